Source: an optimization exercise on an open RTL-to-GDS flow (aim: small area). Production flows keep margins and buffers that such runs may drop.
Only simulation tests tie the RTL to the original design; equivalence was not proved.
Runs are listed by start time; runs that overlapped did not see each other's results, and the first one shown may already differ from the original design.
Not every run is shown, and edits may drop behaviour that the tests do not exercise.
Power is estimated from default activity; no workload was simulated.

### flow/run.sh
#!/bin/bash
# synth_recipe.tcl (not shown) runs the flow's synth.tcl, then flattens the netlist and writes it again
# the make line also repeats each setting of config.mk as NAME=value (left out here)
make -C /OpenROAD-flow-scripts/flow DESIGN_CONFIG=/design/flow/config.mk WORK_HOME=/design/flow/orfs CLKGATE_MAP_FILE= SYNTH_SCRIPT=/design/flow/synth_recipe.tcl finish
### flow/config.mk
export PLATFORM = sky130hd
export DESIGN_NAME = proc
export DESIGN_NICKNAME = proc
export VERILOG_FILES = /design/flow/design.v
export SDC_FILE = /design/flow/constraint.sdc
export NUM_CORES = 8
export LEC_CHECK = 0
export CAP_MARGIN = 20
export CORE_MARGIN = 2
export CORE_UTILIZATION = 40
export SLEW_MARGIN = 20
### flow/constraint.sdc
create_clock -name core_clock -period 8.0 [get_ports {Clock}]
set_input_delay 1.6000 -clock core_clock [delete_from_list [all_inputs] [get_ports {Clock}]]
set_output_delay 1.6000 -clock core_clock [all_outputs]
set_load 0.01 [all_outputs]
### flow/design.v
module proc(Clock,Reset,Run,data,Done,reg_A,reg_B,contentA,contentB,memoryB,Gtmp,curr_stage,stage,out);
	input Reset, Clock, Run;
	output reg Done;  
	input [15:0]data;
	output reg [2:0]  reg_A;
	output reg [15:0] contentA;
	output reg [15:0] contentB;
	output reg [15:0] memoryB;
	output reg [2:0]  reg_B;
	output reg [1:0]  curr_stage;  
	output reg [15:0]out;
	output reg [3:0]stage;
	(* mem2reg *) reg [15:0] RegisterBank [7:0];  
	(* mem2reg *) reg [15:0] DataMemory [7:0];  
	reg [15:0] instruction;  
	reg [3:0]  instructionIndex; 
	reg [5:0]  imediate;
	reg [15:0] tmpreg;
	reg [15:0] addrreg;  
	output reg [15:0] Gtmp;
	integer i;
	always @(posedge Clock) begin
		if (Run) begin
			if (Reset) begin
				for(i=0;i<8;i=i+1) begin
					RegisterBank[i] = i;
					DataMemory[i] = i;
				end
				Done = 1'b0;
				curr_stage = 2'b00;
				Gtmp = 0;
				tmpreg = 0;
				out = 0;
			end
			if(Done) begin
				Done = 1'b0;
				curr_stage = 2'b00;
			end
			case (curr_stage)
				2'b00:  
				begin
					stage = 4'b1000;
					instruction = data;
					instructionIndex = instruction[15:12];
					reg_A = instruction[11:9];
					reg_B = instruction[8:6];
					imediate = instruction[5:0];
					contentA = RegisterBank[reg_A];
					contentB = RegisterBank[reg_B];
					memoryB = DataMemory[contentB[2:0]];
				end
				2'b01:begin  
				stage = 4'b0100;
				case (instructionIndex)
					4'b0000:  
					begin
						RegisterBank[reg_A] = RegisterBank[reg_B];
						Done = 1'b1;
						contentA = RegisterBank[reg_A];
						out = RegisterBank[reg_A];
					end
					4'b0001:  
					begin
						RegisterBank[reg_A] = {reg_B,imediate};
						Done = 1'b1;
						contentA = RegisterBank[reg_A];
						out = RegisterBank[reg_A];
					end
					4'b0010:  
					begin
						tmpreg = RegisterBank[reg_A];
					end
					4'b0011:  
					begin
						tmpreg = RegisterBank[reg_A];
					end
					4'b0100:  
					begin
						RegisterBank[reg_A] = RegisterBank[reg_A] & RegisterBank[reg_B];
						Done = 1'b1;
						out = RegisterBank[reg_A];
						contentA = RegisterBank[reg_A];
					end
					4'b0101:  
					begin
						if (RegisterBank[reg_A] < RegisterBank[reg_B])
							RegisterBank[reg_A] = 1;
						else
							RegisterBank[reg_A] = 0;
						Done = 1'b1;
						out = RegisterBank[reg_A];
						contentA = RegisterBank[reg_A];
					end
					4'b0110:  
					begin
						RegisterBank[reg_A] = RegisterBank[reg_A] << RegisterBank[reg_B];
						Done = 1'b1;
						out = RegisterBank[reg_A];
						contentA = RegisterBank[reg_A];
					end
					4'b0111:  
					begin
						RegisterBank[reg_A] = RegisterBank[reg_A] >> RegisterBank[reg_B];
						Done = 1'b1;
						out = RegisterBank[reg_A];
						contentA = RegisterBank[reg_A];
					end
					4'b1000:  
					begin
						if (Gtmp != 0) begin
							RegisterBank[reg_A] = RegisterBank[reg_B];
						end
						contentA = RegisterBank[reg_A];
						Done = 1'b1;
					end
					4'b1001:  
					begin
						tmpreg = RegisterBank[reg_B];
					end
					4'b1010:  
					begin
						tmpreg = RegisterBank[reg_A];
					end
				endcase
				end
				2'b10: begin 
				stage = 4'b0010;
				case (instructionIndex)
					4'b0010:  
					begin
						Gtmp = tmpreg + RegisterBank[reg_B];
					end
					4'b0011: 
					begin
						Gtmp = tmpreg - RegisterBank[reg_B];
					end
					4'b1001:  
					begin
						RegisterBank[reg_A] = DataMemory[tmpreg[2:0]];
						Done = 1'b1;
						out = RegisterBank[reg_A];
						contentA = RegisterBank[reg_A];
					end
					4'b1010:  
					begin
						addrreg = RegisterBank[reg_B];
						DataMemory[addrreg[2:0]] = tmpreg;
						Done = 1'b1;
						out = RegisterBank[reg_A];
						memoryB = tmpreg;
					end
				endcase
				end
				2'b11: begin 
				stage = 4'b0001;
				case (instructionIndex)
					4'b0010: 
					begin
						RegisterBank[reg_A] = Gtmp;
						Done = 1'b1;
						contentA = RegisterBank[reg_A];
						out = RegisterBank[reg_A];
					end
					4'b0011: 
					begin
						RegisterBank[reg_A] = Gtmp;
						Done = 1'b1;
						contentA = RegisterBank[reg_A];
						out = RegisterBank[reg_A];
					end
				endcase
				end
			endcase
			curr_stage = curr_stage + 1'b1;
		end
	end
endmodule
==> qor.txt, run 1 <==
status = timing/DRC/antenna clean
sequential cell area fraction in the yosys report = 27.2%
CP Class = reg -> reg
vias after detailed routing = 54.5k
ys flop type = edfxtp_1
EDFF count, synth = 375
Multi-input gate area = 28000 µm²
RSZ-0062 raised after global routing = false
Critical Path AT = 6730 ps
Starting Density = 40.2%
routed length per placed instance = 43.6 µm
largest net degree at the start of global routing = 119
number of DRC markers in iteration 0 = 11.7k
PortBufs = 111
clock latency on the worst-skew pair = 730 ps
peak supply drop = 0.000205 V
DR top layer = met5
core area = 103000 µm²
wire length on met2 = 113000 µm
max_cap viols = 0
most frequent cells in the layout = 772 x nand2_1, 647 x a21oi_1, 611 x o21ai_0, 467 x nor2_1, 375 x edfxtp_1
Post-synth ARST share = 0%
global route overflow = 0
DRC Markers = 0
Pre-Repair DR Iteration Count = 10
Root Driver = clkbuf_16
Hold Startpoint = DataMemory[5][2]
Final Instance Area = 46700 µm²
Hold Path Depth = 2
clock-pin slew on the worst setup and hold paths = 70 ps
Worst Hold Path EP = DataMemory[5][2]
Placed Area = 44800 µm²
reg2reg end = contentA[0]
LEAKAGE = 0.0165 µW
Reg area = 11300 µm²
YS warnings = 1
gpl congestion = 1.15
top-area cell type share of the netlist area = 27.2%
initial antenna violation count = 33
final hold violations = 0
worst hold path type = reg -> reg
Unique masters post-synth = 109
synthesized instance count = 5576
Period minus WS final = 6280 ps
io pins = 112
cts hold-fix bufs = 0
vias per cell = 7.85
RR Startpoint = reg_B[1]
R2R Setup Slk = 1720 ps
Yosys top cell by area = edfxtp_1
clock sink count = 375
fmax = 159 MHz
row count = 118
H-tree Lvls = 2
Max Root-Sink Buffers = 3
drt total wl = 302000 µm
Crit. End Element = flop
Slew @ Worst Pin = 1360 ps
#FFs+latches synth = 375
routed wl met3 = 53500 µm
commonest non-fill, non-tap cell in the layout = nand2_1
Max Slew Vio Count = 0
Die Wd = 326 µm
Worst slew margin = 9.35%
clock skew = 38.7 ps
syn avg cell area = 7.43 µm²
HPWL after DPL = 203000 µm
vias in the first global route = 47.6k
Die Ht = 326 µm
final setup TNS = 0 ps
Antenna Nets Post-Route = 0
global-route wire length before repair = 407000 µm
final setup violating endpoints = 0
power per cell area = 179 nW/µm²
Worst setup SP type = flop
DRT met1 WL = 104000 µm
Die ar. = 106000 µm²
Area contributors post-synth = edfxtp_1 27%, a21oi_1 7.9%, o21ai_0 7.4%, nand2_1 7.0%, mux2i_1 4.9%
Area Growth Syn to Fin = 12.8%
worst-path fanout max = 22
fraction of layout instances using a drive strength above 1 = 11.3%
cts bufs inserted = 53
GR Util All Layers = 54.4%
final worst path period share = 78.6%
Required @ worst endpoint = 8440 ps
setup repair bufs after CTS = 0
syn_nets = 5654
post-CTS sizing = 0
Fillers = 10.5k
Cell Area, Synth = 41400 µm²
worst r2r path cells = 16
nets@finish = 5561
CTS tree = yes
## power by group
group | leakage [µW] | internal, µW | switching [µW]
registers | 0.00375 | 2370 | 221
logic | 0.0118 | 907 | 2220
clock network | 0.000879 | 1480 | 1160
## flip-flops by register name, indices dropped and copies added, names as in the netlist
name              flops
Done                  1
Gtmp                 16
DataMemory          128
memoryB              16
out                  16
imediate              6
instructionIndex      4
stage                 4
curr_stage            2
RegisterBank        128
reg_A                 3
contentA             16
contentB             16
reg_B                 3
tmpreg               16
## logic make-up (layout without fill, tap and decap cells)
kind of cell    Yosys count  after routing  synth area share (%)
xor+xnor                 28             28                 0.592
simple gates           1872           1872                  20.5
flops                   375            375                  27.2
mux                     266            266                  7.06
compound gates         2344           2344                  36.6
other cells               0             34                     0
fa+ha+maj                59             59                  1.80
buf+inv                 632            583                  6.30
## worst max-delay path by stage
stage                        endpoint     start
after floorplan           contentA[0]     Reset
after global placement       Gtmp[14]     Reset
after detailed placement     Gtmp[14]     Reset
after CTS                    Gtmp[14]     Reset
after global routing         Gtmp[12]     Reset
final                     contentA[0]  reg_B[1]
## routing by layer
layer  vias to the layer above  GRT usage (%)
met1                     25700           65.1
met4                        22           41.5
met2                      5971           72.4
met3                      1819           29.0
li1                      21000              -
met5                         -          0.710
## stage by stage
stage               hold slack, ps  instances  power [µW]  util [%]  worst slack (ps)
floorplan                      543       5576        4160         -              1270
global placement               587       6805        5500      43.4              1220
detailed placement             598       6807        5490      43.5              1250
CTS                            610       6906        8080      45.2              1950
global route                   649       6910        8420      45.3              1520
finish                         613       6941        8370      45.4              1720
## area by class of cell
cell class                 count  share of cell area (%)
timing repair buffer         419                    7.67
multi-input combinational   4569                    60.0
sequential                   375                    24.1
tap                         1380                    3.69
clock buffer                  64                    2.93
inverter                      65                   0.535
clock inverter                35                   0.937
antenna                       34                   0.182
## Yosys cell counts (all sizes together), types with 30 or more instances
| library cell | instances |
|---|---|
| a211oi | 127 |
| a21oi | 657 |
| a221o | 45 |
| a221oi | 122 |
| a22o | 41 |
| a22oi | 78 |
| a31oi | 64 |
| buf | 176 |
| clkbuf | 391 |
| edfxtp | 375 |
| ha | 58 |
| inv | 57 |
| mux2 | 46 |
| mux2i | 204 |
| nand2 | 777 |
| nand2b | 64 |
| nand3 | 76 |
| nor2 | 494 |
| nor2b | 155 |
| nor3 | 132 |
| o211ai | 65 |
| o21a | 30 |
| o21ai | 631 |
| o221ai | 60 |
| o22ai | 98 |
| o31ai | 48 |
## worst max-delay path: stages, from the launching register on
cell and delay, ps:
edfxtp_1 680, buf_12 300, buf_4 350, nand2_1 550, nor2_1 240, a21oi_1 130, a211oi_4 690, buf_4 450
inv_1 390, ha_1 410, nand4_1 100, nor2_1 140, o211ai_1 110, o31ai_1 290, o41a_1 240, and3_1 690
a41oi_2 200
==> run 2, diff against run 1 <==
==> flow/design.v (replaced) <==
module proc(Clock,Reset,Run,data,Done,reg_A,reg_B,contentA,contentB,memoryB,Gtmp,curr_stage,stage,out);
	input Reset, Clock, Run;
	input [15:0] data;
	output Done;
	output reg [2:0]  reg_A;
	output reg [2:0]  reg_B;
	output [15:0] contentA;
	output [15:0] contentB;
	output [15:0] memoryB;
	output reg [15:0] Gtmp;
	output reg [1:0]  curr_stage;
	output [3:0] stage;
	output reg [15:0] out;
	reg [15:0] R [0:7];	 
	reg [15:0] M [0:7];	 
	reg [3:0]  op;
	reg [5:0]  imm;
	integer i;
	wire s0 = curr_stage == 2'd0;
	wire s1 = curr_stage == 2'd1;
	wire s2 = curr_stage == 2'd2;
	wire s3 = curr_stage == 2'd3;
	assign stage = {s1, s2, s3, s0};
	wire op_mvnz = op == 4'd8;
	wire one_stage = (op[3:1] == 3'd0) | (op[3:2] == 2'b01) | op_mvnz;	 
	wire two_stage = (op == 4'd9) | (op == 4'd10);
	wire addsub = op[3:1] == 3'b001;
	assign Done = (s2 & one_stage) | (s3 & two_stage) | (s0 & addsub);
	wire pend = Done & ~op_mvnz;
	wire [7:0] selA = pend ? 8'd0 : 8'd1 << reg_A;
	wire [7:0] selB = 8'd1 << reg_B;
	reg [15:0] ra, rb;
	always @* begin
		ra = pend ? out : 16'd0;
		rb = 16'd0;
		for (i = 0; i < 8; i = i + 1) begin
			ra = ra | (R[i] & {16{selA[i]}});
			rb = rb | (R[i] & {16{selB[i]}});
		end
	end
	assign contentA = ra;
	assign contentB = rb;
	wire [7:0] selM = 8'd1 << rb[2:0];
	reg [15:0] rm;
	always @* begin
		rm = 16'd0;
		for (i = 0; i < 8; i = i + 1)
			rm = rm | (M[i] & {16{selM[i]}});
	end
	assign memoryB = rm;
	wire [15:0] a = ra;
	wire [15:0] b = rb;
	wire [16:0] sum = {1'b0, a} + {1'b0, b ^ {16{op[0]}}} + {16'd0, op[0]};
	wire lt = ~sum[16];
	reg [15:0] ar, x, yr;
	always @* begin
		for (i = 0; i < 16; i = i + 1) ar[i] = a[15 - i];
	end
	wire big = |b[15:4];
	wire [15:0] y = big ? 16'd0 : ((op[0] ? a : ar) >> b[3:0]);
	always @* begin
		for (i = 0; i < 16; i = i + 1) yr[i] = y[15 - i];
	end
	reg [15:0] res;
	always @* begin
		case (op)
			4'd0: res = b;
			4'd1: res = {7'd0, reg_B, imm};
			4'd4: res = a & b;
			4'd5: res = {15'd0, lt};
			4'd6: res = yr;
			4'd7: res = y;
			4'd9: res = memoryB;
			4'd10: res = a;
			default: res = Gtmp;
		endcase
	end
	wire fetch = Reset | Done | s0;
	wire upd_out = ~Reset & ((s1 & (one_stage & ~op_mvnz)) | (s2 & two_stage) | (s3 & addsub));
	wire wr_mvnz = ~Reset & s1 & op_mvnz & (Gtmp != 16'd0);
	wire wr_commit = ~Reset & pend;
	wire wr_mem = ~Reset & s2 & (op == 4'd10);
	wire wr_g = ~Reset & s2 & addsub;
	wire [15:0] wd = op_mvnz ? b : out;
	always @(posedge Clock) begin
		if (Run) begin
			for (i = 0; i < 8; i = i + 1) begin
				if (Reset)
					R[i] <= i;
				else if ((wr_commit | wr_mvnz) && reg_A == i)
					R[i] <= wd;
				if (Reset)
					M[i] <= i;
				else if (wr_mem && b[2:0] == i)
					M[i] <= a;
			end
			if (Reset)
				Gtmp <= 16'd0;
			else if (wr_g)
				Gtmp <= sum[15:0];
			if (Reset)
				out <= 16'd0;
			else if (upd_out)
				out <= res;
			if (fetch) begin
				op <= data[15:12];
				reg_A <= data[11:9];
				reg_B <= data[8:6];
				imm <= data[5:0];
				curr_stage <= 2'd1;
			end else begin
				curr_stage <= curr_stage + 2'd1;
			end
		end
	end
endmodule
--- a/flow/config.mk
+++ b/flow/config.mk
@@ -5,6 +5,7 @@
 export SDC_FILE = /design/flow/constraint.sdc
 export NUM_CORES = 8
 export LEC_CHECK = 0
+export ABC_AREA = 1
 export CAP_MARGIN = 20
 export CORE_MARGIN = 2
 export CORE_UTILIZATION = 40
==> run 2 against run 1 <==
First-iteration DRC count down 84%; largest power group is now registers; design area down 59%; critical endpoint is now contentA[6]; clock power down 38%; via count down 74%; sequential cell count down 69; fmax down 2.6%.
==> qor.txt, run 2 <==
vias per cell = 5.95
Worst setup SP type = flop
sequential cell area fraction in the yosys report = 56.5%
final setup violating endpoints = 0
status = timing/DRC/antenna clean
CP max stage cell = edfxtp_1
LEAKAGE = 0.00723 µW
Max Slew Vio Count = 0
fmax = 155 MHz
CP Buf/Inv Count = 4
clock-pin slew on the worst setup and hold paths = 60 ps
most common cell in the synthesized netlist = nand2_1
Die Ht = 206 µm
worst hold path type = reg -> reg
worst-path fanout max = 59
peak supply drop = 0.000142 V
routed length per placed instance = 26.0 µm
clock sink count = 306
EDFF count, synth = 306
global route overflow = 0
Worst slew margin = 30.1%
Antenna Cells = 0
PortBufs = 111
Max Root-Sink Buffers = 3
Die Wd = 206 µm
GR Util All Layers = 29.0%
Final Instance Area = 19000 µm²
syn avg cell area = 9.65 µm²
top-area cell type share of the netlist area = 56.5%
syn_nets = 1724
vias after detailed routing = 13.9k
Fillers = 3731
CP top delay family = buffers and inverters
Placed Area = 17800 µm²
final worst path period share = 80.6%
final hold violations = 0
Required @ worst endpoint = 6400 ps
gpl congestion = 1.01
final setup TNS = 0 ps
Post-synth ARST share = 0%
Root Driver = clkbuf_16
row count = 73
setup repair bufs after CTS = 0
largest net degree at the start of global routing = 60
WHS = 671 ps
Die ar. = 42300 µm²
YS warnings = 3
CP endpoint = contentA[6]
Commonest cells post-synth = 372 x nand2_1, 306 x edfxtp_1, 232 x nand3_1
ys flop type = edfxtp_1
Pre-Repair DR Iteration Count = 5
power per cell area = 241 nW/µm²
clock skew = 18.1 ps
crit-path cells = buf_4 > inv_4 > nor2_2 > nand2_2 > nand2_2 > nand2_2 > nand3_2 > nand2_4 > buf_4 > o21ai_1 > nor2_2 > nand2_1 > clkdlybuf4s50_1
R2R Setup Slk = 1900 ps
Area Growth Syn to Fin = 17.0%
Period minus WS final = 6450 ps
largest stage delay on the critical path = 650 ps
synthesized instance count = 1685
Cell Area, Synth = 16300 µm²
CP startpoint = op[0]
Synth Area in Compound Gates = 10.5%
drt total wl = 60700 µm
Crit. End Element = primary output
most used cell along the critical path = nand2_2
Critical Path AT = 4850 ps
Post-Synth Simple-Gate Area = 24.2%
number of DRC markers in iteration 0 = 1859
DRC Markers = 0
vias in the first global route = 13.2k
CTS tree = yes
io pins = 112
critical path depth = 13
fraction of layout instances using a drive strength above 1 = 11.4%
Area contributors post-synth = edfxtp_1 57%, nand2_1 8.6%, nand3_1 7.1%, a21oi_1 3.4%, inv_1 2.9%
initial antenna violation count = 0
Unique masters post-synth = 51
Slew @ Worst Pin = 1040 ps
post-CTS sizing = 0
worst r2r path cells = 29
most frequent cells in the layout = 372 x nand2_1, 306 x edfxtp_1, 232 x nand3_1, 124 x inv_1, 111 x clkdlybuf4s50_1
HPWL after DPL = 42500 µm
Yosys top cell by area = edfxtp_1
reg2reg end = out[0]
xor/xnor cell area share of the yosys netlist = 0.808%
Antenna Nets Post-Route = 0
global-route wire length before repair = 88400 µm
commonest non-fill, non-tap cell in the layout = nand2_1
#FFs+latches synth = 306
cts hold-fix bufs = 0
RSZ-0062 raised after global routing = false
clock latency on the worst-skew pair = 560 ps
max_cap viols = 0
nets@finish = 1825
cts bufs inserted = 36
post-synthesis mux area share = 0%
largest family of logic cells by synthesized area = simple AND/OR/NAND/NOR gates
RR Startpoint = op[0]
Post-Synth Adder-Cell Area = 1.59%
core area = 39900 µm²
CP Class = reg -> out
Starting Density = 40.7%
H-tree Lvls = 2
[run 2: cell count changes in the layout (fill, tap and decap cells not counted), sizes merged, moves of 75 or more]
| cell | before | now |
|---|---|---|
| a211oi | 127 | 3 |
| a21oi | 657 | 110 |
| a221oi | 122 | 27 |
| a22oi | 78 | 3 |
| buf | 316 | 28 |
| inv | 58 | 148 |
| mux2i | 204 | 0 |
| nand2 | 777 | 388 |
| nand3 | 76 | 253 |
| nor2 | 494 | 127 |
| nor2b | 155 | 0 |
| nor3 | 132 | 15 |
| o21ai | 631 | 116 |
| o22ai | 98 | 6 |
[run 2: worst min path at each step]
| stage | from | endpoint | cells after the start |
|---|---|---|---|
| floorplan | curr_stage[0] | curr_stage[0] | 1 |
| global placement | curr_stage[0] | curr_stage[0] | 1 |
| detailed placement | curr_stage[0] | curr_stage[0] | 1 |
| CTS | curr_stage[0] | curr_stage[0] | 1 |
| global route | curr_stage[0] | curr_stage[0] | 1 |
| finish | curr_stage[0] | curr_stage[0] | 1 |
[run 2: logic make-up after synthesis]
group / after synthesis
XOR/XNOR: 15
adder cells (fa/ha/maj): 20
buffers and inverters: 223
AND/OR/NAND/NOR: 832
flip-flops: 306
AO/OA/AOI/OAI: 289
[run 2: cell type report]
class	instances	area, µm²	share of cell area [%]
timing repair buffer	139	1330	6.99
inverter	147	562	2.95
sequential	306	9190	48.3
tap	525	657	3.45
clock buffer	44	952	5.01
multi-input combinational	1156	6140	32.3
clock inverter	20	186	0.980
[run 2: per-layer routing]
metal	GRT usage, %	share of wire (%)
met5	0	0
met4	12.1	4.6
met3	5.56	9.8
met2	43.8	44
met1	40.9	42
[run 2: power breakdown]
| part | switching (µW) | total, µW | internal [µW] |
|---|---|---|---|
| combinational | 689 | 1010 | 321 |
| sequential | 57.5 | 1950 | 1900 |
| clock | 679 | 1630 | 946 |
[run 2: per-stage QoR]
stage | util [%] | total power [µW] | cells | setup WS, ps
finish | 47.6 | 4590 | 2337 | 1550
global route | 47.6 | 4750 | 2337 | 1270
CTS | 47.6 | 4590 | 2336 | 1650
detailed placement | 44.7 | 2970 | 2272 | 2030
global placement | 44.7 | 2970 | 2272 | 2200
floorplan | - | 2550 | 1685 | 3890
==> run 3, diff against run 2 <==
--- a/flow/design.v
+++ b/flow/design.v
@@ -52,15 +52,21 @@
 	wire [15:0] b = rb;
 	wire [16:0] sum = {1'b0, a} + {1'b0, b ^ {16{op[0]}}} + {16'd0, op[0]};
 	wire lt = ~sum[16];
-	reg [15:0] ar, x, yr;
+	wire sh = op[3:1] == 3'b011;
+	wire shl_op = sh & ~op[0];
+	wire shr_op = sh & op[0];
+	reg [15:0] x [0:4];
+	integer k;
 	always @* begin
-		for (i = 0; i < 16; i = i + 1) ar[i] = a[15 - i];
+		x[0] = a;
+		for (k = 0; k < 4; k = k + 1)
+			for (i = 0; i < 16; i = i + 1)
+				x[k+1][i] = (~(sh & b[k]) & x[k][i])
+					| ((shl_op & b[k] & (i >= (1 << k))) ? x[k][(i - (1 << k)) & 15] : 1'b0)
+					| ((shr_op & b[k] & (i + (1 << k) < 16)) ? x[k][(i + (1 << k)) & 15] : 1'b0);
 	end
-	wire big = |b[15:4];
-	wire [15:0] y = big ? 16'd0 : ((op[0] ? a : ar) >> b[3:0]);
-	always @* begin
-		for (i = 0; i < 16; i = i + 1) yr[i] = y[15 - i];
-	end
+	wire big = sh & (|b[15:4]);
+	wire [15:0] y = big ? 16'd0 : x[4];
 	reg [15:0] res;
 	always @* begin
 		case (op)
@@ -68,10 +74,8 @@
 			4'd1: res = {7'd0, reg_B, imm};
 			4'd4: res = a & b;
 			4'd5: res = {15'd0, lt};
-			4'd6: res = yr;
-			4'd7: res = y;
+			4'd6, 4'd7, 4'd10: res = y;
 			4'd9: res = memoryB;
-			4'd10: res = a;
 			default: res = Gtmp;
 		endcase
 	end
==> flow/flow/run.sh (new file) <==
#!/bin/bash
# Standard ORFS layout with three changes: an area-oriented ABC script for
# the final technology mapping, minimum-size buffers on the ports, and a
# clock tree of small clock buffers without dummy loads.
set -euo pipefail
W=$(pwd)
cat > "$W/flow_synth.tcl" <<EOT
proc abc {args} {
  set i [lsearch -exact \$args -script]
  if {\$i >= 0} { lset args [expr {\$i + 1}] $W/flow/area.abc }
  yosys abc {*}\$args
}
source $W/synth_recipe.tcl
EOT
CTS="-sink_clustering_enable -repair_clock_nets -dont_use_dummy_load -buf_list sky130_fd_sc_hd__clkbuf_4 -sink_clustering_size 9 -sink_clustering_max_diameter 50"
bash "$W/standard.sh" SYNTH_SCRIPT="$W/flow_synth.tcl" \
  "BUFFER_PORTS_ARGS=-buffer_cell sky130_fd_sc_hd__buf_1" \
  "CTS_ARGS=$CTS" finish > "$W/flow.log" 2>&1
==> flow/flow/area.abc (new file) <==
strash
ifraig
scorr
dc2
strash
&get -n
&st
&dch -f
&nf -a
&put
==> flow/standard.sh (new file) <==
#!/bin/bash
# synth_recipe.tcl (not shown) runs the flow's synth.tcl, then flattens the netlist and writes it again
# the make line also repeats each setting of config.mk as NAME=value (left out here)
make -C /OpenROAD-flow-scripts/flow DESIGN_CONFIG=/design/flow/config.mk WORK_HOME=/design/flow/orfs CLKGATE_MAP_FILE= SYNTH_SCRIPT=/design/flow/synth_recipe.tcl "${@:-finish}"
--- a/flow/config.mk
+++ b/flow/config.mk
@@ -5,8 +5,7 @@
 export SDC_FILE = /design/flow/constraint.sdc
 export NUM_CORES = 8
 export LEC_CHECK = 0
-export ABC_AREA = 1
 export CAP_MARGIN = 20
 export CORE_MARGIN = 2
-export CORE_UTILIZATION = 40
+export CORE_UTILIZATION = 60
 export SLEW_MARGIN = 20
removed: flow/run.sh
==> run 3 against run 2 <==
Worst setup slack got worse by 470 ps; still clean on timing, DRC and antenna; largest power group unchanged; hold slack improved by 3.6 ps; non-clock buffer count rose by 13; final cell count fell by 34%.
==> qor.txt, run 3 <==
Pwr Total = 3420 µW
GR Util All Layers = 35.7%
RSZ-0062 raised after global routing = false
peak supply drop = 0.000139 V
GR Layer Usage met2 = 49.9%
row count = 55
drt total wl = 43800 µm
top-area cell type share of the netlist area = 65.5%
Worst slew margin = 26.5%
clock-pin slew on the worst setup and hold paths = 110 ps
most common cell in the synthesized netlist = edfxtp_1
commonest non-fill, non-tap cell in the layout = edfxtp_1
vias after detailed routing = 11.4k
Max Slew Vio Count = 0
power per cell area = 220 nW/µm²
Antenna Nets Post-Route = 0
number of DRC markers in iteration 0 = 2068
vias per cell = 7.35
vias in the first global route = 10.5k
Die Wd = 157 µm
Crit. End Element = flop
ys flop type = edfxtp_1
Post-synth ARST share = 0%
met3 Use GR = 10.2%
cts bufs inserted = 41
Max Root-Sink Buffers = 3
largest net degree at the start of global routing = 53
Die Ht = 157 µm
initial antenna violation count = 1
Hold Path Depth = 1
max_cap viols = 0
PortBufs = 111
Area Growth Syn to Fin = 10.9%
sequential cell area fraction in the yosys report = 65.5%
Cell Area, Synth = 14000 µm²
final hold violations = 0
Commonest cells post-synth = 306 x edfxtp_1, 119 x nor2_1, 98 x a222oi_1
Critical Path AT = 7290 ps
clock sink count = 306
Required @ worst endpoint = 8370 ps
Worst setup SP type = flop
global-route wire length before repair = 64600 µm
largest stage delay on the critical path = 730 ps
HPWL after DPL = 29200 µm
setup repair bufs after CTS = 0
fraction of layout instances using a drive strength above 1 = 8.42%
Yosys top cell by area = edfxtp_1
most frequent cells in the layout = 306 x edfxtp_1, 111 x nor2_1, 110 x buf_1, 98 x a222oi_1, 53 x a22oi_1
H-tree Lvls = 2
clock skew = 91.9 ps
syn avg cell area = 13.4 µm²
Unique masters post-synth = 52
PnR worst setup slack = 1080 ps
core area = 22800 µm²
Die ar. = 24600 µm²
busiest grt layer = met1
CTS tree = yes
DP Cell Count = 1506
DRC Markers = 0
final setup TNS = 0 ps
met1 usage = 53.9%
most used cell along the critical path = o21ai_0
final worst path period share = 86.5%
nets@finish = 1273
CP max stage cell = a31oi_2
gpl congestion = 0.971
final non-filler cell total = 1550
Pre-Repair DR Iteration Count = 13
worst r2r path cells = 25
EDFF count, synth = 306
LEAKAGE = 0.00501 µW
routed length per placed instance = 28.3 µm
post-CTS sizing = 0
cts hold-fix bufs = 0
Starting Density = 61.6%
#FFs+latches synth = 306
status = timing/DRC/antenna clean
Setup WS pre-CTS = 1260 ps
syn_nets = 1082
Root Driver = clkbuf_4
Period minus WS final = 6920 ps
fmax = 144 MHz
YS warnings = 4
CP Class = reg -> reg
worst-path fanout max = 27
global route overflow = 0
Area contributors post-synth = edfxtp_1 66%, a222oi_1 7.0%, nor2_1 3.2%, a22oi_1 2.8%, a22o_1 1.8%
final setup violating endpoints = 0
synthesized instance count = 1046
Fillers = 1710
worst hold path type = reg -> reg
Slew @ Worst Pin = 1100 ps
clock latency on the worst-skew pair = 670 ps
io pins = 112
-- run 3: layer usage --
layer,up-vias,wire length (µm)
li1,4840,-
met1,5383,16900
met2,1043,18600
met3,131,6900
met4,0,1410
met5,-,0
-- run 3: worst paths after layout --
path                                     from       endpoint  slack (ps)
worst max-delay path                    op[2]       Gtmp[15]        1080
worst min-delay path            curr_stage[0]  curr_stage[0]         670
worst max register to register          op[2]       Gtmp[15]        1080
worst min register to register  curr_stage[0]  curr_stage[0]         670
-- run 3: logic make-up (layout without fill, tap and decap cells) --
| logic type | after synthesis | count (layout) | share of synthesized area [%] |
|---|---|---|---|
| buf+inv | 40 | 229 | 1.18 |
| fa+ha+maj | 18 | 18 | 1.64 |
| compound gates | 350 | 350 | 19.8 |
| simple gates | 315 | 315 | 10.8 |
| xor+xnor | 17 | 17 | 1.06 |
| flops | 306 | 306 | 65.5 |
| other cells | 0 | 2 | 0 |
-- run 3: critical path, delay by kind of cell, from the launching register on --
kind / cells / cell delay (ps)
buffers and inverters: 4 / 1110
AO/OA/AOI/OAI: 15 / 3460
adder cells (fa/ha/maj): 1 / 330
AND/OR/NAND/NOR: 5 / 1140
flip-flops: 1 / 600
-- run 3: cell type report --
type	instances	area [µm²]	area share, %
Clock buffer	41	308	1.98
Inverter	36	135	0.869
Timing Repair Buffer	152	728	4.68
Multi-Input combinational cell	700	4790	30.8
Tap cell	313	392	2.52
Sequential cell	306	9190	59.1
Antenna cell	2	5.00	0.0322
-- run 3: stage by stage --
| step | cell area [µm²] | utilization, % | hold WS [ps] |
|---|---|---|---|
| final | 15600 | 68.3 | 675 |
| after global routing | 15600 | 68.3 | 719 |
| after CTS | 15500 | 68.1 | 655 |
| after detailed placement | 15200 | 66.8 | 652 |
| after global placement | 15200 | 66.8 | 628 |
| after floorplan | 14000 | - | 614 |
-- run 3: where the power goes --
group / internal [µW] / switching (µW)
Clock: 236 / 485
Sequential: 1890 / 60.6
Combinational: 236 / 513
==> run 4, diff against run 3 <==
--- a/flow/design.v
+++ b/flow/design.v
@@ -15,7 +15,7 @@
 	reg [15:0] M [0:7];	 
 	reg [3:0]  op;
 	reg [5:0]  imm;
-	integer i;
+	integer i, k;
 	wire s0 = curr_stage == 2'd0;
 	wire s1 = curr_stage == 2'd1;
 	wire s2 = curr_stage == 2'd2;
@@ -52,11 +52,10 @@
 	wire [15:0] b = rb;
 	wire [16:0] sum = {1'b0, a} + {1'b0, b ^ {16{op[0]}}} + {16'd0, op[0]};
 	wire lt = ~sum[16];
-	wire sh = op[3:1] == 3'b011;
+	wire sh = s1 & (op[3:1] == 3'b011);
 	wire shl_op = sh & ~op[0];
 	wire shr_op = sh & op[0];
 	reg [15:0] x [0:4];
-	integer k;
 	always @* begin
 		x[0] = a;
 		for (k = 0; k < 4; k = k + 1)
@@ -67,44 +66,44 @@
 	end
 	wire big = sh & (|b[15:4]);
 	wire [15:0] y = big ? 16'd0 : x[4];
-	reg [15:0] res;
-	always @* begin
-		case (op)
-			4'd0: res = b;
-			4'd1: res = {7'd0, reg_B, imm};
-			4'd4: res = a & b;
-			4'd5: res = {15'd0, lt};
-			4'd6, 4'd7, 4'd10: res = y;
-			4'd9: res = memoryB;
-			default: res = Gtmp;
-		endcase
-	end
+	wire np = ~pend & ~Reset;
+	wire s_b   = np & (op[2:0] == 3'd0);		 
+	wire s_mvi = np & (op == 4'd1);
+	wire s_and = np & (op == 4'd4);
+	wire s_slt = np & (op == 4'd5);
+	wire s_sum = np & addsub;
+	wire s_mem = np & (op == 4'd9);
+	wire s_y   = ~Reset & (pend | (op[3:1] == 3'b011) | (op == 4'd10));
+	wire [15:0] res = (b & {16{s_b}})
+		| ({7'd0, reg_B, imm} & {16{s_mvi}})
+		| (a & b & {16{s_and}})
+		| ({15'd0, lt} & {16{s_slt}})
+		| (sum[15:0] & {16{s_sum}})
+		| (memoryB & {16{s_mem}})
+		| (y & {16{s_y}});
+	wire [2:0] res1 = res[2:0] | {3{Reset}};
 	wire fetch = Reset | Done | s0;
-	wire upd_out = ~Reset & ((s1 & (one_stage & ~op_mvnz)) | (s2 & two_stage) | (s3 & addsub));
-	wire wr_mvnz = ~Reset & s1 & op_mvnz & (Gtmp != 16'd0);
-	wire wr_commit = ~Reset & pend;
-	wire wr_mem = ~Reset & s2 & (op == 4'd10);
-	wire wr_g = ~Reset & s2 & addsub;
-	wire [15:0] wd = op_mvnz ? b : out;
+	wire upd_out = (s1 & (one_stage & ~op_mvnz)) | (s2 & two_stage) | (s3 & addsub);
+	wire wr_r = pend | (s1 & op_mvnz & (Gtmp != 16'd0));
+	wire wr_mem = s2 & (op == 4'd10);
+	wire wr_g = s2 & addsub;
 	always @(posedge Clock) begin
 		if (Run) begin
 			for (i = 0; i < 8; i = i + 1) begin
-				if (Reset)
-					R[i] <= i;
-				else if ((wr_commit | wr_mvnz) && reg_A == i)
-					R[i] <= wd;
-				if (Reset)
-					M[i] <= i;
-				else if (wr_mem && b[2:0] == i)
-					M[i] <= a;
+				if (Reset | (wr_r & (reg_A == i))) begin
+					R[i][15:3] <= res[15:3];
+					for (k = 0; k < 3; k = k + 1)
+						R[i][k] <= ((i >> k) & 1) ? res1[k] : res[k];
+				end
+				if (Reset | (wr_mem & (b[2:0] == i))) begin
+					M[i][15:3] <= res[15:3];
+					for (k = 0; k < 3; k = k + 1)
+						M[i][k] <= ((i >> k) & 1) ? res1[k] : res[k];
+				end
 			end
-			if (Reset)
-				Gtmp <= 16'd0;
-			else if (wr_g)
-				Gtmp <= sum[15:0];
-			if (Reset)
-				out <= 16'd0;
-			else if (upd_out)
+			if (Reset | wr_g)
+				Gtmp <= res;
+			if (Reset | upd_out)
 				out <= res;
 			if (fetch) begin
 				op <= data[15:12];
==> flow/flow/area.abc (replaced) <==
strash
ifraig
scorr
dc2
dc2
strash
&get -n
&st
&dch -f
&nf -a -R 1000
&put
==> run 4 against run 3 <==
Sequential share of layout area increased by 1.6 points; critical endpoint is now M[4][15]; fmax decreased by 7.8%; worst setup slack got worse by 580 ps; clock skew increased by 30 ps; die area decreased by 3.1%; largest power group unchanged; non-clock buffer count increased by 7.
==> qor.txt, run 4 <==
gpl congestion = 0.987
#FFs+latches synth = 306
Area Growth Syn to Fin = 11.4%
H-tree Lvls = 2
commonest non-fill, non-tap cell in the layout = edfxtp_1
core area = 22400 µm²
final worst path period share = 93.8%
final setup TNS = 0 ps
PortBufs = 111
YS warnings = 4
peak supply drop = 0.000155 V
final setup violating endpoints = 0
vias in the first global route = 9898
ys flop type = edfxtp_1
Max Root-Sink Buffers = 3
Seq pwr share = 56.4%
Multi-input gate area = 4390 µm²
fmax = 133 MHz
Max Slew Vio Count = 0
most used cell along the critical path = o21ai_0
fraction of layout instances using a drive strength above 1 = 9.90%
Switching Power = 1100 µW
power per cell area = 232 nW/µm²
WHS = 652 ps
CP Class = reg -> reg
most common cell in the synthesized netlist = edfxtp_1
largest stage delay on the critical path = 560 ps
Period minus WS final = 7510 ps
max_cap viols = 0
Required @ worst endpoint = 8200 ps
Antenna Nets Post-Route = 0
GR Util All Layers = 37.0%
Root Driver = clkbuf_4
Reg area = 9190 µm²
sequential cell area fraction in the yosys report = 67.7%
PnR worst setup slack = 495 ps
Die ar. = 23800 µm²
cts bufs inserted = 42
drt total wl = 44600 µm
clock power share = 20.7%
switching share of power = 31.4%
vias per cell = 7.51
final hold violations = 0
Setup WS pre-CTS = 591 ps
Area contributors post-synth = edfxtp_1 68%, a222oi_1 7.4%, a22oi_1 2.9%, a22o_1 2.1%, nand2_1 1.8%
HPWL after DPL = 29400 µm
Critical Path AT = 7710 ps
CP max stage cell = nor3_1
most frequent cells in the layout = 306 x edfxtp_1, 111 x buf_1, 100 x a222oi_1, 65 x nand2_1, 53 x a22oi_1
Die Wd = 154 µm
vias after detailed routing = 10.7k
nets@finish = 1178
Starting Density = 60.5%
Die Ht = 154 µm
worst-path fanout max = 19
LEAKAGE = 0.00491 µW
routed length per placed instance = 31.2 µm
Unique masters post-synth = 47
EDFF count, synth = 306
global route overflow = 0
Crit. End Element = flop
Worst slew margin = 25.6%
Power Internal = 2400 µW
clock sink count = 306
row count = 55
worst hold path type = reg -> reg
clock latency on the worst-skew pair = 710 ps
io pins = 112
global-route wire length before repair = 64300 µm
Commonest cells post-synth = 306 x edfxtp_1, 100 x a222oi_1, 65 x nand2_1
clock skew = 122 ps
number of DRC markers in iteration 0 = 2088
largest net degree at the start of global routing = 26
syn avg cell area = 14.4 µm²
syn_nets = 979
Slew @ Worst Pin = 1120 ps
DRC Markers = 0
Post-synth ARST share = 0%
Cell Area, Synth = 13600 µm²
cts hold-fix bufs = 0
Fillers = 1664
status = timing/DRC/antenna clean
synthesized instance count = 944
Comb pwr share = 22.8%
initial antenna violation count = 2
Worst setup SP type = flop
CTS tree = yes
final core occ = 67.4%
clock-pin slew on the worst setup and hold paths = 90 ps
top-area cell type share of the netlist area = 67.7%
Yosys top cell by area = edfxtp_1
Pre-Repair DR Iteration Count = 17
==> run 4: cell count changes in the layout (fill, tap and decap cells not counted), sizes merged, moves of 11 or more <==
cell | previous run | this run
nor2 | 119 | 36
a31oi | 21 | 1
nor3 | 30 | 10
a21oi | 28 | 44
nand2 | 49 | 65
nor2b | 6 | 22
o221ai | 2 | 14
clkinv | 36 | 25
==> run 4: cell type report <==
cell class                      instances  share of cell area (%)
Sequential cell                       306                    60.7
Multi-Input combinational cell        609                    29.0
Timing Repair Buffer                  159                    5.14
Tap cell                              285                    2.36
Clock buffer                           42                    2.08
Inverter                               25                   0.620
Antenna cell                            2                  0.0331
==> run 4: cells by family (layout without fill, tap and decap cells) <==
family / after synthesis / count (layout) / share of synthesized area, %
AOI/OAI and AO/OA: 331 / 331 / 19.3
xor gates and xnor gates: 27 / 27 / 1.74
adders and majority gates: 16 / 16 / 1.53
buffers and inverters: 29 / 226 / 0.912
DFF: 306 / 306 / 67.7
other: 0 / 2 / 0
and+or+nand+nor: 235 / 235 / 8.87
==> run 4: power groups by stage <==
stage | Sequential [µW] | Clock [µW] | Combinational, µW
final | 1980 | 727 | 801
after CTS | 1980 | 737 | 774
after global placement | 2010 | 0 | 770
after detailed placement | 2010 | 0 | 772
after global routing | 1990 | 795 | 842
after floorplan | 2000 | 0 | 440
==> run 4: final timing paths <==
check,startpoint,endpoint,depth (start not counted),slack (ps)
max,op[1],M[4][15],32,490
min,curr_stage[0],curr_stage[0],1,650
max reg2reg,op[1],M[4][15],32,490
min reg2reg,curr_stage[0],curr_stage[0],1,650
==> run 4: metrics by stage <==
step                      instances  total power [µW]  area, µm²
final                          1428              3510      15100
after global routing           1427              3630      15100
after CTS                      1426              3490      15100
after detailed placement       1384              2790      14800
after global placement         1384              2780      14800
after floorplan                 944              2440      13600
==> run 4: per-layer routing <==
| layer | vias to the layer above | track usage (%) | part of all wire (%) |
|---|---|---|---|
| met2 | 902 | 55.1 | 44 |
| met4 | 2 | 13.0 | 3.9 |
| li1 | 4489 | - | - |
| met3 | 128 | 8.18 | 15 |
| met5 | - | 0 | 0.016 |
| met1 | 5198 | 54.5 | 37 |
==> run 4: repair_timing <==
action	CTS	global route
setup buffers	0	0
gates resized for setup	0	1
endpoints found under the hold margin	0	0
endpoints found under the setup margin	0	18
==> run 4: critical path, delay by kind of cell, from the launching register on <==
kind	cells	cell delay, ps
and+or+nand+nor	13	2660
DFF	1	490
adders and majority gates	1	330
AOI/OAI and AO/OA	13	2720
buffers and inverters	5	880
==> run 5, diff against run 4 <==
--- a/flow/design.v
+++ b/flow/design.v
@@ -50,7 +50,18 @@
 	assign memoryB = rm;
 	wire [15:0] a = ra;
 	wire [15:0] b = rb;
-	wire [16:0] sum = {1'b0, a} + {1'b0, b ^ {16{op[0]}}} + {16'd0, op[0]};
+	reg [16:0] sum;
+	reg [16:0] cy;
+	reg [15:0] bx;
+	always @* begin
+		bx = b ^ {16{op[0]}};
+		cy[0] = op[0];
+		for (i = 0; i < 16; i = i + 1) begin
+			sum[i] = a[i] ^ bx[i] ^ cy[i];
+			cy[i+1] = (a[i] & bx[i]) | (cy[i] & (a[i] ^ bx[i]));
+		end
+		sum[16] = cy[16];
+	end
 	wire lt = ~sum[16];
 	wire sh = s1 & (op[3:1] == 3'b011);
 	wire shl_op = sh & ~op[0];
==> flow/flow/run.sh (replaced) <==
#!/bin/bash
# Standard ORFS layout with these changes: an area-oriented ABC script for
# the final technology mapping, stronger drivers on high-fanout nets before
# placement, minimum-size buffers on the ports, and a clock tree of small
# clock buffers without dummy loads.
set -euo pipefail
W=$(pwd)
cat > "$W/flow_synth.tcl" <<EOT
proc abc {args} {
  set i [lsearch -exact \$args -script]
  if {\$i >= 0} { lset args [expr {\$i + 1}] $W/flow/area.abc }
  yosys abc {*}\$args
}
source $W/synth_recipe.tcl
EOT
CTS="-sink_clustering_enable -repair_clock_nets -dont_use_dummy_load -buf_list sky130_fd_sc_hd__clkbuf_4 -sink_clustering_size 9 -sink_clustering_max_diameter 50"
export UPSIZE_FO=12 UPSIZE_FO4=40
bash "$W/standard.sh" SYNTH_SCRIPT="$W/flow_synth.tcl" \
  "BUFFER_PORTS_ARGS=-buffer_cell sky130_fd_sc_hd__buf_1" \
  "CTS_ARGS=$CTS" PRE_GLOBAL_PLACE_TCL="$W/flow/upsize.tcl" finish > "$W/flow.log" 2>&1
==> flow/flow/area.abc (replaced) <==
strash
ifraig
scorr
dc2
strash
&get -n
&st
&dch -f
&nf -a -R 1000
&put
mfs3 -a
==> flow/flow/upsize.tcl (new file) <==
# Give the drivers of high-fanout nets a stronger size before placement, so
# that repair_design needs fewer buffers.
set db [ord::get_db]
set block [ord::get_db_block]
set n_up 0
foreach net [$block getNets] {
  if {[$net getSigType] ne "SIGNAL"} continue
  set fo 0
  set drv ""
  foreach it [$net getITerms] {
    if {[$it isOutputSignal]} { set drv $it } elseif {[$it isInputSignal]} { incr fo }
  }
  if {$drv eq "" || $fo < $::env(UPSIZE_FO)} continue
  set inst [$drv getInst]
  set m [[$inst getMaster] getName]
  if {[regexp {df|buf|inv|ha_|fa_} $m]} continue
  if {![regexp {^(.*)_([01])$} $m -> base sz]} continue
  set target "${base}_2"
  if {$fo >= $::env(UPSIZE_FO4)} { set target "${base}_4" }
  set nm [$db findMaster $target]
  if {$nm eq "NULL"} { set nm [$db findMaster "${base}_2"] }
  if {$nm eq "NULL"} continue
  $inst swapMaster $nm
  incr n_up
}
puts "upsize.tcl: upsized $n_up drivers"
--- a/flow/config.mk
+++ b/flow/config.mk
@@ -7,5 +7,5 @@
 export LEC_CHECK = 0
 export CAP_MARGIN = 20
 export CORE_MARGIN = 2
-export CORE_UTILIZATION = 60
+export CORE_UTILIZATION = 66
 export SLEW_MARGIN = 20
==> run 5 against run 4 <==
The layout now fails its checks (negative setup slack); sequential share of layout area shrank 2.2 points; first-iteration DRC count grew 52%; critical path depth grew 1; clock-buffer cell count is the same; global-route usage grew 5.8 points; die area shrank 11%; hold slack gained 60 ps; sequential cell count is the same; power grew 3.1%; largest cell class unchanged.
==> qor.txt, run 5 <==
worst hold path type = reg -> reg
Max Slew Vio Count = 0
Post-synth ARST share = 0%
largest net degree at the start of global routing = 27
CTS tree = yes
Required @ worst endpoint = 8450 ps
routed length per placed instance = 33.3 µm
Unique masters post-synth = 40
clock sink count = 306
PortBufs = 111
gpl congestion = 1.08
YS warnings = 4
sequential cell area fraction in the yosys report = 69.4%
cts bufs inserted = 42
Starting Density = 67.6%
Area Growth Syn to Fin = 18.5%
final setup TNS = -4190 ps
Hold Startpoint = curr_stage[0]
ys flop type = edfxtp_1
most common cell in the synthesized netlist = edfxtp_1
CP max stage cell = edfxtp_1
Die ar. = 21200 µm²
global-route wire length before repair = 66500 µm
vias in the first global route = 10.6k
syn avg cell area = 15.3 µm²
Cell Area, Synth = 13200 µm²
core area = 19600 µm²
Die Ht = 146 µm
synthesized instance count = 866
fmax = 122 MHz
Critical Path AT = 8650 ps
Worst slew margin = 23.9%
RR Startpoint = op[1]
GR Util All Layers = 42.8%
max_cap viols = 0
status = failed layout checks
peak supply drop = 0.000173 V
layout violations = negative setup slack
number of DRC markers in iteration 0 = 3174
top-area cell type share of the netlist area = 69.4%
Antenna Nets Post-Route = 0
Crit. End Element = flop
RSZ-0062 raised after global routing = true
fraction of layout instances using a drive strength above 1 = 23.4%
syn_nets = 904
Fillers = 1150
most used cell along the critical path = fa_2
Yosys top cell by area = edfxtp_1
Root Driver = clkbuf_4
largest stage delay on the critical path = 450 ps
Commonest cells post-synth = 306 x edfxtp_1, 118 x a222oi_1, 57 x nand2_1
nets@finish = 1169
power per cell area = 230 nW/µm²
final setup violating endpoints = 36
io pins = 112
Period minus WS final = 8200 ps
Die Wd = 146 µm
clock latency on the worst-skew pair = 730 ps
Setup WS pre-CTS = -525 ps
clock skew = 64.2 ps
vias after detailed routing = 11.1k
global route overflow = 0
vias per cell = 7.93
Pre-Repair DR Iteration Count = 12
DRC Markers = 0
drt total wl = 46500 µm
final hold violations = 0
row count = 51
Slew @ Worst Pin = 1140 ps
CP Class = reg -> reg
most frequent cells in the layout = 306 x edfxtp_1, 118 x a222oi_1, 111 x buf_1, 103 x buf_4, 48 x nand3_1
commonest non-fill, non-tap cell in the layout = edfxtp_1
CP startpoint = op[1]
CP top delay family = adder cells
EDFF count, synth = 306
final worst path period share = 102%
#FFs+latches synth = 306
Max Root-Sink Buffers = 3
Area contributors post-synth = edfxtp_1 69%, a222oi_1 8.9%, a22oi_1 2.6%, fa_1 2.3%, nand3_1 1.9%
CP Buf/Inv Count = 4
H-tree Lvls = 2
Worst setup SP type = flop
initial antenna violation count = 3
clock-pin slew on the worst setup and hold paths = 100 ps
HPWL after DPL = 29200 µm
PnR worst setup slack = -196 ps
worst-path fanout max = 5
LEAKAGE = 0.00521 µW
[run 5: cell count changes after synthesis, moves of 8 or more]
| cell | change |
|---|---|
| a21oi_1 | -29 |
| nand2_1 | -8 |
| o211ai_1 | -9 |
| nand3_1 | +13 |
| a222oi_1 | +18 |
| nor2b_1 | -10 |
| o221ai_1 | -11 |
| ha_1 | -11 |
| and3_1 | -16 |
| o22a_1 | +15 |
| fa_1 | +14 |
[run 5: power by group]
part / internal (µW) / leakage [µW] / switching, µW
clock: 241 / 0.000193 / 486
sequential: 1930 / 0.00296 / 64.3
combinational: 301 / 0.00206 / 594
[run 5: worst paths after layout]
check / slack (ps) / cells after the start / endpoint
worst min register to register: 710 / 2 / curr_stage[0]
worst max-delay path: -200 / 33 / M[1][15]
worst min-delay path: 710 / 2 / curr_stage[0]
worst max register to register: -200 / 33 / M[1][15]
[run 5: layer usage]
metal	wire, µm	GRT usage [%]
met1	14600	55.9
met2	19600	61.2
met3	8550	17.8
met4	3760	24.3
met5	0	0
[run 5: cell families (layout without fill, tap and decap cells)]
logic type	count (synthesis)	count (layout)	share of synthesized area, %
adders and majority gates	19	19	2.64
and+or+nand+nor	197	199	7.27
other	0	4	0
AOI/OAI and AO/OA	302	303	18.9
buffers and inverters	27	287	0.878
DFF	306	306	69.4
xor gates and xnor gates	15	15	0.992
[run 5: repair_timing]
item | 4_1_cts | 5_1_grt
setup buffers | 33 | 18
pin swaps | 6 | 23
cloned | 2 | 3
setup endpoints to repair | 54 | 262
hold buffers | 0 | 0
resized for setup | 7 | 28
[run 5: worst register-to-register path, delay by kind of cell, from the launching register on]
| family | cells | cell delay (ps) |
|---|---|---|
| fa+ha+maj | 15 | 4780 |
| compound gates | 5 | 1170 |
| simple gates | 9 | 1090 |
| buf+inv | 4 | 470 |
| flops | 1 | 450 |
[run 5: area by class of cell]
class	count	area (µm²)	share of cell area, %
Antenna cell	4	10.0	0.0638
Multi-Input combinational cell	536	4420	28.1
Sequential cell	306	9190	58.5
Clock buffer	42	315	2.01
Inverter	23	92.6	0.590
Tap cell	265	332	2.11
Timing Repair Buffer	222	1340	8.55
[run 5: metrics by stage]
stage / instances / area, µm² / total power (µW) / hold slack, ps / util [%]
6_report: 1398 / 15700 / 3610 / 712 / 80.1
5_1_grt: 1395 / 15700 / 3690 / 759 / 80.1
4_1_cts: 1378 / 15400 / 3500 / 715 / 78.6
3_5_place_dp: 1301 / 14800 / 2770 / 706 / 75.4
3_3_place_gp: 1301 / 14800 / 2740 / 669 / 75.4
2_1_floorplan: 866 / 13400 / 2420 / 651 / -
==> run 6, diff against run 5 <==
--- a/flow/design.v
+++ b/flow/design.v
@@ -25,8 +25,8 @@
 	wire one_stage = (op[3:1] == 3'd0) | (op[3:2] == 2'b01) | op_mvnz;	 
 	wire two_stage = (op == 4'd9) | (op == 4'd10);
 	wire addsub = op[3:1] == 3'b001;
-	assign Done = (s2 & one_stage) | (s3 & two_stage) | (s0 & addsub);
-	wire pend = Done & ~op_mvnz;
+	reg pend;
+	assign Done = pend | (op_mvnz & s2);
 	wire [7:0] selA = pend ? 8'd0 : 8'd1 << reg_A;
 	wire [7:0] selB = 8'd1 << reg_B;
 	reg [15:0] ra, rb;
@@ -51,16 +51,28 @@
 	wire [15:0] a = ra;
 	wire [15:0] b = rb;
 	reg [16:0] sum;
-	reg [16:0] cy;
-	reg [15:0] bx;
+	reg [15:0] bx, p0, g, pp;
+	integer j;
 	always @* begin
 		bx = b ^ {16{op[0]}};
-		cy[0] = op[0];
-		for (i = 0; i < 16; i = i + 1) begin
-			sum[i] = a[i] ^ bx[i] ^ cy[i];
-			cy[i+1] = (a[i] & bx[i]) | (cy[i] & (a[i] ^ bx[i]));
-		end
-		sum[16] = cy[16];
+		p0 = a ^ bx;
+		g = a & bx;
+		pp = p0;
+		g[0] = g[0] | (pp[0] & op[0]);
+		for (k = 1; k <= 4; k = k + 1)
+			for (j = (1 << k) - 1; j < 16; j = j + (1 << k)) begin
+				g[j] = g[j] | (pp[j] & g[j - (1 << (k - 1))]);
+				pp[j] = pp[j] & pp[j - (1 << (k - 1))];
+			end
+		for (k = 4; k > 0; k = k - 1)
+			for (j = (1 << k) + (1 << (k - 1)) - 1; j < 16; j = j + (1 << k)) begin
+				g[j] = g[j] | (pp[j] & g[j - (1 << (k - 1))]);
+				pp[j] = pp[j] & pp[j - (1 << (k - 1))];
+			end
+		sum[0] = p0[0] ^ op[0];
+		for (j = 1; j < 16; j = j + 1)
+			sum[j] = p0[j] ^ g[j - 1];
+		sum[16] = g[15];
 	end
 	wire lt = ~sum[16];
 	wire sh = s1 & (op[3:1] == 3'b011);
@@ -116,6 +128,7 @@
 				Gtmp <= res;
 			if (Reset | upd_out)
 				out <= res;
+			pend <= ~fetch & upd_out;
 			if (fetch) begin
 				op <= data[15:12];
 				reg_A <= data[11:9];
==> run 6 against run 5 <==
The run now finishes clean; sequential share of layout area is 3.4 points higher; fmax is 33% higher; die area is 2.0% higher; synthesized cell count is 9.0% higher; clock-buffer cell count stayed put; clock power hardly changed; critical path type is now reg -> out.
==> qor.txt, run 6 <==
Area Growth Syn to Fin = 9.96%
CP endpoint = memoryB[6]
final setup TNS = 0 ps
Comb pwr share = 20.0%
Post-synth ARST share = 0%
fraction of layout instances using a drive strength above 1 = 11.0%
post-CTS sizing = 0
commonest non-fill, non-tap cell in the layout = edfxtp_1
clock sink count = 307
Die Wd = 147 µm
DP Cell Count = 1335
final hold violations = 0
final setup violating endpoints = 0
largest stage delay on the critical path = 750 ps
global-route wire length before repair = 64300 µm
power per cell area = 229 nW/µm²
global route overflow = 0
syn avg cell area = 14.3 µm²
YS warnings = 4
syn_nets = 988
Required @ worst endpoint = 6400 ps
largest net degree at the start of global routing = 27
crit-path cells = nand2_1 > nor2_2 > a222oi_1 > a21boi_0 > and4_1 > clkinv_1 > nand2_1 > nor2_2 > a222oi_1 > nand3_1 > buf_1
Seq pwr share = 58.5%
cts hold-fix bufs = 0
final non-filler cell total = 1380
number of DRC markers in iteration 0 = 2063
sequential cell area fraction in the yosys report = 68.2%
CP Class = reg -> out
routed length per placed instance = 31.9 µm
row count = 52
Cell Area, Synth = 13500 µm²
Placed Area = 14500 µm²
Period minus WS final = 6180 ps
synthesized instance count = 944
Antenna Nets Post-Route = 0
most common cell in the synthesized netlist = edfxtp_1
max_cap viols = 0
Pre-Repair DR Iteration Count = 13
most frequent cells in the layout = 307 x edfxtp_1, 111 x buf_1, 104 x a222oi_1, 66 x nand2_1, 59 x a22oi_1
cts bufs inserted = 42
PortBufs = 111
Max Slew Vio Count = 0
io pins = 112
top-area cell type share of the netlist area = 68.2%
Crit. End Element = primary output
#FFs+latches synth = 307
Max Root-Sink Buffers = 3
Slew @ Worst Pin = 1250 ps
Starting Density = 67.1%
ys flop type = edfxtp_1
Die ar. = 21700 µm²
gpl congestion = 0.957
worst r2r path cells = 23
clock skew = 82.5 ps
Root Driver = clkbuf_4
final worst path period share = 77.3%
worst-path fanout max = 17
status = timing/DRC/antenna clean
peak supply drop = 0.000162 V
clock-pin slew on the worst setup and hold paths = 90 ps
R2R Setup Slk = 2110 ps
Worst setup SP type = flop
Commonest cells post-synth = 307 x edfxtp_1, 104 x a222oi_1, 72 x nand2_1
clock power share = 21.5%
Die Ht = 147 µm
worst hold path type = reg -> reg
fmax = 162 MHz
nets@finish = 1154
final core occ = 73.7%
GR Util All Layers = 40.7%
reg2reg end = M[0][15]
RSZ-0062 raised after global routing = false
Critical Path AT = 4580 ps
Power Internal = 2350 µW
switching share of power = 30.9%
Yosys top cell by area = edfxtp_1
Final Instance Area = 14900 µm²
LEAKAGE = 0.00489 µW
Switching Power = 1050 µW
CP startpoint = reg_B[0]
CP max stage cell = nor2_2
RR Startpoint = reg_B[0]
Area contributors post-synth = edfxtp_1 68%, a222oi_1 7.7%, a22oi_1 3.3%, nand2_1 2.0%, nand3_1 1.8%
setup repair bufs after CTS = 0
DRC Markers = 0
vias after detailed routing = 10.8k
vias per cell = 7.81
initial antenna violation count = 2
Unique masters post-synth = 42
HPWL after DPL = 28900 µm
Worst slew margin = 16.9%
CTS tree = yes
drt total wl = 44100 µm
core area = 20200 µm²
clock latency on the worst-skew pair = 690 ps
Pwr Total = 3400 µW
vias in the first global route = 9951
H-tree Lvls = 2
EDFF count, synth = 307
[run 6: changes by cell type in the layout (fill, tap and decap cells not counted), sizes merged, moves of 10 or more]
cell,change
a21o,+13
a21oi,+23
a221oi,+11
a222oi,-14
a22o,-15
a22oi,+13
buf,-94
ha,+14
nand2,+13
nor2,+34
o21ai,-10
o22a,-17
[run 6: cell families after synthesis]
group / Yosys count / share of synthesized area, %
buffers and inverters: 30 / 0.943
DFF: 307 / 68.2
and+or+nand+nor: 246 / 8.45
muxes: 1 / 0.0740
AOI/OAI and AO/OA: 316 / 18.4
xor gates and xnor gates: 19 / 1.23
adders and majority gates: 25 / 2.70
[run 6: area by class of cell]
class / instances / area (µm²)
fill: 1326 / 5300
tap: 270 / 338
inverter: 26 / 97.6
clock buffer: 42 / 315
multi-input combinational: 607 / 4370
antenna: 2 / 5.00
sequential: 307 / 9220
timing repair buffer: 126 / 529
[run 6: per-stage QoR]
stage	hold slack [ps]	setup WS (ps)
3_3_place_gp	629	2440
5_1_grt	716	1700
6_report	682	1820
3_5_place_dp	667	2270
2_1_floorplan	648	2150
4_1_cts	686	1930
[run 6: worst max-delay path, delay by kind of cell, from the launching register on]
kind / cells / cell delay, ps
simple gates: 6 / 2310
compound gates: 3 / 660
flops: 1 / 580
buf+inv: 2 / 340
[run 6: worst min path at each step]
stage                     to     startpoint  depth (start not counted)
6_report       curr_stage[0]  curr_stage[0]                          1
5_1_grt        curr_stage[0]  curr_stage[0]                          1
4_1_cts        curr_stage[0]  curr_stage[0]                          1
3_5_place_dp   curr_stage[0]  curr_stage[0]                          1
3_3_place_gp   curr_stage[0]  curr_stage[0]                          1
2_1_floorplan        Gtmp[1]         imm[1]                          2
[run 6: power groups by stage]
stage / combinational [µW] / clock (µW) / sequential, µW
after floorplan: 375 / 0 / 2000
after global placement: 648 / 0 / 2020
after detailed placement: 654 / 0 / 2020
after CTS: 656 / 725 / 1980
after global routing: 718 / 784 / 1990
final: 681 / 731 / 1990
[run 6: routing by layer]
layer | part of all wire (%) | vias up | GRT usage (%) | wire length (µm)
met5 | 0 | - | 0 | 0
met4 | 6.3 | 0 | 19.1 | 2760
met3 | 16 | 224 | 12.7 | 7070
met2 | 43 | 1092 | 58.3 | 18900
met1 | 35 | 5069 | 57.9 | 15400
li1 | - | 4386 | - | -
==> run 7, diff against run 6 <==
--- a/flow/design.v
+++ b/flow/design.v
@@ -29,24 +29,17 @@
 	assign Done = pend | (op_mvnz & s2);
 	wire [7:0] selA = pend ? 8'd0 : 8'd1 << reg_A;
 	wire [7:0] selB = 8'd1 << reg_B;
-	reg [15:0] ra, rb;
-	always @* begin
-		ra = pend ? out : 16'd0;
-		rb = 16'd0;
-		for (i = 0; i < 8; i = i + 1) begin
-			ra = ra | (R[i] & {16{selA[i]}});
-			rb = rb | (R[i] & {16{selB[i]}});
-		end
-	end
+	wire [15:0] ra, rb;
+	proc_read9 readA(.d0(R[0]), .d1(R[1]), .d2(R[2]), .d3(R[3]), .d4(R[4]), .d5(R[5]), .d6(R[6]), .d7(R[7]),
+		.d8(out), .sel({pend, selA}), .q(ra));
+	proc_read8 readB(.d0(R[0]), .d1(R[1]), .d2(R[2]), .d3(R[3]), .d4(R[4]), .d5(R[5]), .d6(R[6]), .d7(R[7]),
+		.sel(selB), .q(rb));
 	assign contentA = ra;
 	assign contentB = rb;
 	wire [7:0] selM = 8'd1 << rb[2:0];
-	reg [15:0] rm;
-	always @* begin
-		rm = 16'd0;
-		for (i = 0; i < 8; i = i + 1)
-			rm = rm | (M[i] & {16{selM[i]}});
-	end
+	wire [15:0] rm;
+	proc_read8 readM(.d0(M[0]), .d1(M[1]), .d2(M[2]), .d3(M[3]), .d4(M[4]), .d5(M[5]), .d6(M[6]), .d7(M[7]),
+		.sel(selM), .q(rm));
 	assign memoryB = rm;
 	wire [15:0] a = ra;
 	wire [15:0] b = rb;
@@ -78,17 +71,10 @@
 	wire sh = s1 & (op[3:1] == 3'b011);
 	wire shl_op = sh & ~op[0];
 	wire shr_op = sh & op[0];
-	reg [15:0] x [0:4];
-	always @* begin
-		x[0] = a;
-		for (k = 0; k < 4; k = k + 1)
-			for (i = 0; i < 16; i = i + 1)
-				x[k+1][i] = (~(sh & b[k]) & x[k][i])
-					| ((shl_op & b[k] & (i >= (1 << k))) ? x[k][(i - (1 << k)) & 15] : 1'b0)
-					| ((shr_op & b[k] & (i + (1 << k) < 16)) ? x[k][(i + (1 << k)) & 15] : 1'b0);
-	end
+	wire [15:0] x4;
+	proc_shifter shifter(.a(a), .lsel({4{shl_op}} & b[3:0]), .rsel({4{shr_op}} & b[3:0]),
+		.nsel(~({4{sh}} & b[3:0])), .y(x4));
 	wire big = sh & (|b[15:4]);
-	wire [15:0] y = big ? 16'd0 : x[4];
 	wire np = ~pend & ~Reset;
 	wire s_b   = np & (op[2:0] == 3'd0);		 
 	wire s_mvi = np & (op == 4'd1);
@@ -97,13 +83,10 @@
 	wire s_sum = np & addsub;
 	wire s_mem = np & (op == 4'd9);
 	wire s_y   = ~Reset & (pend | (op[3:1] == 3'b011) | (op == 4'd10));
-	wire [15:0] res = (b & {16{s_b}})
-		| ({7'd0, reg_B, imm} & {16{s_mvi}})
-		| (a & b & {16{s_and}})
-		| ({15'd0, lt} & {16{s_slt}})
-		| (sum[15:0] & {16{s_sum}})
-		| (memoryB & {16{s_mem}})
-		| (y & {16{s_y}});
+	wire [15:0] res;
+	proc_result result(.a(a), .b(b), .mvi({7'd0, reg_B, imm}), .lt(lt), .sum(sum[15:0]),
+		.mem(memoryB), .y(x4), .s_b(s_b), .s_mvi(s_mvi), .s_and(s_and), .s_slt(s_slt),
+		.s_sum(s_sum), .s_mem(s_mem), .s_y(s_y & ~big), .res(res));
 	wire [2:0] res1 = res[2:0] | {3{Reset}};
 	wire fetch = Reset | Done | s0;
 	wire upd_out = (s1 & (one_stage & ~op_mvnz)) | (s2 & two_stage) | (s3 & addsub);
@@ -141,3 +124,46 @@
 		end
 	end
 endmodule
+module proc_shifter(a, lsel, rsel, nsel, y);
+	input [15:0] a;
+	input [3:0] lsel, rsel, nsel;
+	output [15:0] y;
+	reg [15:0] x [0:4];
+	integer i, k;
+	always @* begin
+		x[0] = a;
+		for (k = 0; k < 4; k = k + 1)
+			for (i = 0; i < 16; i = i + 1)
+				x[k+1][i] = (nsel[k] & x[k][i])
+					| ((i >= (1 << k)) ? (lsel[k] & x[k][(i - (1 << k)) & 15]) : 1'b0)
+					| ((i + (1 << k) < 16) ? (rsel[k] & x[k][(i + (1 << k)) & 15]) : 1'b0);
+	end
+	assign y = x[4];
+endmodule
+module proc_result(a, b, mvi, lt, sum, mem, y, s_b, s_mvi, s_and, s_slt, s_sum, s_mem, s_y, res);
+	input [15:0] a, b, mvi, sum, mem, y;
+	input lt, s_b, s_mvi, s_and, s_slt, s_sum, s_mem, s_y;
+	output [15:0] res;
+	assign res = (b & {16{s_b}})
+		| (mvi & {16{s_mvi}})
+		| (a & b & {16{s_and}})
+		| ({15'd0, lt} & {16{s_slt}})
+		| (sum & {16{s_sum}})
+		| (mem & {16{s_mem}})
+		| (y & {16{s_y}});
+endmodule
+module proc_read8(d0, d1, d2, d3, d4, d5, d6, d7, sel, q);
+	input [15:0] d0, d1, d2, d3, d4, d5, d6, d7;
+	input [7:0] sel;
+	output [15:0] q;
+	assign q = (d0 & {16{sel[0]}}) | (d1 & {16{sel[1]}}) | (d2 & {16{sel[2]}}) | (d3 & {16{sel[3]}})
+		| (d4 & {16{sel[4]}}) | (d5 & {16{sel[5]}}) | (d6 & {16{sel[6]}}) | (d7 & {16{sel[7]}});
+endmodule
+module proc_read9(d0, d1, d2, d3, d4, d5, d6, d7, d8, sel, q);
+	input [15:0] d0, d1, d2, d3, d4, d5, d6, d7, d8;
+	input [8:0] sel;
+	output [15:0] q;
+	assign q = (d0 & {16{sel[0]}}) | (d1 & {16{sel[1]}}) | (d2 & {16{sel[2]}}) | (d3 & {16{sel[3]}})
+		| (d4 & {16{sel[4]}}) | (d5 & {16{sel[5]}}) | (d6 & {16{sel[6]}}) | (d7 & {16{sel[7]}})
+		| (d8 & {16{sel[8]}});
+endmodule
==> flow/flow/run.sh (replaced) <==
#!/bin/bash
# Standard ORFS layout with these changes:
#  - four regular combinational modules (shifter, result bus, read ports) are
#    swapped for hand-mapped gate netlists of the same function (flow/gates.v);
#  - an area-oriented ABC script for the rest of the technology mapping;
#  - stronger drivers on high-fanout nets before placement;
#  - minimum-size buffers on the ports;
#  - a clock tree of small clock buffers without dummy loads.
set -euo pipefail
W=$(pwd)
python3 - "$W/design.v" "$W/flow/gates.v" "$W/design_mapped.v" > "$W/swap.log" 2>&1 <<'PY'
import re, sys
src, gates, dst = sys.argv[1:]
s = open(src).read()
g = open(gates).read()
names = re.findall(r'^module\s+(\w+)', g, re.M)
for n in names:
    s, k = re.subn(r'^module\s+%s\b.*?^endmodule\b' % n, '', s, flags=re.M | re.S)
    print('replaced', n, k)
    assert k == 1
open(dst, 'w').write(s + '\n' + g)
PY
cat > "$W/flow_synth.tcl" <<EOT
proc abc {args} {
  set i [lsearch -exact \$args -script]
  if {\$i >= 0} { lset args [expr {\$i + 1}] $W/flow/area.abc }
  yosys abc {*}\$args
}
source $W/synth_recipe.tcl
EOT
CTS="-sink_clustering_enable -repair_clock_nets -dont_use_dummy_load -buf_list sky130_fd_sc_hd__clkbuf_4 -sink_clustering_size 9 -sink_clustering_max_diameter 50"
export UPSIZE_FO=12 UPSIZE_FO4=40
bash "$W/standard.sh" SYNTH_SCRIPT="$W/flow_synth.tcl" VERILOG_FILES="$W/design_mapped.v" \
  "BUFFER_PORTS_ARGS=-buffer_cell sky130_fd_sc_hd__buf_1" \
  "CTS_ARGS=$CTS" PRE_GLOBAL_PLACE_TCL="$W/flow/upsize.tcl" finish > "$W/flow.log" 2>&1
==> flow/flow/gates.v (new file) <==
module proc_shifter(a, lsel, rsel, nsel, y);
	input [15:0] a;
	input [3:0] lsel, rsel, nsel;
	output [15:0] y;
	wire [15:0] x1n, x2, x3n;
	sky130_fd_sc_hd__a22oi_1 sh0_0 (.A1(nsel[0]), .A2(a[0]), .B1(rsel[0]), .B2(a[1]), .Y(x1n[0]));
	sky130_fd_sc_hd__a222oi_1 sh0_1 (.A1(nsel[0]), .A2(a[1]), .B1(lsel[0]), .B2(a[0]), .C1(rsel[0]), .C2(a[2]), .Y(x1n[1]));
	sky130_fd_sc_hd__a222oi_1 sh0_2 (.A1(nsel[0]), .A2(a[2]), .B1(lsel[0]), .B2(a[1]), .C1(rsel[0]), .C2(a[3]), .Y(x1n[2]));
	sky130_fd_sc_hd__a222oi_1 sh0_3 (.A1(nsel[0]), .A2(a[3]), .B1(lsel[0]), .B2(a[2]), .C1(rsel[0]), .C2(a[4]), .Y(x1n[3]));
	sky130_fd_sc_hd__a222oi_1 sh0_4 (.A1(nsel[0]), .A2(a[4]), .B1(lsel[0]), .B2(a[3]), .C1(rsel[0]), .C2(a[5]), .Y(x1n[4]));
	sky130_fd_sc_hd__a222oi_1 sh0_5 (.A1(nsel[0]), .A2(a[5]), .B1(lsel[0]), .B2(a[4]), .C1(rsel[0]), .C2(a[6]), .Y(x1n[5]));
	sky130_fd_sc_hd__a222oi_1 sh0_6 (.A1(nsel[0]), .A2(a[6]), .B1(lsel[0]), .B2(a[5]), .C1(rsel[0]), .C2(a[7]), .Y(x1n[6]));
	sky130_fd_sc_hd__a222oi_1 sh0_7 (.A1(nsel[0]), .A2(a[7]), .B1(lsel[0]), .B2(a[6]), .C1(rsel[0]), .C2(a[8]), .Y(x1n[7]));
	sky130_fd_sc_hd__a222oi_1 sh0_8 (.A1(nsel[0]), .A2(a[8]), .B1(lsel[0]), .B2(a[7]), .C1(rsel[0]), .C2(a[9]), .Y(x1n[8]));
	sky130_fd_sc_hd__a222oi_1 sh0_9 (.A1(nsel[0]), .A2(a[9]), .B1(lsel[0]), .B2(a[8]), .C1(rsel[0]), .C2(a[10]), .Y(x1n[9]));
	sky130_fd_sc_hd__a222oi_1 sh0_10 (.A1(nsel[0]), .A2(a[10]), .B1(lsel[0]), .B2(a[9]), .C1(rsel[0]), .C2(a[11]), .Y(x1n[10]));
	sky130_fd_sc_hd__a222oi_1 sh0_11 (.A1(nsel[0]), .A2(a[11]), .B1(lsel[0]), .B2(a[10]), .C1(rsel[0]), .C2(a[12]), .Y(x1n[11]));
	sky130_fd_sc_hd__a222oi_1 sh0_12 (.A1(nsel[0]), .A2(a[12]), .B1(lsel[0]), .B2(a[11]), .C1(rsel[0]), .C2(a[13]), .Y(x1n[12]));
	sky130_fd_sc_hd__a222oi_1 sh0_13 (.A1(nsel[0]), .A2(a[13]), .B1(lsel[0]), .B2(a[12]), .C1(rsel[0]), .C2(a[14]), .Y(x1n[13]));
	sky130_fd_sc_hd__a222oi_1 sh0_14 (.A1(nsel[0]), .A2(a[14]), .B1(lsel[0]), .B2(a[13]), .C1(rsel[0]), .C2(a[15]), .Y(x1n[14]));
	sky130_fd_sc_hd__a22oi_1 sh0_15 (.A1(nsel[0]), .A2(a[15]), .B1(lsel[0]), .B2(a[14]), .Y(x1n[15]));
	sky130_fd_sc_hd__a221oi_1 sh1_0 (.A1(nsel[1]), .A2(x1n[0]), .B1(rsel[1]), .B2(x1n[2]), .C1(lsel[1]), .Y(x2[0]));
	sky130_fd_sc_hd__a221oi_1 sh1_1 (.A1(nsel[1]), .A2(x1n[1]), .B1(rsel[1]), .B2(x1n[3]), .C1(lsel[1]), .Y(x2[1]));
	sky130_fd_sc_hd__a222oi_1 sh1_2 (.A1(nsel[1]), .A2(x1n[2]), .B1(lsel[1]), .B2(x1n[0]), .C1(rsel[1]), .C2(x1n[4]), .Y(x2[2]));
	sky130_fd_sc_hd__a222oi_1 sh1_3 (.A1(nsel[1]), .A2(x1n[3]), .B1(lsel[1]), .B2(x1n[1]), .C1(rsel[1]), .C2(x1n[5]), .Y(x2[3]));
	sky130_fd_sc_hd__a222oi_1 sh1_4 (.A1(nsel[1]), .A2(x1n[4]), .B1(lsel[1]), .B2(x1n[2]), .C1(rsel[1]), .C2(x1n[6]), .Y(x2[4]));
	sky130_fd_sc_hd__a222oi_1 sh1_5 (.A1(nsel[1]), .A2(x1n[5]), .B1(lsel[1]), .B2(x1n[3]), .C1(rsel[1]), .C2(x1n[7]), .Y(x2[5]));
	sky130_fd_sc_hd__a222oi_1 sh1_6 (.A1(nsel[1]), .A2(x1n[6]), .B1(lsel[1]), .B2(x1n[4]), .C1(rsel[1]), .C2(x1n[8]), .Y(x2[6]));
	sky130_fd_sc_hd__a222oi_1 sh1_7 (.A1(nsel[1]), .A2(x1n[7]), .B1(lsel[1]), .B2(x1n[5]), .C1(rsel[1]), .C2(x1n[9]), .Y(x2[7]));
	sky130_fd_sc_hd__a222oi_1 sh1_8 (.A1(nsel[1]), .A2(x1n[8]), .B1(lsel[1]), .B2(x1n[6]), .C1(rsel[1]), .C2(x1n[10]), .Y(x2[8]));
	sky130_fd_sc_hd__a222oi_1 sh1_9 (.A1(nsel[1]), .A2(x1n[9]), .B1(lsel[1]), .B2(x1n[7]), .C1(rsel[1]), .C2(x1n[11]), .Y(x2[9]));
	sky130_fd_sc_hd__a222oi_1 sh1_10 (.A1(nsel[1]), .A2(x1n[10]), .B1(lsel[1]), .B2(x1n[8]), .C1(rsel[1]), .C2(x1n[12]), .Y(x2[10]));
	sky130_fd_sc_hd__a222oi_1 sh1_11 (.A1(nsel[1]), .A2(x1n[11]), .B1(lsel[1]), .B2(x1n[9]), .C1(rsel[1]), .C2(x1n[13]), .Y(x2[11]));
	sky130_fd_sc_hd__a222oi_1 sh1_12 (.A1(nsel[1]), .A2(x1n[12]), .B1(lsel[1]), .B2(x1n[10]), .C1(rsel[1]), .C2(x1n[14]), .Y(x2[12]));
	sky130_fd_sc_hd__a222oi_1 sh1_13 (.A1(nsel[1]), .A2(x1n[13]), .B1(lsel[1]), .B2(x1n[11]), .C1(rsel[1]), .C2(x1n[15]), .Y(x2[13]));
	sky130_fd_sc_hd__a221oi_1 sh1_14 (.A1(nsel[1]), .A2(x1n[14]), .B1(lsel[1]), .B2(x1n[12]), .C1(rsel[1]), .Y(x2[14]));
	sky130_fd_sc_hd__a221oi_1 sh1_15 (.A1(nsel[1]), .A2(x1n[15]), .B1(lsel[1]), .B2(x1n[13]), .C1(rsel[1]), .Y(x2[15]));
	sky130_fd_sc_hd__a22oi_1 sh2_0 (.A1(nsel[2]), .A2(x2[0]), .B1(rsel[2]), .B2(x2[4]), .Y(x3n[0]));
	sky130_fd_sc_hd__a22oi_1 sh2_1 (.A1(nsel[2]), .A2(x2[1]), .B1(rsel[2]), .B2(x2[5]), .Y(x3n[1]));
	sky130_fd_sc_hd__a22oi_1 sh2_2 (.A1(nsel[2]), .A2(x2[2]), .B1(rsel[2]), .B2(x2[6]), .Y(x3n[2]));
	sky130_fd_sc_hd__a22oi_1 sh2_3 (.A1(nsel[2]), .A2(x2[3]), .B1(rsel[2]), .B2(x2[7]), .Y(x3n[3]));
	sky130_fd_sc_hd__a222oi_1 sh2_4 (.A1(nsel[2]), .A2(x2[4]), .B1(lsel[2]), .B2(x2[0]), .C1(rsel[2]), .C2(x2[8]), .Y(x3n[4]));
	sky130_fd_sc_hd__a222oi_1 sh2_5 (.A1(nsel[2]), .A2(x2[5]), .B1(lsel[2]), .B2(x2[1]), .C1(rsel[2]), .C2(x2[9]), .Y(x3n[5]));
	sky130_fd_sc_hd__a222oi_1 sh2_6 (.A1(nsel[2]), .A2(x2[6]), .B1(lsel[2]), .B2(x2[2]), .C1(rsel[2]), .C2(x2[10]), .Y(x3n[6]));
	sky130_fd_sc_hd__a222oi_1 sh2_7 (.A1(nsel[2]), .A2(x2[7]), .B1(lsel[2]), .B2(x2[3]), .C1(rsel[2]), .C2(x2[11]), .Y(x3n[7]));
	sky130_fd_sc_hd__a222oi_1 sh2_8 (.A1(nsel[2]), .A2(x2[8]), .B1(lsel[2]), .B2(x2[4]), .C1(rsel[2]), .C2(x2[12]), .Y(x3n[8]));
	sky130_fd_sc_hd__a222oi_1 sh2_9 (.A1(nsel[2]), .A2(x2[9]), .B1(lsel[2]), .B2(x2[5]), .C1(rsel[2]), .C2(x2[13]), .Y(x3n[9]));
	sky130_fd_sc_hd__a222oi_1 sh2_10 (.A1(nsel[2]), .A2(x2[10]), .B1(lsel[2]), .B2(x2[6]), .C1(rsel[2]), .C2(x2[14]), .Y(x3n[10]));
	sky130_fd_sc_hd__a222oi_1 sh2_11 (.A1(nsel[2]), .A2(x2[11]), .B1(lsel[2]), .B2(x2[7]), .C1(rsel[2]), .C2(x2[15]), .Y(x3n[11]));
	sky130_fd_sc_hd__a22oi_1 sh2_12 (.A1(nsel[2]), .A2(x2[12]), .B1(lsel[2]), .B2(x2[8]), .Y(x3n[12]));
	sky130_fd_sc_hd__a22oi_1 sh2_13 (.A1(nsel[2]), .A2(x2[13]), .B1(lsel[2]), .B2(x2[9]), .Y(x3n[13]));
	sky130_fd_sc_hd__a22oi_1 sh2_14 (.A1(nsel[2]), .A2(x2[14]), .B1(lsel[2]), .B2(x2[10]), .Y(x3n[14]));
	sky130_fd_sc_hd__a22oi_1 sh2_15 (.A1(nsel[2]), .A2(x2[15]), .B1(lsel[2]), .B2(x2[11]), .Y(x3n[15]));
	sky130_fd_sc_hd__a221oi_1 sh3_0 (.A1(nsel[3]), .A2(x3n[0]), .B1(rsel[3]), .B2(x3n[8]), .C1(lsel[3]), .Y(y[0]));
	sky130_fd_sc_hd__a221oi_1 sh3_1 (.A1(nsel[3]), .A2(x3n[1]), .B1(rsel[3]), .B2(x3n[9]), .C1(lsel[3]), .Y(y[1]));
	sky130_fd_sc_hd__a221oi_1 sh3_2 (.A1(nsel[3]), .A2(x3n[2]), .B1(rsel[3]), .B2(x3n[10]), .C1(lsel[3]), .Y(y[2]));
	sky130_fd_sc_hd__a221oi_1 sh3_3 (.A1(nsel[3]), .A2(x3n[3]), .B1(rsel[3]), .B2(x3n[11]), .C1(lsel[3]), .Y(y[3]));
	sky130_fd_sc_hd__a221oi_1 sh3_4 (.A1(nsel[3]), .A2(x3n[4]), .B1(rsel[3]), .B2(x3n[12]), .C1(lsel[3]), .Y(y[4]));
	sky130_fd_sc_hd__a221oi_1 sh3_5 (.A1(nsel[3]), .A2(x3n[5]), .B1(rsel[3]), .B2(x3n[13]), .C1(lsel[3]), .Y(y[5]));
	sky130_fd_sc_hd__a221oi_1 sh3_6 (.A1(nsel[3]), .A2(x3n[6]), .B1(rsel[3]), .B2(x3n[14]), .C1(lsel[3]), .Y(y[6]));
	sky130_fd_sc_hd__a221oi_1 sh3_7 (.A1(nsel[3]), .A2(x3n[7]), .B1(rsel[3]), .B2(x3n[15]), .C1(lsel[3]), .Y(y[7]));
	sky130_fd_sc_hd__a221oi_1 sh3_8 (.A1(nsel[3]), .A2(x3n[8]), .B1(lsel[3]), .B2(x3n[0]), .C1(rsel[3]), .Y(y[8]));
	sky130_fd_sc_hd__a221oi_1 sh3_9 (.A1(nsel[3]), .A2(x3n[9]), .B1(lsel[3]), .B2(x3n[1]), .C1(rsel[3]), .Y(y[9]));
	sky130_fd_sc_hd__a221oi_1 sh3_10 (.A1(nsel[3]), .A2(x3n[10]), .B1(lsel[3]), .B2(x3n[2]), .C1(rsel[3]), .Y(y[10]));
	sky130_fd_sc_hd__a221oi_1 sh3_11 (.A1(nsel[3]), .A2(x3n[11]), .B1(lsel[3]), .B2(x3n[3]), .C1(rsel[3]), .Y(y[11]));
	sky130_fd_sc_hd__a221oi_1 sh3_12 (.A1(nsel[3]), .A2(x3n[12]), .B1(lsel[3]), .B2(x3n[4]), .C1(rsel[3]), .Y(y[12]));
	sky130_fd_sc_hd__a221oi_1 sh3_13 (.A1(nsel[3]), .A2(x3n[13]), .B1(lsel[3]), .B2(x3n[5]), .C1(rsel[3]), .Y(y[13]));
	sky130_fd_sc_hd__a221oi_1 sh3_14 (.A1(nsel[3]), .A2(x3n[14]), .B1(lsel[3]), .B2(x3n[6]), .C1(rsel[3]), .Y(y[14]));
	sky130_fd_sc_hd__a221oi_1 sh3_15 (.A1(nsel[3]), .A2(x3n[15]), .B1(lsel[3]), .B2(x3n[7]), .C1(rsel[3]), .Y(y[15]));
endmodule

module proc_result(a, b, mvi, lt, sum, mem, y, s_b, s_mvi, s_and, s_slt, s_sum, s_mem, s_y, res);
	input [15:0] a, b, mvi, sum, mem, y;
	input lt, s_b, s_mvi, s_and, s_slt, s_sum, s_mem, s_y;
	output [15:0] res;
	wire [15:0] t, n1, n2;
	sky130_fd_sc_hd__a21o_1 rt_0 (.A1(a[0]), .A2(s_and), .B1(s_b), .X(t[0]));
	sky130_fd_sc_hd__a222oi_1 rn1_0 (.A1(b[0]), .A2(t[0]), .B1(sum[0]), .B2(s_sum), .C1(mem[0]), .C2(s_mem), .Y(n1[0]));
	sky130_fd_sc_hd__a222oi_1 rn2_0 (.A1(y[0]), .A2(s_y), .B1(mvi[0]), .B2(s_mvi), .C1(lt), .C2(s_slt), .Y(n2[0]));
	sky130_fd_sc_hd__nand2_1 rr_0 (.A(n1[0]), .B(n2[0]), .Y(res[0]));
	sky130_fd_sc_hd__a21o_1 rt_1 (.A1(a[1]), .A2(s_and), .B1(s_b), .X(t[1]));
	sky130_fd_sc_hd__a222oi_1 rn1_1 (.A1(b[1]), .A2(t[1]), .B1(sum[1]), .B2(s_sum), .C1(mem[1]), .C2(s_mem), .Y(n1[1]));
	sky130_fd_sc_hd__a22oi_1 rn2_1 (.A1(y[1]), .A2(s_y), .B1(mvi[1]), .B2(s_mvi), .Y(n2[1]));
	sky130_fd_sc_hd__nand2_1 rr_1 (.A(n1[1]), .B(n2[1]), .Y(res[1]));
	sky130_fd_sc_hd__a21o_1 rt_2 (.A1(a[2]), .A2(s_and), .B1(s_b), .X(t[2]));
	sky130_fd_sc_hd__a222oi_1 rn1_2 (.A1(b[2]), .A2(t[2]), .B1(sum[2]), .B2(s_sum), .C1(mem[2]), .C2(s_mem), .Y(n1[2]));
	sky130_fd_sc_hd__a22oi_1 rn2_2 (.A1(y[2]), .A2(s_y), .B1(mvi[2]), .B2(s_mvi), .Y(n2[2]));
	sky130_fd_sc_hd__nand2_1 rr_2 (.A(n1[2]), .B(n2[2]), .Y(res[2]));
	sky130_fd_sc_hd__a21o_1 rt_3 (.A1(a[3]), .A2(s_and), .B1(s_b), .X(t[3]));
	sky130_fd_sc_hd__a222oi_1 rn1_3 (.A1(b[3]), .A2(t[3]), .B1(sum[3]), .B2(s_sum), .C1(mem[3]), .C2(s_mem), .Y(n1[3]));
	sky130_fd_sc_hd__a22oi_1 rn2_3 (.A1(y[3]), .A2(s_y), .B1(mvi[3]), .B2(s_mvi), .Y(n2[3]));
	sky130_fd_sc_hd__nand2_1 rr_3 (.A(n1[3]), .B(n2[3]), .Y(res[3]));
	sky130_fd_sc_hd__a21o_1 rt_4 (.A1(a[4]), .A2(s_and), .B1(s_b), .X(t[4]));
	sky130_fd_sc_hd__a222oi_1 rn1_4 (.A1(b[4]), .A2(t[4]), .B1(sum[4]), .B2(s_sum), .C1(mem[4]), .C2(s_mem), .Y(n1[4]));
	sky130_fd_sc_hd__a22oi_1 rn2_4 (.A1(y[4]), .A2(s_y), .B1(mvi[4]), .B2(s_mvi), .Y(n2[4]));
	sky130_fd_sc_hd__nand2_1 rr_4 (.A(n1[4]), .B(n2[4]), .Y(res[4]));
	sky130_fd_sc_hd__a21o_1 rt_5 (.A1(a[5]), .A2(s_and), .B1(s_b), .X(t[5]));
	sky130_fd_sc_hd__a222oi_1 rn1_5 (.A1(b[5]), .A2(t[5]), .B1(sum[5]), .B2(s_sum), .C1(mem[5]), .C2(s_mem), .Y(n1[5]));
	sky130_fd_sc_hd__a22oi_1 rn2_5 (.A1(y[5]), .A2(s_y), .B1(mvi[5]), .B2(s_mvi), .Y(n2[5]));
	sky130_fd_sc_hd__nand2_1 rr_5 (.A(n1[5]), .B(n2[5]), .Y(res[5]));
	sky130_fd_sc_hd__a21o_1 rt_6 (.A1(a[6]), .A2(s_and), .B1(s_b), .X(t[6]));
	sky130_fd_sc_hd__a222oi_1 rn1_6 (.A1(b[6]), .A2(t[6]), .B1(sum[6]), .B2(s_sum), .C1(mem[6]), .C2(s_mem), .Y(n1[6]));
	sky130_fd_sc_hd__a22oi_1 rn2_6 (.A1(y[6]), .A2(s_y), .B1(mvi[6]), .B2(s_mvi), .Y(n2[6]));
	sky130_fd_sc_hd__nand2_1 rr_6 (.A(n1[6]), .B(n2[6]), .Y(res[6]));
	sky130_fd_sc_hd__a21o_1 rt_7 (.A1(a[7]), .A2(s_and), .B1(s_b), .X(t[7]));
	sky130_fd_sc_hd__a222oi_1 rn1_7 (.A1(b[7]), .A2(t[7]), .B1(sum[7]), .B2(s_sum), .C1(mem[7]), .C2(s_mem), .Y(n1[7]));
	sky130_fd_sc_hd__a22oi_1 rn2_7 (.A1(y[7]), .A2(s_y), .B1(mvi[7]), .B2(s_mvi), .Y(n2[7]));
	sky130_fd_sc_hd__nand2_1 rr_7 (.A(n1[7]), .B(n2[7]), .Y(res[7]));
	sky130_fd_sc_hd__a21o_1 rt_8 (.A1(a[8]), .A2(s_and), .B1(s_b), .X(t[8]));
	sky130_fd_sc_hd__a222oi_1 rn1_8 (.A1(b[8]), .A2(t[8]), .B1(sum[8]), .B2(s_sum), .C1(mem[8]), .C2(s_mem), .Y(n1[8]));
	sky130_fd_sc_hd__a22oi_1 rn2_8 (.A1(y[8]), .A2(s_y), .B1(mvi[8]), .B2(s_mvi), .Y(n2[8]));
	sky130_fd_sc_hd__nand2_1 rr_8 (.A(n1[8]), .B(n2[8]), .Y(res[8]));
	sky130_fd_sc_hd__a21o_1 rt_9 (.A1(a[9]), .A2(s_and), .B1(s_b), .X(t[9]));
	sky130_fd_sc_hd__a222oi_1 rn1_9 (.A1(b[9]), .A2(t[9]), .B1(sum[9]), .B2(s_sum), .C1(mem[9]), .C2(s_mem), .Y(n1[9]));
	sky130_fd_sc_hd__nand2_1 rn2_9 (.A(y[9]), .B(s_y), .Y(n2[9]));
	sky130_fd_sc_hd__nand2_1 rr_9 (.A(n1[9]), .B(n2[9]), .Y(res[9]));
	sky130_fd_sc_hd__a21o_1 rt_10 (.A1(a[10]), .A2(s_and), .B1(s_b), .X(t[10]));
	sky130_fd_sc_hd__a222oi_1 rn1_10 (.A1(b[10]), .A2(t[10]), .B1(sum[10]), .B2(s_sum), .C1(mem[10]), .C2(s_mem), .Y(n1[10]));
	sky130_fd_sc_hd__nand2_1 rn2_10 (.A(y[10]), .B(s_y), .Y(n2[10]));
	sky130_fd_sc_hd__nand2_1 rr_10 (.A(n1[10]), .B(n2[10]), .Y(res[10]));
	sky130_fd_sc_hd__a21o_1 rt_11 (.A1(a[11]), .A2(s_and), .B1(s_b), .X(t[11]));
	sky130_fd_sc_hd__a222oi_1 rn1_11 (.A1(b[11]), .A2(t[11]), .B1(sum[11]), .B2(s_sum), .C1(mem[11]), .C2(s_mem), .Y(n1[11]));
	sky130_fd_sc_hd__nand2_1 rn2_11 (.A(y[11]), .B(s_y), .Y(n2[11]));
	sky130_fd_sc_hd__nand2_1 rr_11 (.A(n1[11]), .B(n2[11]), .Y(res[11]));
	sky130_fd_sc_hd__a21o_1 rt_12 (.A1(a[12]), .A2(s_and), .B1(s_b), .X(t[12]));
	sky130_fd_sc_hd__a222oi_1 rn1_12 (.A1(b[12]), .A2(t[12]), .B1(sum[12]), .B2(s_sum), .C1(mem[12]), .C2(s_mem), .Y(n1[12]));
	sky130_fd_sc_hd__nand2_1 rn2_12 (.A(y[12]), .B(s_y), .Y(n2[12]));
	sky130_fd_sc_hd__nand2_1 rr_12 (.A(n1[12]), .B(n2[12]), .Y(res[12]));
	sky130_fd_sc_hd__a21o_1 rt_13 (.A1(a[13]), .A2(s_and), .B1(s_b), .X(t[13]));
	sky130_fd_sc_hd__a222oi_1 rn1_13 (.A1(b[13]), .A2(t[13]), .B1(sum[13]), .B2(s_sum), .C1(mem[13]), .C2(s_mem), .Y(n1[13]));
	sky130_fd_sc_hd__nand2_1 rn2_13 (.A(y[13]), .B(s_y), .Y(n2[13]));
	sky130_fd_sc_hd__nand2_1 rr_13 (.A(n1[13]), .B(n2[13]), .Y(res[13]));
	sky130_fd_sc_hd__a21o_1 rt_14 (.A1(a[14]), .A2(s_and), .B1(s_b), .X(t[14]));
	sky130_fd_sc_hd__a222oi_1 rn1_14 (.A1(b[14]), .A2(t[14]), .B1(sum[14]), .B2(s_sum), .C1(mem[14]), .C2(s_mem), .Y(n1[14]));
	sky130_fd_sc_hd__nand2_1 rn2_14 (.A(y[14]), .B(s_y), .Y(n2[14]));
	sky130_fd_sc_hd__nand2_1 rr_14 (.A(n1[14]), .B(n2[14]), .Y(res[14]));
	sky130_fd_sc_hd__a21o_1 rt_15 (.A1(a[15]), .A2(s_and), .B1(s_b), .X(t[15]));
	sky130_fd_sc_hd__a222oi_1 rn1_15 (.A1(b[15]), .A2(t[15]), .B1(sum[15]), .B2(s_sum), .C1(mem[15]), .C2(s_mem), .Y(n1[15]));
	sky130_fd_sc_hd__nand2_1 rn2_15 (.A(y[15]), .B(s_y), .Y(n2[15]));
	sky130_fd_sc_hd__nand2_1 rr_15 (.A(n1[15]), .B(n2[15]), .Y(res[15]));
endmodule

module proc_read8(d0, d1, d2, d3, d4, d5, d6, d7, sel, q);
	input [15:0] d0, d1, d2, d3, d4, d5, d6, d7;
	input [7:0] sel;
	output [15:0] q;
	wire [15:0] n0, n1, n2;
	sky130_fd_sc_hd__a222oi_1 g0_0 (.A1(sel[0]), .A2(d0[0]), .B1(sel[1]), .B2(d1[0]), .C1(sel[2]), .C2(d2[0]), .Y(n0[0]));
	sky130_fd_sc_hd__a222oi_1 g1_0 (.A1(sel[3]), .A2(d3[0]), .B1(sel[4]), .B2(d4[0]), .C1(sel[5]), .C2(d5[0]), .Y(n1[0]));
	sky130_fd_sc_hd__a22oi_1 g2_0 (.A1(sel[6]), .A2(d6[0]), .B1(sel[7]), .B2(d7[0]), .Y(n2[0]));
	sky130_fd_sc_hd__nand3_1 o_0 (.A(n0[0]), .B(n1[0]), .C(n2[0]), .Y(q[0]));
	sky130_fd_sc_hd__a222oi_1 g0_1 (.A1(sel[0]), .A2(d0[1]), .B1(sel[1]), .B2(d1[1]), .C1(sel[2]), .C2(d2[1]), .Y(n0[1]));
	sky130_fd_sc_hd__a222oi_1 g1_1 (.A1(sel[3]), .A2(d3[1]), .B1(sel[4]), .B2(d4[1]), .C1(sel[5]), .C2(d5[1]), .Y(n1[1]));
	sky130_fd_sc_hd__a22oi_1 g2_1 (.A1(sel[6]), .A2(d6[1]), .B1(sel[7]), .B2(d7[1]), .Y(n2[1]));
	sky130_fd_sc_hd__nand3_1 o_1 (.A(n0[1]), .B(n1[1]), .C(n2[1]), .Y(q[1]));
	sky130_fd_sc_hd__a222oi_1 g0_2 (.A1(sel[0]), .A2(d0[2]), .B1(sel[1]), .B2(d1[2]), .C1(sel[2]), .C2(d2[2]), .Y(n0[2]));
	sky130_fd_sc_hd__a222oi_1 g1_2 (.A1(sel[3]), .A2(d3[2]), .B1(sel[4]), .B2(d4[2]), .C1(sel[5]), .C2(d5[2]), .Y(n1[2]));
	sky130_fd_sc_hd__a22oi_1 g2_2 (.A1(sel[6]), .A2(d6[2]), .B1(sel[7]), .B2(d7[2]), .Y(n2[2]));
	sky130_fd_sc_hd__nand3_1 o_2 (.A(n0[2]), .B(n1[2]), .C(n2[2]), .Y(q[2]));
	sky130_fd_sc_hd__a222oi_1 g0_3 (.A1(sel[0]), .A2(d0[3]), .B1(sel[1]), .B2(d1[3]), .C1(sel[2]), .C2(d2[3]), .Y(n0[3]));
	sky130_fd_sc_hd__a222oi_1 g1_3 (.A1(sel[3]), .A2(d3[3]), .B1(sel[4]), .B2(d4[3]), .C1(sel[5]), .C2(d5[3]), .Y(n1[3]));
	sky130_fd_sc_hd__a22oi_1 g2_3 (.A1(sel[6]), .A2(d6[3]), .B1(sel[7]), .B2(d7[3]), .Y(n2[3]));
	sky130_fd_sc_hd__nand3_1 o_3 (.A(n0[3]), .B(n1[3]), .C(n2[3]), .Y(q[3]));
	sky130_fd_sc_hd__a222oi_1 g0_4 (.A1(sel[0]), .A2(d0[4]), .B1(sel[1]), .B2(d1[4]), .C1(sel[2]), .C2(d2[4]), .Y(n0[4]));
	sky130_fd_sc_hd__a222oi_1 g1_4 (.A1(sel[3]), .A2(d3[4]), .B1(sel[4]), .B2(d4[4]), .C1(sel[5]), .C2(d5[4]), .Y(n1[4]));
	sky130_fd_sc_hd__a22oi_1 g2_4 (.A1(sel[6]), .A2(d6[4]), .B1(sel[7]), .B2(d7[4]), .Y(n2[4]));
	sky130_fd_sc_hd__nand3_1 o_4 (.A(n0[4]), .B(n1[4]), .C(n2[4]), .Y(q[4]));
	sky130_fd_sc_hd__a222oi_1 g0_5 (.A1(sel[0]), .A2(d0[5]), .B1(sel[1]), .B2(d1[5]), .C1(sel[2]), .C2(d2[5]), .Y(n0[5]));
	sky130_fd_sc_hd__a222oi_1 g1_5 (.A1(sel[3]), .A2(d3[5]), .B1(sel[4]), .B2(d4[5]), .C1(sel[5]), .C2(d5[5]), .Y(n1[5]));
	sky130_fd_sc_hd__a22oi_1 g2_5 (.A1(sel[6]), .A2(d6[5]), .B1(sel[7]), .B2(d7[5]), .Y(n2[5]));
	sky130_fd_sc_hd__nand3_1 o_5 (.A(n0[5]), .B(n1[5]), .C(n2[5]), .Y(q[5]));
	sky130_fd_sc_hd__a222oi_1 g0_6 (.A1(sel[0]), .A2(d0[6]), .B1(sel[1]), .B2(d1[6]), .C1(sel[2]), .C2(d2[6]), .Y(n0[6]));
	sky130_fd_sc_hd__a222oi_1 g1_6 (.A1(sel[3]), .A2(d3[6]), .B1(sel[4]), .B2(d4[6]), .C1(sel[5]), .C2(d5[6]), .Y(n1[6]));
	sky130_fd_sc_hd__a22oi_1 g2_6 (.A1(sel[6]), .A2(d6[6]), .B1(sel[7]), .B2(d7[6]), .Y(n2[6]));
	sky130_fd_sc_hd__nand3_1 o_6 (.A(n0[6]), .B(n1[6]), .C(n2[6]), .Y(q[6]));
	sky130_fd_sc_hd__a222oi_1 g0_7 (.A1(sel[0]), .A2(d0[7]), .B1(sel[1]), .B2(d1[7]), .C1(sel[2]), .C2(d2[7]), .Y(n0[7]));
	sky130_fd_sc_hd__a222oi_1 g1_7 (.A1(sel[3]), .A2(d3[7]), .B1(sel[4]), .B2(d4[7]), .C1(sel[5]), .C2(d5[7]), .Y(n1[7]));
	sky130_fd_sc_hd__a22oi_1 g2_7 (.A1(sel[6]), .A2(d6[7]), .B1(sel[7]), .B2(d7[7]), .Y(n2[7]));
	sky130_fd_sc_hd__nand3_1 o_7 (.A(n0[7]), .B(n1[7]), .C(n2[7]), .Y(q[7]));
	sky130_fd_sc_hd__a222oi_1 g0_8 (.A1(sel[0]), .A2(d0[8]), .B1(sel[1]), .B2(d1[8]), .C1(sel[2]), .C2(d2[8]), .Y(n0[8]));
	sky130_fd_sc_hd__a222oi_1 g1_8 (.A1(sel[3]), .A2(d3[8]), .B1(sel[4]), .B2(d4[8]), .C1(sel[5]), .C2(d5[8]), .Y(n1[8]));
	sky130_fd_sc_hd__a22oi_1 g2_8 (.A1(sel[6]), .A2(d6[8]), .B1(sel[7]), .B2(d7[8]), .Y(n2[8]));
	sky130_fd_sc_hd__nand3_1 o_8 (.A(n0[8]), .B(n1[8]), .C(n2[8]), .Y(q[8]));
	sky130_fd_sc_hd__a222oi_1 g0_9 (.A1(sel[0]), .A2(d0[9]), .B1(sel[1]), .B2(d1[9]), .C1(sel[2]), .C2(d2[9]), .Y(n0[9]));
	sky130_fd_sc_hd__a222oi_1 g1_9 (.A1(sel[3]), .A2(d3[9]), .B1(sel[4]), .B2(d4[9]), .C1(sel[5]), .C2(d5[9]), .Y(n1[9]));
	sky130_fd_sc_hd__a22oi_1 g2_9 (.A1(sel[6]), .A2(d6[9]), .B1(sel[7]), .B2(d7[9]), .Y(n2[9]));
	sky130_fd_sc_hd__nand3_1 o_9 (.A(n0[9]), .B(n1[9]), .C(n2[9]), .Y(q[9]));
	sky130_fd_sc_hd__a222oi_1 g0_10 (.A1(sel[0]), .A2(d0[10]), .B1(sel[1]), .B2(d1[10]), .C1(sel[2]), .C2(d2[10]), .Y(n0[10]));
	sky130_fd_sc_hd__a222oi_1 g1_10 (.A1(sel[3]), .A2(d3[10]), .B1(sel[4]), .B2(d4[10]), .C1(sel[5]), .C2(d5[10]), .Y(n1[10]));
	sky130_fd_sc_hd__a22oi_1 g2_10 (.A1(sel[6]), .A2(d6[10]), .B1(sel[7]), .B2(d7[10]), .Y(n2[10]));
	sky130_fd_sc_hd__nand3_1 o_10 (.A(n0[10]), .B(n1[10]), .C(n2[10]), .Y(q[10]));
	sky130_fd_sc_hd__a222oi_1 g0_11 (.A1(sel[0]), .A2(d0[11]), .B1(sel[1]), .B2(d1[11]), .C1(sel[2]), .C2(d2[11]), .Y(n0[11]));
	sky130_fd_sc_hd__a222oi_1 g1_11 (.A1(sel[3]), .A2(d3[11]), .B1(sel[4]), .B2(d4[11]), .C1(sel[5]), .C2(d5[11]), .Y(n1[11]));
	sky130_fd_sc_hd__a22oi_1 g2_11 (.A1(sel[6]), .A2(d6[11]), .B1(sel[7]), .B2(d7[11]), .Y(n2[11]));
	sky130_fd_sc_hd__nand3_1 o_11 (.A(n0[11]), .B(n1[11]), .C(n2[11]), .Y(q[11]));
	sky130_fd_sc_hd__a222oi_1 g0_12 (.A1(sel[0]), .A2(d0[12]), .B1(sel[1]), .B2(d1[12]), .C1(sel[2]), .C2(d2[12]), .Y(n0[12]));
	sky130_fd_sc_hd__a222oi_1 g1_12 (.A1(sel[3]), .A2(d3[12]), .B1(sel[4]), .B2(d4[12]), .C1(sel[5]), .C2(d5[12]), .Y(n1[12]));
	sky130_fd_sc_hd__a22oi_1 g2_12 (.A1(sel[6]), .A2(d6[12]), .B1(sel[7]), .B2(d7[12]), .Y(n2[12]));
	sky130_fd_sc_hd__nand3_1 o_12 (.A(n0[12]), .B(n1[12]), .C(n2[12]), .Y(q[12]));
	sky130_fd_sc_hd__a222oi_1 g0_13 (.A1(sel[0]), .A2(d0[13]), .B1(sel[1]), .B2(d1[13]), .C1(sel[2]), .C2(d2[13]), .Y(n0[13]));
	sky130_fd_sc_hd__a222oi_1 g1_13 (.A1(sel[3]), .A2(d3[13]), .B1(sel[4]), .B2(d4[13]), .C1(sel[5]), .C2(d5[13]), .Y(n1[13]));
	sky130_fd_sc_hd__a22oi_1 g2_13 (.A1(sel[6]), .A2(d6[13]), .B1(sel[7]), .B2(d7[13]), .Y(n2[13]));
	sky130_fd_sc_hd__nand3_1 o_13 (.A(n0[13]), .B(n1[13]), .C(n2[13]), .Y(q[13]));
	sky130_fd_sc_hd__a222oi_1 g0_14 (.A1(sel[0]), .A2(d0[14]), .B1(sel[1]), .B2(d1[14]), .C1(sel[2]), .C2(d2[14]), .Y(n0[14]));
	sky130_fd_sc_hd__a222oi_1 g1_14 (.A1(sel[3]), .A2(d3[14]), .B1(sel[4]), .B2(d4[14]), .C1(sel[5]), .C2(d5[14]), .Y(n1[14]));
	sky130_fd_sc_hd__a22oi_1 g2_14 (.A1(sel[6]), .A2(d6[14]), .B1(sel[7]), .B2(d7[14]), .Y(n2[14]));
	sky130_fd_sc_hd__nand3_1 o_14 (.A(n0[14]), .B(n1[14]), .C(n2[14]), .Y(q[14]));
	sky130_fd_sc_hd__a222oi_1 g0_15 (.A1(sel[0]), .A2(d0[15]), .B1(sel[1]), .B2(d1[15]), .C1(sel[2]), .C2(d2[15]), .Y(n0[15]));
	sky130_fd_sc_hd__a222oi_1 g1_15 (.A1(sel[3]), .A2(d3[15]), .B1(sel[4]), .B2(d4[15]), .C1(sel[5]), .C2(d5[15]), .Y(n1[15]));
	sky130_fd_sc_hd__a22oi_1 g2_15 (.A1(sel[6]), .A2(d6[15]), .B1(sel[7]), .B2(d7[15]), .Y(n2[15]));
	sky130_fd_sc_hd__nand3_1 o_15 (.A(n0[15]), .B(n1[15]), .C(n2[15]), .Y(q[15]));
endmodule

module proc_read9(d0, d1, d2, d3, d4, d5, d6, d7, d8, sel, q);
	input [15:0] d0, d1, d2, d3, d4, d5, d6, d7, d8;
	input [8:0] sel;
	output [15:0] q;
	wire [15:0] n0, n1, n2;
	sky130_fd_sc_hd__a222oi_1 g0_0 (.A1(sel[0]), .A2(d0[0]), .B1(sel[1]), .B2(d1[0]), .C1(sel[2]), .C2(d2[0]), .Y(n0[0]));
	sky130_fd_sc_hd__a222oi_1 g1_0 (.A1(sel[3]), .A2(d3[0]), .B1(sel[4]), .B2(d4[0]), .C1(sel[5]), .C2(d5[0]), .Y(n1[0]));
	sky130_fd_sc_hd__a222oi_1 g2_0 (.A1(sel[6]), .A2(d6[0]), .B1(sel[7]), .B2(d7[0]), .C1(sel[8]), .C2(d8[0]), .Y(n2[0]));
	sky130_fd_sc_hd__nand3_1 o_0 (.A(n0[0]), .B(n1[0]), .C(n2[0]), .Y(q[0]));
	sky130_fd_sc_hd__a222oi_1 g0_1 (.A1(sel[0]), .A2(d0[1]), .B1(sel[1]), .B2(d1[1]), .C1(sel[2]), .C2(d2[1]), .Y(n0[1]));
	sky130_fd_sc_hd__a222oi_1 g1_1 (.A1(sel[3]), .A2(d3[1]), .B1(sel[4]), .B2(d4[1]), .C1(sel[5]), .C2(d5[1]), .Y(n1[1]));
	sky130_fd_sc_hd__a222oi_1 g2_1 (.A1(sel[6]), .A2(d6[1]), .B1(sel[7]), .B2(d7[1]), .C1(sel[8]), .C2(d8[1]), .Y(n2[1]));
	sky130_fd_sc_hd__nand3_1 o_1 (.A(n0[1]), .B(n1[1]), .C(n2[1]), .Y(q[1]));
	sky130_fd_sc_hd__a222oi_1 g0_2 (.A1(sel[0]), .A2(d0[2]), .B1(sel[1]), .B2(d1[2]), .C1(sel[2]), .C2(d2[2]), .Y(n0[2]));
	sky130_fd_sc_hd__a222oi_1 g1_2 (.A1(sel[3]), .A2(d3[2]), .B1(sel[4]), .B2(d4[2]), .C1(sel[5]), .C2(d5[2]), .Y(n1[2]));
	sky130_fd_sc_hd__a222oi_1 g2_2 (.A1(sel[6]), .A2(d6[2]), .B1(sel[7]), .B2(d7[2]), .C1(sel[8]), .C2(d8[2]), .Y(n2[2]));
	sky130_fd_sc_hd__nand3_1 o_2 (.A(n0[2]), .B(n1[2]), .C(n2[2]), .Y(q[2]));
	sky130_fd_sc_hd__a222oi_1 g0_3 (.A1(sel[0]), .A2(d0[3]), .B1(sel[1]), .B2(d1[3]), .C1(sel[2]), .C2(d2[3]), .Y(n0[3]));
	sky130_fd_sc_hd__a222oi_1 g1_3 (.A1(sel[3]), .A2(d3[3]), .B1(sel[4]), .B2(d4[3]), .C1(sel[5]), .C2(d5[3]), .Y(n1[3]));
	sky130_fd_sc_hd__a222oi_1 g2_3 (.A1(sel[6]), .A2(d6[3]), .B1(sel[7]), .B2(d7[3]), .C1(sel[8]), .C2(d8[3]), .Y(n2[3]));
	sky130_fd_sc_hd__nand3_1 o_3 (.A(n0[3]), .B(n1[3]), .C(n2[3]), .Y(q[3]));
	sky130_fd_sc_hd__a222oi_1 g0_4 (.A1(sel[0]), .A2(d0[4]), .B1(sel[1]), .B2(d1[4]), .C1(sel[2]), .C2(d2[4]), .Y(n0[4]));
	sky130_fd_sc_hd__a222oi_1 g1_4 (.A1(sel[3]), .A2(d3[4]), .B1(sel[4]), .B2(d4[4]), .C1(sel[5]), .C2(d5[4]), .Y(n1[4]));
	sky130_fd_sc_hd__a222oi_1 g2_4 (.A1(sel[6]), .A2(d6[4]), .B1(sel[7]), .B2(d7[4]), .C1(sel[8]), .C2(d8[4]), .Y(n2[4]));
	sky130_fd_sc_hd__nand3_1 o_4 (.A(n0[4]), .B(n1[4]), .C(n2[4]), .Y(q[4]));
	sky130_fd_sc_hd__a222oi_1 g0_5 (.A1(sel[0]), .A2(d0[5]), .B1(sel[1]), .B2(d1[5]), .C1(sel[2]), .C2(d2[5]), .Y(n0[5]));
	sky130_fd_sc_hd__a222oi_1 g1_5 (.A1(sel[3]), .A2(d3[5]), .B1(sel[4]), .B2(d4[5]), .C1(sel[5]), .C2(d5[5]), .Y(n1[5]));
	sky130_fd_sc_hd__a222oi_1 g2_5 (.A1(sel[6]), .A2(d6[5]), .B1(sel[7]), .B2(d7[5]), .C1(sel[8]), .C2(d8[5]), .Y(n2[5]));
	sky130_fd_sc_hd__nand3_1 o_5 (.A(n0[5]), .B(n1[5]), .C(n2[5]), .Y(q[5]));
	sky130_fd_sc_hd__a222oi_1 g0_6 (.A1(sel[0]), .A2(d0[6]), .B1(sel[1]), .B2(d1[6]), .C1(sel[2]), .C2(d2[6]), .Y(n0[6]));
	sky130_fd_sc_hd__a222oi_1 g1_6 (.A1(sel[3]), .A2(d3[6]), .B1(sel[4]), .B2(d4[6]), .C1(sel[5]), .C2(d5[6]), .Y(n1[6]));
	sky130_fd_sc_hd__a222oi_1 g2_6 (.A1(sel[6]), .A2(d6[6]), .B1(sel[7]), .B2(d7[6]), .C1(sel[8]), .C2(d8[6]), .Y(n2[6]));
	sky130_fd_sc_hd__nand3_1 o_6 (.A(n0[6]), .B(n1[6]), .C(n2[6]), .Y(q[6]));
	sky130_fd_sc_hd__a222oi_1 g0_7 (.A1(sel[0]), .A2(d0[7]), .B1(sel[1]), .B2(d1[7]), .C1(sel[2]), .C2(d2[7]), .Y(n0[7]));
	sky130_fd_sc_hd__a222oi_1 g1_7 (.A1(sel[3]), .A2(d3[7]), .B1(sel[4]), .B2(d4[7]), .C1(sel[5]), .C2(d5[7]), .Y(n1[7]));
	sky130_fd_sc_hd__a222oi_1 g2_7 (.A1(sel[6]), .A2(d6[7]), .B1(sel[7]), .B2(d7[7]), .C1(sel[8]), .C2(d8[7]), .Y(n2[7]));
	sky130_fd_sc_hd__nand3_1 o_7 (.A(n0[7]), .B(n1[7]), .C(n2[7]), .Y(q[7]));
	sky130_fd_sc_hd__a222oi_1 g0_8 (.A1(sel[0]), .A2(d0[8]), .B1(sel[1]), .B2(d1[8]), .C1(sel[2]), .C2(d2[8]), .Y(n0[8]));
	sky130_fd_sc_hd__a222oi_1 g1_8 (.A1(sel[3]), .A2(d3[8]), .B1(sel[4]), .B2(d4[8]), .C1(sel[5]), .C2(d5[8]), .Y(n1[8]));
	sky130_fd_sc_hd__a222oi_1 g2_8 (.A1(sel[6]), .A2(d6[8]), .B1(sel[7]), .B2(d7[8]), .C1(sel[8]), .C2(d8[8]), .Y(n2[8]));
	sky130_fd_sc_hd__nand3_1 o_8 (.A(n0[8]), .B(n1[8]), .C(n2[8]), .Y(q[8]));
	sky130_fd_sc_hd__a222oi_1 g0_9 (.A1(sel[0]), .A2(d0[9]), .B1(sel[1]), .B2(d1[9]), .C1(sel[2]), .C2(d2[9]), .Y(n0[9]));
	sky130_fd_sc_hd__a222oi_1 g1_9 (.A1(sel[3]), .A2(d3[9]), .B1(sel[4]), .B2(d4[9]), .C1(sel[5]), .C2(d5[9]), .Y(n1[9]));
	sky130_fd_sc_hd__a222oi_1 g2_9 (.A1(sel[6]), .A2(d6[9]), .B1(sel[7]), .B2(d7[9]), .C1(sel[8]), .C2(d8[9]), .Y(n2[9]));
	sky130_fd_sc_hd__nand3_1 o_9 (.A(n0[9]), .B(n1[9]), .C(n2[9]), .Y(q[9]));
	sky130_fd_sc_hd__a222oi_1 g0_10 (.A1(sel[0]), .A2(d0[10]), .B1(sel[1]), .B2(d1[10]), .C1(sel[2]), .C2(d2[10]), .Y(n0[10]));
	sky130_fd_sc_hd__a222oi_1 g1_10 (.A1(sel[3]), .A2(d3[10]), .B1(sel[4]), .B2(d4[10]), .C1(sel[5]), .C2(d5[10]), .Y(n1[10]));
	sky130_fd_sc_hd__a222oi_1 g2_10 (.A1(sel[6]), .A2(d6[10]), .B1(sel[7]), .B2(d7[10]), .C1(sel[8]), .C2(d8[10]), .Y(n2[10]));
	sky130_fd_sc_hd__nand3_1 o_10 (.A(n0[10]), .B(n1[10]), .C(n2[10]), .Y(q[10]));
	sky130_fd_sc_hd__a222oi_1 g0_11 (.A1(sel[0]), .A2(d0[11]), .B1(sel[1]), .B2(d1[11]), .C1(sel[2]), .C2(d2[11]), .Y(n0[11]));
	sky130_fd_sc_hd__a222oi_1 g1_11 (.A1(sel[3]), .A2(d3[11]), .B1(sel[4]), .B2(d4[11]), .C1(sel[5]), .C2(d5[11]), .Y(n1[11]));
	sky130_fd_sc_hd__a222oi_1 g2_11 (.A1(sel[6]), .A2(d6[11]), .B1(sel[7]), .B2(d7[11]), .C1(sel[8]), .C2(d8[11]), .Y(n2[11]));
	sky130_fd_sc_hd__nand3_1 o_11 (.A(n0[11]), .B(n1[11]), .C(n2[11]), .Y(q[11]));
	sky130_fd_sc_hd__a222oi_1 g0_12 (.A1(sel[0]), .A2(d0[12]), .B1(sel[1]), .B2(d1[12]), .C1(sel[2]), .C2(d2[12]), .Y(n0[12]));
	sky130_fd_sc_hd__a222oi_1 g1_12 (.A1(sel[3]), .A2(d3[12]), .B1(sel[4]), .B2(d4[12]), .C1(sel[5]), .C2(d5[12]), .Y(n1[12]));
	sky130_fd_sc_hd__a222oi_1 g2_12 (.A1(sel[6]), .A2(d6[12]), .B1(sel[7]), .B2(d7[12]), .C1(sel[8]), .C2(d8[12]), .Y(n2[12]));
	sky130_fd_sc_hd__nand3_1 o_12 (.A(n0[12]), .B(n1[12]), .C(n2[12]), .Y(q[12]));
	sky130_fd_sc_hd__a222oi_1 g0_13 (.A1(sel[0]), .A2(d0[13]), .B1(sel[1]), .B2(d1[13]), .C1(sel[2]), .C2(d2[13]), .Y(n0[13]));
	sky130_fd_sc_hd__a222oi_1 g1_13 (.A1(sel[3]), .A2(d3[13]), .B1(sel[4]), .B2(d4[13]), .C1(sel[5]), .C2(d5[13]), .Y(n1[13]));
	sky130_fd_sc_hd__a222oi_1 g2_13 (.A1(sel[6]), .A2(d6[13]), .B1(sel[7]), .B2(d7[13]), .C1(sel[8]), .C2(d8[13]), .Y(n2[13]));
	sky130_fd_sc_hd__nand3_1 o_13 (.A(n0[13]), .B(n1[13]), .C(n2[13]), .Y(q[13]));
	sky130_fd_sc_hd__a222oi_1 g0_14 (.A1(sel[0]), .A2(d0[14]), .B1(sel[1]), .B2(d1[14]), .C1(sel[2]), .C2(d2[14]), .Y(n0[14]));
	sky130_fd_sc_hd__a222oi_1 g1_14 (.A1(sel[3]), .A2(d3[14]), .B1(sel[4]), .B2(d4[14]), .C1(sel[5]), .C2(d5[14]), .Y(n1[14]));
	sky130_fd_sc_hd__a222oi_1 g2_14 (.A1(sel[6]), .A2(d6[14]), .B1(sel[7]), .B2(d7[14]), .C1(sel[8]), .C2(d8[14]), .Y(n2[14]));
	sky130_fd_sc_hd__nand3_1 o_14 (.A(n0[14]), .B(n1[14]), .C(n2[14]), .Y(q[14]));
	sky130_fd_sc_hd__a222oi_1 g0_15 (.A1(sel[0]), .A2(d0[15]), .B1(sel[1]), .B2(d1[15]), .C1(sel[2]), .C2(d2[15]), .Y(n0[15]));
	sky130_fd_sc_hd__a222oi_1 g1_15 (.A1(sel[3]), .A2(d3[15]), .B1(sel[4]), .B2(d4[15]), .C1(sel[5]), .C2(d5[15]), .Y(n1[15]));
	sky130_fd_sc_hd__a222oi_1 g2_15 (.A1(sel[6]), .A2(d6[15]), .B1(sel[7]), .B2(d7[15]), .C1(sel[8]), .C2(d8[15]), .Y(n2[15]));
	sky130_fd_sc_hd__nand3_1 o_15 (.A(n0[15]), .B(n1[15]), .C(n2[15]), .Y(q[15]));
endmodule
==> run 7 against run 6 <==
Sequential cell count did not move; non-clock buffer count did not move; hold slack improved by 0.52 ps; sequential share of layout area rose by 0.68 points; core utilization fell by 0.33 points; via count fell by 3.9%; die area fell by 1.3%; fmax fell by 4.0%; final cell count fell by 7.3%; first-iteration DRC count rose by 9.2%; critical endpoint is now M[7][0]; largest power group unchanged; highest routed layer is now met5.
==> qor.txt, run 7 <==
status = timing/DRC/antenna clean
Commonest cells post-synth = 307 x edfxtp_1, 163 x a222oi_1, 52 x nand3_1
commonest non-fill, non-tap cell in the layout = edfxtp_1
Cell Area, Synth = 13300 µm²
nets@finish = 1055
number of DRC markers in iteration 0 = 2253
PortBufs = 111
synthesized instance count = 845
fmax = 155 MHz
drt total wl = 42800 µm
Die Wd = 146 µm
global route overflow = 0
clock-pin slew on the worst setup and hold paths = 100 ps
Antenna Nets Post-Route = 0
Pre-Repair DR Iteration Count = 15
worst-path fanout max = 16
Reg area = 9220 µm²
setup repair bufs after CTS = 0
PnR worst setup slack = 1560 ps
vias in the first global route = 9790
final hold violations = 0
routed length per placed instance = 33.5 µm
max_cap viols = 0
sequential cell area fraction in the yosys report = 69.1%
Final Instance Area = 14700 µm²
Synth Area in Compound Gates = 19.2%
cts bufs inserted = 41
largest family of logic cells by synthesized area = compound AO/OA/AOI/OAI gates
Placed Area = 14400 µm²
fraction of layout instances using a drive strength above 1 = 13.1%
io pins = 112
Required @ worst endpoint = 8360 ps
gpl congestion = 0.967
CTS tree = yes
top-area cell type share of the netlist area = 69.1%
LEAKAGE = 0.00494 µW
Post-Synth Simple-Gate Area = 6.49%
Critical Path AT = 6800 ps
Yosys top cell by area = edfxtp_1
syn_nets = 890
row count = 52
Period minus WS final = 6440 ps
vias after detailed routing = 10.4k
Max Root-Sink Buffers = 3
syn avg cell area = 15.8 µm²
largest net degree at the start of global routing = 31
HPWL after DPL = 27600 µm
peak supply drop = 0.000174 V
final worst path period share = 80.5%
Crit. End Element = flop
Starting Density = 66.6%
Worst slew margin = 24.2%
final setup violating endpoints = 0
Multi-input gate area = 4250 µm²
post-CTS sizing = 0
WHS = 683 ps
H-tree Lvls = 2
vias per cell = 8.09
final core occ = 73.4%
EDFF count, synth = 307
clock sink count = 307
core area = 20000 µm²
Slew @ Worst Pin = 1130 ps
R2R Setup Slk = 1560 ps
RSZ-0062 raised after global routing = false
post-synthesis mux area share = 0.0750%
Max Slew Vio Count = 0
Area Growth Syn to Fin = 10.3%
cts hold-fix bufs = 0
DRC Markers = 0
Unique masters post-synth = 31
Root Driver = clkbuf_4
Worst setup SP type = flop
Setup WS pre-CTS = 1750 ps
#FFs+latches synth = 307
most frequent cells in the layout = 307 x edfxtp_1, 163 x a222oi_1, 111 x buf_1, 50 x a22oi_1, 49 x nand3_1
GR Util All Layers = 39.3%
final setup TNS = 0 ps
Post-synth ARST share = 0%
worst hold path type = reg -> reg
initial antenna violation count = 2
power per cell area = 231 nW/µm²
Fillers = 1284
most common cell in the synthesized netlist = edfxtp_1
ys flop type = edfxtp_1
Die ar. = 21400 µm²
CP Class = reg -> reg
clock latency on the worst-skew pair = 670 ps
Die Ht = 146 µm
global-route wire length before repair = 61500 µm
clock skew = 93.1 ps
YS warnings = 5
Area contributors post-synth = edfxtp_1 69%, a222oi_1 12%, a22oi_1 2.8%, nand3_1 2.0%, ha_1 1.7%
Post-Synth Adder-Cell Area = 2.89%
xor/xnor cell area share of the yosys netlist = 1.51%
[run 7: layout make-up]
| type | count | share of cell area, % |
|---|---|---|
| timing repair buffer | 126 | 3.60 |
| inverter | 18 | 0.459 |
| tap | 270 | 2.30 |
| clock buffer | 41 | 2.09 |
| multi-input combinational | 516 | 28.9 |
| sequential | 307 | 62.7 |
| antenna | 1 | 0.0170 |
[run 7: path summary, 6_finish.rpt]
path / endpoint / depth (start not counted) / from
setup / recovery: M[7][0] / 23 / reg_B[1]
hold / removal: curr_stage[0] / 1 / curr_stage[0]
setup reg to reg: M[7][0] / 23 / reg_B[1]
hold reg to reg: curr_stage[0] / 1 / curr_stage[0]
[run 7: where the power goes]
group | switching [µW] | total [µW] | internal (µW)
logic | 507 | 716 | 208
clock network | 470 | 706 | 236
registers | 55.8 | 1980 | 1930
total | 1030 | 3400 | 2370
[run 7: critical path: stages, from the launching register on]
cell and delay [ps]:
edfxtp_1 560, nor3_2 970, a222oi_1 290, nand3_2 340
mux2i_1 260, fa_1 210, clkinv_1 100, a21o_1 190
a21o_1 210, a21o_1 200, a21o_1 210, a21o_1 180
a21oi_1 210, o21bai_1 90, a21o_1 200, a21o_1 190
a21oi_1 230, o21bai_1 90, a21oi_1 250, o21bai_1 90
a21oi_1 190, a222oi_1 120, nand2_1 330, or2_0 450
[run 7: metrics by stage]
step           power [µW]  std cells
2_1_floorplan        2400        845
3_3_place_gp         2670       1237
3_5_place_dp         2700       1237
4_1_cts              3370       1278
5_1_grt              3500       1279
6_report             3400       1279
[run 7: metal layers]
layer,vias up,wire length [µm],global-route usage [%]
met5,-,27,0
met4,4,2690,22.8
met3,184,6610,10.3
met2,1087,19700,60.1
met1,4909,13700,51.6
li1,4169,-,-
[run 7: kinds of logic after synthesis]
| kind of cell | count (synthesis) |
|---|---|
| compound gates | 288 |
| xor+xnor | 23 |
| fa+ha+maj | 26 |
| buf+inv | 22 |
| flops | 307 |
| mux | 1 |
| simple gates | 178 |
==> run 8, diff against run 7 <==
--- a/flow/design.v
+++ b/flow/design.v
@@ -43,30 +43,8 @@
 	assign memoryB = rm;
 	wire [15:0] a = ra;
 	wire [15:0] b = rb;
-	reg [16:0] sum;
-	reg [15:0] bx, p0, g, pp;
-	integer j;
-	always @* begin
-		bx = b ^ {16{op[0]}};
-		p0 = a ^ bx;
-		g = a & bx;
-		pp = p0;
-		g[0] = g[0] | (pp[0] & op[0]);
-		for (k = 1; k <= 4; k = k + 1)
-			for (j = (1 << k) - 1; j < 16; j = j + (1 << k)) begin
-				g[j] = g[j] | (pp[j] & g[j - (1 << (k - 1))]);
-				pp[j] = pp[j] & pp[j - (1 << (k - 1))];
-			end
-		for (k = 4; k > 0; k = k - 1)
-			for (j = (1 << k) + (1 << (k - 1)) - 1; j < 16; j = j + (1 << k)) begin
-				g[j] = g[j] | (pp[j] & g[j - (1 << (k - 1))]);
-				pp[j] = pp[j] & pp[j - (1 << (k - 1))];
-			end
-		sum[0] = p0[0] ^ op[0];
-		for (j = 1; j < 16; j = j + 1)
-			sum[j] = p0[j] ^ g[j - 1];
-		sum[16] = g[15];
-	end
+	wire [16:0] sum;
+	proc_adder adder(.a(a), .b(b), .sub(op[0]), .sum(sum));
 	wire lt = ~sum[16];
 	wire sh = s1 & (op[3:1] == 3'b011);
 	wire shl_op = sh & ~op[0];
@@ -167,3 +145,9 @@
 		| (d4 & {16{sel[4]}}) | (d5 & {16{sel[5]}}) | (d6 & {16{sel[6]}}) | (d7 & {16{sel[7]}})
 		| (d8 & {16{sel[8]}});
 endmodule
+module proc_adder(a, b, sub, sum);
+	input [15:0] a, b;
+	input sub;
+	output [16:0] sum;
+	assign sum = {1'b0, a} + {1'b0, b ^ {16{sub}}} + {16'd0, sub};
+endmodule
--- a/flow/flow/run.sh
+++ b/flow/flow/run.sh
@@ -1,7 +1,8 @@
 #!/bin/bash
 # Standard ORFS layout with these changes:
-#  - four regular combinational modules (shifter, result bus, read ports) are
-#    swapped for hand-mapped gate netlists of the same function (flow/gates.v);
+#  - five regular combinational modules (shifter, result bus, read ports,
+#    adder) are swapped for hand-mapped gate netlists of the same function
+#    (flow/gates.v);
 #  - an area-oriented ABC script for the rest of the technology mapping;
 #  - stronger drivers on high-fanout nets before placement;
 #  - minimum-size buffers on the ports;
@@ -29,7 +30,7 @@
 source $W/synth_recipe.tcl
 EOT
 CTS="-sink_clustering_enable -repair_clock_nets -dont_use_dummy_load -buf_list sky130_fd_sc_hd__clkbuf_4 -sink_clustering_size 9 -sink_clustering_max_diameter 50"
-export UPSIZE_FO=12 UPSIZE_FO4=40
+export UPSIZE_FO=16 UPSIZE_FO4=40
 bash "$W/standard.sh" SYNTH_SCRIPT="$W/flow_synth.tcl" VERILOG_FILES="$W/design_mapped.v" \
   "BUFFER_PORTS_ARGS=-buffer_cell sky130_fd_sc_hd__buf_1" \
   "CTS_ARGS=$CTS" PRE_GLOBAL_PLACE_TCL="$W/flow/upsize.tcl" finish > "$W/flow.log" 2>&1
--- a/flow/flow/gates.v
+++ b/flow/flow/gates.v
@@ -281,3 +281,93 @@
 	sky130_fd_sc_hd__a222oi_1 g2_15 (.A1(sel[6]), .A2(d6[15]), .B1(sel[7]), .B2(d7[15]), .C1(sel[8]), .C2(d8[15]), .Y(n2[15]));
 	sky130_fd_sc_hd__nand3_1 o_15 (.A(n0[15]), .B(n1[15]), .C(n2[15]), .Y(q[15]));
 endmodule
+
+module proc_adder(a, b, sub, sum);
+	input [15:0] a, b;
+	input sub;
+	output [16:0] sum;
+	wire [15:0] bx, pp, ng;
+	wire [16:0] c;
+	assign c[0] = sub;
+	sky130_fd_sc_hd__xor2_1 bx_0 (.A(b[0]), .B(sub), .X(bx[0]));
+	sky130_fd_sc_hd__nand2_1 ng_0 (.A(a[0]), .B(bx[0]), .Y(ng[0]));
+	sky130_fd_sc_hd__xor2_1 p_0 (.A(a[0]), .B(bx[0]), .X(pp[0]));
+	sky130_fd_sc_hd__a21boi_1 c_0 (.A1(pp[0]), .A2(c[0]), .B1_N(ng[0]), .Y(c[1]));
+	sky130_fd_sc_hd__xor2_1 s_0 (.A(pp[0]), .B(c[0]), .X(sum[0]));
+	sky130_fd_sc_hd__xor2_1 bx_1 (.A(b[1]), .B(sub), .X(bx[1]));
+	sky130_fd_sc_hd__nand2_1 ng_1 (.A(a[1]), .B(bx[1]), .Y(ng[1]));
+	sky130_fd_sc_hd__xnor2_1 p_1 (.A(a[1]), .B(bx[1]), .Y(pp[1]));
+	sky130_fd_sc_hd__o21ai_1 c_1 (.A1(pp[1]), .A2(c[1]), .B1(ng[1]), .Y(c[2]));
+	sky130_fd_sc_hd__xor2_1 s_1 (.A(pp[1]), .B(c[1]), .X(sum[1]));
+	sky130_fd_sc_hd__xor2_1 bx_2 (.A(b[2]), .B(sub), .X(bx[2]));
+	sky130_fd_sc_hd__nand2_1 ng_2 (.A(a[2]), .B(bx[2]), .Y(ng[2]));
+	sky130_fd_sc_hd__xor2_1 p_2 (.A(a[2]), .B(bx[2]), .X(pp[2]));
+	sky130_fd_sc_hd__a21boi_1 c_2 (.A1(pp[2]), .A2(c[2]), .B1_N(ng[2]), .Y(c[3]));
+	sky130_fd_sc_hd__xor2_1 s_2 (.A(pp[2]), .B(c[2]), .X(sum[2]));
+	sky130_fd_sc_hd__xor2_1 bx_3 (.A(b[3]), .B(sub), .X(bx[3]));
+	sky130_fd_sc_hd__nand2_1 ng_3 (.A(a[3]), .B(bx[3]), .Y(ng[3]));
+	sky130_fd_sc_hd__xnor2_1 p_3 (.A(a[3]), .B(bx[3]), .Y(pp[3]));
+	sky130_fd_sc_hd__o21ai_1 c_3 (.A1(pp[3]), .A2(c[3]), .B1(ng[3]), .Y(c[4]));
+	sky130_fd_sc_hd__xor2_1 s_3 (.A(pp[3]), .B(c[3]), .X(sum[3]));
+	sky130_fd_sc_hd__xor2_1 bx_4 (.A(b[4]), .B(sub), .X(bx[4]));
+	sky130_fd_sc_hd__nand2_1 ng_4 (.A(a[4]), .B(bx[4]), .Y(ng[4]));
+	sky130_fd_sc_hd__xor2_1 p_4 (.A(a[4]), .B(bx[4]), .X(pp[4]));
+	sky130_fd_sc_hd__a21boi_1 c_4 (.A1(pp[4]), .A2(c[4]), .B1_N(ng[4]), .Y(c[5]));
+	sky130_fd_sc_hd__xor2_1 s_4 (.A(pp[4]), .B(c[4]), .X(sum[4]));
+	sky130_fd_sc_hd__xor2_1 bx_5 (.A(b[5]), .B(sub), .X(bx[5]));
+	sky130_fd_sc_hd__nand2_1 ng_5 (.A(a[5]), .B(bx[5]), .Y(ng[5]));
+	sky130_fd_sc_hd__xnor2_1 p_5 (.A(a[5]), .B(bx[5]), .Y(pp[5]));
+	sky130_fd_sc_hd__o21ai_1 c_5 (.A1(pp[5]), .A2(c[5]), .B1(ng[5]), .Y(c[6]));
+	sky130_fd_sc_hd__xor2_1 s_5 (.A(pp[5]), .B(c[5]), .X(sum[5]));
+	sky130_fd_sc_hd__xor2_1 bx_6 (.A(b[6]), .B(sub), .X(bx[6]));
+	sky130_fd_sc_hd__nand2_1 ng_6 (.A(a[6]), .B(bx[6]), .Y(ng[6]));
+	sky130_fd_sc_hd__xor2_1 p_6 (.A(a[6]), .B(bx[6]), .X(pp[6]));
+	sky130_fd_sc_hd__a21boi_1 c_6 (.A1(pp[6]), .A2(c[6]), .B1_N(ng[6]), .Y(c[7]));
+	sky130_fd_sc_hd__xor2_1 s_6 (.A(pp[6]), .B(c[6]), .X(sum[6]));
+	sky130_fd_sc_hd__xor2_1 bx_7 (.A(b[7]), .B(sub), .X(bx[7]));
+	sky130_fd_sc_hd__nand2_1 ng_7 (.A(a[7]), .B(bx[7]), .Y(ng[7]));
+	sky130_fd_sc_hd__xnor2_1 p_7 (.A(a[7]), .B(bx[7]), .Y(pp[7]));
+	sky130_fd_sc_hd__o21ai_1 c_7 (.A1(pp[7]), .A2(c[7]), .B1(ng[7]), .Y(c[8]));
+	sky130_fd_sc_hd__xor2_1 s_7 (.A(pp[7]), .B(c[7]), .X(sum[7]));
+	sky130_fd_sc_hd__xor2_1 bx_8 (.A(b[8]), .B(sub), .X(bx[8]));
+	sky130_fd_sc_hd__nand2_1 ng_8 (.A(a[8]), .B(bx[8]), .Y(ng[8]));
+	sky130_fd_sc_hd__xor2_1 p_8 (.A(a[8]), .B(bx[8]), .X(pp[8]));
+	sky130_fd_sc_hd__a21boi_1 c_8 (.A1(pp[8]), .A2(c[8]), .B1_N(ng[8]), .Y(c[9]));
+	sky130_fd_sc_hd__xor2_1 s_8 (.A(pp[8]), .B(c[8]), .X(sum[8]));
+	sky130_fd_sc_hd__xor2_1 bx_9 (.A(b[9]), .B(sub), .X(bx[9]));
+	sky130_fd_sc_hd__nand2_1 ng_9 (.A(a[9]), .B(bx[9]), .Y(ng[9]));
+	sky130_fd_sc_hd__xnor2_1 p_9 (.A(a[9]), .B(bx[9]), .Y(pp[9]));
+	sky130_fd_sc_hd__o21ai_1 c_9 (.A1(pp[9]), .A2(c[9]), .B1(ng[9]), .Y(c[10]));
+	sky130_fd_sc_hd__xor2_1 s_9 (.A(pp[9]), .B(c[9]), .X(sum[9]));
+	sky130_fd_sc_hd__xor2_1 bx_10 (.A(b[10]), .B(sub), .X(bx[10]));
+	sky130_fd_sc_hd__nand2_1 ng_10 (.A(a[10]), .B(bx[10]), .Y(ng[10]));
+	sky130_fd_sc_hd__xor2_1 p_10 (.A(a[10]), .B(bx[10]), .X(pp[10]));
+	sky130_fd_sc_hd__a21boi_1 c_10 (.A1(pp[10]), .A2(c[10]), .B1_N(ng[10]), .Y(c[11]));
+	sky130_fd_sc_hd__xor2_1 s_10 (.A(pp[10]), .B(c[10]), .X(sum[10]));
+	sky130_fd_sc_hd__xor2_1 bx_11 (.A(b[11]), .B(sub), .X(bx[11]));
+	sky130_fd_sc_hd__nand2_1 ng_11 (.A(a[11]), .B(bx[11]), .Y(ng[11]));
+	sky130_fd_sc_hd__xnor2_1 p_11 (.A(a[11]), .B(bx[11]), .Y(pp[11]));
+	sky130_fd_sc_hd__o21ai_1 c_11 (.A1(pp[11]), .A2(c[11]), .B1(ng[11]), .Y(c[12]));
+	sky130_fd_sc_hd__xor2_1 s_11 (.A(pp[11]), .B(c[11]), .X(sum[11]));
+	sky130_fd_sc_hd__xor2_1 bx_12 (.A(b[12]), .B(sub), .X(bx[12]));
+	sky130_fd_sc_hd__nand2_1 ng_12 (.A(a[12]), .B(bx[12]), .Y(ng[12]));
+	sky130_fd_sc_hd__xor2_1 p_12 (.A(a[12]), .B(bx[12]), .X(pp[12]));
+	sky130_fd_sc_hd__a21boi_1 c_12 (.A1(pp[12]), .A2(c[12]), .B1_N(ng[12]), .Y(c[13]));
+	sky130_fd_sc_hd__xor2_1 s_12 (.A(pp[12]), .B(c[12]), .X(sum[12]));
+	sky130_fd_sc_hd__xor2_1 bx_13 (.A(b[13]), .B(sub), .X(bx[13]));
+	sky130_fd_sc_hd__nand2_1 ng_13 (.A(a[13]), .B(bx[13]), .Y(ng[13]));
+	sky130_fd_sc_hd__xnor2_1 p_13 (.A(a[13]), .B(bx[13]), .Y(pp[13]));
+	sky130_fd_sc_hd__o21ai_1 c_13 (.A1(pp[13]), .A2(c[13]), .B1(ng[13]), .Y(c[14]));
+	sky130_fd_sc_hd__xor2_1 s_13 (.A(pp[13]), .B(c[13]), .X(sum[13]));
+	sky130_fd_sc_hd__xor2_1 bx_14 (.A(b[14]), .B(sub), .X(bx[14]));
+	sky130_fd_sc_hd__nand2_1 ng_14 (.A(a[14]), .B(bx[14]), .Y(ng[14]));
+	sky130_fd_sc_hd__xor2_1 p_14 (.A(a[14]), .B(bx[14]), .X(pp[14]));
+	sky130_fd_sc_hd__a21boi_1 c_14 (.A1(pp[14]), .A2(c[14]), .B1_N(ng[14]), .Y(c[15]));
+	sky130_fd_sc_hd__xor2_1 s_14 (.A(pp[14]), .B(c[14]), .X(sum[14]));
+	sky130_fd_sc_hd__xor2_1 bx_15 (.A(b[15]), .B(sub), .X(bx[15]));
+	sky130_fd_sc_hd__nand2_1 ng_15 (.A(a[15]), .B(bx[15]), .Y(ng[15]));
+	sky130_fd_sc_hd__xnor2_1 p_15 (.A(a[15]), .B(bx[15]), .Y(pp[15]));
+	sky130_fd_sc_hd__o21ai_1 c_15 (.A1(pp[15]), .A2(c[15]), .B1(ng[15]), .Y(c[16]));
+	sky130_fd_sc_hd__xor2_1 s_15 (.A(pp[15]), .B(c[15]), .X(sum[15]));
+	assign sum[16] = c[16];
+endmodule
==> run 8 against run 7 <==
Critical endpoint is now R[5][0]; first-iteration DRC count up 12%; die area is 0.77% lower; clock skew down 18 ps; critical path depth is 3 higher; fmax shrank 7.9%; synthesized area down 0.80%; clock power up 2%; sequential power about the same; synthesized cell count is 0.59% higher; critical path type unchanged.
==> qor.txt, run 8 <==
status = timing/DRC/antenna clean
R2R Setup Slk = 1010 ps
Commonest cells post-synth = 307 x edfxtp_1, 163 x a222oi_1, 56 x nand2_1
RSZ-0062 raised after global routing = false
EDFF count, synth = 307
DRC Markers = 0
RR Startpoint = reg_B[2]
Die Wd = 146 µm
core area = 19600 µm²
syn avg cell area = 15.6 µm²
drt total wl = 40500 µm
Starting Density = 67.6%
io pins = 112
vias per cell = 8.09
Area contributors post-synth = edfxtp_1 70%, a222oi_1 12%, a22oi_1 2.8%, xor2_1 2.6%, nand3_1 2.0%
syn_nets = 873
nets@finish = 1041
CTS tree = yes
Period minus WS final = 6990 ps
most common cell in the synthesized netlist = edfxtp_1
most frequent cells in the layout = 307 x edfxtp_1, 163 x a222oi_1, 111 x buf_1, 52 x nand3_1, 50 x a22oi_1
worst hold path type = reg -> reg
row count = 51
Unique masters post-synth = 33
YS warnings = 5
Worst setup SP type = flop
CP max stage cell = nor2_2
largest stage delay on the critical path = 810 ps
clock latency on the worst-skew pair = 660 ps
largest net degree at the start of global routing = 31
Worst slew margin = 20.9%
fraction of layout instances using a drive strength above 1 = 12.6%
Setup WS pre-CTS = 1330 ps
CP Class = reg -> reg
gpl congestion = 0.973
final worst path period share = 87.4%
Crit. End Element = flop
Fillers = 1249
final setup TNS = 0 ps
LEAKAGE = 0.00486 µW
CP Buf/Inv Count = 1
vias after detailed routing = 10.4k
#FFs+latches synth = 307
sequential cell area fraction in the yosys report = 69.7%
worst-path fanout max = 16
CP startpoint = reg_B[2]
initial antenna violation count = 1
number of DRC markers in iteration 0 = 2516
Switching Power = 1020 µW
Die Ht = 146 µm
Required @ worst endpoint = 8330 ps
global route overflow = 0
clock skew = 75.4 ps
fmax = 143 MHz
Seq pwr share = 58.5%
cts bufs inserted = 41
setup repair bufs after CTS = 0
Slew @ Worst Pin = 1190 ps
HPWL after DPL = 26400 µm
Yosys top cell by area = edfxtp_1
Power Internal = 2360 µW
ys flop type = edfxtp_1
Cell Area, Synth = 13200 µm²
Hold Startpoint = curr_stage[0]
synthesized instance count = 850
clock power share = 21.2%
final hold violations = 0
max_cap viols = 0
post-CTS sizing = 0
clock-pin slew on the worst setup and hold paths = 100 ps
routed length per placed instance = 31.6 µm
CP top delay family = compound AO/OA/AOI/OAI gates
Comb pwr share = 20.4%
top-area cell type share of the netlist area = 69.7%
Antenna Nets Post-Route = 0
PortBufs = 111
clock sink count = 307
Root Driver = clkbuf_4
Area Growth Syn to Fin = 10.3%
PnR worst setup slack = 1010 ps
vias in the first global route = 9543
cts hold-fix bufs = 0
Die ar. = 21200 µm²
Critical Path AT = 7320 ps
GR Util All Layers = 37.7%
H-tree Lvls = 2
Post-synth ARST share = 0%
peak supply drop = 0.000178 V
final setup violating endpoints = 0
power per cell area = 232 nW/µm²
commonest non-fill, non-tap cell in the layout = edfxtp_1
global-route wire length before repair = 59900 µm
switching share of power = 30.2%
Pre-Repair DR Iteration Count = 17
Max Slew Vio Count = 0
Max Root-Sink Buffers = 3
## run 8: changes by cell type after synthesis, sizes merged, moves of 8 or more
cell,before,now
a21o,24,16
clkinv,18,3
a21boi,0,8
ha,18,4
xor2,19,40
o21ai,0,9
fa,8,0
nand2,42,56
## run 8: path summary, 6_finish.rpt
kind	end	cells after the start
setup / recovery	R[5][0]	26
hold / removal	curr_stage[0]	1
setup reg to reg	R[5][0]	26
hold reg to reg	curr_stage[0]	1
## run 8: logic make-up after synthesis
group           synth area share (%)
compound gates                  19.4
xor+xnor                        3.18
fa+ha+maj                      0.378
buf+inv                        0.312
flops                           69.7
simple gates                    7.08
## run 8: per-layer routing
metal / wire length [µm] / GRT usage [%] / up-vias
li1: - / - / 4204
met1: 14400 / 56.3 / 4901
met2: 18000 / 57.1 / 1115
met4: 1580 / 11.8 / 0
met5: 0 / 0 / -
met3: 6600 / 7.87 / 154
## run 8: power by group through the flow
stage	clock network, µW	registers (µW)	logic, µW
floorplan	0	2010	399
global placement	0	2010	647
detailed placement	0	2020	665
CTS	712	1980	667
global route	774	1990	724
finish	717	1980	690
## run 8: through the flow
stage	total power [µW]	instance area, µm²	cells	hold slack (ps)	utilization (%)
2_1_floorplan	2410	13200	850	651	-
5_1_grt	3490	14600	1282	719	74.5
3_5_place_dp	2680	14300	1239	652	72.8
6_report	3390	14600	1282	672	74.5
3_3_place_gp	2660	14300	1239	618	72.8
4_1_cts	3360	14600	1280	676	74.4
## run 8: final cells by class
class                   instances  area, µm²  share of cell area [%]
flip-flops and latches        307       9220                    63.2
multi-input cells             536       4170                    28.5
repair buffers                129        556                    3.81
well taps                     265        332                    2.27
clock buffers                  41        308                    2.11
inverters                       3       11.3                  0.0772
diodes                          1       2.50                  0.0171

port drivers added, routing unchanged:
How much do the figures lean on ideal ports? The routed layouts below were timed once more, with nothing changed but the port constraints.
Step 1 assumes that a clkbuf_16 drives the clock port and a buf_2 every other input.
Step 2 also shifts input and output timing later by t, the mid clock arrival at the registers, as if the neighbouring blocks saw the same clock.
Slacks: no drivers / after step 1 / after step 2; pairs: no drivers / after step 1.
| run | t (ns) | setup WS [ns] | worst register clock-pin slew, ns |
|---|---|---|---|
| run 1 | 0.784 | 1.716 / 1.716 / 0.971 | 0.07 / 0.07 |
| run 2 | 0.603 | 1.550 / 1.496 / 1.898 | 0.07 / 0.07 |
| run 3 | 0.676 | 1.076 / 1.076 / 1.076 | 0.11 / 0.11 |
| run 4 | 0.693 | 0.495 / 0.495 / 0.495 | 0.11 / 0.11 |
| run 5 | 0.738 | -0.196 / -0.196 / -0.196 | 0.11 / 0.11 |
| run 6 | 0.688 | 1.819 / 1.775 / 2.110 | 0.11 / 0.11 |
| run 7 | 0.664 | 1.561 / 1.561 / 1.561 | 0.10 / 0.10 |
| run 8 | 0.662 | 1.012 / 1.012 / 1.012 | 0.11 / 0.11 |
The setup slack of run 1, which loses most, moves by 0.000 ns with the drivers and by -0.745 ns with both steps.
